Context: an optimization exercise on an open-source flow, tuned for small area and a short achievable clock period. The choices shown serve that exercise and are no tape-out recipe.
At most, simulation tests tie the RTL to the original design; equivalence was not proved.
The runs stand in the order in which they began. Some may have run side by side, so a run need not build on the results above it, and the first need not be the original design.
Some runs may be left out. An edit can pass the tests and still lose a function that they never use.
No functional check of the RTL was part of runs 3 to 5.

==> design.v <==
`timescale 1ns / 10ps
`timescale 1ns / 10ps
module PC1(
       clk,
		 rst,       
		 nextPC,		 
		 currPC);
		 input clk,rst;		 
		 input [16 - 1:0]nextPC;		  
		 output reg [16 - 1:0]currPC;
always @( posedge clk)
begin
if (rst) begin
	 currPC <= 16'h0000;
	end else begin
	 currPC <= nextPC;
	end
end
endmodule	
`timescale 1ns / 10ps
module alu(
   a,    
   b,    
   op,    
   imm,    
	zero,  
   out    
   );
   input [16-1:0] a, b;
   input [2:0] op;
   input [16-1:0] imm;
	output zero;
   output [16-1:0] out;
	reg zero;
	reg [16-1:0] out; 
always @(a or b or op or imm)
begin
   case(op)
       4'h0: out = a+b;
       4'h1: out = a - b;
       4'h2: out = a & b;
       4'h3:  out = a^b;
       4'h4: out = a << imm;
       4'h5: out = a >> imm;
       4'h6: out = a<=b;
       4'h7: out = a*b;       
       default: out = a*b;
   endcase
	zero = out==0;
end
endmodule
`timescale 1ns / 10ps
module control(
	input [3:0] inst, 
	output reg reg_dst,
	output reg write_en,
	output reg alu_src,
	output reg branch,
	output reg mem_write,
	output reg mem_read,
	output reg mem_to_reg,
	output reg [2:0] aluop,
	output reg jump,
	output reg jal,
	output reg jr
	);
	always@(*)
	begin
		reg_dst = 0;
		alu_src = 0;
		branch = 0;
		write_en = 0;
		mem_write = 0;
		mem_read = 0;
		mem_to_reg = 1;
		aluop = inst[2:0];
		jal = 0;
		jump = 0;
		jr = 0;
		case(inst)
			4'h8:
				begin
					mem_read = 1;
					alu_src = 1;
					write_en = 1;
					mem_to_reg = 0;
					aluop = 4'h0;
				end
			4'h9:
				begin
					reg_dst = 1;
					mem_write = 1;
					alu_src = 1;
					aluop = 4'h0;
				end
			4'ha:
				begin
					reg_dst = 1;
					branch = 1;
					aluop = 4'h1;
				end
			4'hc:
				begin
					jr = 1;
				end
			4'hb:
				begin
					jump = 1;
				end
			4'hd:
				begin
					jal = 1;
					jump = 1;
				end
			default:
				begin
					write_en=1;
					mem_to_reg=1;
				end
		endcase
	end
endmodule
`timescale 1ns / 10ps
module regfile (
	clk,
	rst,
	wen,
	raddr1, 
	raddr2, 
	waddr, 
	wdata, 
	rdata1,
	rdata2
	);
	input clk;
	input rst;
	input wen;
	input [4-1:0] raddr1; 
	input [4-1:0] raddr2; 
	input [4-1:0] waddr; 
	input [16-1:0] wdata; 
	output [16-1:0] rdata1;
	output [16-1:0] rdata2;
	reg [16-1:0] regdata [0:16-1];
integer i;
	always@(posedge clk)
		begin
			if(rst)
				begin
					for (i=0; i<16; i=i+1)
					regdata[i] <=0;
					regdata[1] <=5; 
					end
			else
				regdata[waddr] <= ((wen == 1)) ? wdata : regdata[waddr];
		end
	assign rdata1 = ((wen) && (waddr == raddr1)) ? wdata : regdata[raddr1];
	assign rdata2 = ((wen) && (waddr == raddr2)) ? wdata : regdata[raddr2];
endmodule 
`timescale 1ns / 10ps
module ID_EXE_stage (
	input  clk,  rst, 
	input [16-1:0] nextpc_in,
	input [16-1:0] aluin1_in,
	input [16-1:0] aluin2_in,
	input [16-1:0] rdata2_in,
	input [16-1:0] imm_in,
	input [4-1:0] waddr_in,
	input write_en_in,
	input branch_in,
	input mem_write_in,
	input mem_read_in,
	input mem_to_reg_in,
	input [2:0] aluop_in,
	output reg [16-1:0] nextpc_out,
	output reg [16-1:0] aluin1_out,
	output reg [16-1:0] aluin2_out,
	output reg [16-1:0] rdata2_out,
	output reg [16-1:0] imm_out,
	output reg [4-1:0] waddr_out,
	output reg write_en_out,
	output reg branch_out,
	output reg mem_write_out,
	output reg mem_read_out,
	output reg mem_to_reg_out,
	output reg [2:0] aluop_out
);
always @ (posedge clk) begin
	if(rst)
	begin
		nextpc_out			<= 0;
		aluin1_out 			<= 0;
		aluin2_out 			<= 0;
		rdata2_out			<= 0;
		imm_out 				<= 0;
		waddr_out 			<= 0;
		write_en_out		<= 0;
		branch_out			<= 0;
		mem_write_out		<= 0;
		mem_read_out		<= 0;
		mem_to_reg_out		<= 0;
		aluop_out			<= 0;
	end
   else
	begin
		nextpc_out			<= nextpc_in;
		aluin1_out 			<= aluin1_in;
		aluin2_out 			<= aluin2_in;
		rdata2_out			<= rdata2_in;
		imm_out 				<= imm_in;
		waddr_out 			<= waddr_in;
		write_en_out		<= write_en_in;
		branch_out			<= branch_in;
		mem_write_out		<= mem_write_in;
		mem_read_out		<= mem_read_in;
		mem_to_reg_out		<= mem_to_reg_in;
		aluop_out			<= aluop_in;
	end
end
endmodule
`timescale 1ns / 10ps
module EXE_MEM_stage(
	input clk,
	input rst,
	input [16-1:0] aluout_in,
	input [16-1:0] rdata2_in,
	input [4-1:0] waddr_in,
	input write_en_in,
	input mem_write_in,
	input mem_read_in,
	input mem_to_reg_in,
	output reg [16-1:0] aluout_out,
	output reg [16-1:0] rdata2_out,
	output reg [4-1:0] waddr_out,
	output reg write_en_out,
	output reg mem_write_out,
	output reg mem_read_out,
	output reg mem_to_reg_out
   );
	always @ (posedge clk) begin
		if(rst)
		begin
			aluout_out 		<= 0;
			rdata2_out 		<= 0;
			waddr_out		<= 0;
			write_en_out 	<= 0;
			mem_write_out 	<= 0;
			mem_read_out	<= 0;
			mem_to_reg_out <= 0;
		end
		else
		begin
			aluout_out	 	<= aluout_in;
			rdata2_out 		<= rdata2_in;
			waddr_out		<= waddr_in;
			write_en_out 	<= write_en_in;
			mem_write_out 	<= mem_write_in;
			mem_read_out	<= mem_read_in;
			mem_to_reg_out <= mem_to_reg_in;
		end
	end
endmodule
`timescale 1ns / 10ps
`timescale 1ns / 1ps
module MEM_WB_stage(
    input clk,
    input rst,
    input [16-1:0] mem_data_in,
    input [16-1:0] aluout_in,
	 input [4-1:0] waddr_in,
	 input write_en_in,
	 input mem_to_reg_in,
    output reg [16-1:0] mem_data_out,
    output reg [16-1:0] aluout_out,
	 output reg [4-1:0] waddr_out,
	 output reg write_en_out,
	 output reg mem_to_reg_out
    );
	 always @ (posedge clk) begin
		if(rst)
			begin
				mem_data_out 	<= 0;
				aluout_out		<= 0;
				waddr_out		<= 0;
				write_en_out	<= 0;
				mem_to_reg_out	<= 0;
			end
		else
			begin
				mem_data_out	<= mem_data_in;
				aluout_out		<= aluout_in;
				waddr_out		<= waddr_in;
				write_en_out	<= write_en_in;
				mem_to_reg_out	<= mem_to_reg_in;
			end	 
	end
endmodule
`timescale 1ns / 1ps
`timescale 1ns / 10ps
module MEM_delay(
    input clk,
    input rst,
    input [16-1:0] aluout_in,
	 input [4-1:0] waddr_in,
	 input write_en_in,
	 input mem_to_reg_in,
    output reg [16-1:0] aluout_out,
	 output reg [4-1:0] waddr_out,
	 output reg write_en_out,
	 output reg mem_to_reg_out
    );
	 always @ (posedge clk) begin
		if(rst)
			begin
				aluout_out		<= 0;
				waddr_out		<= 0;
				write_en_out	<= 0;
				mem_to_reg_out	<= 0;
			end
		else
			begin
				aluout_out		<= aluout_in;
				waddr_out		<= waddr_in;
				write_en_out	<= write_en_in;
				mem_to_reg_out	<= mem_to_reg_in;
			end	 
	end
endmodule
`timescale 1ns / 1ps
`timescale 1ns / 10ps
module pipelined_regfile_3stage(clk, rst, aluout,
	imem_addr, imem_rdata,
	dmem_raddr, dmem_rdata, dmem_wen, dmem_waddr, dmem_wdata);
input clk;				
input	rst;
output [16-1:0] imem_addr;
input  [16-1:0] imem_rdata;
output [16-1:0] dmem_raddr;
input  [16-1:0] dmem_rdata;
output dmem_wen;
output [16-1:0] dmem_waddr;
output [16-1:0] dmem_wdata;
wire [16-1:0]PCOUT;
wire [16-1:0] INST;
output [16-1:0] aluout;				
wire [16-1:0]PCIN;
PC1 pc(.clk(clk),.rst(rst),.nextPC(PCIN),.currPC(PCOUT)); 
wire [16-1:0]nextpc;
assign nextpc = PCOUT + 16'b1;  
reg [16-1:0] im_addr_r;
always @(posedge clk)
	if (rst) im_addr_r <= 0;
	else     im_addr_r <= PCOUT;
assign imem_addr = im_addr_r;
assign INST = imem_rdata; 
wire [4-1:0] opcode = INST[15:12];
wire [4-1:0] rs = INST[7:4];
wire [4-1:0] rt = INST[3:0];
wire [4-1:0] imm = INST[3:0];
wire [4-1:0] rd = INST[11:8];
wire reg_dst_ID;
wire branch_ID;
wire mem_write_ID;
wire mem_read_ID;
wire mem_to_reg_ID;
wire write_en_ID;
wire alu_src_ID;
wire [2:0] aluop;
wire [4-1:0] waddr_ID;
wire jump;
wire jal;
wire jr;
control C0 (.inst(opcode),
				.reg_dst(reg_dst_ID),
				.write_en(write_en_ID),
				.alu_src(alu_src_ID),
				.branch(branch_ID),
				.mem_write(mem_write_ID),
				.mem_read(mem_read_ID),
				.mem_to_reg(mem_to_reg_ID),
				.aluop(aluop),
				.jump(jump),
				.jr(jr),
				.jal(jal)
				);
wire write_en_WB;
wire [4-1:0] waddr_WB;
wire [4-1:0] readaddr1 = rs;
wire [4-1:0] readaddr2 = (reg_dst_ID)? rd : rt;
wire [16-1:0] rdata1;
wire [16-1:0] rdata2;
wire [16-1:0] writeback_data;
wire [16-1:0] pcsrc_addr;
wire [16-1:0] jump_addr = {{nextpc[15:11]},{INST[11:0]}};
wire [16-1:0] pcsrc_or_jump_addr = (jump)? jump_addr : pcsrc_addr;
assign PCIN = (jr)? rdata1 : pcsrc_or_jump_addr;
wire [4-1:0] waddr = (jal)? 15'hf : waddr_WB;
wire [16-1:0] wdata = (jal)? nextpc : writeback_data;
regfile  RF0 (.clk(clk),
					.rst(rst),
					.wen(write_en_WB),
					.raddr1(readaddr1),
					.raddr2(readaddr2),
					.waddr(waddr),
					.wdata(wdata),
					.rdata1(rdata1),
					.rdata2(rdata2)
					); 
wire [16-1:0] imm_extended;
assign imm_extended = {{13{imm[3]}},{imm[2:0]}};
wire [16-1:0] aluin1_ID = rdata1;
wire [16-1:0] aluin2_ID = (alu_src_ID)?imm_extended:rdata2;
wire [16-1:0] nextpc_EXE;
wire [16-1:0] aluin1_EXE;
wire [16-1:0] aluin2_EXE;
wire [16-1:0] rdata2_EXE;
wire [16-1:0] imm_EXE;
wire [4-1:0] waddr_EXE;
wire [2:0] aluop_EXE;
wire branch_EXE;
wire mem_write_EXE;
wire mem_read_EXE;
wire mem_to_reg_EXE;
wire write_en_EXE;
wire [16-1:0] aluout_EXE;
wire aluzero;
ID_EXE_stage id_exe_pipe(.clk(clk),
								 .rst(rst),
								 .nextpc_in(nextpc),
								 .aluin1_in(aluin1_ID),
								 .aluin2_in(aluin2_ID),
								 .rdata2_in(rdata2),
								 .waddr_in(rd),
								 .imm_in(imm_extended),
								 .write_en_in(write_en_ID),
								 .branch_in(branch_ID),
								 .mem_write_in(mem_write_ID),
								 .mem_read_in(mem_read_ID),
								 .mem_to_reg_in(mem_to_reg_ID),
								 .aluop_in(aluop),
								 .nextpc_out(nextpc_EXE),
								 .waddr_out(waddr_EXE),
								 .imm_out(imm_EXE),
								 .aluin1_out(aluin1_EXE),
								 .aluin2_out(aluin2_EXE),
								 .rdata2_out(rdata2_EXE),
								 .write_en_out(write_en_EXE),
								 .branch_out(branch_EXE),
								 .mem_write_out(mem_write_EXE),
								 .mem_read_out(mem_read_EXE),
								 .mem_to_reg_out(mem_to_reg_EXE),
								 .aluop_out(aluop_EXE)
								 );
wire [16-1:0] newaddr = nextpc_EXE + imm_EXE;
wire pc_src = branch_EXE & aluzero;
assign pcsrc_addr = (pc_src)? newaddr: nextpc;
alu ALU0 (  .a(aluin1_EXE),
				.b(aluin2_EXE),
				.op(aluop_EXE),
				.imm(imm_EXE),
				.zero(aluzero),
				.out(aluout_EXE)); 
wire [16-1:0] aluout_MEM;
wire [16-1:0] rdata2_MEM;
wire [16-1:0] mem_data_MEM;
wire [4-1:0] waddr_MEM;
wire write_en_MEM;
wire mem_write_MEM;
wire mem_read_MEM;
wire mem_to_reg_MEM;
EXE_MEM_stage exe_mem_pipe(.clk(clk),
									.rst(rst),
									.aluout_in(aluout_EXE),
									.rdata2_in(rdata2_EXE),
									.waddr_in(waddr_EXE),
									.write_en_in(write_en_EXE),
									.mem_write_in(mem_write_EXE),
									.mem_read_in(mem_read_EXE),
									.mem_to_reg_in(mem_to_reg_EXE),
									.aluout_out(aluout_MEM),
									.rdata2_out(rdata2_MEM),
									.waddr_out(waddr_MEM),
									.write_en_out(write_en_MEM),
									.mem_write_out(mem_write_MEM),
									.mem_read_out(mem_read_MEM),
									.mem_to_reg_out(mem_to_reg_MEM)
									);
wire [16-1:0] aluout_delayed_MEM;
wire [16-1:0] rdata2_delayed_MEM;
wire [4-1:0] waddr_delayed_MEM;
wire write_en_delayed_MEM;
wire mem_write_delayed_MEM;
wire mem_read_delayed_MEM;
wire mem_to_reg_delayed_MEM;
reg [16-1:0] dm_addr_r;
always @(posedge clk)
	if (rst) dm_addr_r <= 0;
	else     dm_addr_r <= aluout_MEM;
assign dmem_raddr = dm_addr_r;
assign mem_data_MEM = dmem_rdata;
assign dmem_wen = mem_write_MEM & ~rst;
assign dmem_waddr = aluout_MEM;
assign dmem_wdata = rdata2_MEM;
MEM_delay delay(.clk(clk),
					 .rst(rst),
					 .aluout_in(aluout_MEM),
					 .waddr_in(waddr_MEM),
					 .write_en_in(write_en_MEM),
					 .mem_to_reg_in(mem_to_reg_MEM),
					 .aluout_out(aluout_delayed_MEM),
					 .waddr_out(waddr_delayed_MEM),
					 .write_en_out(write_en_delayed_MEM),
					 .mem_to_reg_out(mem_to_reg_delayed_MEM)
					 );
wire mem_to_reg_WB;
wire [16-1:0] mem_data_WB;
wire [16-1:0] aluout_WB;
MEM_WB_stage mem_wb_pipe(
    .clk(clk),
    .rst(rst),
    .mem_data_in(mem_data_MEM),
    .aluout_in(aluout_delayed_MEM),
	 .waddr_in(waddr_delayed_MEM),
	 .write_en_in(write_en_delayed_MEM),
	 .mem_to_reg_in(mem_to_reg_delayed_MEM),
    .mem_data_out(mem_data_WB),
    .aluout_out(aluout_WB),
	 .waddr_out(waddr_WB),
	 .write_en_out(write_en_WB),
	 .mem_to_reg_out(mem_to_reg_WB)
    );
assign writeback_data = (mem_to_reg_WB) ? aluout_WB : mem_data_WB;
assign aluout = aluout_WB;
endmodule
==> run.sh <==
#!/bin/bash
# synth_recipe.tcl (not shown) runs the flow's synth.tcl, then flattens the netlist and writes it again
# the make line also repeats each setting of config.mk as NAME=value (left out here)
make -C /OpenROAD-flow-scripts/flow DESIGN_CONFIG=/design/flow/config.mk WORK_HOME=/design/flow/orfs CLKGATE_MAP_FILE= SYNTH_SCRIPT=/design/flow/synth_recipe.tcl finish
==> config.mk <==
export PLATFORM = sky130hd
export DESIGN_NAME = pipelined_regfile_3stage
export DESIGN_NICKNAME = pipelined_regfile_3stage
export VERILOG_FILES = /design/flow/design.v
export SDC_FILE = /design/flow/constraint.sdc
export NUM_CORES = 4
export LEC_CHECK = 0
export CAP_MARGIN = 20
export CORE_MARGIN = 2
export CORE_UTILIZATION = 40
export SLEW_MARGIN = 20
==> constraint.sdc <==
create_clock -name core_clock -period 8.0 [get_ports {clk}]
set_input_delay 1.6000 -clock core_clock [delete_from_list [all_inputs] [get_ports {clk}]]
set_output_delay 1.6000 -clock core_clock [all_outputs]
set_load 0.01 [all_outputs]
==> results of run 1 <==
final cells by class:
class / instances / area [µm²] / share of cell area (%)
inverters: 171 / 642 / 2.01
flip-flops and latches: 466 / 11900 / 37.2
clock buffers: 70 / 1450 / 4.53
well taps: 940 / 1180 / 3.68
multi-input cells: 1822 / 14900 / 46.6
repair buffers: 184 / 1660 / 5.19
clock inverters: 28 / 256 / 0.801
state kept, by name, summed over array words and instances (netlist names), 4 cells and up:
| name | cells |
|---|---|
| RF0.regdata | 256 |
| delay.aluout_out | 16 |
| exe_mem_pipe.aluout_out | 16 |
| exe_mem_pipe.rdata2_out | 16 |
| id_exe_pipe.aluin1_out | 16 |
| id_exe_pipe.aluin2_out | 16 |
| id_exe_pipe.nextpc_out | 16 |
| id_exe_pipe.rdata2_out | 16 |
| im_addr_r | 16 |
| mem_wb_pipe.aluout_out | 16 |
| mem_wb_pipe.mem_data_out | 16 |
| pc.currPC | 16 |
| delay.waddr_out | 4 |
| exe_mem_pipe.waddr_out | 4 |
| id_exe_pipe.imm_out | 4 |
| id_exe_pipe.waddr_out | 4 |
| mem_wb_pipe.waddr_out | 4 |
layer usage:
layer	GRT usage, %	wire length, µm	up-vias
met4	8.84	3280	2
met3	5.10	8250	177
li1	-	-	9387
met5	0	7	-
met1	32.8	35800	10600
met2	42.2	44000	1105
logic make-up after synthesis:
group           Yosys count
xor+xnor                 77
mux                     219
buf+inv                 354
simple gates            979
compound gates          367
flops                   466
fa+ha+maj               180
metrics by stage:
stage / area, µm² / utilization (%) / hold slack [ns] / worst slack (ns)
after floorplan: 28100 / - / 0.414 / 1.57
after global placement: 30300 / 43.4 / 0.422 / 0.872
after detailed placement: 30300 / 43.4 / 0.422 / 0.797
after CTS: 32000 / 45.8 / 0.437 / 0.743
after global routing: 32000 / 45.9 / 0.454 / 0.375
final: 32000 / 45.9 / 0.434 / 0.759
Yosys cell counts, types with 4 or more instances:
cell type,count,area share [%]
ha_1,97,4.3
mux4_1,6,0.56
nor2b_1,129,2.9
o21ai_0,49,0.87
o211ai_1,19,0.51
o21bai_1,10,0.27
fa_1,83,5.9
a32oi_1,4,0.12
a31oi_1,10,0.22
buf_1,22,0.29
a21boi_0,4,0.11
inv_1,169,2.3
nor2_1,411,5.5
clkbuf_1,132,1.8
nand3_1,45,0.80
nand2_1,212,2.8
or4_1,4,0.11
xnor2_1,53,1.7
mux2i_1,41,1.5
a311oi_1,4,0.12
a211oi_1,18,0.48
nand2b_1,32,0.71
nor3_1,20,0.36
or2_2,15,0.33
dfxtp_1,210,15
a21oi_1,127,2.3
o31ai_1,10,0.27
a21o_1,23,0.62
and2_1,54,1.2
o21a_1,10,0.27
edfxtp_1,256,27
nand4_1,12,0.27
o22ai_1,20,0.45
mux2_2,12,0.48
a221oi_1,11,0.34
and3_1,12,0.27
buf_2,23,0.41
a22oi_1,5,0.13
xor2_1,23,0.72
nor4_1,5,0.11
mux4_2,158,13
or3_1,6,0.13
o21ai_1,7,0.12
how the worst max path moves through the flow:
stage / from / to / slack, ns / depth (start not counted)
after floorplan: id_exe_pipe.aluin1_out[1] / pc.currPC[15] / 1.57 / 24
after global placement: id_exe_pipe.aluin1_out[10] / pc.currPC[14] / 0.87 / 21
after detailed placement: id_exe_pipe.aluin1_out[10] / pc.currPC[14] / 0.80 / 21
after CTS: id_exe_pipe.aluin1_out[10] / pc.currPC[14] / 0.74 / 21
after global routing: id_exe_pipe.aluin1_out[11] / pc.currPC[14] / 0.38 / 21
final: id_exe_pipe.aluin1_out[10] / pc.currPC[14] / 0.76 / 21
==> reports/metrics.cfg, run 1 <==
[worst_setup_path]
path_class=reg2reg
crit_required_ns=8.55
end_kind=register
critical_path.max_stage_delay_ns=0.76
crit_family=adder cells
crit_buf_inv=3
rr_startpoint=id_exe_pipe.aluin1_out[10]
critPathSlowestCell=dfxtp_1
rrSetupSlack_ns=0.76
cp.arrival_ns=7.79
crit_top_cell=fa_1
start_kind=register
reg2reg_depth=21
r2r_end=pc.currPC[14]
crit_fanout=16
cp_cell_sequence=nand2_1 > fa_1 > fa_1 > fa_1 > fa_1 > inv_1 > fa_1 > inv_1 > fa_1 > inv_1 > ha_1 > nand2_1 > a211oi_1 > o21a_1 > o31ai_1 > a311oi_1 > nand2_1 > a211oi_2 > nand3_4 > mux2_4 > a211oi_2

[synth]
synth-simple-area-share_pct=16.2
synthXorXnorAreaFrac_pct=2.45
synth-edff-count=256
syn_avg_cell_area_um2=10.6
synthAdderAreaFrac_pct=10.2
synthArstFlopShare_pct=0
yosysUniqueCellTypes=90
postSynthCellCount=2642
yosysSeqAreaShare_pct=42.4
dominantRegCellSynth=edfxtp_1
synth_top_family_by_area=simple AND/OR/NAND/NOR gates
yosys_register_bits=466
synth_compound_area_share_pct=8.49
yosys_warnings=9
synthMuxAreaShare_pct=15.3
synthesis.area_mm2=0.0281
syn_nets=2856

[outcome]
status=timing/DRC/antenna clean

[clock_network]
cts_sinks=466
cts_made_buffers=53
cts-htree-levels=2
clock_latency_ns=0.63
cts_tree=yes
postCtsSetupRepairBufs=0
cts_buffer_depth=3
cts_hold_buffers=0
clockRootBuffer=clkbuf_16
cts-resized-gates=0
clk_pin_slew_worst_paths_ns=0.07

[min_path]
whs_path_depth=1
worstHoldStart=id_exe_pipe.mem_write_out
holdPathEnd=exe_mem_pipe.mem_write_out
hold_path_class=reg2reg

[route]
drt_iter0_drc=2129
wl_per_cell_um=24.8
vias=21300
dr.pass1.iters=5
ant_nets=0
drt-total-wl_mm=91.3
drc=0
viasPerCell=5.78

[global_route]
grt_pass1_wl_mm=137
grt_max_degree=74
antenna_found_initial=2
overflow=0
grt_pass1_vias=21300
track_usage_pct=25.3

[sta]
min_period_ns=7.24
finalMaxSlewViolations=0
setup_viol=0
skew_ns=0.0323
setup_tns_ns=0
relSlewSlack_pct=22.0
rsz0062_at_grt=false
tightest_slew_ns=1.17
hold_viol_final=0
fmax_ghz=0.138
fin_crit_sh_pct=90.5

[floorplanning]
initial_utilization_pct=40.2
die-area_mm2=0.0723
fp.dieH_um=269
placementRows=97
io_pins=115
core_area_mm2=0.0698
die_w_um=269

[placement]
dp.cells=3583
hpwlAfterDp_mm=65.0
gp_routability_congestion=0.965
portBuffers=114

[final_layout]
num-nets-final=2912
drive_above_1_share_pct=13.9
fill_cells=6445
antenna_cells=0
final_common_cell=nor2_1
final_cells=3681
syn2layout_area_growth_pct=14.0
final_cell_mix=nor2_1, edfxtp_1, nand2_1, dfxtp_1, inv_1

[job]
drv_cap=0

Power of run 1 is not shown: the default activity estimate is doubtful for this run.
==> inputs of run 2 (changes only) <==
==> design.v (replaced) <==
module mul16_csa(input [15:0] a, input [15:0] b, output [15:0] x, output [15:0] y);
wire one0, two0, neg0, pp0_0, pp0_1, pp0_2, pp0_3, pp0_4, pp0_5, pp0_6, pp0_7, pp0_8, pp0_9, pp0_10, pp0_11, pp0_12, pp0_13, pp0_14, pp0_15, nc0, one1, two1, neg1, pp1_0, pp1_1, pp1_2, pp1_3, pp1_4, pp1_5, pp1_6, pp1_7, pp1_8, pp1_9, pp1_10, pp1_11, pp1_12, pp1_13, nc1, one2, two2, neg2, pp2_0, pp2_1, pp2_2, pp2_3, pp2_4, pp2_5, pp2_6, pp2_7, pp2_8, pp2_9, pp2_10, pp2_11, nc2, one3, two3, neg3, pp3_0, pp3_1, pp3_2, pp3_3, pp3_4, pp3_5, pp3_6, pp3_7, pp3_8, pp3_9, nc3, one4, two4, neg4, pp4_0, pp4_1, pp4_2, pp4_3, pp4_4, pp4_5, pp4_6, pp4_7, nc4, one5, two5, neg5, pp5_0, pp5_1, pp5_2, pp5_3, pp5_4, pp5_5, nc5, one6, two6, neg6, pp6_0, pp6_1, pp6_2, pp6_3, nc6, one7, two7, neg7, pp7_0, pp7_1, nc7, s0, c0, s1, c1, s2, c2, s3, c3, s4, c4, s5, c5, s6, s7, s8, s9, c9, s10, c10, s11, c11, s12, c12, s13, c13, s14, c14, s15, c15, s16, c16, s17, c17, s18, c18, s19, c19, s20, c20, s21, c21, s22, c22, s23, s24, s25, c25, s26, c26, s27, c27, s28, c28, s29, c29, s30, c30, s31, c31, s32, c32, s33, c33, s34, c34, s35, s36, c36, s37, c37, s38, c38, s39, c39, s40, c40, s41, c41, s42, c42, s43, c43, s44, c44, s45, c45, s46, c46, s47, c47, s48;
assign one0 = b[0] ^ 1'b0;
assign two0 = (b[1] & ~b[0] & ~1'b0) | (~b[1] & b[0] & 1'b0);
assign neg0 = b[1];
assign pp0_0 = one0 & a[0];
assign pp0_1 = ((one0 & a[1]) | (two0 & a[0])) ^ neg0;
assign pp0_2 = ((one0 & a[2]) | (two0 & a[1])) ^ neg0;
assign pp0_3 = ((one0 & a[3]) | (two0 & a[2])) ^ neg0;
assign pp0_4 = ((one0 & a[4]) | (two0 & a[3])) ^ neg0;
assign pp0_5 = ((one0 & a[5]) | (two0 & a[4])) ^ neg0;
assign pp0_6 = ((one0 & a[6]) | (two0 & a[5])) ^ neg0;
assign pp0_7 = ((one0 & a[7]) | (two0 & a[6])) ^ neg0;
assign pp0_8 = ((one0 & a[8]) | (two0 & a[7])) ^ neg0;
assign pp0_9 = ((one0 & a[9]) | (two0 & a[8])) ^ neg0;
assign pp0_10 = ((one0 & a[10]) | (two0 & a[9])) ^ neg0;
assign pp0_11 = ((one0 & a[11]) | (two0 & a[10])) ^ neg0;
assign pp0_12 = ((one0 & a[12]) | (two0 & a[11])) ^ neg0;
assign pp0_13 = ((one0 & a[13]) | (two0 & a[12])) ^ neg0;
assign pp0_14 = ((one0 & a[14]) | (two0 & a[13])) ^ neg0;
assign pp0_15 = ((one0 & a[15]) | (two0 & a[14])) ^ neg0;
assign nc0 = neg0 & ~pp0_0;
assign one1 = b[2] ^ b[1];
assign two1 = (b[3] & ~b[2] & ~b[1]) | (~b[3] & b[2] & b[1]);
assign neg1 = b[3];
assign pp1_0 = one1 & a[0];
assign pp1_1 = ((one1 & a[1]) | (two1 & a[0])) ^ neg1;
assign pp1_2 = ((one1 & a[2]) | (two1 & a[1])) ^ neg1;
assign pp1_3 = ((one1 & a[3]) | (two1 & a[2])) ^ neg1;
assign pp1_4 = ((one1 & a[4]) | (two1 & a[3])) ^ neg1;
assign pp1_5 = ((one1 & a[5]) | (two1 & a[4])) ^ neg1;
assign pp1_6 = ((one1 & a[6]) | (two1 & a[5])) ^ neg1;
assign pp1_7 = ((one1 & a[7]) | (two1 & a[6])) ^ neg1;
assign pp1_8 = ((one1 & a[8]) | (two1 & a[7])) ^ neg1;
assign pp1_9 = ((one1 & a[9]) | (two1 & a[8])) ^ neg1;
assign pp1_10 = ((one1 & a[10]) | (two1 & a[9])) ^ neg1;
assign pp1_11 = ((one1 & a[11]) | (two1 & a[10])) ^ neg1;
assign pp1_12 = ((one1 & a[12]) | (two1 & a[11])) ^ neg1;
assign pp1_13 = ((one1 & a[13]) | (two1 & a[12])) ^ neg1;
assign nc1 = neg1 & ~pp1_0;
assign one2 = b[4] ^ b[3];
assign two2 = (b[5] & ~b[4] & ~b[3]) | (~b[5] & b[4] & b[3]);
assign neg2 = b[5];
assign pp2_0 = one2 & a[0];
assign pp2_1 = ((one2 & a[1]) | (two2 & a[0])) ^ neg2;
assign pp2_2 = ((one2 & a[2]) | (two2 & a[1])) ^ neg2;
assign pp2_3 = ((one2 & a[3]) | (two2 & a[2])) ^ neg2;
assign pp2_4 = ((one2 & a[4]) | (two2 & a[3])) ^ neg2;
assign pp2_5 = ((one2 & a[5]) | (two2 & a[4])) ^ neg2;
assign pp2_6 = ((one2 & a[6]) | (two2 & a[5])) ^ neg2;
assign pp2_7 = ((one2 & a[7]) | (two2 & a[6])) ^ neg2;
assign pp2_8 = ((one2 & a[8]) | (two2 & a[7])) ^ neg2;
assign pp2_9 = ((one2 & a[9]) | (two2 & a[8])) ^ neg2;
assign pp2_10 = ((one2 & a[10]) | (two2 & a[9])) ^ neg2;
assign pp2_11 = ((one2 & a[11]) | (two2 & a[10])) ^ neg2;
assign nc2 = neg2 & ~pp2_0;
assign one3 = b[6] ^ b[5];
assign two3 = (b[7] & ~b[6] & ~b[5]) | (~b[7] & b[6] & b[5]);
assign neg3 = b[7];
assign pp3_0 = one3 & a[0];
assign pp3_1 = ((one3 & a[1]) | (two3 & a[0])) ^ neg3;
assign pp3_2 = ((one3 & a[2]) | (two3 & a[1])) ^ neg3;
assign pp3_3 = ((one3 & a[3]) | (two3 & a[2])) ^ neg3;
assign pp3_4 = ((one3 & a[4]) | (two3 & a[3])) ^ neg3;
assign pp3_5 = ((one3 & a[5]) | (two3 & a[4])) ^ neg3;
assign pp3_6 = ((one3 & a[6]) | (two3 & a[5])) ^ neg3;
assign pp3_7 = ((one3 & a[7]) | (two3 & a[6])) ^ neg3;
assign pp3_8 = ((one3 & a[8]) | (two3 & a[7])) ^ neg3;
assign pp3_9 = ((one3 & a[9]) | (two3 & a[8])) ^ neg3;
assign nc3 = neg3 & ~pp3_0;
assign one4 = b[8] ^ b[7];
assign two4 = (b[9] & ~b[8] & ~b[7]) | (~b[9] & b[8] & b[7]);
assign neg4 = b[9];
assign pp4_0 = one4 & a[0];
assign pp4_1 = ((one4 & a[1]) | (two4 & a[0])) ^ neg4;
assign pp4_2 = ((one4 & a[2]) | (two4 & a[1])) ^ neg4;
assign pp4_3 = ((one4 & a[3]) | (two4 & a[2])) ^ neg4;
assign pp4_4 = ((one4 & a[4]) | (two4 & a[3])) ^ neg4;
assign pp4_5 = ((one4 & a[5]) | (two4 & a[4])) ^ neg4;
assign pp4_6 = ((one4 & a[6]) | (two4 & a[5])) ^ neg4;
assign pp4_7 = ((one4 & a[7]) | (two4 & a[6])) ^ neg4;
assign nc4 = neg4 & ~pp4_0;
assign one5 = b[10] ^ b[9];
assign two5 = (b[11] & ~b[10] & ~b[9]) | (~b[11] & b[10] & b[9]);
assign neg5 = b[11];
assign pp5_0 = one5 & a[0];
assign pp5_1 = ((one5 & a[1]) | (two5 & a[0])) ^ neg5;
assign pp5_2 = ((one5 & a[2]) | (two5 & a[1])) ^ neg5;
assign pp5_3 = ((one5 & a[3]) | (two5 & a[2])) ^ neg5;
assign pp5_4 = ((one5 & a[4]) | (two5 & a[3])) ^ neg5;
assign pp5_5 = ((one5 & a[5]) | (two5 & a[4])) ^ neg5;
assign nc5 = neg5 & ~pp5_0;
assign one6 = b[12] ^ b[11];
assign two6 = (b[13] & ~b[12] & ~b[11]) | (~b[13] & b[12] & b[11]);
assign neg6 = b[13];
assign pp6_0 = one6 & a[0];
assign pp6_1 = ((one6 & a[1]) | (two6 & a[0])) ^ neg6;
assign pp6_2 = ((one6 & a[2]) | (two6 & a[1])) ^ neg6;
assign pp6_3 = ((one6 & a[3]) | (two6 & a[2])) ^ neg6;
assign nc6 = neg6 & ~pp6_0;
assign one7 = b[14] ^ b[13];
assign two7 = (b[15] & ~b[14] & ~b[13]) | (~b[15] & b[14] & b[13]);
assign neg7 = b[15];
assign pp7_0 = one7 & a[0];
assign pp7_1 = ((one7 & a[1]) | (two7 & a[0])) ^ neg7;
assign nc7 = neg7 & ~pp7_0;
assign s0 = pp0_11 ^ pp1_9;
assign c0 = pp0_11 & pp1_9;
assign s1 = pp0_12 ^ pp1_10 ^ pp2_8;
assign c1 = (pp0_12 & pp1_10) | (pp0_12 & pp2_8) | (pp1_10 & pp2_8);
assign s2 = pp0_13 ^ pp1_11 ^ pp2_9;
assign c2 = (pp0_13 & pp1_11) | (pp0_13 & pp2_9) | (pp1_11 & pp2_9);
assign s3 = pp3_7 ^ pp4_5;
assign c3 = pp3_7 & pp4_5;
assign s4 = pp0_14 ^ pp1_12 ^ pp2_10;
assign c4 = (pp0_14 & pp1_12) | (pp0_14 & pp2_10) | (pp1_12 & pp2_10);
assign s5 = pp3_8 ^ pp4_6 ^ pp5_4;
assign c5 = (pp3_8 & pp4_6) | (pp3_8 & pp5_4) | (pp4_6 & pp5_4);
assign s6 = pp0_15 ^ pp1_13 ^ pp2_11;
assign s7 = pp3_9 ^ pp4_7 ^ pp5_5;
assign s8 = pp6_3 ^ pp7_1;
assign s9 = pp0_7 ^ pp1_5;
assign c9 = pp0_7 & pp1_5;
assign s10 = pp0_8 ^ pp1_6 ^ pp2_4;
assign c10 = (pp0_8 & pp1_6) | (pp0_8 & pp2_4) | (pp1_6 & pp2_4);
assign s11 = pp0_9 ^ pp1_7 ^ pp2_5;
assign c11 = (pp0_9 & pp1_7) | (pp0_9 & pp2_5) | (pp1_7 & pp2_5);
assign s12 = pp3_3 ^ pp4_1;
assign c12 = pp3_3 & pp4_1;
assign s13 = pp0_10 ^ pp1_8 ^ pp2_6;
assign c13 = (pp0_10 & pp1_8) | (pp0_10 & pp2_6) | (pp1_8 & pp2_6);
assign s14 = pp3_4 ^ pp4_2 ^ pp5_0;
assign c14 = (pp3_4 & pp4_2) | (pp3_4 & pp5_0) | (pp4_2 & pp5_0);
assign s15 = s0 ^ pp2_7 ^ pp3_5;
assign c15 = (s0 & pp2_7) | (s0 & pp3_5) | (pp2_7 & pp3_5);
assign s16 = pp4_3 ^ pp5_1 ^ nc5;
assign c16 = (pp4_3 & pp5_1) | (pp4_3 & nc5) | (pp5_1 & nc5);
assign s17 = c0 ^ s1 ^ pp3_6;
assign c17 = (c0 & s1) | (c0 & pp3_6) | (s1 & pp3_6);
assign s18 = pp4_4 ^ pp5_2 ^ pp6_0;
assign c18 = (pp4_4 & pp5_2) | (pp4_4 & pp6_0) | (pp5_2 & pp6_0);
assign s19 = c1 ^ s2 ^ s3;
assign c19 = (c1 & s2) | (c1 & s3) | (s2 & s3);
assign s20 = pp5_3 ^ pp6_1 ^ nc6;
assign c20 = (pp5_3 & pp6_1) | (pp5_3 & nc6) | (pp6_1 & nc6);
assign s21 = c2 ^ c3 ^ s4;
assign c21 = (c2 & c3) | (c2 & s4) | (c3 & s4);
assign s22 = s5 ^ pp6_2 ^ pp7_0;
assign c22 = (s5 & pp6_2) | (s5 & pp7_0) | (pp6_2 & pp7_0);
assign s23 = c4 ^ c5 ^ s6;
assign s24 = s7 ^ s8 ^ nc7;
assign s25 = pp0_5 ^ pp1_3;
assign c25 = pp0_5 & pp1_3;
assign s26 = pp0_6 ^ pp1_4 ^ pp2_2;
assign c26 = (pp0_6 & pp1_4) | (pp0_6 & pp2_2) | (pp1_4 & pp2_2);
assign s27 = s9 ^ pp2_3 ^ pp3_1;
assign c27 = (s9 & pp2_3) | (s9 & pp3_1) | (pp2_3 & pp3_1);
assign s28 = c9 ^ s10 ^ pp3_2;
assign c28 = (c9 & s10) | (c9 & pp3_2) | (s10 & pp3_2);
assign s29 = c10 ^ s11 ^ s12;
assign c29 = (c10 & s11) | (c10 & s12) | (s11 & s12);
assign s30 = c11 ^ c12 ^ s13;
assign c30 = (c11 & c12) | (c11 & s13) | (c12 & s13);
assign s31 = c13 ^ c14 ^ s15;
assign c31 = (c13 & c14) | (c13 & s15) | (c14 & s15);
assign s32 = c15 ^ c16 ^ s17;
assign c32 = (c15 & c16) | (c15 & s17) | (c16 & s17);
assign s33 = c17 ^ c18 ^ s19;
assign c33 = (c17 & c18) | (c17 & s19) | (c18 & s19);
assign s34 = c19 ^ c20 ^ s21;
assign c34 = (c19 & c20) | (c19 & s21) | (c20 & s21);
assign s35 = c21 ^ c22 ^ s23;
assign s36 = pp0_3 ^ pp1_1;
assign c36 = pp0_3 & pp1_1;
assign s37 = pp0_4 ^ pp1_2 ^ pp2_0;
assign c37 = (pp0_4 & pp1_2) | (pp0_4 & pp2_0) | (pp1_2 & pp2_0);
assign s38 = s25 ^ pp2_1 ^ nc2;
assign c38 = (s25 & pp2_1) | (s25 & nc2) | (pp2_1 & nc2);
assign s39 = c25 ^ s26 ^ pp3_0;
assign c39 = (c25 & s26) | (c25 & pp3_0) | (s26 & pp3_0);
assign s40 = c26 ^ s27 ^ nc3;
assign c40 = (c26 & s27) | (c26 & nc3) | (s27 & nc3);
assign s41 = c27 ^ s28 ^ pp4_0;
assign c41 = (c27 & s28) | (c27 & pp4_0) | (s28 & pp4_0);
assign s42 = c28 ^ s29 ^ nc4;
assign c42 = (c28 & s29) | (c28 & nc4) | (s29 & nc4);
assign s43 = c29 ^ s30 ^ s14;
assign c43 = (c29 & s30) | (c29 & s14) | (s30 & s14);
assign s44 = c30 ^ s31 ^ s16;
assign c44 = (c30 & s31) | (c30 & s16) | (s31 & s16);
assign s45 = c31 ^ s32 ^ s18;
assign c45 = (c31 & s32) | (c31 & s18) | (s32 & s18);
assign s46 = c32 ^ s33 ^ s20;
assign c46 = (c32 & s33) | (c32 & s20) | (s33 & s20);
assign s47 = c33 ^ s34 ^ s22;
assign c47 = (c33 & s34) | (c33 & s22) | (s34 & s22);
assign s48 = c34 ^ s35 ^ s24;
assign x = {c47, c46, c45, c44, c43, c42, c41, c40, c39, c38, c37, c36, s36, pp0_2, pp0_1, pp0_0};
assign y = {s48, s47, s46, s45, s44, s43, s42, s41, s40, s39, s38, s37, nc1, pp1_0, nc0, 1'b0};
endmodule
`timescale 1ns / 1ps
module pipelined_regfile_3stage(clk, rst, aluout,
	imem_addr, imem_rdata,
	dmem_raddr, dmem_rdata, dmem_wen, dmem_waddr, dmem_wdata);
input clk;
input rst;
output [15:0] imem_addr;
input  [15:0] imem_rdata;
output [15:0] dmem_raddr;
input  [15:0] dmem_rdata;
output dmem_wen;
output [15:0] dmem_waddr;
output [15:0] dmem_wdata;
output [15:0] aluout;
function [15:0] rev16(input [15:0] v);
	integer k;
	for (k = 0; k < 16; k = k + 1) rev16[k] = v[15-k];
endfunction
reg [15:0] pc;            
reg [15:0] ia;            
reg [15:0] a_E, b_E;
reg [3:0]  imm_E, wa_E;
reg [2:0]  op_E;
reg        v_E, we_E, ld_E, sw_E, br_E, ls_E;
reg [15:0] x_M, y_M;
reg [3:0]  wa_M;
reg        we_M, ld_M, sw_M, mul_M, srl_M;
reg [15:0] dm;            
reg [3:0]  wa_D;
reg        we_D, ld_D;
reg [15:0] alu_W, md_W;
reg [3:0]  wa_W;
reg        we_W, ld_W;
reg [15:0] rf [0:15];
wire [15:0] inst = imem_rdata;
wire [3:0] op = inst[15:12];
wire [3:0] rd = inst[11:8];
wire [3:0] rs = inst[7:4];
wire [3:0] rt = inst[3:0];
wire d_lw  = op == 4'h8;
wire d_sw  = op == 4'h9;
wire d_beq = op == 4'ha;
wire d_jr  = op == 4'hc;
wire d_jal = op == 4'hd;
wire d_jmp = (op == 4'hb) | d_jal;
wire d_we  = ~(d_sw | d_beq | (op == 4'hb) | d_jr | d_jal);
wire [2:0] d_aluop = (d_lw | d_sw) ? 3'd0 : d_beq ? 3'd1 : op[2:0];
wire d_sll = d_aluop == 3'd4;
wire d_srl = d_aluop == 3'd5;
wire [15:0] nextpc = pc + 16'd1;
wire [3:0]  ra2 = (d_sw | d_beq) ? rd : rt;
wire [3:0]  wa  = d_jal ? 4'hf : wa_W;
wire [15:0] wd  = d_jal ? nextpc : (ld_W ? md_W : alu_W);
wire [15:0] rdata1 = (we_W && wa == rs)  ? wd : rf[rs];
wire [15:0] rdata2 = (we_W && wa == ra2) ? wd : rf[ra2];
integer i;
always @(posedge clk) begin
	if (rst) begin
		for (i = 0; i < 16; i = i + 1) rf[i] <= 16'd0;
		rf[1] <= 16'd5;
	end else if (we_W)
		rf[wa] <= wd;
end
wire [15:0] shf = rt[3] ? 16'd0 : (16'd1 << rt[2:0]);
wire [15:0] immx_E = {{12{imm_E[3]}}, imm_E};
wire eq_E = a_E == b_E;
wire take = br_E & eq_E;
wire [15:0] btarget = ia + 16'd1 + immx_E;
wire sub_E = (op_E == 3'd1) | (op_E == 3'd6);
wire mul_E = (op_E == 3'd7) | (op_E == 3'd4) | (op_E == 3'd5);
wire [15:0] bb_E = (ls_E ? immx_E : b_E) ^ {16{sub_E}};
wire [16:0] as_E = {1'b0, a_E} + {1'b0, bb_E} + {16'd0, sub_E};
wire le_E = ~as_E[16] | eq_E;
wire [15:0] mx, my;
mul16_csa MUL0(.a(a_E), .b(b_E), .x(mx), .y(my));
reg [15:0] res_E;
always @(*) begin
	case (op_E)
		3'd0, 3'd1: res_E = as_E[15:0];
		3'd2:       res_E = a_E & b_E;
		3'd3:       res_E = a_E ^ b_E;
		3'd6:       res_E = {15'd0, le_E};
		default:    res_E = mx;
	endcase
end
wire [15:0] pcin = d_jr ? rdata1 : d_jmp ? {nextpc[14:11], inst[11:0]} :
                   take ? btarget : nextpc;
always @(posedge clk) begin
	if (rst) begin
		pc <= 16'd0;
		ia <= 16'd0;
	end else begin
		pc <= pcin;
		ia <= pc;
	end
end
assign imem_addr = ia;
wire [15:0] mem_sum = x_M + (mul_M ? y_M : 16'd0);
always @(posedge clk) begin
	a_E   <= d_srl ? rev16(rdata1) : rdata1;
	b_E   <= (d_sll | d_srl) ? shf : rdata2;
	imm_E <= rt;
	wa_E  <= rd;
	op_E  <= d_aluop;
	ld_E  <= d_lw;
	ls_E  <= d_lw | d_sw;
	y_M   <= mul_E ? my : b_E;
	wa_M  <= wa_E;
	ld_M  <= ld_E;
	srl_M <= op_E == 3'd5;
	wa_D  <= wa_M;
	ld_D  <= ld_M;
	md_W  <= dmem_rdata;
	wa_W  <= wa_D;
	ld_W  <= ld_D;
	if (rst) begin
		v_E <= 1'b0; we_E <= 1'b0; sw_E <= 1'b0; br_E <= 1'b0;
		x_M <= 16'd0; we_M <= 1'b0; sw_M <= 1'b0; mul_M <= 1'b0;
		dm <= 16'd0; we_D <= 1'b0;
		alu_W <= 16'd0; we_W <= 1'b0;
	end else begin
		v_E <= 1'b1; we_E <= d_we; sw_E <= d_sw; br_E <= d_beq;
		x_M <= v_E ? res_E : 16'd0;
		we_M <= we_E; sw_M <= sw_E; mul_M <= v_E & mul_E;
		dm <= srl_M ? rev16(mem_sum) : mem_sum;
		we_D <= we_M;
		alu_W <= dm;
		we_W <= we_D;
	end
end
assign dmem_raddr = dm;
assign dmem_wen   = sw_M & ~rst;
assign dmem_waddr = x_M;
assign dmem_wdata = y_M;
assign aluout     = alu_W;
endmodule
==> reports/metrics.cfg, run 2 <==
[outcome]
status=timing/DRC/antenna clean  ; unchanged

[sta]
rsz0062_at_grt=false  ; unchanged
finalMaxSlewViolations=0  ; unchanged
setup_tns_ns=0  ; unchanged
hold_viol_final=0  ; unchanged
skew_ns=0.0315  ; was 0.0323 ns
relSlewSlack_pct=25.6  ; was 22.0%
min_period_ns=5.36  ; was 7.24 ns
setup_viol=0  ; unchanged
fmax_ghz=0.187  ; was 0.138 GHz
fin_ws_ns=2.64  ; was 0.759 ns
fin_crit_sh_pct=67.0  ; was 90.5%
tightest_slew_ns=1.12  ; was 1.17 ns

[route]
dr.pass1.iters=6  ; was 5
vias=20700  ; was 21.3k
drt-total-wl_mm=85.6  ; was 91.3 mm
wl_per_cell_um=24.8  ; about the same
viasPerCell=5.99  ; was 5.78
drc=0  ; unchanged
drt_iter0_drc=2385  ; was 2129
ant_nets=0  ; unchanged

[floorplanning]
io_pins=115  ; unchanged
die_w_um=259  ; was 269 µm
placementRows=93  ; was 97
initial_utilization_pct=40.3  ; was 40.2%
fp.dieH_um=259  ; was 269 µm
core_area_mm2=0.0642  ; was 0.0698 mm²
die-area_mm2=0.0668  ; was 0.0723 mm²

[final_layout]
largest_reg_flops=256  ; unchanged
fill_cells=5996  ; was 6445
final_common_cell=nor2_1  ; unchanged
final_cells=3447  ; was 3681
antenna_cells=0  ; unchanged
drive_above_1_share_pct=10.9  ; was 13.9%
final_cell_mix=nor2_1, nand2_1, edfxtp_1, dfxtp_1, a21oi_1  ; was nor2_1, edfxtp_1, nand2_1, dfxtp_1, inv_1
syn2layout_area_growth_pct=12.4  ; was 14.0%
regArea_mm2=0.0113  ; was 0.0119 mm²
multi_input_area_mm2=0.0135  ; was 0.0149 mm²
num-nets-final=2697  ; was 2912
largest-register=rf  ; was RF0.regdata

[job]
drv_cap=0  ; unchanged

[synth]
postSynthCellCount=2546  ; was 2642
dominantRegCellSynth=edfxtp_1  ; unchanged
yosysMostFrequentCell=nor2_1  ; unchanged
yosys_register_bits=438  ; was 466
synthesis.area_mm2=0.0259  ; was 0.0281 mm²
syn_avg_cell_area_um2=10.2  ; was 10.6 µm²
synth-edff-count=256  ; unchanged
synthArstFlopShare_pct=0  ; unchanged
synth.top_cells.by_count=nor2_1, nand2_1, edfxtp_1, dfxtp_1, clkbuf_1  ; was nor2_1, edfxtp_1, nand2_1, dfxtp_1, inv_1
yosys_warnings=1  ; was 9
yosysSeqAreaShare_pct=43.7  ; was 42.4%
synth_area_leaders=edfxtp_1, dfxtp_1, mux4_2, nor2_1, nand2_1  ; was edfxtp_1, dfxtp_1, mux4_2, fa_1, nor2_1
yosysTopAreaCell=edfxtp_1  ; unchanged
synth_top_area_share_pct=29.7  ; was 27.4%
syn_nets=2687  ; was 2856
yosysUniqueCellTypes=79  ; was 90

[worst_setup_path]
path_class=in2reg  ; was reg2reg
cp.arrival_ns=5.55  ; was 7.79 ns
end_kind=register  ; unchanged
start_kind=primary input  ; was register
crit_fanout=17  ; was 16
crit_required_ns=8.19  ; was 8.55 ns

[clock_network]
cts-resized-gates=0  ; unchanged
cts-htree-levels=2  ; unchanged
cts_sinks=438  ; was 466
postCtsSetupRepairBufs=0  ; unchanged
clk_pin_slew_worst_paths_ns=0.07  ; about the same
cts_hold_buffers=0  ; unchanged
clockRootBuffer=clkbuf_16  ; unchanged
cts_made_buffers=46  ; was 53
cts_buffer_depth=3  ; unchanged
cts_tree=yes  ; unchanged
clock_latency_ns=0.59  ; was 0.63 ns

[global_route]
antenna_found_initial=0  ; was 2
overflow=0  ; unchanged
track_usage_pct=25.2  ; was 25.3%
grt_pass1_vias=19700  ; was 21.3k
grt_pass1_wl_mm=128  ; was 137 mm
grt_max_degree=73  ; was 74

[placement]
place_ws_ns=2.18  ; was 0.797 ns
dp.cells=3363  ; was 3583
hpwlAfterDp_mm=62.8  ; was 65.0 mm
portBuffers=114  ; unchanged
gp_routability_congestion=0.905  ; was 0.965

[min_path]
hold_path_class=reg2reg  ; unchanged

## run 2: cell families after synthesis
kind of cell / synth area share (%)
and+or+nand+nor: 15.6
buffers and inverters: 4.15
muxes: 15.0
adders and majority gates: 6.68
xor gates and xnor gates: 3.29
AOI/OAI and AO/OA: 11.5
DFF: 43.7
## run 2: per-stage QoR
step / util, % / cell area [µm²] / hold slack, ns
after floorplan: - / 25900 / 0.310
after global placement: 43.0 / 27600 / 0.310
after detailed placement: 43.0 / 27600 / 0.312
after CTS: 45.3 / 29100 / 0.322
after global routing: 45.3 / 29100 / 0.331
final: 45.3 / 29100 / 0.323
## run 2: final timing paths
| path | start | end | slack (ns) | depth (start not counted) |
|---|---|---|---|---|
| max | imem_rdata[13] | rf[15][12] | 2.64 | 6 |
| min | wa_E[2] | wa_M[2] | 0.32 | 0 |
| max reg2reg | b_E[2] | x_M[15] | 3.30 | 13 |
| min reg2reg | wa_E[2] | wa_M[2] | 0.32 | 0 |
## run 2: critical path: stages
cell	delay [ns]
clkdlybuf4s50_1	0.67
nor2b_1	0.73
nand3_1	0.74
o21ai_0	0.26
nand3_1	0.60
nand2_1	0.92
## run 2: area by class of cell
class	count	share of cell area, %
clock buffer	51	4.09
timing repair buffer	158	5.02
sequential	438	38.9
tap	855	3.67
multi-input combinational	1844	46.4
clock inverter	33	1.01
inverter	68	0.877
## run 2: per-layer routing
layer / vias to the layer above / wire length (µm) / share of wire [%] / global-route usage [%]
li1: 9195 / - / - / -
met1: 10200 / 36100 / 42 / 35.2
met2: 1128 / 39300 / 46 / 40.2
met3: 134 / 8290 / 9.7 / 5.01
met4: 0 / 1910 / 2.2 / 6.13
met5: - / 0 / 0 / 0
Power of run 2 is not shown: the default activity estimate is doubtful for this run.
==> inputs of run 3 (changes only) <==
--- a/design.v
+++ b/design.v
@@ -252,13 +252,23 @@
 wire [3:0]  wa  = d_jal ? 4'hf : wa_W;
 wire [15:0] wd  = d_jal ? nextpc : (ld_W ? md_W : alu_W);
-wire [15:0] rdata1 = (we_W && wa == rs)  ? wd : rf[rs];
-wire [15:0] rdata2 = (we_W && wa == ra2) ? wd : rf[ra2];
+reg [15:0] vld;
+wire [15:0] s1 = vld & (16'd1 << rs);
+wire [15:0] s2 = vld & (16'd1 << ra2);
+reg [15:0] t1, t2;
 integer i;
+always @(*) begin
+	t1 = {13'd0, rs == 4'd1 && !vld[1], 1'b0, rs == 4'd1 && !vld[1]};
+	t2 = {13'd0, ra2 == 4'd1 && !vld[1], 1'b0, ra2 == 4'd1 && !vld[1]};
+	for (i = 0; i < 16; i = i + 1) begin
+		t1 = t1 | (rf[i] & {16{s1[i]}});
+		t2 = t2 | (rf[i] & {16{s2[i]}});
+	end
+end
+wire [15:0] rdata1 = (we_W && wa == rs)  ? wd : t1;
+wire [15:0] rdata2 = (we_W && wa == ra2) ? wd : t2;
 always @(posedge clk) begin
-	if (rst) begin
-		for (i = 0; i < 16; i = i + 1) rf[i] <= 16'd0;
-		rf[1] <= 16'd5;
-	end else if (we_W)
-		rf[wa] <= wd;
+	if (we_W) rf[wa] <= wd;
+	if (rst) vld <= 16'd0;
+	else if (we_W) vld[wa] <= 1'b1;
 end
 wire [15:0] shf = rt[3] ? 16'd0 : (16'd1 << rt[2:0]);
--- a/config.mk
+++ b/config.mk
@@ -9,3 +9,4 @@
 export CORE_MARGIN = 2
 export CORE_UTILIZATION = 40
+export SETUP_SLACK_MARGIN = 4
 export SLEW_MARGIN = 20
==> reports/metrics.cfg, run 3 <==
[route]
dr_wl_met3_mm=10.8  ; was 8.29 mm
viasPerCell=6.42  ; was 5.99
dr.pass1.iters=7  ; was 6
wl_met2_mm=41.6  ; was 39.3 mm
wl_per_cell_um=28.3  ; was 24.8 µm
drt_iter0_drc=3104  ; was 2385
highest_layer=met5  ; was met4
drc=0  ; unchanged
vias=21200  ; was 20.7k
met1_length_mm=36.5  ; was 36.1 mm
ant_nets=0  ; unchanged
drt-total-wl_mm=93.1  ; was 85.6 mm

[min_path]
whs_path_depth=0  ; unchanged
hold_path_class=reg2reg  ; unchanged
worstHoldStart=wa_E[0]  ; was wa_E[2]
holdPathEnd=wa_M[0]  ; was wa_M[2]

[sta]
tightest_slew_ns=1.14  ; was 1.12 ns
hold_viol_final=0  ; unchanged
skew_ns=0.0400  ; was 0.0315 ns
setup_viol=0  ; unchanged
finalMaxSlewViolations=0  ; unchanged
setup_tns_ns=0  ; unchanged
fmax_ghz=0.251  ; was 0.187 GHz
relSlewSlack_pct=24.2  ; was 25.6%
min_period_ns=3.98  ; was 5.36 ns
rsz0062_at_grt=true  ; was false
fin_crit_sh_pct=49.8  ; was 67.0%

[floorplanning]
io_pins=115  ; unchanged
die-area_mm2=0.0638  ; was 0.0668 mm²
die_w_um=253  ; was 259 µm
placementRows=91  ; was 93
initial_utilization_pct=40.3  ; about the same
core_area_mm2=0.0614  ; was 0.0642 mm²
fp.dieH_um=253  ; was 259 µm

[synth]
yosysMostFrequentCell=edfxtp_1  ; was nor2_1
synth.top_cells.by_count=edfxtp_1, nand2_1, dfxtp_1, nor2_1, clkbuf_1  ; was nor2_1, nand2_1, edfxtp_1, dfxtp_1, clkbuf_1
synthesis.area_mm2=0.0247  ; was 0.0259 mm²
yosysUniqueCellTypes=77  ; was 79
dominantRegCellSynth=edfxtp_1  ; unchanged
yosysSeqAreaShare_pct=47.1  ; was 43.7%
postSynthCellCount=2406  ; was 2546
synth-edff-count=256  ; unchanged
synth_top_area_share_pct=31.1  ; was 29.7%
synthArstFlopShare_pct=0  ; unchanged
yosys_warnings=1  ; unchanged
syn_avg_cell_area_um2=10.3  ; was 10.2 µm²
synth_area_leaders=edfxtp_1, dfxtp_1, a221oi_1, a22o_1, ha_1  ; was edfxtp_1, dfxtp_1, mux4_2, nor2_1, nand2_1
yosys_register_bits=454  ; was 438
yosysTopAreaCell=edfxtp_1  ; unchanged
syn_nets=2552  ; was 2687

[clock_network]
clock_latency_ns=0.59  ; about the same
cts_made_buffers=48  ; was 46
cts-htree-levels=2  ; unchanged
cts_hold_buffers=0  ; unchanged
clockRootBuffer=clkbuf_16  ; unchanged
cts_sinks=454  ; was 438
cts_buffer_depth=3  ; unchanged
cts_tree=yes  ; unchanged
clk_pin_slew_worst_paths_ns=0.06  ; was 0.07 ns

[placement]
hpwlAfterDp_mm=61.6  ; was 62.8 mm
portBuffers=114  ; unchanged
gp_routability_congestion=0.952  ; was 0.905

[final_layout]
final_common_cell=edfxtp_1  ; was nor2_1
largest_reg_flops=256  ; unchanged
drive_above_1_share_pct=12.2  ; was 10.9%
syn2layout_area_growth_pct=17.6  ; was 12.4%
fill_cells=5558  ; was 5996
largest-register=rf  ; unchanged
num-nets-final=2611  ; was 2697
final_cell_mix=edfxtp_1, nand2_1, dfxtp_1, nor2_1, a21oi_1  ; was nor2_1, nand2_1, edfxtp_1, dfxtp_1, a21oi_1

[job]
drv_cap=0  ; unchanged

[global_route]
grt_pass1_wl_mm=134  ; was 128 mm
antenna_found_initial=6  ; was 0
track_usage_pct=28.3  ; was 25.2%
grt_max_degree=78  ; was 73
overflow=0  ; unchanged
grt_pass1_vias=20400  ; was 19.7k

[worst_setup_path]
rr_startpoint=b_E[3]  ; was b_E[2]
r2r_end=y_M[15]  ; was x_M[15]
path_class=in2reg  ; unchanged
cp.arrival_ns=4.45  ; was 5.55 ns
start_kind=primary input  ; unchanged
crit_required_ns=8.47  ; was 8.19 ns
end_kind=register  ; unchanged
crit_fanout=16  ; was 17
reg2reg_depth=20  ; was 13
rrSetupSlack_ns=4.02  ; was 3.30 ns

[outcome]
status=timing/DRC/antenna clean  ; unchanged

## run 3: cell count changes after synthesis, moves of 27 or more
cell / change
nor2_1: -205
nand4_1: +28
a22oi_1: +56
nand2_1: -93
mux4_2: -102
a221oi_1: +89
mux2i_1: -58
clkbuf_1: -27
a22o_1: +96
and3_1: +33
## run 3: worst max-delay path: stages
cell and delay (ns):
clkdlybuf4s15_2 0.47, xor2_4 0.36, nand3_1 0.23, a22oi_1 0.50, and3_4 0.53, a22o_1 0.21, a221oi_1 0.05, nand3_1 0.10
nor2_1 0.10, a211oi_1 0.28
## run 3: worst max-delay path by stage
stage / from / end / slack (ns) / cells after the start
6_report: imem_rdata[12] / b_E[14] / 4.02 / 10
5_1_grt: b_E[3] / y_M[15] / 3.87 / 20
4_1_cts: b_E[3] / y_M[15] / 3.82 / 20
3_5_place_dp: imem_rdata[13] / rf[1][14] / 2.26 / 7
3_3_place_gp: imem_rdata[13] / rf[7][14] / 1.82 / 7
2_1_floorplan: b_E[5] / x_M[14] / 4.00 / 15
## run 3: timing repair
item,in CTS,in global routing
setup buffers,18,8
hold endpoints to repair,0,0
endpoints found under the setup margin,355,284
gates cloned,3,1
resized for setup,92,56
pin swaps,13,20
## run 3: through the flow
| step | setup slack, ns | utilization (%) | hold WS [ns] | cells | instance area, µm² |
|---|---|---|---|---|---|
| global placement | 1.82 | 43.2 | 0.310 | 3175 | 26500 |
| floorplan | 4.00 | - | 0.310 | 2406 | 24700 |
| global route | 3.87 | 47.3 | 0.328 | 3293 | 29100 |
| finish | 4.02 | 47.3 | 0.322 | 3294 | 29100 |
| CTS | 3.82 | 46.9 | 0.321 | 3284 | 28800 |
| detailed placement | 2.26 | 43.2 | 0.312 | 3175 | 26500 |
## run 3: layout make-up
cell class              count  area [µm²]  share of cell area [%]
clock inverters            25         350                    1.21
multi-input cells        1699       12500                    42.9
inverters                  68         267                   0.917
clock buffers              63        1350                    4.65
repair buffers            194        1980                    6.80
flip-flops and latches    454       11700                    40.2
diodes                      1        2.50                 0.00861
well taps                 790         988                    3.40
## run 3: cells by family after synthesis
family	synth area share (%)
xor gates and xnor gates	3.51
buffers and inverters	4.37
DFF	47.1
and+or+nand+nor	13.8
muxes	3.57
AOI/OAI and AO/OA	20.2
adders and majority gates	7.42
## run 3: routing by layer
layer | up-vias | GRT usage (%)
li1 | 9143 | -
met1 | 10200 | 36.9
met2 | 1479 | 44.7
met3 | 354 | 7.44
met4 | 6 | 11.4
met5 | - | 0.232
Power of run 3 is not shown: the default activity estimate is doubtful for this run.
==> inputs of run 4 (changes only) <==
--- a/config.mk
+++ b/config.mk
@@ -9,4 +9,4 @@
 export CORE_MARGIN = 2
 export CORE_UTILIZATION = 40
-export SETUP_SLACK_MARGIN = 4
+export SETUP_SLACK_MARGIN = 3
 export SLEW_MARGIN = 20
==> reports/metrics.cfg, run 4 <==
[synth]
synthMuxAreaShare_pct=3.57  ; unchanged
syn_avg_cell_area_um2=10.3  ; unchanged
synth.top_cells.by_count=edfxtp_1, nand2_1, dfxtp_1, nor2_1, clkbuf_1  ; unchanged
yosysUniqueCellTypes=77  ; unchanged
yosysMostFrequentCell=edfxtp_1  ; unchanged
yosysTopAreaCell=edfxtp_1  ; unchanged
postSynthCellCount=2406  ; unchanged
yosys_register_bits=454  ; unchanged
synth_top_area_share_pct=31.1  ; unchanged
yosysSeqAreaShare_pct=47.1  ; unchanged
synthAdderAreaFrac_pct=7.42  ; unchanged
syn_nets=2552  ; unchanged
synthesis.area_mm2=0.0247  ; unchanged
synthXorXnorAreaFrac_pct=3.51  ; unchanged
yosys_warnings=1  ; unchanged
synth-simple-area-share_pct=13.8  ; unchanged
dominantRegCellSynth=edfxtp_1  ; unchanged
synth_compound_area_share_pct=20.2  ; unchanged
synth_area_leaders=edfxtp_1, dfxtp_1, a221oi_1, a22o_1, ha_1  ; unchanged
synth-edff-count=256  ; unchanged
synthArstFlopShare_pct=0  ; unchanged
synth_top_family_by_area=compound AO/OA/AOI/OAI gates  ; unchanged

[route]
viasPerCell=6.44  ; was 6.42
vias=21100  ; was 21.2k
ant_nets=0  ; unchanged
dr.pass1.iters=9  ; was 7
drt_iter0_drc=3157  ; was 3104
wl_per_cell_um=27.9  ; was 28.3 µm
drc=0  ; unchanged
drt-total-wl_mm=91.2  ; was 93.1 mm

[min_path]
hold_path_class=reg2reg  ; unchanged

[final_layout]
largest-register=rf  ; unchanged
final_common_cell=edfxtp_1  ; unchanged
largest_reg_flops=256  ; unchanged
drive_above_1_share_pct=9.70  ; was 12.2%
final_cell_mix=edfxtp_1, nand2_1, dfxtp_1, nor2_1, a21oi_1  ; unchanged
syn2layout_area_growth_pct=14.7  ; was 17.6%
num-nets-final=2581  ; was 2611

[worst_setup_path]
crit_family=simple AND/OR/NAND/NOR gates  ; was compound AO/OA/AOI/OAI gates
critPathSlowestCell=nor2b_1  ; was and3_4
cp.arrival_ns=5.37  ; was 4.45 ns
critical_path.max_stage_delay_ns=0.81  ; was 0.53 ns
crit_required_ns=8.53  ; was 8.47 ns
crit_buf_inv=1  ; unchanged
path_class=in2reg  ; unchanged
start_kind=primary input  ; unchanged
end_kind=register  ; unchanged
cp_cell_sequence=clkdlybuf4s50_1 > nor2b_1 > nand2_1 > a221oi_2 > and3_2 > a221oi_1 > nand4_1 > mux2i_1 > o21ai_1  ; was clkdlybuf4s15_2 > xor2_4 > nand3_1 > a22oi_1 > and3_4 > a22o_1 > a221oi_1 > nand3_1 > nor2_1 > a211oi_1
crit_fanout=16  ; unchanged

[sta]
tightest_slew_ns=1.30  ; was 1.14 ns
skew_ns=0.0343  ; was 0.0400 ns
hold_viol_final=0  ; unchanged
fmax_ghz=0.207  ; was 0.251 GHz
rsz0062_at_grt=true  ; unchanged
relSlewSlack_pct=13.6  ; was 24.2%
min_period_ns=4.84  ; was 3.98 ns
fin_crit_sh_pct=60.5  ; was 49.8%
finalMaxSlewViolations=0  ; unchanged
setup_tns_ns=0  ; unchanged
setup_viol=0  ; unchanged

[job]
drv_cap=0  ; unchanged

[outcome]
status=timing/DRC/antenna clean  ; unchanged

[clock_network]
cts_tree=yes  ; unchanged
clock_latency_ns=0.62  ; was 0.59 ns
cts-htree-levels=2  ; unchanged
cts_sinks=454  ; unchanged
clk_pin_slew_worst_paths_ns=0.07  ; was 0.06 ns
cts_made_buffers=49  ; was 48
cts_hold_buffers=0  ; unchanged
clockRootBuffer=clkbuf_16  ; unchanged
cts_buffer_depth=3  ; unchanged
postCtsSetupRepairBufs=0  ; was 18

[global_route]
antenna_found_initial=6  ; unchanged
overflow=0  ; unchanged
grt_pass1_vias=20000  ; was 20.4k
track_usage_pct=27.8  ; was 28.3%
grt_pass1_wl_mm=132  ; was 134 mm
grt_max_degree=47  ; was 78

[floorplanning]
die-area_mm2=0.0638  ; unchanged
io_pins=115  ; unchanged
die_w_um=253  ; unchanged
core_area_mm2=0.0614  ; unchanged
initial_utilization_pct=40.3  ; unchanged
placementRows=91  ; unchanged
fp.dieH_um=253  ; unchanged

[placement]
portBuffers=114  ; unchanged
hpwlAfterDp_mm=61.8  ; was 61.6 mm
gp_routability_congestion=0.947  ; was 0.952

[run 4: cell counts after synthesis]
Identical to the previous run, type by type.
[run 4: worst register-to-register path: stages, from the launching register on]
cell	delay [ns]
dfxtp_1	0.40
buf_4	0.37
clkinvlp_4	0.47
a22oi_1	0.33
o221ai_1	0.19
fa_1	0.57
inv_1	0.06
fa_1	0.53
inv_1	0.06
fa_1	0.43
xnor2_1	0.19
xnor2_1	0.16
xnor2_1	0.16
xnor2_1	0.15
xnor2_1	0.15
xnor2_1	0.08
o21ai_0	0.31
[run 4: worst paths after layout]
kind | slack, ns | endpoint | cells after the start | from
max | 3.16 | b_E[4] | 9 | imem_rdata[14]
max reg2reg | 3.25 | y_M[15] | 16 | b_E[2]
min reg2reg | 0.31 | wa_W[0] | 0 | wa_D[0]
min | 0.31 | wa_W[0] | 0 | wa_D[0]
[run 4: layout make-up]
class,instances,area (µm²)
diodes,2,5.00
clock buffers,55,1330
clock inverters,36,420
fillers,5623,33000
inverters,68,259
multi-input cells,1697,12200
flip-flops and latches,454,11700
well taps,790,988
repair buffers,165,1520
[run 4: cells by family (layout without fill, tap and decap cells)]
family / count (synthesis) / in the layout
adder cells (fa/ha/maj): 126 / 126
multiplexers: 84 / 84
other: 0 / 2
flip-flops: 454 / 454
AO/OA/AOI/OAI: 683 / 683
buffers and inverters: 256 / 324
AND/OR/NAND/NOR: 704 / 705
XOR/XNOR: 99 / 99
[run 4: per-stage QoR]
stage	cells	hold slack (ns)	worst slack (ns)	cell area, µm²	util [%]
global placement	3173	0.311	1.80	26500	43.1
finish	3267	0.315	3.16	28400	46.2
CTS	3264	0.319	2.88	28300	46.1
detailed placement	3173	0.312	2.21	26500	43.2
global route	3265	0.328	2.92	28300	46.2
floorplan	2406	0.310	3.92	24700	-
[run 4: what timing repair did]
| action | 4_1_cts | 5_1_grt |
|---|---|---|
| resized for setup | 9 | 16 |
| gates cloned | 0 | 1 |
| setup endpoints to repair | 58 | 183 |
| pin swaps | 0 | 0 |
[run 4: layer usage]
| metal | share of wire, % | track usage [%] |
|---|---|---|
| met1 | 40 | 36.8 |
| met2 | 44 | 43.5 |
| met3 | 12 | 6.84 |
| met4 | 4.5 | 11.3 |
| met5 | 0.12 | 0 |
Power of run 4 is not shown: the default activity estimate is doubtful for this run.
==> inputs of run 5 (changes only) <==
--- a/design.v
+++ b/design.v
@@ -1,4 +1,4 @@
-module mul16_csa(input [15:0] a, input [15:0] b, output [15:0] x, output [15:0] y);
-wire one0, two0, neg0, pp0_0, pp0_1, pp0_2, pp0_3, pp0_4, pp0_5, pp0_6, pp0_7, pp0_8, pp0_9, pp0_10, pp0_11, pp0_12, pp0_13, pp0_14, pp0_15, nc0, one1, two1, neg1, pp1_0, pp1_1, pp1_2, pp1_3, pp1_4, pp1_5, pp1_6, pp1_7, pp1_8, pp1_9, pp1_10, pp1_11, pp1_12, pp1_13, nc1, one2, two2, neg2, pp2_0, pp2_1, pp2_2, pp2_3, pp2_4, pp2_5, pp2_6, pp2_7, pp2_8, pp2_9, pp2_10, pp2_11, nc2, one3, two3, neg3, pp3_0, pp3_1, pp3_2, pp3_3, pp3_4, pp3_5, pp3_6, pp3_7, pp3_8, pp3_9, nc3, one4, two4, neg4, pp4_0, pp4_1, pp4_2, pp4_3, pp4_4, pp4_5, pp4_6, pp4_7, nc4, one5, two5, neg5, pp5_0, pp5_1, pp5_2, pp5_3, pp5_4, pp5_5, nc5, one6, two6, neg6, pp6_0, pp6_1, pp6_2, pp6_3, nc6, one7, two7, neg7, pp7_0, pp7_1, nc7, s0, c0, s1, c1, s2, c2, s3, c3, s4, c4, s5, c5, s6, s7, s8, s9, c9, s10, c10, s11, c11, s12, c12, s13, c13, s14, c14, s15, c15, s16, c16, s17, c17, s18, c18, s19, c19, s20, c20, s21, c21, s22, c22, s23, s24, s25, c25, s26, c26, s27, c27, s28, c28, s29, c29, s30, c30, s31, c31, s32, c32, s33, c33, s34, c34, s35, s36, c36, s37, c37, s38, c38, s39, c39, s40, c40, s41, c41, s42, c42, s43, c43, s44, c44, s45, c45, s46, c46, s47, c47, s48;
+module mul16_csa(input [15:0] a, input [15:0] b, output [15:0] x, output [15:0] y, output [15:0] z);
+wire one0, two0, neg0, pp0_0, pp0_1, pp0_2, pp0_3, pp0_4, pp0_5, pp0_6, pp0_7, pp0_8, pp0_9, pp0_10, pp0_11, pp0_12, pp0_13, pp0_14, pp0_15, nc0, one1, two1, neg1, pp1_0, pp1_1, pp1_2, pp1_3, pp1_4, pp1_5, pp1_6, pp1_7, pp1_8, pp1_9, pp1_10, pp1_11, pp1_12, pp1_13, nc1, one2, two2, neg2, pp2_0, pp2_1, pp2_2, pp2_3, pp2_4, pp2_5, pp2_6, pp2_7, pp2_8, pp2_9, pp2_10, pp2_11, nc2, one3, two3, neg3, pp3_0, pp3_1, pp3_2, pp3_3, pp3_4, pp3_5, pp3_6, pp3_7, pp3_8, pp3_9, nc3, one4, two4, neg4, pp4_0, pp4_1, pp4_2, pp4_3, pp4_4, pp4_5, pp4_6, pp4_7, nc4, one5, two5, neg5, pp5_0, pp5_1, pp5_2, pp5_3, pp5_4, pp5_5, nc5, one6, two6, neg6, pp6_0, pp6_1, pp6_2, pp6_3, nc6, one7, two7, neg7, pp7_0, pp7_1, nc7, s0, c0, s1, c1, s2, c2, s3, c3, s4, c4, s5, c5, s6, s7, s8, s9, c9, s10, c10, s11, c11, s12, c12, s13, c13, s14, c14, s15, c15, s16, c16, s17, c17, s18, c18, s19, c19, s20, c20, s21, c21, s22, c22, s23, s24, s25, c25, s26, c26, s27, c27, s28, c28, s29, c29, s30, c30, s31, c31, s32, c32, s33, c33, s34, c34, s35;
 assign one0 = b[0] ^ 1'b0;
 assign two0 = (b[1] & ~b[0] & ~1'b0) | (~b[1] & b[0] & 1'b0);
@@ -171,31 +171,7 @@
 assign c34 = (c19 & c20) | (c19 & s21) | (c20 & s21);
 assign s35 = c21 ^ c22 ^ s23;
-assign s36 = pp0_3 ^ pp1_1;
-assign c36 = pp0_3 & pp1_1;
-assign s37 = pp0_4 ^ pp1_2 ^ pp2_0;
-assign c37 = (pp0_4 & pp1_2) | (pp0_4 & pp2_0) | (pp1_2 & pp2_0);
-assign s38 = s25 ^ pp2_1 ^ nc2;
-assign c38 = (s25 & pp2_1) | (s25 & nc2) | (pp2_1 & nc2);
-assign s39 = c25 ^ s26 ^ pp3_0;
-assign c39 = (c25 & s26) | (c25 & pp3_0) | (s26 & pp3_0);
-assign s40 = c26 ^ s27 ^ nc3;
-assign c40 = (c26 & s27) | (c26 & nc3) | (s27 & nc3);
-assign s41 = c27 ^ s28 ^ pp4_0;
-assign c41 = (c27 & s28) | (c27 & pp4_0) | (s28 & pp4_0);
-assign s42 = c28 ^ s29 ^ nc4;
-assign c42 = (c28 & s29) | (c28 & nc4) | (s29 & nc4);
-assign s43 = c29 ^ s30 ^ s14;
-assign c43 = (c29 & s30) | (c29 & s14) | (s30 & s14);
-assign s44 = c30 ^ s31 ^ s16;
-assign c44 = (c30 & s31) | (c30 & s16) | (s31 & s16);
-assign s45 = c31 ^ s32 ^ s18;
-assign c45 = (c31 & s32) | (c31 & s18) | (s32 & s18);
-assign s46 = c32 ^ s33 ^ s20;
-assign c46 = (c32 & s33) | (c32 & s20) | (s33 & s20);
-assign s47 = c33 ^ s34 ^ s22;
-assign c47 = (c33 & s34) | (c33 & s22) | (s34 & s22);
-assign s48 = c34 ^ s35 ^ s24;
-assign x = {c47, c46, c45, c44, c43, c42, c41, c40, c39, c38, c37, c36, s36, pp0_2, pp0_1, pp0_0};
-assign y = {s48, s47, s46, s45, s44, s43, s42, s41, s40, s39, s38, s37, nc1, pp1_0, nc0, 1'b0};
+assign x = {c34, c33, c32, c31, c30, c29, c28, c27, c26, c25, s25, pp0_4, pp0_3, pp0_2, pp0_1, pp0_0};
+assign y = {s35, s34, s33, s32, s31, s30, s29, s28, s27, s26, pp2_1, pp1_2, pp1_1, pp1_0, nc0, 1'b0};
+assign z = {s24, s22, s20, s18, s16, s14, nc4, pp4_0, nc3, pp3_0, nc2, pp2_0, nc1, 1'b0, 1'b0, 1'b0};
 endmodule
 `timescale 1ns / 1ps
@@ -223,5 +199,5 @@
 reg [2:0]  op_E;
 reg        v_E, we_E, ld_E, sw_E, br_E, ls_E;
-reg [15:0] x_M, y_M;
+reg [15:0] x_M, y_M, z_M;
 reg [3:0]  wa_M;
 reg        we_M, ld_M, sw_M, mul_M, srl_M;
@@ -249,15 +225,19 @@
 wire d_srl = d_aluop == 3'd5;
 wire [15:0] nextpc = pc + 16'd1;
+wire [15:0] wbdata = ld_W ? md_W : alu_W;
+wire [15:0] woh = (16'd1 << wa_W) & {16{we_W}};
+wire [15:0] wen = d_jal ? {we_W, 15'd0} : woh;
+wire [15:0] wd  = d_jal ? nextpc : wbdata;
+wire [15:0] oh1 = 16'd1 << rs;
+wire [15:0] oh2 = (d_sw | d_beq) ? (16'd1 << rd) : (16'd1 << rt);
 wire [3:0]  ra2 = (d_sw | d_beq) ? rd : rt;
-wire [3:0]  wa  = d_jal ? 4'hf : wa_W;
-wire [15:0] wd  = d_jal ? nextpc : (ld_W ? md_W : alu_W);
 reg [15:0] vld;
-wire [15:0] s1 = vld & (16'd1 << rs);
-wire [15:0] s2 = vld & (16'd1 << ra2);
+wire [15:0] s1 = vld & oh1;
+wire [15:0] s2 = vld & oh2;
 reg [15:0] t1, t2;
 integer i;
 always @(*) begin
-	t1 = {13'd0, rs == 4'd1 && !vld[1], 1'b0, rs == 4'd1 && !vld[1]};
-	t2 = {13'd0, ra2 == 4'd1 && !vld[1], 1'b0, ra2 == 4'd1 && !vld[1]};
+	t1 = {13'd0, oh1[1] && !vld[1], 1'b0, oh1[1] && !vld[1]};
+	t2 = {13'd0, oh2[1] && !vld[1], 1'b0, oh2[1] && !vld[1]};
 	for (i = 0; i < 16; i = i + 1) begin
 		t1 = t1 | (rf[i] & {16{s1[i]}});
@@ -265,10 +245,16 @@
 	end
 end
-wire [15:0] rdata1 = (we_W && wa == rs)  ? wd : t1;
-wire [15:0] rdata2 = (we_W && wa == ra2) ? wd : t2;
+wire jb1 = we_W & d_jal & oh1[15];
+wire jb2 = we_W & d_jal & oh2[15];
+wire wb1 = we_W & ~d_jal & (wa_W == rs);
+wire wb2 = we_W & ~d_jal & (wa_W == ra2);
+wire [15:0] rdata1 = jb1 ? nextpc : wb1 ? wbdata : t1;
+wire [15:0] rdata2 = jb2 ? nextpc : wb2 ? wbdata : t2;
+integer k;
 always @(posedge clk) begin
-	if (we_W) rf[wa] <= wd;
+	for (k = 0; k < 16; k = k + 1)
+		if (wen[k]) rf[k] <= wd;
 	if (rst) vld <= 16'd0;
-	else if (we_W) vld[wa] <= 1'b1;
+	else     vld <= vld | wen;
 end
 wire [15:0] shf = rt[3] ? 16'd0 : (16'd1 << rt[2:0]);
@@ -282,6 +268,6 @@
 wire [16:0] as_E = {1'b0, a_E} + {1'b0, bb_E} + {16'd0, sub_E};
 wire le_E = ~as_E[16] | eq_E;
-wire [15:0] mx, my;
-mul16_csa MUL0(.a(a_E), .b(b_E), .x(mx), .y(my));
+wire [15:0] mx, my, mz;
+mul16_csa MUL0(.a(a_E), .b(b_E), .x(mx), .y(my), .z(mz));
 reg [15:0] res_E;
 always @(*) begin
@@ -294,6 +280,6 @@
 	endcase
 end
-wire [15:0] pcin = d_jr ? rdata1 : d_jmp ? {nextpc[14:11], inst[11:0]} :
-                   take ? btarget : nextpc;
+wire [15:0] pc_seq = d_jmp ? {nextpc[14:11], inst[11:0]} : take ? btarget : nextpc;
+wire [15:0] pcin = d_jr ? rdata1 : pc_seq;
 always @(posedge clk) begin
 	if (rst) begin
@@ -306,5 +292,5 @@
 end
 assign imem_addr = ia;
-wire [15:0] mem_sum = x_M + (mul_M ? y_M : 16'd0);
+wire [15:0] mem_sum = x_M + (mul_M ? y_M : 16'd0) + (mul_M ? z_M : 16'd0);
 always @(posedge clk) begin
 	a_E   <= d_srl ? rev16(rdata1) : rdata1;
@@ -316,4 +302,5 @@
 	ls_E  <= d_lw | d_sw;
 	y_M   <= mul_E ? my : b_E;
+	z_M   <= mz;
 	wa_M  <= wa_E;
 	ld_M  <= ld_E;
--- a/config.mk
+++ b/config.mk
@@ -9,4 +9,4 @@
 export CORE_MARGIN = 2
 export CORE_UTILIZATION = 40
-export SETUP_SLACK_MARGIN = 3
+export SETUP_SLACK_MARGIN = 4.5
 export SLEW_MARGIN = 20
==> reports/metrics.cfg, run 5 <==
[final_layout]
finalInstanceArea_mm2=0.0317  ; was 0.0284 mm²
final_cell_mix=edfxtp_1, dfxtp_1, nand2_1, nor2_1, a22oi_1  ; was edfxtp_1, nand2_1, dfxtp_1, nor2_1, a21oi_1
antenna_cells=0  ; was 2
largest_reg_flops=256  ; unchanged
final_common_cell=edfxtp_1  ; unchanged
fill_cells=5575  ; was 5623
largest-register=rf  ; unchanged
num-nets-final=2809  ; was 2581
syn2layout_area_growth_pct=23.8  ; was 14.7%
drive_above_1_share_pct=17.9  ; was 9.70%

[synth]
postSynthCellCount=2508  ; was 2406
yosysTopAreaCell=edfxtp_1  ; unchanged
yosysSeqAreaShare_pct=46.5  ; was 47.1%
yosysMostFrequentCell=edfxtp_1  ; unchanged
yosys_register_bits=467  ; was 454
synth.top_cells.by_count=edfxtp_1, dfxtp_1, nor2_1, nand2_1, a21oi_1  ; was edfxtp_1, nand2_1, dfxtp_1, nor2_1, clkbuf_1
yosysUniqueCellTypes=88  ; was 77
syn_nets=2651  ; was 2552
synthArstFlopShare_pct=0  ; unchanged
synth-edff-count=256  ; unchanged
syn_avg_cell_area_um2=10.2  ; was 10.3 µm²
synthesis.area_mm2=0.0256  ; was 0.0247 mm²
dominantRegCellSynth=edfxtp_1  ; unchanged
synth_area_leaders=edfxtp_1, dfxtp_1, a22oi_1, ha_1, fa_1  ; was edfxtp_1, dfxtp_1, a221oi_1, a22o_1, ha_1
yosys_warnings=2  ; was 1
synth_top_area_share_pct=30.0  ; was 31.1%

[worst_setup_path]
crit_buf_inv=3  ; was 1
crit_fanout=12  ; was 16
path_class=in2reg  ; unchanged
cp_cell_sequence=clkdlybuf4s50_1 > buf_8 > nand2_1 > mux2i_2 > and3_4 > buf_8 > a22o_1 > a221oi_2 > nand3_1 > o22a_1  ; was clkdlybuf4s50_1 > nor2b_1 > nand2_1 > a221oi_2 > and3_2 > a221oi_1 > nand4_1 > mux2i_1 > o21ai_1
critical_path.max_stage_delay_ns=0.49  ; was 0.81 ns
end_kind=register  ; unchanged
cp.arrival_ns=4.03  ; was 5.37 ns
cp.depth=10  ; was 9
start_kind=primary input  ; unchanged
crit_family=buffers and inverters  ; was simple AND/OR/NAND/NOR gates
critPathSlowestCell=clkdlybuf4s50_1  ; was nor2b_1
crit_top_cell=buf_8
crit_required_ns=8.51  ; was 8.53 ns
reg2reg_depth=13  ; was 16

[sta]
relSlewSlack_pct=27.1  ; was 13.6%
finalMaxSlewViolations=0  ; unchanged
setup_viol=0  ; unchanged
fmax_ghz=0.284  ; was 0.207 GHz
rsz0062_at_grt=true  ; unchanged
hold_viol_final=0  ; unchanged
setup_tns_ns=0  ; unchanged
min_period_ns=3.52  ; was 4.84 ns
fin_crit_sh_pct=44.0  ; was 60.5%
tightest_slew_ns=1.06  ; was 1.30 ns
skew_ns=0.0373  ; was 0.0343 ns

[global_route]
track_usage_pct=31.0  ; was 27.8%
grt_max_degree=49  ; was 47
overflow=0  ; unchanged
grt_pass1_vias=21800  ; was 20.0k
grt_pass1_wl_mm=152  ; was 132 mm
antenna_found_initial=0  ; was 6

[route]
drc=0  ; unchanged
wl_per_cell_um=30.2  ; was 27.9 µm
drt_iter0_drc=4338  ; was 3157
viasPerCell=6.62  ; was 6.44
dr.pass1.iters=13  ; was 9
vias=23500  ; was 21.1k
drt-total-wl_mm=107  ; was 91.2 mm
ant_nets=0  ; unchanged

[placement]
hpwlAfterDp_mm=69.3  ; was 61.8 mm
gp_routability_congestion=1.01  ; was 0.947
placed_area_mm2=0.0277  ; was 0.0265 mm²
portBuffers=114  ; unchanged

[floorplanning]
placementRows=92  ; was 91
core_area_mm2=0.0632  ; was 0.0614 mm²
initial_utilization_pct=40.6  ; was 40.3%
fp.dieH_um=257  ; was 253 µm
die_w_um=257  ; was 253 µm
die-area_mm2=0.0661  ; was 0.0638 mm²
io_pins=115  ; unchanged

[clock_network]
cts_tree=yes  ; unchanged
clockRootBuffer=clkbuf_16  ; unchanged
clock_latency_ns=0.63  ; was 0.62 ns
cts_buffer_depth=3  ; unchanged
cts_made_buffers=50  ; was 49
cts-htree-levels=2  ; unchanged
clk_pin_slew_worst_paths_ns=0.06  ; was 0.07 ns
cts_sinks=467  ; was 454

[min_path]
whs_path_depth=0  ; unchanged
hold_path_class=reg2reg  ; unchanged

[job]
drv_cap=0  ; unchanged

[outcome]
status=timing/DRC/antenna clean  ; unchanged

## run 5: changes by cell type in the layout (fill, tap and decap cells not counted), moves of 18 or more
| cell | previous run | this run |
|---|---|---|
| buf_12 | 0 | 34 |
| a22oi_1 | 83 | 137 |
| buf_4 | 51 | 123 |
| a221oi_1 | 111 | 37 |
| nand2_1 | 204 | 167 |
| a222oi_1 | 1 | 40 |
| a22o_1 | 106 | 34 |
| and3_1 | 30 | 48 |
## run 5: cells by family (layout without fill, tap and decap cells)
logic type,after synthesis,in the layout,share of synthesized area [%]
AO/OA/AOI/OAI,723,723,20.4
multiplexers,70,70,2.84
adder cells (fa/ha/maj),130,130,7.31
XOR/XNOR,92,92,3.25
AND/OR/NAND/NOR,771,772,15.6
flip-flops,467,467,46.5
buffers and inverters,255,451,4.15
## run 5: final cells by class
cell class | instances | area [µm²] | share of cell area, %
Multi-Input combinational cell | 1787 | 13500 | 42.6
Sequential cell | 467 | 11900 | 37.7
Timing Repair Buffer | 301 | 3280 | 10.4
Clock buffer | 68 | 1410 | 4.44
Tap cell | 846 | 1060 | 3.34
Clock inverter | 23 | 282 | 0.887
Inverter | 58 | 238 | 0.749
Timing Repair inverter | 1 | 7.51 | 0.0237
## run 5: worst reg2reg max path, delay by kind of cell (launching register included)
| family | cells | cell delay [ns] |
|---|---|---|
| adders and majority gates | 2 | 0.92 |
| xor gates and xnor gates | 5 | 0.92 |
| buffers and inverters | 2 | 0.48 |
| AOI/OAI and AO/OA | 3 | 0.43 |
| DFF | 1 | 0.35 |
| and+or+nand+nor | 1 | 0.19 |
## run 5: timing repair
item,4_1_cts,5_1_grt
buffers inserted,69,42
resized for setup,209,102
setup endpoints to repair,602,108
pin swaps,29,26
endpoints found under the hold margin,0,0
gates cloned,7,5
hold buffers,0,0
## run 5: worst paths after layout
check	startpoint	to	slack [ns]
hold / removal	wa_M[2]	wa_D[2]	0.32
hold reg to reg	wa_M[2]	wa_D[2]	0.32
setup reg to reg	a_E[6]	y_M[15]	4.57
setup / recovery	imem_rdata[1]	b_E[2]	4.48
## run 5: stage by stage
step	worst slack [ns]	util, %	instances	hold slack (ns)
6_report	4.48	50.2	3551	0.322
5_1_grt	4.45	50.2	3551	0.334
4_1_cts	4.41	48.9	3503	0.322
3_5_place_dp	2.58	43.9	3336	0.312
3_3_place_gp	2.41	43.8	3335	0.311
2_1_floorplan	4.38	-	2508	0.310
## run 5: routing by layer
| layer | GRT usage (%) | part of all wire [%] |
|---|---|---|
| met1 | 40.8 | 38 |
| met2 | 45.5 | 42 |
| met3 | 10.3 | 14 |
| met4 | 15.3 | 5.9 |
| met5 | 0 | 0 |
Power of run 5 is not shown: the default activity estimate is doubtful for this run.
==> inputs of run 6 (changes only) <==
==> design.v (replaced) <==
module mul16_csa(input [15:0] a, input [15:0] b, output [15:0] x, output [15:0] y, output [15:0] z);
wire pp0_0, pp0_1, pp0_2, pp0_3, pp0_4, pp0_5, pp0_6, pp0_7, pp0_8, pp0_9, pp0_10, pp0_11, pp0_12, pp0_13, pp0_14, pp0_15, pp1_0, pp1_1, pp1_2, pp1_3, pp1_4, pp1_5, pp1_6, pp1_7, pp1_8, pp1_9, pp1_10, pp1_11, pp1_12, pp1_13, pp1_14, pp2_0, pp2_1, pp2_2, pp2_3, pp2_4, pp2_5, pp2_6, pp2_7, pp2_8, pp2_9, pp2_10, pp2_11, pp2_12, pp2_13, pp3_0, pp3_1, pp3_2, pp3_3, pp3_4, pp3_5, pp3_6, pp3_7, pp3_8, pp3_9, pp3_10, pp3_11, pp3_12, pp4_0, pp4_1, pp4_2, pp4_3, pp4_4, pp4_5, pp4_6, pp4_7, pp4_8, pp4_9, pp4_10, pp4_11, pp5_0, pp5_1, pp5_2, pp5_3, pp5_4, pp5_5, pp5_6, pp5_7, pp5_8, pp5_9, pp5_10, pp6_0, pp6_1, pp6_2, pp6_3, pp6_4, pp6_5, pp6_6, pp6_7, pp6_8, pp6_9, pp7_0, pp7_1, pp7_2, pp7_3, pp7_4, pp7_5, pp7_6, pp7_7, pp7_8, pp8_0, pp8_1, pp8_2, pp8_3, pp8_4, pp8_5, pp8_6, pp8_7, pp9_0, pp9_1, pp9_2, pp9_3, pp9_4, pp9_5, pp9_6, pp10_0, pp10_1, pp10_2, pp10_3, pp10_4, pp10_5, pp11_0, pp11_1, pp11_2, pp11_3, pp11_4, pp12_0, pp12_1, pp12_2, pp12_3, pp13_0, pp13_1, pp13_2, pp14_0, pp14_1, pp15_0, s0, c0, s1, c1, s2, c2, s3, s4, s5, s6, c6, s7, c7, s8, c8, s9, c9, s10, c10, s11, c11, s12, c12, s13, c13, s14, c14, s15, c15, s16, c16, s17, c17, s18, c18, s19, c19, s20, c20, s21, c21, s22, c22, s23, c23, s24, s25, s26, s27, s28, c28, s29, c29, s30, c30, s31, c31, s32, c32, s33, c33, s34, c34, s35, c35, s36, c36, s37, c37, s38, c38, s39, c39, s40, c40, s41, c41, s42, c42, s43, c43, s44, c44, s45, c45, s46, c46, s47, c47, s48, c48, s49, c49, s50, c50, s51, c51, s52, s53, s54, s55, c55, s56, c56, s57, c57, s58, c58, s59, c59, s60, c60, s61, c61, s62, c62, s63, c63, s64, c64, s65, c65, s66, c66, s67, c67, s68, c68, s69, c69, s70, c70, s71, c71, s72, c72, s73, c73, s74, c74, s75, c75, s76, s77, s78, c78, s79, c79, s80, c80, s81, c81, s82, c82, s83, c83, s84, c84, s85, c85, s86, c86, s87, c87, s88, c88, s89, c89, s90;
assign pp0_0 = a[0] & b[0];
assign pp0_1 = a[1] & b[0];
assign pp0_2 = a[2] & b[0];
assign pp0_3 = a[3] & b[0];
assign pp0_4 = a[4] & b[0];
assign pp0_5 = a[5] & b[0];
assign pp0_6 = a[6] & b[0];
assign pp0_7 = a[7] & b[0];
assign pp0_8 = a[8] & b[0];
assign pp0_9 = a[9] & b[0];
assign pp0_10 = a[10] & b[0];
assign pp0_11 = a[11] & b[0];
assign pp0_12 = a[12] & b[0];
assign pp0_13 = a[13] & b[0];
assign pp0_14 = a[14] & b[0];
assign pp0_15 = a[15] & b[0];
assign pp1_0 = a[0] & b[1];
assign pp1_1 = a[1] & b[1];
assign pp1_2 = a[2] & b[1];
assign pp1_3 = a[3] & b[1];
assign pp1_4 = a[4] & b[1];
assign pp1_5 = a[5] & b[1];
assign pp1_6 = a[6] & b[1];
assign pp1_7 = a[7] & b[1];
assign pp1_8 = a[8] & b[1];
assign pp1_9 = a[9] & b[1];
assign pp1_10 = a[10] & b[1];
assign pp1_11 = a[11] & b[1];
assign pp1_12 = a[12] & b[1];
assign pp1_13 = a[13] & b[1];
assign pp1_14 = a[14] & b[1];
assign pp2_0 = a[0] & b[2];
assign pp2_1 = a[1] & b[2];
assign pp2_2 = a[2] & b[2];
assign pp2_3 = a[3] & b[2];
assign pp2_4 = a[4] & b[2];
assign pp2_5 = a[5] & b[2];
assign pp2_6 = a[6] & b[2];
assign pp2_7 = a[7] & b[2];
assign pp2_8 = a[8] & b[2];
assign pp2_9 = a[9] & b[2];
assign pp2_10 = a[10] & b[2];
assign pp2_11 = a[11] & b[2];
assign pp2_12 = a[12] & b[2];
assign pp2_13 = a[13] & b[2];
assign pp3_0 = a[0] & b[3];
assign pp3_1 = a[1] & b[3];
assign pp3_2 = a[2] & b[3];
assign pp3_3 = a[3] & b[3];
assign pp3_4 = a[4] & b[3];
assign pp3_5 = a[5] & b[3];
assign pp3_6 = a[6] & b[3];
assign pp3_7 = a[7] & b[3];
assign pp3_8 = a[8] & b[3];
assign pp3_9 = a[9] & b[3];
assign pp3_10 = a[10] & b[3];
assign pp3_11 = a[11] & b[3];
assign pp3_12 = a[12] & b[3];
assign pp4_0 = a[0] & b[4];
assign pp4_1 = a[1] & b[4];
assign pp4_2 = a[2] & b[4];
assign pp4_3 = a[3] & b[4];
assign pp4_4 = a[4] & b[4];
assign pp4_5 = a[5] & b[4];
assign pp4_6 = a[6] & b[4];
assign pp4_7 = a[7] & b[4];
assign pp4_8 = a[8] & b[4];
assign pp4_9 = a[9] & b[4];
assign pp4_10 = a[10] & b[4];
assign pp4_11 = a[11] & b[4];
assign pp5_0 = a[0] & b[5];
assign pp5_1 = a[1] & b[5];
assign pp5_2 = a[2] & b[5];
assign pp5_3 = a[3] & b[5];
assign pp5_4 = a[4] & b[5];
assign pp5_5 = a[5] & b[5];
assign pp5_6 = a[6] & b[5];
assign pp5_7 = a[7] & b[5];
assign pp5_8 = a[8] & b[5];
assign pp5_9 = a[9] & b[5];
assign pp5_10 = a[10] & b[5];
assign pp6_0 = a[0] & b[6];
assign pp6_1 = a[1] & b[6];
assign pp6_2 = a[2] & b[6];
assign pp6_3 = a[3] & b[6];
assign pp6_4 = a[4] & b[6];
assign pp6_5 = a[5] & b[6];
assign pp6_6 = a[6] & b[6];
assign pp6_7 = a[7] & b[6];
assign pp6_8 = a[8] & b[6];
assign pp6_9 = a[9] & b[6];
assign pp7_0 = a[0] & b[7];
assign pp7_1 = a[1] & b[7];
assign pp7_2 = a[2] & b[7];
assign pp7_3 = a[3] & b[7];
assign pp7_4 = a[4] & b[7];
assign pp7_5 = a[5] & b[7];
assign pp7_6 = a[6] & b[7];
assign pp7_7 = a[7] & b[7];
assign pp7_8 = a[8] & b[7];
assign pp8_0 = a[0] & b[8];
assign pp8_1 = a[1] & b[8];
assign pp8_2 = a[2] & b[8];
assign pp8_3 = a[3] & b[8];
assign pp8_4 = a[4] & b[8];
assign pp8_5 = a[5] & b[8];
assign pp8_6 = a[6] & b[8];
assign pp8_7 = a[7] & b[8];
assign pp9_0 = a[0] & b[9];
assign pp9_1 = a[1] & b[9];
assign pp9_2 = a[2] & b[9];
assign pp9_3 = a[3] & b[9];
assign pp9_4 = a[4] & b[9];
assign pp9_5 = a[5] & b[9];
assign pp9_6 = a[6] & b[9];
assign pp10_0 = a[0] & b[10];
assign pp10_1 = a[1] & b[10];
assign pp10_2 = a[2] & b[10];
assign pp10_3 = a[3] & b[10];
assign pp10_4 = a[4] & b[10];
assign pp10_5 = a[5] & b[10];
assign pp11_0 = a[0] & b[11];
assign pp11_1 = a[1] & b[11];
assign pp11_2 = a[2] & b[11];
assign pp11_3 = a[3] & b[11];
assign pp11_4 = a[4] & b[11];
assign pp12_0 = a[0] & b[12];
assign pp12_1 = a[1] & b[12];
assign pp12_2 = a[2] & b[12];
assign pp12_3 = a[3] & b[12];
assign pp13_0 = a[0] & b[13];
assign pp13_1 = a[1] & b[13];
assign pp13_2 = a[2] & b[13];
assign pp14_0 = a[0] & b[14];
assign pp14_1 = a[1] & b[14];
assign pp15_0 = a[0] & b[15];
assign s0 = pp0_13 ^ pp1_12;
assign c0 = pp0_13 & pp1_12;
assign s1 = pp0_14 ^ pp1_13 ^ pp2_12;
assign c1 = (pp0_14 & pp1_13) | (pp0_14 & pp2_12) | (pp1_13 & pp2_12);
assign s2 = pp3_11 ^ pp4_10;
assign c2 = pp3_11 & pp4_10;
assign s3 = pp0_15 ^ pp1_14 ^ pp2_13;
assign s4 = pp3_12 ^ pp4_11 ^ pp5_10;
assign s5 = pp6_9 ^ pp7_8;
assign s6 = pp0_9 ^ pp1_8;
assign c6 = pp0_9 & pp1_8;
assign s7 = pp0_10 ^ pp1_9 ^ pp2_8;
assign c7 = (pp0_10 & pp1_9) | (pp0_10 & pp2_8) | (pp1_9 & pp2_8);
assign s8 = pp3_7 ^ pp4_6;
assign c8 = pp3_7 & pp4_6;
assign s9 = pp0_11 ^ pp1_10 ^ pp2_9;
assign c9 = (pp0_11 & pp1_10) | (pp0_11 & pp2_9) | (pp1_10 & pp2_9);
assign s10 = pp3_8 ^ pp4_7 ^ pp5_6;
assign c10 = (pp3_8 & pp4_7) | (pp3_8 & pp5_6) | (pp4_7 & pp5_6);
assign s11 = pp6_5 ^ pp7_4;
assign c11 = pp6_5 & pp7_4;
assign s12 = pp0_12 ^ pp1_11 ^ pp2_10;
assign c12 = (pp0_12 & pp1_11) | (pp0_12 & pp2_10) | (pp1_11 & pp2_10);
assign s13 = pp3_9 ^ pp4_8 ^ pp5_7;
assign c13 = (pp3_9 & pp4_8) | (pp3_9 & pp5_7) | (pp4_8 & pp5_7);
assign s14 = pp6_6 ^ pp7_5 ^ pp8_4;
assign c14 = (pp6_6 & pp7_5) | (pp6_6 & pp8_4) | (pp7_5 & pp8_4);
assign s15 = pp9_3 ^ pp10_2;
assign c15 = pp9_3 & pp10_2;
assign s16 = s0 ^ pp2_11 ^ pp3_10;
assign c16 = (s0 & pp2_11) | (s0 & pp3_10) | (pp2_11 & pp3_10);
assign s17 = pp4_9 ^ pp5_8 ^ pp6_7;
assign c17 = (pp4_9 & pp5_8) | (pp4_9 & pp6_7) | (pp5_8 & pp6_7);
assign s18 = pp7_6 ^ pp8_5 ^ pp9_4;
assign c18 = (pp7_6 & pp8_5) | (pp7_6 & pp9_4) | (pp8_5 & pp9_4);
assign s19 = pp10_3 ^ pp11_2 ^ pp12_1;
assign c19 = (pp10_3 & pp11_2) | (pp10_3 & pp12_1) | (pp11_2 & pp12_1);
assign s20 = c0 ^ s1 ^ s2;
assign c20 = (c0 & s1) | (c0 & s2) | (s1 & s2);
assign s21 = pp5_9 ^ pp6_8 ^ pp7_7;
assign c21 = (pp5_9 & pp6_8) | (pp5_9 & pp7_7) | (pp6_8 & pp7_7);
assign s22 = pp8_6 ^ pp9_5 ^ pp10_4;
assign c22 = (pp8_6 & pp9_5) | (pp8_6 & pp10_4) | (pp9_5 & pp10_4);
assign s23 = pp11_3 ^ pp12_2 ^ pp13_1;
assign c23 = (pp11_3 & pp12_2) | (pp11_3 & pp13_1) | (pp12_2 & pp13_1);
assign s24 = c1 ^ c2 ^ s3;
assign s25 = s4 ^ s5 ^ pp8_7;
assign s26 = pp9_6 ^ pp10_5 ^ pp11_4;
assign s27 = pp12_3 ^ pp13_2 ^ pp14_1;
assign s28 = pp0_6 ^ pp1_5;
assign c28 = pp0_6 & pp1_5;
assign s29 = pp0_7 ^ pp1_6 ^ pp2_5;
assign c29 = (pp0_7 & pp1_6) | (pp0_7 & pp2_5) | (pp1_6 & pp2_5);
assign s30 = pp3_4 ^ pp4_3;
assign c30 = pp3_4 & pp4_3;
assign s31 = pp0_8 ^ pp1_7 ^ pp2_6;
assign c31 = (pp0_8 & pp1_7) | (pp0_8 & pp2_6) | (pp1_7 & pp2_6);
assign s32 = pp3_5 ^ pp4_4 ^ pp5_3;
assign c32 = (pp3_5 & pp4_4) | (pp3_5 & pp5_3) | (pp4_4 & pp5_3);
assign s33 = pp6_2 ^ pp7_1;
assign c33 = pp6_2 & pp7_1;
assign s34 = s6 ^ pp2_7 ^ pp3_6;
assign c34 = (s6 & pp2_7) | (s6 & pp3_6) | (pp2_7 & pp3_6);
assign s35 = pp4_5 ^ pp5_4 ^ pp6_3;
assign c35 = (pp4_5 & pp5_4) | (pp4_5 & pp6_3) | (pp5_4 & pp6_3);
assign s36 = pp7_2 ^ pp8_1 ^ pp9_0;
assign c36 = (pp7_2 & pp8_1) | (pp7_2 & pp9_0) | (pp8_1 & pp9_0);
assign s37 = c6 ^ s7 ^ s8;
assign c37 = (c6 & s7) | (c6 & s8) | (s7 & s8);
assign s38 = pp5_5 ^ pp6_4 ^ pp7_3;
assign c38 = (pp5_5 & pp6_4) | (pp5_5 & pp7_3) | (pp6_4 & pp7_3);
assign s39 = pp8_2 ^ pp9_1 ^ pp10_0;
assign c39 = (pp8_2 & pp9_1) | (pp8_2 & pp10_0) | (pp9_1 & pp10_0);
assign s40 = c7 ^ c8 ^ s9;
assign c40 = (c7 & c8) | (c7 & s9) | (c8 & s9);
assign s41 = s10 ^ s11 ^ pp8_3;
assign c41 = (s10 & s11) | (s10 & pp8_3) | (s11 & pp8_3);
assign s42 = pp9_2 ^ pp10_1 ^ pp11_0;
assign c42 = (pp9_2 & pp10_1) | (pp9_2 & pp11_0) | (pp10_1 & pp11_0);
assign s43 = c9 ^ c10 ^ c11;
assign c43 = (c9 & c10) | (c9 & c11) | (c10 & c11);
assign s44 = s12 ^ s13 ^ s14;
assign c44 = (s12 & s13) | (s12 & s14) | (s13 & s14);
assign s45 = s15 ^ pp11_1 ^ pp12_0;
assign c45 = (s15 & pp11_1) | (s15 & pp12_0) | (pp11_1 & pp12_0);
assign s46 = c12 ^ c13 ^ c14;
assign c46 = (c12 & c13) | (c12 & c14) | (c13 & c14);
assign s47 = c15 ^ s16 ^ s17;
assign c47 = (c15 & s16) | (c15 & s17) | (s16 & s17);
assign s48 = s18 ^ s19 ^ pp13_0;
assign c48 = (s18 & s19) | (s18 & pp13_0) | (s19 & pp13_0);
assign s49 = c16 ^ c17 ^ c18;
assign c49 = (c16 & c17) | (c16 & c18) | (c17 & c18);
assign s50 = c19 ^ s20 ^ s21;
assign c50 = (c19 & s20) | (c19 & s21) | (s20 & s21);
assign s51 = s22 ^ s23 ^ pp14_0;
assign c51 = (s22 & s23) | (s22 & pp14_0) | (s23 & pp14_0);
assign s52 = c20 ^ c21 ^ c22;
assign s53 = c23 ^ s24 ^ s25;
assign s54 = s26 ^ s27 ^ pp15_0;
assign s55 = pp0_4 ^ pp1_3;
assign c55 = pp0_4 & pp1_3;
assign s56 = pp0_5 ^ pp1_4 ^ pp2_3;
assign c56 = (pp0_5 & pp1_4) | (pp0_5 & pp2_3) | (pp1_4 & pp2_3);
assign s57 = pp3_2 ^ pp4_1;
assign c57 = pp3_2 & pp4_1;
assign s58 = s28 ^ pp2_4 ^ pp3_3;
assign c58 = (s28 & pp2_4) | (s28 & pp3_3) | (pp2_4 & pp3_3);
assign s59 = pp4_2 ^ pp5_1 ^ pp6_0;
assign c59 = (pp4_2 & pp5_1) | (pp4_2 & pp6_0) | (pp5_1 & pp6_0);
assign s60 = c28 ^ s29 ^ s30;
assign c60 = (c28 & s29) | (c28 & s30) | (s29 & s30);
assign s61 = pp5_2 ^ pp6_1 ^ pp7_0;
assign c61 = (pp5_2 & pp6_1) | (pp5_2 & pp7_0) | (pp6_1 & pp7_0);
assign s62 = c29 ^ c30 ^ s31;
assign c62 = (c29 & c30) | (c29 & s31) | (c30 & s31);
assign s63 = s32 ^ s33 ^ pp8_0;
assign c63 = (s32 & s33) | (s32 & pp8_0) | (s33 & pp8_0);
assign s64 = c31 ^ c32 ^ c33;
assign c64 = (c31 & c32) | (c31 & c33) | (c32 & c33);
assign s65 = s34 ^ s35 ^ s36;
assign c65 = (s34 & s35) | (s34 & s36) | (s35 & s36);
assign s66 = c34 ^ c35 ^ c36;
assign c66 = (c34 & c35) | (c34 & c36) | (c35 & c36);
assign s67 = s37 ^ s38 ^ s39;
assign c67 = (s37 & s38) | (s37 & s39) | (s38 & s39);
assign s68 = c37 ^ c38 ^ c39;
assign c68 = (c37 & c38) | (c37 & c39) | (c38 & c39);
assign s69 = s40 ^ s41 ^ s42;
assign c69 = (s40 & s41) | (s40 & s42) | (s41 & s42);
assign s70 = c40 ^ c41 ^ c42;
assign c70 = (c40 & c41) | (c40 & c42) | (c41 & c42);
assign s71 = s43 ^ s44 ^ s45;
assign c71 = (s43 & s44) | (s43 & s45) | (s44 & s45);
assign s72 = c43 ^ c44 ^ c45;
assign c72 = (c43 & c44) | (c43 & c45) | (c44 & c45);
assign s73 = s46 ^ s47 ^ s48;
assign c73 = (s46 & s47) | (s46 & s48) | (s47 & s48);
assign s74 = c46 ^ c47 ^ c48;
assign c74 = (c46 & c47) | (c46 & c48) | (c47 & c48);
assign s75 = s49 ^ s50 ^ s51;
assign c75 = (s49 & s50) | (s49 & s51) | (s50 & s51);
assign s76 = c49 ^ c50 ^ c51;
assign s77 = s52 ^ s53 ^ s54;
assign s78 = pp0_3 ^ pp1_2;
assign c78 = pp0_3 & pp1_2;
assign s79 = s55 ^ pp2_2 ^ pp3_1;
assign c79 = (s55 & pp2_2) | (s55 & pp3_1) | (pp2_2 & pp3_1);
assign s80 = c55 ^ s56 ^ s57;
assign c80 = (c55 & s56) | (c55 & s57) | (s56 & s57);
assign s81 = c56 ^ c57 ^ s58;
assign c81 = (c56 & c57) | (c56 & s58) | (c57 & s58);
assign s82 = c58 ^ c59 ^ s60;
assign c82 = (c58 & c59) | (c58 & s60) | (c59 & s60);
assign s83 = c60 ^ c61 ^ s62;
assign c83 = (c60 & c61) | (c60 & s62) | (c61 & s62);
assign s84 = c62 ^ c63 ^ s64;
assign c84 = (c62 & c63) | (c62 & s64) | (c63 & s64);
assign s85 = c64 ^ c65 ^ s66;
assign c85 = (c64 & c65) | (c64 & s66) | (c65 & s66);
assign s86 = c66 ^ c67 ^ s68;
assign c86 = (c66 & c67) | (c66 & s68) | (c67 & s68);
assign s87 = c68 ^ c69 ^ s70;
assign c87 = (c68 & c69) | (c68 & s70) | (c69 & s70);
assign s88 = c70 ^ c71 ^ s72;
assign c88 = (c70 & c71) | (c70 & s72) | (c71 & s72);
assign s89 = c72 ^ c73 ^ s74;
assign c89 = (c72 & c73) | (c72 & s74) | (c73 & s74);
assign s90 = c74 ^ c75 ^ s76;
assign x = {c89, c88, c87, c86, c85, c84, c83, c82, c81, c80, c79, c78, s78, pp0_2, pp0_1, pp0_0};
assign y = {s90, s89, s88, s87, s86, s85, s84, s83, s82, s81, s80, s79, pp2_1, pp1_1, pp1_0, 1'b0};
assign z = {s77, s75, s73, s71, s69, s67, s65, s63, s61, s59, pp5_0, pp4_0, pp3_0, pp2_0, 1'b0, 1'b0};
endmodule
`timescale 1ns / 1ps
module pipelined_regfile_3stage(clk, rst, aluout,
	imem_addr, imem_rdata,
	dmem_raddr, dmem_rdata, dmem_wen, dmem_waddr, dmem_wdata);
input clk;
input rst;
output [15:0] imem_addr;
input  [15:0] imem_rdata;
output [15:0] dmem_raddr;
input  [15:0] dmem_rdata;
output dmem_wen;
output [15:0] dmem_waddr;
output [15:0] dmem_wdata;
output [15:0] aluout;
function [15:0] rev16(input [15:0] v);
	integer k;
	for (k = 0; k < 16; k = k + 1) rev16[k] = v[15-k];
endfunction
reg [15:0] pc;            
reg [15:0] ia;            
reg [15:0] a_E, b_E;
reg [3:0]  imm_E, wa_E;
reg [2:0]  op_E;
reg        v_E, we_E, ld_E, sw_E, br_E, ls_E;
reg [15:0] x_M, y_M, z_M;
reg [3:0]  wa_M;
reg        we_M, ld_M, sw_M, mul_M, srl_M;
reg [15:0] dm;            
reg [3:0]  wa_D;
reg        we_D, ld_D;
reg [15:0] alu_W, md_W;
reg [3:0]  wa_W;
reg        we_W, ld_W;
reg [15:0] rf [0:15];
wire [15:0] inst = imem_rdata;
wire [3:0] op = inst[15:12];
wire [3:0] rd = inst[11:8];
wire [3:0] rs = inst[7:4];
wire [3:0] rt = inst[3:0];
wire d_lw  = op == 4'h8;
wire d_sw  = op == 4'h9;
wire d_beq = op == 4'ha;
wire d_jr  = op == 4'hc;
wire d_jal = op == 4'hd;
wire d_jmp = (op == 4'hb) | d_jal;
wire d_we  = ~(d_sw | d_beq | (op == 4'hb) | d_jr | d_jal);
wire [2:0] d_aluop = (d_lw | d_sw) ? 3'd0 : d_beq ? 3'd1 : op[2:0];
wire d_sll = d_aluop == 3'd4;
wire d_srl = d_aluop == 3'd5;
wire [15:0] nextpc = pc + 16'd1;
wire [15:0] wbdata = ld_W ? md_W : alu_W;
wire [15:0] woh = (16'd1 << wa_W) & {16{we_W}};
wire [15:0] wen = d_jal ? {we_W, 15'd0} : woh;
wire [15:0] wd  = d_jal ? nextpc : wbdata;
wire [15:0] oh1 = 16'd1 << rs;
wire [15:0] oh2 = (d_sw | d_beq) ? (16'd1 << rd) : (16'd1 << rt);
wire [3:0]  ra2 = (d_sw | d_beq) ? rd : rt;
reg [15:0] vld;
wire [15:0] s1 = vld & oh1;
wire [15:0] s2 = vld & oh2;
reg [15:0] t1, t2;
integer i;
always @(*) begin
	t1 = {13'd0, oh1[1] && !vld[1], 1'b0, oh1[1] && !vld[1]};
	t2 = {13'd0, oh2[1] && !vld[1], 1'b0, oh2[1] && !vld[1]};
	for (i = 0; i < 16; i = i + 1) begin
		t1 = t1 | (rf[i] & {16{s1[i]}});
		t2 = t2 | (rf[i] & {16{s2[i]}});
	end
end
wire jb1 = we_W & d_jal & oh1[15];
wire jb2 = we_W & d_jal & oh2[15];
wire wb1 = we_W & ~d_jal & (wa_W == rs);
wire wb2 = we_W & ~d_jal & (wa_W == ra2);
wire [15:0] rdata1 = jb1 ? nextpc : wb1 ? wbdata : t1;
wire [15:0] rdata2 = jb2 ? nextpc : wb2 ? wbdata : t2;
integer k;
always @(posedge clk) begin
	for (k = 0; k < 16; k = k + 1)
		if (wen[k]) rf[k] <= wd;
	if (rst) vld <= 16'd0;
	else     vld <= vld | wen;
end
wire [15:0] shf = rt[3] ? 16'd0 : (16'd1 << rt[2:0]);
wire [15:0] immx_E = {{12{imm_E[3]}}, imm_E};
wire eq_E = a_E == b_E;
wire take = br_E & eq_E;
wire [15:0] btarget = ia + 16'd1 + immx_E;
wire sub_E = (op_E == 3'd1) | (op_E == 3'd6);
wire mul_E = (op_E == 3'd7) | (op_E == 3'd4) | (op_E == 3'd5);
wire [15:0] bb_E = (ls_E ? immx_E : b_E) ^ {16{sub_E}};
wire [16:0] as_E = {1'b0, a_E} + {1'b0, bb_E} + {16'd0, sub_E};
wire le_E = ~as_E[16] | eq_E;
wire [15:0] mx, my, mz;
mul16_csa MUL0(.a(a_E), .b(b_E), .x(mx), .y(my), .z(mz));
reg [15:0] res_E;
always @(*) begin
	case (op_E)
		3'd0, 3'd1: res_E = as_E[15:0];
		3'd2:       res_E = a_E & b_E;
		3'd3:       res_E = a_E ^ b_E;
		3'd6:       res_E = {15'd0, le_E};
		default:    res_E = mx;
	endcase
end
wire [15:0] pc_seq = d_jmp ? {nextpc[14:11], inst[11:0]} : take ? btarget : nextpc;
wire [15:0] pcin = d_jr ? rdata1 : pc_seq;
always @(posedge clk) begin
	if (rst) begin
		pc <= 16'd0;
		ia <= 16'd0;
	end else begin
		pc <= pcin;
		ia <= pc;
	end
end
assign imem_addr = ia;
wire [15:0] mem_sum = x_M + (mul_M ? y_M : 16'd0) + (mul_M ? z_M : 16'd0);
always @(posedge clk) begin
	a_E   <= d_srl ? rev16(rdata1) : rdata1;
	b_E   <= (d_sll | d_srl) ? shf : rdata2;
	imm_E <= rt;
	wa_E  <= rd;
	op_E  <= d_aluop;
	ld_E  <= d_lw;
	ls_E  <= d_lw | d_sw;
	y_M   <= mul_E ? my : b_E;
	z_M   <= mz;
	wa_M  <= wa_E;
	ld_M  <= ld_E;
	srl_M <= op_E == 3'd5;
	wa_D  <= wa_M;
	ld_D  <= ld_M;
	md_W  <= dmem_rdata;
	wa_W  <= wa_D;
	ld_W  <= ld_D;
	if (rst) begin
		v_E <= 1'b0; we_E <= 1'b0; sw_E <= 1'b0; br_E <= 1'b0;
		x_M <= 16'd0; we_M <= 1'b0; sw_M <= 1'b0; mul_M <= 1'b0;
		dm <= 16'd0; we_D <= 1'b0;
		alu_W <= 16'd0; we_W <= 1'b0;
	end else begin
		v_E <= 1'b1; we_E <= d_we; sw_E <= d_sw; br_E <= d_beq;
		x_M <= v_E ? res_E : 16'd0;
		we_M <= we_E; sw_M <= sw_E; mul_M <= v_E & mul_E;
		dm <= srl_M ? rev16(mem_sum) : mem_sum;
		we_D <= we_M;
		alu_W <= dm;
		we_W <= we_D;
	end
end
assign dmem_raddr = dm;
assign dmem_wen   = sw_M & ~rst;
assign dmem_waddr = x_M;
assign dmem_wdata = y_M;
assign aluout     = alu_W;
endmodule
==> flow/run.sh (new file) <==
#!/bin/bash
# Standard layout, with plain buffers (instead of ORFS's default delay cell)
# on the input and output ports.
export BUFFER_PORTS_ARGS="-buffer_cell sky130_fd_sc_hd__buf_2"
bash standard.sh > standard.log 2>&1
==> standard.sh (new file) <==
#!/bin/bash
# synth_recipe.tcl (not shown) runs the flow's synth.tcl, then flattens the netlist and writes it again
# the make line also repeats each setting of config.mk as NAME=value (left out here)
make -C /OpenROAD-flow-scripts/flow DESIGN_CONFIG=/design/flow/config.mk WORK_HOME=/design/flow/orfs CLKGATE_MAP_FILE= SYNTH_SCRIPT=/design/flow/synth_recipe.tcl "${@:-finish}"
removed: run.sh
==> reports/metrics.cfg, run 6 <==
[outcome]
status=timing/DRC/antenna clean  ; unchanged

[sta]
fin_crit_sh_pct=44.9  ; was 44.0%
min_period_ns=3.59  ; was 3.52 ns
relSlewSlack_pct=30.6  ; was 27.1%
rsz0062_at_grt=true  ; unchanged
fin_ws_ns=4.41  ; was 4.48 ns
setup_viol=0  ; unchanged
hold_viol_final=0  ; unchanged
fmax_ghz=0.278  ; was 0.284 GHz
skew_ns=0.0364  ; was 0.0373 ns
tightest_slew_ns=1.04  ; was 1.06 ns
setup_tns_ns=0  ; unchanged
finalMaxSlewViolations=0  ; unchanged

[route]
drt_iter0_drc=2911  ; was 4338
drt-total-wl_mm=96.0  ; was 107 mm
wl_per_cell_um=29.4  ; was 30.2 µm
drc=0  ; unchanged
dr.pass1.iters=10  ; was 13
vias=20500  ; was 23.5k
ant_nets=0  ; unchanged
viasPerCell=6.28  ; was 6.62

[worst_setup_path]
end_kind=output pin  ; was register
critPathSlowestCell=buf_6  ; was clkdlybuf4s50_1
crit_family=buffers and inverters  ; unchanged
rr_startpoint=op_E[1]  ; was a_E[6]
crit_buf_inv=2  ; was 3
cp_cell_sequence=buf_12 > nor2b_4 > buf_6  ; was clkdlybuf4s50_1 > buf_8 > nand2_1 > mux2i_2 > and3_4 > buf_8 > a22o_1 > a221oi_2 > nand3_1 > o22a_1
reg2reg_depth=13  ; unchanged
r2r_end=x_M[9]  ; was y_M[15]
crit_fanout=2  ; was 12
critical_path.max_stage_delay_ns=0.15  ; was 0.49 ns
start_kind=primary input  ; unchanged
cp.arrival_ns=1.99  ; was 4.03 ns
path_class=in2out  ; was in2reg
crit_required_ns=6.40  ; was 8.51 ns
rrSetupSlack_ns=4.53  ; was 4.57 ns
cp.depth=3  ; was 10

[global_route]
use_met3_pct=7.32  ; was 10.3%
track_usage_pct=29.7  ; was 31.0%
grt_pass1_vias=20100  ; was 21.8k
overflow=0  ; unchanged
antenna_found_initial=0  ; unchanged
grt_use_met2_pct=48.1  ; was 45.5%
grt_max_degree=71  ; was 49
grtUsageMet1_pct=35.6  ; was 40.8%
grt_pass1_wl_mm=138  ; was 152 mm
grt.busiest_layer=met2  ; unchanged

[placement]
place_ws_ns=3.10  ; was 2.58 ns
dp.cells=3114  ; was 3336
gp_routability_congestion=1.01  ; about the same
hpwlAfterDp_mm=64.5  ; was 69.3 mm
portBuffers=114  ; unchanged

[clock_network]
cts_tree=yes  ; unchanged
clockRootBuffer=clkbuf_16  ; unchanged
cts-htree-levels=2  ; unchanged
cts_hold_buffers=0  ; unchanged
cts_made_buffers=51  ; was 50
clock_latency_ns=0.63  ; about the same
clk_pin_slew_worst_paths_ns=0.06  ; about the same
cts_sinks=468  ; was 467
cts_buffer_depth=3  ; unchanged

[min_path]
holdPathEnd=wa_W[2]  ; was wa_D[2]
hold_path_class=reg2reg  ; unchanged
worstHoldStart=wa_D[2]  ; was wa_M[2]
whs_path_depth=0  ; unchanged

[synth]
syn_avg_cell_area_um2=10.8  ; was 10.2 µm²
yosysSeqAreaShare_pct=48.5  ; was 46.5%
synthesis.area_mm2=0.0246  ; was 0.0256 mm²
synth.top_cells.by_count=edfxtp_1, dfxtp_1, nand2_1, and2_1, nor2_1  ; was edfxtp_1, dfxtp_1, nor2_1, nand2_1, a21oi_1
synth-edff-count=256  ; unchanged
dominantRegCellSynth=edfxtp_1  ; unchanged
yosys_warnings=2  ; unchanged
synth_area_leaders=edfxtp_1, dfxtp_1, fa_1, ha_1, and2_1  ; was edfxtp_1, dfxtp_1, a22oi_1, ha_1, fa_1
synthArstFlopShare_pct=0  ; unchanged
yosys_register_bits=468  ; was 467
yosysUniqueCellTypes=73  ; was 88
yosysMostFrequentCell=edfxtp_1  ; unchanged
syn_nets=2479  ; was 2651
postSynthCellCount=2288  ; was 2508
synth_top_area_share_pct=31.2  ; was 30.0%
yosysTopAreaCell=edfxtp_1  ; unchanged

[final_layout]
final_cell_mix=edfxtp_1, dfxtp_1, nand2_1, and2_1, nor2_1  ; was edfxtp_1, dfxtp_1, nand2_1, nor2_1, a22oi_1
num-nets-final=2629  ; was 2809
largest-register=rf  ; unchanged
final_cells=3262  ; was 3551
drive_above_1_share_pct=19.1  ; was 17.9%
final_common_cell=edfxtp_1  ; unchanged
syn2layout_area_growth_pct=19.5  ; was 23.8%
fill_cells=5416  ; was 5575
antenna_cells=0  ; unchanged
largest_reg_flops=256  ; unchanged

[floorplanning]
initial_utilization_pct=40.6  ; about the same
io_pins=115  ; unchanged
die_w_um=252  ; was 257 µm
core_area_mm2=0.0606  ; was 0.0632 mm²
fp.dieH_um=252  ; was 257 µm
placementRows=90  ; was 92
die-area_mm2=0.0635  ; was 0.0661 mm²

[job]
drv_cap=0  ; unchanged

-- run 6: changes by cell type in the layout (fill, tap and decap cells not counted), sizes merged, moves of 31 or more --
cell / previous run / this run
and2: 57 / 137
clkdlybuf4s50: 98 / 0
inv: 58 / 89
nor2: 186 / 132
fa: 40 / 82
a21oi: 154 / 122
nand2: 170 / 205
a22oi: 138 / 103
buf: 181 / 218
-- run 6: kinds of logic (layout without fill, tap and decap cells) --
logic type	after synthesis	after routing	share of synthesized area (%)
and+or+nand+nor	754	755	16.0
AOI/OAI and AO/OA	534	534	15.4
DFF	468	468	48.5
buffers and inverters	212	403	3.38
adders and majority gates	157	157	10.5
xor gates and xnor gates	100	100	3.59
muxes	63	63	2.65
-- run 6: repair_timing --
item,CTS,global route
setup endpoints to repair,92,74
cloned,1,0
gates resized for setup,91,84
pin swaps,16,22
buffers inserted,24,27
-- run 6: worst register-to-register path: cells and delay by family (launching register included) --
family	cells	cell delay [ns]
fa+ha+maj	1	0.21
xor+xnor	2	0.33
flops	1	0.32
simple gates	3	0.77
buf+inv	2	0.40
compound gates	5	1.31
-- run 6: worst max path at each step --
stage | start | to | slack [ns]
2_1_floorplan | imem_rdata[14] | rf[3][0] | 4.33
3_5_place_dp | imem_rdata[6] | pc[4] | 3.10
5_1_grt | op_E[1] | x_M[0] | 4.37
6_report | rst | dmem_wen | 4.41
4_1_cts | rst | dmem_wen | 4.41
3_3_place_gp | imem_rdata[12] | pc[0] | 3.14
-- run 6: through the flow --
| step | hold slack [ns] | util, % | area [µm²] |
|---|---|---|---|
| final | 0.323 | 48.6 | 29400 |
| after floorplan | 0.310 | - | 24900 |
| after global routing | 0.324 | 48.6 | 29400 |
| after global placement | 0.310 | 43.6 | 26400 |
| after CTS | 0.325 | 47.5 | 28800 |
| after detailed placement | 0.312 | 43.6 | 26400 |
-- run 6: routing by layer --
metal  vias to the layer above  wire length, µm
met5                         -                0
met3                       450            10200
met1                      9878            34800
li1                       8746                -
met2                      1399            43900
met4                         0             7110
-- run 6: area by class of cell --
class / instances / area [µm²] / share of cell area [%]
timing repair buffer: 222 / 1580 / 5.38
multi-input combinational: 1609 / 12800 / 43.4
clock buffer: 65 / 1380 / 4.69
clock inverter: 30 / 438 / 1.49
inverter: 86 / 323 / 1.10
tap: 782 / 978 / 3.33
sequential: 468 / 11900 / 40.6
Power of run 6 is not shown: the default activity estimate is doubtful for this run.
==> inputs of run 7 (changes only) <==
--- a/config.mk
+++ b/config.mk
@@ -9,4 +9,6 @@
 export CORE_MARGIN = 2
 export CORE_UTILIZATION = 40
+export CTS_BUF_LIST = sky130_fd_sc_hd__clkbuf_8
+export CTS_CLUSTER_SIZE = 25
 export SETUP_SLACK_MARGIN = 4.5
 export SLEW_MARGIN = 20
==> reports/metrics.cfg, run 7 <==
[job]
drv_cap=0  ; unchanged

[clock_network]
cts_sinks=468  ; unchanged
clockRootBuffer=clkbuf_8  ; was clkbuf_16
cts_hold_buffers=0  ; unchanged
cts_tree=yes  ; unchanged
clock_latency_ns=0.70  ; was 0.63 ns
cts_buffer_depth=3  ; unchanged
cts_made_buffers=81  ; was 51
clk_pin_slew_worst_paths_ns=0.06  ; about the same
cts-htree-levels=3  ; was 2

[global_route]
grt_max_degree=71  ; unchanged
overflow=0  ; unchanged
grt_pass1_vias=20400  ; was 20.1k
antenna_found_initial=2  ; was 0
grt_pass1_wl_mm=138  ; about the same
track_usage_pct=29.9  ; was 29.7%

[sta]
setup_tns_ns=0  ; unchanged
tightest_slew_ns=1.08  ; was 1.04 ns
fin_crit_sh_pct=45.0  ; was 44.9%
hold_viol_final=0  ; unchanged
fmax_ghz=0.278  ; about the same
finalMaxSlewViolations=0  ; unchanged
relSlewSlack_pct=27.5  ; was 30.6%
setup_viol=0  ; unchanged
rsz0062_at_grt=true  ; unchanged
skew_ns=0.0423  ; was 0.0364 ns
min_period_ns=3.60  ; was 3.59 ns

[synth]
dominantRegCellSynth=edfxtp_1  ; unchanged
synth_top_area_share_pct=31.2  ; unchanged
yosysUniqueCellTypes=73  ; unchanged
synthMuxAreaShare_pct=2.65  ; unchanged
synth-edff-count=256  ; unchanged
syn_nets=2479  ; unchanged
yosys_register_bits=468  ; unchanged
synthXorXnorAreaFrac_pct=3.59  ; unchanged
synth-simple-area-share_pct=16.0  ; unchanged
yosys_warnings=2  ; unchanged
yosysMostFrequentCell=edfxtp_1  ; unchanged
syn_avg_cell_area_um2=10.8  ; unchanged
synth_area_leaders=edfxtp_1, dfxtp_1, fa_1, ha_1, and2_1  ; unchanged
synthesis.area_mm2=0.0246  ; unchanged
synth.top_cells.by_count=edfxtp_1, dfxtp_1, nand2_1, and2_1, nor2_1  ; unchanged
synth_top_family_by_area=simple AND/OR/NAND/NOR gates  ; unchanged
postSynthCellCount=2288  ; unchanged
synth_compound_area_share_pct=15.4  ; unchanged
yosysSeqAreaShare_pct=48.5  ; unchanged
synthArstFlopShare_pct=0  ; unchanged
synthAdderAreaFrac_pct=10.5  ; unchanged
yosysTopAreaCell=edfxtp_1  ; unchanged

[final_layout]
multi_input_area_mm2=0.0127  ; was 0.0128 mm²
syn2layout_area_growth_pct=17.4  ; was 19.5%
regArea_mm2=0.0119  ; about the same
final_common_cell=edfxtp_1  ; unchanged
largest_reg_flops=256  ; unchanged
final_cell_mix=edfxtp_1, dfxtp_1, nand2_1, and2_1, nor2_1  ; unchanged
drive_above_1_share_pct=19.0  ; was 19.1%
finalInstanceArea_mm2=0.0289  ; was 0.0294 mm²
fill_cells=5522  ; was 5416
num-nets-final=2640  ; was 2629
largest-register=rf  ; unchanged

[min_path]
hold_path_class=reg2reg  ; unchanged
whs_path_depth=0  ; unchanged
holdPathEnd=wa_W[2]  ; unchanged
worstHoldStart=wa_D[2]  ; unchanged

[route]
viasPerCell=6.23  ; was 6.28
ant_nets=0  ; unchanged
dr.pass1.iters=11  ; was 10
drt_iter0_drc=3156  ; was 2911
wl_per_cell_um=29.1  ; was 29.4 µm
drc=0  ; unchanged
drt-total-wl_mm=95.8  ; was 96.0 mm
vias=20500  ; about the same

[floorplanning]
initial_utilization_pct=40.6  ; unchanged
placementRows=90  ; unchanged
die-area_mm2=0.0635  ; unchanged
io_pins=115  ; unchanged
die_w_um=252  ; unchanged
fp.dieH_um=252  ; unchanged
core_area_mm2=0.0606  ; unchanged

[worst_setup_path]
path_class=in2out  ; unchanged
end_kind=output pin  ; unchanged
start_kind=primary input  ; unchanged
rr_startpoint=ia[0]  ; was op_E[1]
cp.arrival_ns=2.00  ; was 1.99 ns
r2r_end=pc[10]  ; was x_M[9]
reg2reg_depth=12  ; was 13
crit_fanout=2  ; unchanged
rrSetupSlack_ns=4.59  ; was 4.53 ns
crit_required_ns=6.40  ; about the same

[outcome]
status=timing/DRC/antenna clean  ; unchanged

[placement]
placed_area_mm2=0.0264  ; unchanged
gp_routability_congestion=1.01  ; unchanged
portBuffers=114  ; unchanged
hpwlAfterDp_mm=64.5  ; unchanged

[run 7: worst max-delay path by stage]
stage	from	to	slack, ns	depth (start not counted)
after global routing	op_E[1]	x_M[0]	4.40	13
after detailed placement	imem_rdata[6]	pc[4]	3.10	9
after global placement	imem_rdata[12]	pc[0]	3.14	9
final	rst	dmem_wen	4.40	3
after CTS	op_E[1]	x_M[0]	4.38	13
after floorplan	imem_rdata[14]	rf[3][0]	4.33	5
[run 7: timing repair]
action	4_1_cts	5_1_grt
cloned	1	1
setup endpoints to repair	77	59
pin swaps	11	9
setup buffers	19	11
resized for setup	76	73
[run 7: final cells by class]
type / count / share of cell area [%]
Antenna cell: 1 / 0.00866
Clock buffer: 92 / 4.38
Clock inverter: 53 / 1.19
Inverter: 86 / 1.12
Multi-Input combinational cell: 1610 / 43.9
Sequential cell: 468 / 41.3
Tap cell: 782 / 3.39
Timing Repair Buffer: 202 / 4.70
[run 7: worst max-delay path: stages]
cell	delay, ns
buf_12	0.11
nor2b_4	0.14
buf_6	0.15
[run 7: routing by layer]
| layer | GRT usage, % | vias to the layer above | part of all wire [%] |
|---|---|---|---|
| met5 | 0 | - | 0.031 |
| met4 | 17.9 | 4 | 7.2 |
| met3 | 7.55 | 444 | 10 |
| met2 | 48.6 | 1411 | 46 |
| met1 | 35.7 | 9870 | 36 |
| li1 | - | 8783 | - |
[run 7: kinds of logic (layout without fill, tap and decap cells)]
family / Yosys count / after routing
xor+xnor: 100 / 100
buf+inv: 212 / 433
fa+ha+maj: 157 / 157
compound gates: 534 / 534
other cells: 0 / 1
simple gates: 754 / 756
mux: 63 / 63
flops: 468 / 468
[run 7: per-stage QoR]
stage / instances / worst slack (ns) / hold WS [ns] / util (%)
finish: 3294 / 4.40 / 0.316 / 47.7
global route: 3293 / 4.40 / 0.316 / 47.7
CTS: 3279 / 4.38 / 0.318 / 47.0
detailed placement: 3114 / 3.10 / 0.312 / 43.6
global placement: 3113 / 3.14 / 0.310 / 43.6
floorplan: 2288 / 4.33 / 0.310 / -
Power of run 7 is not shown: the default activity estimate is doubtful for this run.
==> inputs of run 8 (changes only) <==
--- a/design.v
+++ b/design.v
@@ -368,11 +368,11 @@
 wire [3:0]  ra2 = (d_sw | d_beq) ? rd : rt;
 reg [15:0] vld;
-wire [15:0] s1 = vld & oh1;
-wire [15:0] s2 = vld & oh2;
+wire [15:0] s1 = vld & oh1 & ~wen;
+wire [15:0] s2 = vld & oh2 & ~wen;
 reg [15:0] t1, t2;
 integer i;
 always @(*) begin
-	t1 = {13'd0, oh1[1] && !vld[1], 1'b0, oh1[1] && !vld[1]};
-	t2 = {13'd0, oh2[1] && !vld[1], 1'b0, oh2[1] && !vld[1]};
+	t1 = {13'd0, oh1[1] && !vld[1] && !wen[1], 1'b0, oh1[1] && !vld[1] && !wen[1]};
+	t2 = {13'd0, oh2[1] && !vld[1] && !wen[1], 1'b0, oh2[1] && !vld[1] && !wen[1]};
 	for (i = 0; i < 16; i = i + 1) begin
 		t1 = t1 | (rf[i] & {16{s1[i]}});
@@ -384,6 +384,6 @@
 wire wb1 = we_W & ~d_jal & (wa_W == rs);
 wire wb2 = we_W & ~d_jal & (wa_W == ra2);
-wire [15:0] rdata1 = jb1 ? nextpc : wb1 ? wbdata : t1;
-wire [15:0] rdata2 = jb2 ? nextpc : wb2 ? wbdata : t2;
+wire [15:0] rdata1 = t1 | ({16{jb1}} & nextpc) | ({16{wb1}} & wbdata);
+wire [15:0] rdata2 = t2 | ({16{jb2}} & nextpc) | ({16{wb2}} & wbdata);
 integer k;
 always @(posedge clk) begin
--- a/config.mk
+++ b/config.mk
@@ -8,7 +8,8 @@
 export CAP_MARGIN = 20
 export CORE_MARGIN = 2
-export CORE_UTILIZATION = 40
-export CTS_BUF_LIST = sky130_fd_sc_hd__clkbuf_8
-export CTS_CLUSTER_SIZE = 25
+export CORE_UTILIZATION = 55
+export CTS_BUF_LIST = sky130_fd_sc_hd__clkbuf_16
+export CTS_CLUSTER_DIAMETER = 100
+export CTS_CLUSTER_SIZE = 20
 export SETUP_SLACK_MARGIN = 4.5
 export SLEW_MARGIN = 20
==> reports/metrics.cfg, run 8 <==
[synth]
syn_avg_cell_area_um2=10.9  ; was 10.8 µm²
synthAdderAreaFrac_pct=10.4  ; was 10.5%
synth_top_family_by_area=simple AND/OR/NAND/NOR gates  ; unchanged
synth_compound_area_share_pct=16.1  ; was 15.4%
synth.top_cells.by_count=edfxtp_1, dfxtp_1, nand2_1, nor2_1, and2_1  ; was edfxtp_1, dfxtp_1, nand2_1, and2_1, nor2_1
synthArstFlopShare_pct=0  ; unchanged
synth-simple-area-share_pct=16.2  ; was 16.0%
yosysUniqueCellTypes=86  ; was 73
synthMuxAreaShare_pct=2.19  ; was 2.65%
yosys_register_bits=468  ; unchanged
postSynthCellCount=2281  ; was 2288
synth_top_area_share_pct=31.0  ; was 31.2%
synth-edff-count=256  ; unchanged
yosysTopAreaCell=edfxtp_1  ; unchanged
syn_nets=2472  ; was 2479
synth_area_leaders=edfxtp_1, dfxtp_1, fa_1, ha_1, and2_1  ; unchanged
yosysSeqAreaShare_pct=48.1  ; was 48.5%
dominantRegCellSynth=edfxtp_1  ; unchanged
synthesis.area_mm2=0.0248  ; was 0.0246 mm²
yosys_warnings=2  ; unchanged
yosysMostFrequentCell=edfxtp_1  ; unchanged
synthXorXnorAreaFrac_pct=3.60  ; was 3.59%

[sta]
fmax_ghz=0.278  ; about the same
rsz0062_at_grt=true  ; unchanged
finalMaxSlewViolations=0  ; unchanged
tightest_slew_ns=1.18  ; was 1.08 ns
hold_viol_final=0  ; unchanged
relSlewSlack_pct=20.9  ; was 27.5%
setup_viol=0  ; unchanged
fin_crit_sh_pct=45.0  ; about the same
min_period_ns=3.60  ; about the same
setup_tns_ns=0  ; unchanged
skew_ns=0.0207  ; was 0.0423 ns

[worst_setup_path]
crit_fanout=19  ; was 2
end_kind=register  ; was output pin
critical_path.max_stage_delay_ns=0.84  ; was 0.15 ns
critPathSlowestCell=nor2_4  ; was buf_6
crit_required_ns=8.49  ; was 6.40 ns
path_class=in2reg  ; was in2out
rrSetupSlack_ns=4.60  ; was 4.59 ns
cp.arrival_ns=4.09  ; was 2.00 ns
cp_cell_sequence=buf_12 > nand4b_4 > nand2_2 > nor2_4 > nor4b_4 > buf_4 > a22o_1 > a221oi_1 > nand4_1 > a2bb2oi_1  ; was buf_12 > nor2b_4 > buf_6
start_kind=primary input  ; unchanged

[final_layout]
final_common_cell=edfxtp_1  ; unchanged
fill_cells=3534  ; was 5522
drive_above_1_share_pct=18.8  ; was 19.0%
num-nets-final=2638  ; was 2640
largest-register=rf  ; unchanged
postLayoutCoreUtil_pct=64.9  ; was 47.7%
syn2layout_area_growth_pct=16.1  ; was 17.4%
largest_reg_flops=256  ; unchanged
finalInstanceArea_mm2=0.0288  ; was 0.0289 mm²
final_cell_mix=edfxtp_1, dfxtp_1, nand2_1, nor2_1, and2_1  ; was edfxtp_1, dfxtp_1, nand2_1, and2_1, nor2_1

[floorplanning]
die_w_um=216  ; was 252 µm
die-area_mm2=0.0469  ; was 0.0635 mm²
core_area_mm2=0.0444  ; was 0.0606 mm²
initial_utilization_pct=55.9  ; was 40.6%
fp.dieH_um=216  ; was 252 µm
placementRows=77  ; was 90
io_pins=115  ; unchanged

[placement]
gp_routability_congestion=0.991  ; was 1.01
hpwlAfterDp_mm=66.3  ; was 64.5 mm
portBuffers=114  ; unchanged
placed_area_mm2=0.0263  ; was 0.0264 mm²

[global_route]
overflow=0  ; unchanged
track_usage_pct=40.9  ; was 29.9%
antenna_found_initial=2  ; unchanged
grt_pass1_wl_mm=138  ; about the same
grt_pass1_vias=20400  ; about the same
grt_max_degree=41  ; was 71

[route]
drt-total-wl_mm=98.6  ; was 95.8 mm
drc=0  ; unchanged
ant_nets=0  ; unchanged
dr.pass1.iters=9  ; was 11
drt_iter0_drc=3310  ; was 3156
vias=21100  ; was 20.5k
viasPerCell=6.89  ; was 6.23
wl_per_cell_um=32.3  ; was 29.1 µm

[job]
drv_cap=0  ; unchanged

[clock_network]
cts_buffer_depth=3  ; unchanged
cts_sinks=468  ; unchanged
clk_pin_slew_worst_paths_ns=0.09  ; was 0.06 ns
cts-htree-levels=1  ; was 3
cts_tree=yes  ; unchanged
clockRootBuffer=clkbuf_16  ; was clkbuf_8
cts_made_buffers=28  ; was 81
cts_hold_buffers=0  ; unchanged
clock_latency_ns=0.62  ; was 0.70 ns

[min_path]
hold_path_class=reg2reg  ; unchanged

[outcome]
status=timing/DRC/antenna clean  ; unchanged

==> run 8: cell types whose count changed after synthesis, moves of 7 or more <==
cell and delta:
mux2i_1 -20, nand2_1 -12, a21oi_1 -24, o2111ai_1 +7
a211oi_1 -14, nand4_1 +15, nor2_1 +8, nand3_1 -13
a221oi_1 +19, nor4b_1 -10, nor2b_1 +7, nand2b_1 +9
mux2_2 +8
==> run 8: metrics by stage <==
step                cells  setup slack (ns)  hold WS (ns)
floorplan            2281              4.24         0.310
global placement     2902              2.74         0.310
detailed placement   2906              2.72         0.312
CTS                  3001              4.49         0.331
global route         3057              4.42         0.337
finish               3058              4.40         0.333
==> run 8: cell families (layout without fill, tap and decap cells) <==
logic type,Yosys count,in the layout
simple gates,750,752
compound gates,540,540
flops,468,468
buf+inv,213,395
fa+ha+maj,157,157
xor+xnor,102,102
mux,51,51
other cells,0,1
==> run 8: routing by layer <==
metal / global-route usage (%) / part of all wire (%) / up-vias
li1: - / - / 8773
met1: 49.6 / 35 / 10200
met2: 65.6 / 45 / 1521
met3: 8.88 / 11 / 540
met4: 27.7 / 8.7 / 2
met5: 0 / 0.014 / -
==> run 8: final timing paths <==
path                                 to  cells after the start            from
worst min-delay path            wa_M[0]                      0         wa_E[0]
worst min register to register  wa_M[0]                      0         wa_E[0]
worst max register to register  x_M[15]                      6         b_E[10]
worst max-delay path             b_E[6]                     10  imem_rdata[13]
==> run 8: repair_timing <==
action	CTS	global route
gates cloned	3	5
resized for setup	64	74
endpoints found under the setup margin	231	86
pin swaps	23	35
buffers inserted	44	51
==> run 8: cell type report <==
type | count | area [µm²] | area share, %
clock inverters | 18 | 86.3 | 0.300
clock buffers | 30 | 751 | 2.60
flip-flops and latches | 468 | 12000 | 41.5
repair buffers | 266 | 2240 | 7.77
diodes | 1 | 2.50 | 0.00868
inverters | 81 | 304 | 1.06
well taps | 592 | 741 | 2.57
multi-input cells | 1602 | 12700 | 44.2
==> run 8: critical path, delay by kind of cell <==
family                 cells  cell delay (ns)
AOI/OAI and AO/OA          3             0.66
and+or+nand+nor            5             1.46
buffers and inverters      2             0.34
Power of run 8 is not shown: the default activity estimate is doubtful for this run.
==> inputs of run 9 (changes only) <==
--- a/config.mk
+++ b/config.mk
@@ -9,7 +9,4 @@
 export CORE_MARGIN = 2
 export CORE_UTILIZATION = 55
-export CTS_BUF_LIST = sky130_fd_sc_hd__clkbuf_16
-export CTS_CLUSTER_DIAMETER = 100
-export CTS_CLUSTER_SIZE = 20
 export SETUP_SLACK_MARGIN = 4.5
 export SLEW_MARGIN = 20
==> reports/metrics.cfg, run 9 <==
[sta]
setup_viol=0  ; unchanged
fin_crit_sh_pct=44.0  ; was 45.0%
skew_ns=0.0290  ; was 0.0207 ns
relSlewSlack_pct=20.2  ; was 20.9%
fmax_ghz=0.284  ; was 0.278 GHz
tightest_slew_ns=1.20  ; was 1.18 ns
hold_viol_final=0  ; unchanged
rsz0062_at_grt=true  ; unchanged
finalMaxSlewViolations=0  ; unchanged
min_period_ns=3.52  ; was 3.60 ns
setup_tns_ns=0  ; unchanged
fin_ws_ns=4.48  ; was 4.40 ns

[placement]
gp_routability_congestion=0.991  ; unchanged
portBuffers=114  ; unchanged
hpwlAfterDp_mm=66.3  ; unchanged
place_ws_ns=2.72  ; unchanged

[clock_network]
cts_sinks=468  ; unchanged
cts-htree-levels=2  ; was 1
clockRootBuffer=clkbuf_16  ; unchanged
clock_latency_ns=0.61  ; was 0.62 ns
cts_made_buffers=49  ; was 28
cts_buffer_depth=3  ; unchanged
clk_pin_slew_worst_paths_ns=0.07  ; was 0.09 ns
cts_tree=yes  ; unchanged

[synth]
synth.top_cells.by_count=edfxtp_1, dfxtp_1, nand2_1, nor2_1, and2_1  ; unchanged
dominantRegCellSynth=edfxtp_1  ; unchanged
synth_top_area_share_pct=31.0  ; unchanged
postSynthCellCount=2281  ; unchanged
synthArstFlopShare_pct=0  ; unchanged
synthesis.area_mm2=0.0248  ; unchanged
syn_avg_cell_area_um2=10.9  ; unchanged
yosysSeqAreaShare_pct=48.1  ; unchanged
yosysMostFrequentCell=edfxtp_1  ; unchanged
yosysTopAreaCell=edfxtp_1  ; unchanged
synth_area_leaders=edfxtp_1, dfxtp_1, fa_1, ha_1, and2_1  ; unchanged
yosysUniqueCellTypes=86  ; unchanged
yosys_warnings=2  ; unchanged
synth-edff-count=256  ; unchanged
syn_nets=2472  ; unchanged
yosys_register_bits=468  ; unchanged

[route]
ant_nets=0  ; unchanged
vias=21200  ; was 21.1k
dr.pass1.iters=9  ; unchanged
drt_iter0_drc=3589  ; was 3310
wl_per_cell_um=31.9  ; was 32.3 µm
viasPerCell=6.85  ; was 6.89
drt-total-wl_mm=98.8  ; was 98.6 mm
drc=0  ; unchanged

[final_layout]
num-nets-final=2653  ; was 2638
drive_above_1_share_pct=19.9  ; was 18.8%
largest_reg_flops=256  ; unchanged
syn2layout_area_growth_pct=18.8  ; was 16.1%
fill_cells=3454  ; was 3534
largest-register=rf  ; unchanged
final_common_cell=edfxtp_1  ; unchanged
final_cell_mix=edfxtp_1, dfxtp_1, nand2_1, nor2_1, and2_1  ; unchanged

[worst_setup_path]
path_class=in2reg  ; unchanged
crit_required_ns=8.55  ; was 8.49 ns
crit_fanout=11  ; was 19
cp.arrival_ns=4.07  ; was 4.09 ns
end_kind=register  ; unchanged
start_kind=primary input  ; unchanged

[floorplanning]
die-area_mm2=0.0469  ; unchanged
io_pins=115  ; unchanged
placementRows=77  ; unchanged
core_area_mm2=0.0444  ; unchanged
fp.dieH_um=216  ; unchanged
initial_utilization_pct=55.9  ; unchanged
die_w_um=216  ; unchanged

[global_route]
antenna_found_initial=1  ; was 2
track_usage_pct=41.4  ; was 40.9%
grt_pass1_vias=20800  ; was 20.4k
overflow=0  ; unchanged
grt_max_degree=41  ; unchanged
grt_pass1_wl_mm=140  ; was 138 mm

[min_path]
hold_path_class=reg2reg  ; unchanged

[outcome]
status=timing/DRC/antenna clean  ; unchanged

[job]
drv_cap=0  ; unchanged

run 9: cell counts after synthesis:
Identical to the previous run, type by type.
run 9: cell families (layout without fill, tap and decap cells):
| family | after synthesis | after routing | share of synthesized area, % |
|---|---|---|---|
| buffers and inverters | 213 | 433 | 3.46 |
| and+or+nand+nor | 750 | 751 | 16.2 |
| DFF | 468 | 468 | 48.1 |
| AOI/OAI and AO/OA | 540 | 540 | 16.1 |
| adders and majority gates | 157 | 157 | 10.4 |
| xor gates and xnor gates | 102 | 102 | 3.60 |
| muxes | 51 | 51 | 2.19 |
| other | 0 | 2 | 0 |
run 9: layout make-up:
type                    instances  area [µm²]  share of cell area (%)
multi-input cells            1601       12700                    43.1
flip-flops and latches        468       11900                    40.5
repair buffers                261        2110                    7.15
clock buffers                  57        1300                    4.39
well taps                     592         741                    2.51
clock inverters                34         379                    1.29
inverters                      81         304                    1.03
diodes                          2        5.00                  0.0170
run 9: layer usage:
| layer | vias to the layer above | global-route usage, % | share of wire, % |
|---|---|---|---|
| met3 | 534 | 10.1 | 12 |
| met5 | - | 0 | 0 |
| met2 | 1585 | 65.5 | 45 |
| met1 | 10200 | 49.8 | 35 |
| li1 | 8836 | - | - |
| met4 | 0 | 29.4 | 8.9 |
run 9: stage by stage:
stage          area (µm²)  cells  utilization [%]  hold slack, ns
3_3_place_gp        26300   2902             59.2           0.310
4_1_cts             28800   3044             64.8           0.321
2_1_floorplan       25200   2281                -           0.310
5_1_grt             29500   3094             66.4           0.324
6_report            29500   3096             66.4           0.322
3_5_place_dp        26300   2906             59.3           0.312
run 9: what timing repair did:
action | CTS | global route
gates cloned | 3 | 1
setup endpoints to repair | 231 | 87
gates resized for setup | 62 | 61
setup buffers | 44 | 49
pin swaps | 24 | 32
hold buffers | 0 | 0
run 9: final timing paths:
kind / start / slack, ns / cells after the start / to
setup / recovery: imem_rdata[14] / 4.48 / 9 / pc[9]
hold / removal: wa_E[2] / 0.32 / 0 / wa_M[2]
setup reg to reg: wa_W[2] / 4.55 / 9 / pc[10]
hold reg to reg: wa_E[2] / 0.32 / 0 / wa_M[2]
run 9: critical path, stage by stage:
cell and delay (ns):
buf_12 0.12, clkbuf_2 0.15, nand2b_1 0.51, nor3b_1 0.11, buf_4 0.21, nor2_1 0.62
o21ai_0 0.33, a221oi_1 0.29, a21o_1 0.12
Power of run 9 is not shown: the default activity estimate is doubtful for this run.
==> inputs of run 10 (changes only) <==
--- a/design.v
+++ b/design.v
@@ -368,11 +368,11 @@
 wire [3:0]  ra2 = (d_sw | d_beq) ? rd : rt;
 reg [15:0] vld;
-wire [15:0] s1 = vld & oh1 & ~wen;
-wire [15:0] s2 = vld & oh2 & ~wen;
+wire [15:0] s1 = vld & oh1;
+wire [15:0] s2 = vld & oh2;
 reg [15:0] t1, t2;
 integer i;
 always @(*) begin
-	t1 = {13'd0, oh1[1] && !vld[1] && !wen[1], 1'b0, oh1[1] && !vld[1] && !wen[1]};
-	t2 = {13'd0, oh2[1] && !vld[1] && !wen[1], 1'b0, oh2[1] && !vld[1] && !wen[1]};
+	t1 = {13'd0, oh1[1] && !vld[1], 1'b0, oh1[1] && !vld[1]};
+	t2 = {13'd0, oh2[1] && !vld[1], 1'b0, oh2[1] && !vld[1]};
 	for (i = 0; i < 16; i = i + 1) begin
 		t1 = t1 | (rf[i] & {16{s1[i]}});
@@ -384,6 +384,6 @@
 wire wb1 = we_W & ~d_jal & (wa_W == rs);
 wire wb2 = we_W & ~d_jal & (wa_W == ra2);
-wire [15:0] rdata1 = t1 | ({16{jb1}} & nextpc) | ({16{wb1}} & wbdata);
-wire [15:0] rdata2 = t2 | ({16{jb2}} & nextpc) | ({16{wb2}} & wbdata);
+wire [15:0] rdata1 = jb1 ? nextpc : wb1 ? wbdata : t1;
+wire [15:0] rdata2 = jb2 ? nextpc : wb2 ? wbdata : t2;
 integer k;
 always @(posedge clk) begin
==> flow/run.sh (replaced) <==
#!/bin/bash
# Standard layout, with plain buffers (instead of ORFS's default delay cell)
# on the input and output ports, and the rst and dmem_wen pins side by side
# (dmem_wen is rst gated, a path from an input straight to an output).
export BUFFER_PORTS_ARGS="-buffer_cell sky130_fd_sc_hd__buf_2"
export IO_CONSTRAINTS=$PWD/flow/io.tcl
bash standard.sh > standard.log 2>&1
==> flow/io.tcl (new file) <==
set_io_pin_constraint -pin_names {rst dmem_wen} -group -order
--- a/config.mk
+++ b/config.mk
@@ -8,5 +8,7 @@
 export CAP_MARGIN = 20
 export CORE_MARGIN = 2
-export CORE_UTILIZATION = 55
+export CORE_UTILIZATION = 40
+export CTS_BUF_LIST = sky130_fd_sc_hd__clkbuf_8
+export CTS_CLUSTER_SIZE = 25
 export SETUP_SLACK_MARGIN = 4.5
 export SLEW_MARGIN = 20
==> reports/metrics.cfg, run 10 <==
[synth]
yosysSeqAreaShare_pct=48.5  ; was 48.1%
syn_avg_cell_area_um2=10.8  ; was 10.9 µm²
synth_compound_area_share_pct=15.4  ; was 16.1%
yosys_register_bits=468  ; unchanged
dominantRegCellSynth=edfxtp_1  ; unchanged
yosysMostFrequentCell=edfxtp_1  ; unchanged
yosysTopAreaCell=edfxtp_1  ; unchanged
synthMuxAreaShare_pct=2.65  ; was 2.19%
yosysUniqueCellTypes=73  ; was 86
synthArstFlopShare_pct=0  ; unchanged
synth_top_area_share_pct=31.2  ; was 31.0%
postSynthCellCount=2288  ; was 2281
synthXorXnorAreaFrac_pct=3.59  ; was 3.60%
yosys_warnings=2  ; unchanged
synth.top_cells.by_count=edfxtp_1, dfxtp_1, nand2_1, and2_1, nor2_1  ; was edfxtp_1, dfxtp_1, nand2_1, nor2_1, and2_1
synthAdderAreaFrac_pct=10.5  ; was 10.4%
synth-simple-area-share_pct=16.0  ; was 16.2%
synth-edff-count=256  ; unchanged
synth_top_family_by_area=simple AND/OR/NAND/NOR gates  ; unchanged
synth_area_leaders=edfxtp_1, dfxtp_1, fa_1, ha_1, and2_1  ; unchanged
syn_nets=2479  ; was 2472
synthesis.area_mm2=0.0246  ; was 0.0248 mm²

[sta]
setup_viol=0  ; unchanged
fmax_ghz=0.277  ; was 0.284 GHz
skew_ns=0.0415  ; was 0.0290 ns
tightest_slew_ns=1.12  ; was 1.20 ns
fin_ws_ns=4.39  ; was 4.48 ns
fin_crit_sh_pct=45.2  ; was 44.0%
relSlewSlack_pct=24.7  ; was 20.2%
min_period_ns=3.61  ; was 3.52 ns
setup_tns_ns=0  ; unchanged
rsz0062_at_grt=true  ; unchanged
hold_viol_final=0  ; unchanged
finalMaxSlewViolations=0  ; unchanged

[placement]
portBuffers=114  ; unchanged
gp_routability_congestion=0.995  ; was 0.991
hpwlAfterDp_mm=65.0  ; was 66.3 mm
place_ws_ns=3.18  ; was 2.72 ns
placed_area_mm2=0.0264  ; was 0.0263 mm²

[worst_setup_path]
path_class=in2out  ; was in2reg
crit_required_ns=6.40  ; was 8.55 ns
rrSetupSlack_ns=4.60  ; was 4.55 ns
cp.arrival_ns=2.01  ; was 4.07 ns
end_kind=output pin  ; was register
crit_fanout=2  ; was 11
start_kind=primary input  ; unchanged

[global_route]
overflow=0  ; unchanged
track_usage_pct=30.1  ; was 41.4%
antenna_found_initial=2  ; was 1
grt_pass1_vias=20200  ; was 20.8k
grt_max_degree=55  ; was 41
grt_pass1_wl_mm=139  ; was 140 mm

[route]
viasPerCell=6.29  ; was 6.85
ant_nets=0  ; unchanged
drt-total-wl_mm=97.4  ; was 98.8 mm
drt_iter0_drc=3087  ; was 3589
drc=0  ; unchanged
vias=20700  ; was 21.2k
dr.pass1.iters=9  ; unchanged
wl_per_cell_um=29.6  ; was 31.9 µm

[floorplanning]
initial_utilization_pct=40.6  ; was 55.9%
placementRows=90  ; was 77
io_pins=115  ; unchanged
fp.dieH_um=252  ; was 216 µm
core_area_mm2=0.0606  ; was 0.0444 mm²
die-area_mm2=0.0635  ; was 0.0469 mm²
die_w_um=252  ; was 216 µm

[clock_network]
clockRootBuffer=clkbuf_8  ; was clkbuf_16
clock_latency_ns=0.72  ; was 0.61 ns
cts_made_buffers=83  ; was 49
cts_buffer_depth=3  ; unchanged
cts-htree-levels=3  ; was 2
cts_sinks=468  ; unchanged
clk_pin_slew_worst_paths_ns=0.06  ; was 0.07 ns
cts_tree=yes  ; unchanged

[final_layout]
largest_reg_flops=256  ; unchanged
largest-register=rf  ; unchanged
finalInstanceArea_mm2=0.0290  ; was 0.0295 mm²
regArea_mm2=0.0119  ; about the same
syn2layout_area_growth_pct=17.9  ; was 18.8%
final_common_cell=edfxtp_1  ; unchanged
antenna_cells=0  ; was 2
multi_input_area_mm2=0.0127  ; about the same
fill_cells=5526  ; was 3454
drive_above_1_share_pct=19.3  ; was 19.9%
num-nets-final=2641  ; was 2653
final_cell_mix=edfxtp_1, nand2_1, dfxtp_1, and2_1  ; was edfxtp_1, dfxtp_1, nand2_1, nor2_1, and2_1

[job]
drv_cap=0  ; unchanged

[min_path]
hold_path_class=reg2reg  ; unchanged

[outcome]
status=timing/DRC/antenna clean  ; unchanged

-- run 10: area by class of cell --
| cell class | count | share of cell area (%) |
|---|---|---|
| multi-input combinational | 1609 | 43.6 |
| sequential | 468 | 41.1 |
| timing repair buffer | 202 | 5.14 |
| clock buffer | 95 | 4.50 |
| tap | 782 | 3.37 |
| inverter | 86 | 1.11 |
| clock inverter | 51 | 1.09 |
-- run 10: worst paths after layout --
check | cells after the start | endpoint | from
worst min register to register | 0 | wa_W[3] | wa_D[3]
worst max register to register | 10 | x_M[14] | a_E[6]
worst max-delay path | 4 | dmem_wen | rst
worst min-delay path | 0 | wa_W[3] | wa_D[3]
-- run 10: through the flow --
step	utilization [%]	hold WS (ns)	cells
floorplan	-	0.310	2288
global placement	43.6	0.310	3117
detailed placement	43.6	0.312	3117
CTS	47.1	0.326	3281
finish	47.9	0.325	3293
global route	47.9	0.325	3293
-- run 10: per-layer routing --
layer,up-vias,GRT usage (%),part of all wire (%)
li1,8763,-,-
met1,10000,36.0,36
met2,1464,48.3,46
met3,446,8.90,11
met4,2,17.8,7.2
met5,-,0,0.012
-- run 10: repair_timing --
item,4_1_cts,5_1_grt
cloned,2,1
pin swaps,6,20
gates resized for setup,81,73
setup endpoints to repair,72,55
buffers inserted,16,11
hold buffers,0,0
hold endpoints to repair,0,0
-- run 10: cell families after synthesis --
logic type,count (synthesis)
simple gates,754
compound gates,534
flops,468
buf+inv,212
fa+ha+maj,157
xor+xnor,100
mux,63
-- run 10: critical path: stages --
cell     delay, ns
buf_8         0.10
buf_12        0.11
nor2b_4       0.10
buf_6         0.10
Power of run 10 is not shown: the default activity estimate is doubtful for this run.
==> inputs of run 11 (changes only) <==
--- a/design.v
+++ b/design.v
@@ -380,10 +380,9 @@
 	end
 end
-wire jb1 = we_W & d_jal & oh1[15];
-wire jb2 = we_W & d_jal & oh2[15];
-wire wb1 = we_W & ~d_jal & (wa_W == rs);
-wire wb2 = we_W & ~d_jal & (wa_W == ra2);
-wire [15:0] rdata1 = jb1 ? nextpc : wb1 ? wbdata : t1;
-wire [15:0] rdata2 = jb2 ? nextpc : wb2 ? wbdata : t2;
+wire hit1 = we_W & (wa_W == rs);
+wire hit2 = we_W & (wa_W == ra2);
+wire [15:0] rdata1 = hit1 ? wbdata : t1;
+wire [15:0] rdata2 = hit2 ? wbdata : t2;
+wire [15:0] rdata1_jal = (we_W & oh1[15]) ? nextpc : t1;
 integer k;
 always @(posedge clk) begin
@@ -429,5 +428,5 @@
 wire [15:0] mem_sum = x_M + (mul_M ? y_M : 16'd0) + (mul_M ? z_M : 16'd0);
 always @(posedge clk) begin
-	a_E   <= d_srl ? rev16(rdata1) : rdata1;
+	a_E   <= d_srl ? rev16(d_jal ? rdata1_jal : rdata1) : rdata1;
 	b_E   <= (d_sll | d_srl) ? shf : rdata2;
 	imm_E <= rt;
--- a/config.mk
+++ b/config.mk
@@ -11,4 +11,4 @@
 export CTS_BUF_LIST = sky130_fd_sc_hd__clkbuf_8
 export CTS_CLUSTER_SIZE = 25
-export SETUP_SLACK_MARGIN = 4.5
+export SETUP_SLACK_MARGIN = 4.6
 export SLEW_MARGIN = 20
==> reports/metrics.cfg, run 11 <==
[synth]
yosysMostFrequentCell=edfxtp_1  ; unchanged
syn_avg_cell_area_um2=10.8  ; about the same
yosysUniqueCellTypes=94  ; was 73
synthAdderAreaFrac_pct=10.2  ; was 10.5%
synthXorXnorAreaFrac_pct=3.37  ; was 3.59%
synth_compound_area_share_pct=15.6  ; was 15.4%
synth.top_cells.by_count=edfxtp_1, dfxtp_1, nand2_1, and2_1, nor2_1  ; unchanged
synthMuxAreaShare_pct=3.07  ; was 2.65%
yosys_register_bits=468  ; unchanged
synthArstFlopShare_pct=0  ; unchanged
synthesis.area_mm2=0.0252  ; was 0.0246 mm²
synth_top_family_by_area=simple AND/OR/NAND/NOR gates  ; unchanged
synth_top_area_share_pct=30.5  ; was 31.2%
synth_area_leaders=edfxtp_1, dfxtp_1, fa_1, ha_1, and2_1  ; unchanged
yosysSeqAreaShare_pct=47.4  ; was 48.5%
synth-edff-count=256  ; unchanged
yosys_warnings=2  ; unchanged
synth-simple-area-share_pct=16.5  ; was 16.0%
yosysTopAreaCell=edfxtp_1  ; unchanged
syn_nets=2527  ; was 2479
postSynthCellCount=2336  ; was 2288
dominantRegCellSynth=edfxtp_1  ; unchanged

[route]
ant_nets=0  ; unchanged
viasPerCell=6.37  ; was 6.29
drc=0  ; unchanged
drt_iter0_drc=3676  ; was 3087
drt-total-wl_mm=104  ; was 97.4 mm
vias=21600  ; was 20.7k
dr.pass1.iters=11  ; was 9
wl_per_cell_um=30.7  ; was 29.6 µm

[worst_setup_path]
crit_fanout=2  ; unchanged
r2r_end=y_M[15]  ; was x_M[14]
crit_required_ns=6.40  ; about the same
reg2reg_depth=10  ; unchanged
start_kind=primary input  ; unchanged
cp.arrival_ns=1.92  ; was 2.01 ns
end_kind=output pin  ; unchanged
rrSetupSlack_ns=4.68  ; was 4.60 ns
path_class=in2out  ; unchanged
rr_startpoint=a_E[12]  ; was a_E[6]

[sta]
hold_viol_final=0  ; unchanged
skew_ns=0.0508  ; was 0.0415 ns
tightest_slew_ns=0.982  ; was 1.12 ns
relSlewSlack_pct=34.3  ; was 24.7%
min_period_ns=3.52  ; was 3.61 ns
rsz0062_at_grt=true  ; unchanged
holdWs_ns=0.323  ; was 0.325 ns
fin_ws_ns=4.48  ; was 4.39 ns
finalMaxSlewViolations=0  ; unchanged
fin_crit_sh_pct=44.0  ; was 45.2%
setup_tns_ns=0  ; unchanged
setup_viol=0  ; unchanged
fmax_ghz=0.284  ; was 0.277 GHz

[min_path]
holdPathEnd=ld_D  ; was wa_W[3]
whs_path_depth=0  ; unchanged
worstHoldStart=ld_M  ; was wa_D[3]
hold_path_class=reg2reg  ; unchanged

[clock_network]
cts_made_buffers=80  ; was 83
clock_latency_ns=0.73  ; was 0.72 ns
cts_tree=yes  ; unchanged
cts_sinks=468  ; unchanged
cts_buffer_depth=3  ; unchanged
cts_hold_buffers=0  ; unchanged
clockRootBuffer=clkbuf_8  ; unchanged
cts-htree-levels=3  ; unchanged
clk_pin_slew_worst_paths_ns=0.06  ; about the same

[final_layout]
final_cell_mix=edfxtp_1, dfxtp_1, nand2_1, and2_1, nor2_1  ; was edfxtp_1, nand2_1, dfxtp_1, and2_1
num-nets-final=2679  ; was 2641
fill_cells=5705  ; was 5526
largest-register=rf  ; unchanged
drive_above_1_share_pct=21.5  ; was 19.3%
syn2layout_area_growth_pct=18.5  ; was 17.9%
final_cells=3391  ; was 3293
final_common_cell=edfxtp_1  ; unchanged
largest_reg_flops=256  ; unchanged

[floorplanning]
die_w_um=255  ; was 252 µm
placementRows=91  ; was 90
die-area_mm2=0.0650  ; was 0.0635 mm²
core_area_mm2=0.0619  ; was 0.0606 mm²
initial_utilization_pct=40.7  ; was 40.6%
io_pins=115  ; unchanged
fp.dieH_um=255  ; was 252 µm

[placement]
portBuffers=114  ; unchanged
hpwlAfterDp_mm=68.9  ; was 65.0 mm
place_ws_ns=2.82  ; was 3.18 ns
dp.cells=3173  ; was 3117
gp_routability_congestion=1.01  ; was 0.995

[global_route]
antenna_found_initial=4  ; was 2
grt_max_degree=55  ; unchanged
overflow=0  ; unchanged
grt_pass1_vias=21200  ; was 20.2k
grt_pass1_wl_mm=146  ; was 139 mm
track_usage_pct=31.3  ; was 30.1%

[outcome]
status=timing/DRC/antenna clean  ; unchanged

[job]
drv_cap=0  ; unchanged

## run 11: changes by cell type after synthesis, moves of 17 or more
cell	previous run	this run
and3_1	29	68
a221oi_1	36	19
a31oi_1	10	27
a21oi_1	121	78
nand2_1	205	185
xnor2_1	71	50
xor2_1	28	47
## run 11: final cells by class
type / instances / area [µm²] / area share (%)
multi-input combinational: 1647 / 13100 / 43.8
sequential: 468 / 12000 / 40.1
timing repair buffer: 214 / 1730 / 5.81
clock buffer: 92 / 1270 / 4.24
tap: 837 / 1050 / 3.51
clock inverter: 54 / 449 / 1.51
inverter: 77 / 293 / 0.981
antenna: 2 / 5.00 / 0.0168
## run 11: how the worst max path moves through the flow
stage | start | end | slack (ns) | cells past startpoint
after CTS | imem_rdata[12] | b_E[12] | 4.31 | 9
final | rst | dmem_wen | 4.48 | 3
after global routing | rst | dmem_wen | 4.47 | 3
after detailed placement | imem_rdata[15] | b_E[0] | 2.82 | 9
after global placement | imem_rdata[15] | b_E[0] | 2.76 | 9
after floorplan | imem_rdata[13] | rf[0][0] | 4.37 | 9
## run 11: per-layer routing
layer  up-vias  part of all wire [%]  global-route usage [%]
li1       8956                     -                       -
met1     10500                    36                    36.5
met2      1660                    45                    49.8
met3       515                    12                    9.50
met4         2                   7.5                    21.0
met5         -                 0.013                       0
## run 11: stage by stage
| stage | util, % | cell area [µm²] |
|---|---|---|
| final | 48.2 | 29800 |
| after global routing | 48.2 | 29800 |
| after CTS | 47.2 | 29200 |
| after detailed placement | 43.1 | 26700 |
| after global placement | 43.1 | 26700 |
| after floorplan | - | 25600 |
## run 11: critical path: stages
cell	delay, ns
buf_16	0.10
nor2b_4	0.11
buf_6	0.11
## run 11: cells by family (layout without fill, tap and decap cells)
group / count (synthesis) / in the layout
simple gates: 782 / 783
fa+ha+maj: 157 / 157
other cells: 0 / 2
flops: 468 / 468
compound gates: 536 / 536
mux: 73 / 73
buf+inv: 223 / 437
xor+xnor: 97 / 98
## run 11: what timing repair did
action,CTS,global route
resized for setup,104,76
endpoints found under the setup margin,504,189
gates cloned,2,3
pin swaps,20,22
buffers inserted,35,30
endpoints found under the hold margin,0,0
Power of run 11 is not shown: the default activity estimate is doubtful for this run.
==> inputs of run 12 (changes only) <==
--- a/design.v
+++ b/design.v
@@ -380,9 +380,10 @@
 	end
 end
-wire hit1 = we_W & (wa_W == rs);
-wire hit2 = we_W & (wa_W == ra2);
-wire [15:0] rdata1 = hit1 ? wbdata : t1;
-wire [15:0] rdata2 = hit2 ? wbdata : t2;
-wire [15:0] rdata1_jal = (we_W & oh1[15]) ? nextpc : t1;
+wire jb1 = we_W & d_jal & oh1[15];
+wire jb2 = we_W & d_jal & oh2[15];
+wire wb1 = we_W & ~d_jal & (wa_W == rs);
+wire wb2 = we_W & ~d_jal & (wa_W == ra2);
+wire [15:0] rdata1 = jb1 ? nextpc : wb1 ? wbdata : t1;
+wire [15:0] rdata2 = jb2 ? nextpc : wb2 ? wbdata : t2;
 integer k;
 always @(posedge clk) begin
@@ -428,5 +429,5 @@
 wire [15:0] mem_sum = x_M + (mul_M ? y_M : 16'd0) + (mul_M ? z_M : 16'd0);
 always @(posedge clk) begin
-	a_E   <= d_srl ? rev16(d_jal ? rdata1_jal : rdata1) : rdata1;
+	a_E   <= d_srl ? rev16(rdata1) : rdata1;
 	b_E   <= (d_sll | d_srl) ? shf : rdata2;
 	imm_E <= rt;
==> flow/run.sh (replaced) <==
#!/bin/bash
# Standard layout, with plain buffers (instead of ORFS's default delay cell)
# on the input and output ports.
export BUFFER_PORTS_ARGS="-buffer_cell sky130_fd_sc_hd__buf_2"
bash standard.sh > standard.log 2>&1
--- a/config.mk
+++ b/config.mk
@@ -9,6 +9,7 @@
 export CORE_MARGIN = 2
 export CORE_UTILIZATION = 40
-export CTS_BUF_LIST = sky130_fd_sc_hd__clkbuf_8
-export CTS_CLUSTER_SIZE = 25
-export SETUP_SLACK_MARGIN = 4.6
+export CTS_BUF_LIST = sky130_fd_sc_hd__clkbuf_16
+export CTS_CLUSTER_DIAMETER = 100
+export CTS_CLUSTER_SIZE = 20
+export SETUP_SLACK_MARGIN = 4.5
 export SLEW_MARGIN = 20
removed: flow/io.tcl
==> reports/metrics.cfg, run 12 <==
[route]
drc=0  ; unchanged
viasPerCell=6.28  ; was 6.37
dr.pass1.iters=11  ; unchanged
vias=20100  ; was 21.6k
drt-total-wl_mm=95.0  ; was 104 mm
ant_nets=0  ; unchanged
wl_per_cell_um=29.6  ; was 30.7 µm
drt_iter0_drc=3188  ; was 3676

[synth]
yosysMostFrequentCell=edfxtp_1  ; unchanged
synth-simple-area-share_pct=16.0  ; was 16.5%
synthXorXnorAreaFrac_pct=3.59  ; was 3.37%
synth-edff-count=256  ; unchanged
synth_area_leaders=edfxtp_1, dfxtp_1, fa_1, ha_1, and2_1  ; unchanged
synthAdderAreaFrac_pct=10.5  ; was 10.2%
synth_top_area_share_pct=31.2  ; was 30.5%
synth.top_cells.by_count=edfxtp_1, dfxtp_1, nand2_1, and2_1, nor2_1  ; unchanged
yosysSeqAreaShare_pct=48.5  ; was 47.4%
synth_top_family_by_area=simple AND/OR/NAND/NOR gates  ; unchanged
synthArstFlopShare_pct=0  ; unchanged
yosys_warnings=2  ; unchanged
yosysTopAreaCell=edfxtp_1  ; unchanged
synthMuxAreaShare_pct=2.65  ; was 3.07%
dominantRegCellSynth=edfxtp_1  ; unchanged
yosys_register_bits=468  ; unchanged
syn_nets=2479  ; was 2527
syn_avg_cell_area_um2=10.8  ; about the same
yosysUniqueCellTypes=73  ; was 94
postSynthCellCount=2288  ; was 2336
synth_compound_area_share_pct=15.4  ; was 15.6%
synthesis.area_mm2=0.0246  ; was 0.0252 mm²

[clock_network]
cts-htree-levels=1  ; was 3
cts_tree=yes  ; unchanged
cts_sinks=468  ; unchanged
clk_pin_slew_worst_paths_ns=0.08  ; was 0.06 ns
cts_made_buffers=29  ; was 80
cts_hold_buffers=0  ; unchanged
clock_latency_ns=0.64  ; was 0.73 ns
clockRootBuffer=clkbuf_16  ; was clkbuf_8
cts_buffer_depth=3  ; unchanged

[global_route]
antenna_found_initial=0  ; was 4
overflow=0  ; unchanged
grt_pass1_wl_mm=136  ; was 146 mm
grt_pass1_vias=19800  ; was 21.2k
track_usage_pct=29.2  ; was 31.3%
grt_max_degree=71  ; was 55

[worst_setup_path]
r2r_end=x_M[0]  ; was y_M[15]
reg2reg_depth=14  ; was 10
crit_family=buffers and inverters  ; unchanged
crit_path_end=dmem_wen  ; unchanged
rr_startpoint=op_E[1]  ; was a_E[12]
cp.depth=3  ; unchanged
crit_required_ns=6.40  ; about the same
start_kind=primary input  ; unchanged
cp.arrival_ns=2.00  ; was 1.92 ns
rrSetupSlack_ns=4.60  ; was 4.68 ns
crit_fanout=2  ; unchanged
critPathSlowestCell=buf_6  ; was nor2b_4
cp_cell_sequence=buf_12 > nor2b_4 > buf_6  ; was buf_16 > nor2b_4 > buf_6
critical_path.max_stage_delay_ns=0.15  ; was 0.11 ns
end_kind=output pin  ; unchanged
crit_start=rst  ; unchanged
path_class=in2out  ; unchanged
crit_buf_inv=2  ; unchanged

[sta]
setup_viol=0  ; unchanged
hold_viol_final=0  ; unchanged
min_period_ns=3.60  ; was 3.52 ns
skew_ns=0.0348  ; was 0.0508 ns
holdWs_ns=0.325  ; was 0.323 ns
tightest_slew_ns=1.04  ; was 0.982 ns
fmax_ghz=0.278  ; was 0.284 GHz
relSlewSlack_pct=30.6  ; was 34.3%
rsz0062_at_grt=true  ; unchanged
setup_tns_ns=0  ; unchanged
fin_crit_sh_pct=45.0  ; was 44.0%
finalMaxSlewViolations=0  ; unchanged

[floorplanning]
core_area_mm2=0.0606  ; was 0.0619 mm²
die_w_um=252  ; was 255 µm
fp.dieH_um=252  ; was 255 µm
die-area_mm2=0.0635  ; was 0.0650 mm²
io_pins=115  ; unchanged
initial_utilization_pct=40.6  ; was 40.7%
placementRows=90  ; was 91

[min_path]
hold_path_class=reg2reg  ; unchanged

[final_layout]
final_common_cell=edfxtp_1  ; unchanged
final_cell_mix=edfxtp_1, dfxtp_1, nand2_1, and2_1, nor2_1  ; unchanged
drive_above_1_share_pct=17.2  ; was 21.5%
fill_cells=5517  ; was 5705
largest-register=rf  ; unchanged
num-nets-final=2597  ; was 2679
syn2layout_area_growth_pct=15.3  ; was 18.5%
largest_reg_flops=256  ; unchanged
postLayoutCoreUtil_pct=46.9  ; was 48.2%

[placement]
portBuffers=114  ; unchanged
gp_routability_congestion=1.01  ; about the same
hpwlAfterDp_mm=64.5  ; was 68.9 mm

[job]
drv_cap=0  ; unchanged

[outcome]
status=timing/DRC/antenna clean  ; unchanged

run 12: repair_timing:
action | CTS | global route
buffers inserted | 23 | 17
cloned | 1 | 1
resized for setup | 94 | 85
endpoints found under the setup margin | 92 | 74
pin swaps | 14 | 16
run 12: worst min-delay path by stage:
stage / startpoint / endpoint / slack [ns] / cells after the start
final: ld_E / ld_M / 0.32 / 0
after global routing: ld_E / ld_M / 0.33 / 0
after CTS: ld_E / ld_M / 0.33 / 0
after detailed placement: ld_D / ld_W / 0.31 / 0
after global placement: wa_E[0] / wa_M[0] / 0.31 / 0
after floorplan: ld_M / ld_D / 0.31 / 0
run 12: area by class of cell:
type                            count  area, µm²  share of cell area (%)
Antenna cell                        1       2.50                 0.00881
Inverter                           86        323                    1.14
Timing Repair Buffer              211       1490                    5.26
Clock inverter                     19        156                   0.551
Multi-Input combinational cell   1610      12800                    45.0
Clock buffer                       29        726                    2.56
Tap cell                          782        978                    3.45
Sequential cell                   468      11900                    42.1
run 12: cell families after synthesis:
group | count (synthesis)
and+or+nand+nor | 754
AOI/OAI and AO/OA | 534
DFF | 468
buffers and inverters | 212
adders and majority gates | 157
xor gates and xnor gates | 100
muxes | 63
run 12: layer usage:
metal / track usage [%] / vias up / wire length, µm
met4: 16.6 / 0 / 7140
met3: 6.61 / 411 / 9710
met5: 0 / - / 0
met2: 48.1 / 1338 / 43400
li1: - / 8656 / -
met1: 35.4 / 9742 / 34700
run 12: per-stage QoR:
stage          area (µm²)  setup WS (ns)  cells
3_5_place_dp        26400           3.10   3114
5_1_grt             28400           4.40   3205
4_1_cts             27900           4.37   3186
6_report            28400           4.40   3206
2_1_floorplan       24900           4.33   2288
3_3_place_gp        26400           3.14   3113
run 12: worst register-to-register path, cell delays in order (launching register included):
cell	delay, ns
dfxtp_1	0.35
buf_8	0.22
nor2_2	0.14
a22o_4	0.31
xnor2_1	0.26
inv_1	0.09
fa_1	0.41
nor2b_1	0.12
o21ai_0	0.13
a21boi_2	0.27
o31ai_4	0.11
a211oi_2	0.25
o21ai_1	0.14
o31ai_1	0.32
o41ai_2	0.14
Power of run 12 is not shown: the default activity estimate is doubtful for this run.
==> inputs of run 13 (changes only) <==
==> config.mk (replaced) <==
export PLATFORM = sky130hd
export DESIGN_NAME = pipelined_regfile_3stage
export DESIGN_NICKNAME = pipelined_regfile_3stage
export VERILOG_FILES = /design/flow/design.v
export SDC_FILE = /design/flow/constraint.sdc
export NUM_CORES = 4
export LEC_CHECK = 0
export CAP_MARGIN = 10
export CORE_MARGIN = 2
export CORE_UTILIZATION = 40
export CTS_BUF_LIST = sky130_fd_sc_hd__clkbuf_8
export CTS_CLUSTER_SIZE = 25
export PLACE_DENSITY = 0.72
export SETUP_SLACK_MARGIN = 4.5
export SLEW_MARGIN = 10
==> reports/metrics.cfg, run 13 <==
[outcome]
status=timing/DRC/antenna clean  ; unchanged

[global_route]
antenna_found_initial=3  ; was 0
grt_max_degree=36  ; was 71
overflow=0  ; unchanged
grt_pass1_vias=21000  ; was 19.8k
grt_pass1_wl_mm=132  ; was 136 mm
track_usage_pct=27.8  ; was 29.2%

[floorplanning]
die-area_mm2=0.0635  ; unchanged
placementRows=90  ; unchanged
initial_utilization_pct=40.6  ; unchanged
fp.dieH_um=252  ; unchanged
core_area_mm2=0.0606  ; unchanged
die_w_um=252  ; unchanged
io_pins=115  ; unchanged

[synth]
syn_nets=2479  ; unchanged
yosysMostFrequentCell=edfxtp_1  ; unchanged
postSynthCellCount=2288  ; unchanged
dominantRegCellSynth=edfxtp_1  ; unchanged
synthArstFlopShare_pct=0  ; unchanged
synthesis.area_mm2=0.0246  ; unchanged
syn_avg_cell_area_um2=10.8  ; unchanged
yosysUniqueCellTypes=73  ; unchanged
yosys_register_bits=468  ; unchanged
synth.top_cells.by_count=edfxtp_1, dfxtp_1, nand2_1, and2_1, nor2_1  ; unchanged
synth_area_leaders=edfxtp_1, dfxtp_1, fa_1, ha_1, and2_1  ; unchanged
synth_top_area_share_pct=31.2  ; unchanged
synth-edff-count=256  ; unchanged
yosysSeqAreaShare_pct=48.5  ; unchanged
yosys_warnings=2  ; unchanged
yosysTopAreaCell=edfxtp_1  ; unchanged

[clock_network]
clockRootBuffer=clkbuf_8  ; was clkbuf_16
clk_pin_slew_worst_paths_ns=0.06  ; was 0.08 ns
cts_tree=yes  ; unchanged
cts_hold_buffers=0  ; unchanged
cts_sinks=468  ; unchanged
cts_made_buffers=74  ; was 29
cts_buffer_depth=3  ; unchanged
clock_latency_ns=0.71  ; was 0.64 ns
cts-htree-levels=3  ; was 1

[worst_setup_path]
cp.arrival_ns=2.05  ; was 2.00 ns
crit_top_cell=buf_12
start_kind=primary input  ; unchanged
cp_cell_sequence=buf_12 > buf_12 > nor2b_4 > buf_6  ; was buf_12 > nor2b_4 > buf_6
reg2reg_depth=13  ; was 14
critPathSlowestCell=buf_12  ; was buf_6
rrSetupSlack_ns=4.54  ; was 4.60 ns
crit_fanout=2  ; unchanged
crit_family=buffers and inverters  ; unchanged
crit_buf_inv=3  ; was 2
crit_required_ns=6.40  ; about the same
path_class=in2out  ; unchanged
rr_startpoint=op_E[0]  ; was op_E[1]
r2r_end=x_M[11]  ; was x_M[0]
critical_path.max_stage_delay_ns=0.13  ; was 0.15 ns
end_kind=output pin  ; unchanged

[min_path]
whs_path_depth=0  ; unchanged
hold_path_class=reg2reg  ; unchanged
holdPathEnd=ld_W  ; was ld_M
worstHoldStart=ld_D  ; was ld_E

[route]
vias=21100  ; was 20.1k
drt-total-wl_mm=90.8  ; was 95.0 mm
wl_per_cell_um=27.5  ; was 29.6 µm
drc=0  ; unchanged
dr.pass1.iters=13  ; was 11
drt_iter0_drc=3755  ; was 3188
viasPerCell=6.39  ; was 6.28
ant_nets=0  ; unchanged

[sta]
fin_ws_ns=4.35  ; was 4.40 ns
finalMaxSlewViolations=0  ; unchanged
tightest_slew_ns=1.32  ; was 1.04 ns
setup_viol=0  ; unchanged
fmax_ghz=0.274  ; was 0.278 GHz
skew_ns=0.0547  ; was 0.0348 ns
hold_viol_final=0  ; unchanged
fin_crit_sh_pct=45.6  ; was 45.0%
relSlewSlack_pct=11.7  ; was 30.6%
min_period_ns=3.65  ; was 3.60 ns
rsz0062_at_grt=true  ; unchanged
setup_tns_ns=0  ; unchanged

[placement]
portBuffers=114  ; unchanged
place_ws_ns=3.31  ; was 3.10 ns
hpwlAfterDp_mm=60.8  ; was 64.5 mm
gp_routability_congestion=1.05  ; was 1.01

[final_layout]
final_cell_mix=edfxtp_1, dfxtp_1, nand2_1, and2_1, nor2_1  ; unchanged
final_common_cell=edfxtp_1  ; unchanged
syn2layout_area_growth_pct=17.9  ; was 15.3%
largest-register=rf  ; unchanged
fill_cells=5387  ; was 5517
largest_reg_flops=256  ; unchanged
num-nets-final=2651  ; was 2597
drive_above_1_share_pct=18.9  ; was 17.2%

[job]
drv_cap=0  ; unchanged

[run 13: cell families (layout without fill, tap and decap cells)]
family                     after synthesis  count (layout)  share of synthesized area, %
adders and majority gates              157             157                          10.5
xor gates and xnor gates               100             100                          3.59
buffers and inverters                  212             441                          3.38
muxes                                   63              63                          2.65
and+or+nand+nor                        754             755                          16.0
DFF                                    468             468                          48.5
other                                    0               3                             0
AOI/OAI and AO/OA                      534             534                          15.4
[run 13: layer usage]
metal  wire (µm)  global-route usage [%]  vias to the layer above
met1       31400                    32.5                    10000
met3       11700                    8.90                      570
li1            -                       -                     8776
met4        7440                    19.3                        2
met5          35                       0                        -
met2       40200                    43.6                     1733
[run 13: worst max path at each step]
stage                        start        to  slack [ns]  depth (start not counted)
detailed placement  imem_rdata[14]    b_E[4]        3.31                          8
global route                   rst  dmem_wen        4.34                          4
finish                         rst  dmem_wen        4.35                          4
CTS                            rst  dmem_wen        4.35                          4
floorplan           imem_rdata[14]  rf[3][0]        4.33                          5
global placement    imem_rdata[15]   b_E[15]        2.76                          8
[run 13: area by class of cell]
class | count | area (µm²) | share of cell area [%]
well taps | 782 | 978 | 3.37
flip-flops and latches | 468 | 11900 | 41.2
inverters | 86 | 323 | 1.11
repair buffers | 221 | 1690 | 5.83
clock buffers | 86 | 1180 | 4.08
clock inverters | 48 | 304 | 1.05
multi-input cells | 1609 | 12600 | 43.4
diodes | 3 | 7.51 | 0.0259
[run 13: metrics by stage]
| step | std cells | util [%] | area, µm² | hold slack (ns) |
|---|---|---|---|---|
| after floorplan | 2288 | - | 24900 | 0.310 |
| after global placement | 3101 | 43.4 | 26300 | 0.310 |
| after detailed placement | 3102 | 43.4 | 26300 | 0.313 |
| after CTS | 3270 | 46.9 | 28400 | 0.329 |
| after global routing | 3302 | 47.9 | 29000 | 0.331 |
| final | 3303 | 47.9 | 29000 | 0.328 |
[run 13: timing repair]
item,4_1_cts,5_1_grt
resized for setup,70,73
endpoints found under the setup margin,74,64
gates cloned,3,0
setup buffers,31,30
pin swaps,15,18
Power of run 13 is not shown: the default activity estimate is doubtful for this run.
==> inputs of run 14 (changes only) <==
--- a/design.v
+++ b/design.v
@@ -368,11 +368,11 @@
 wire [3:0]  ra2 = (d_sw | d_beq) ? rd : rt;
 reg [15:0] vld;
-wire [15:0] s1 = vld & oh1;
-wire [15:0] s2 = vld & oh2;
+wire [15:0] s1 = vld & oh1 & ~wen;
+wire [15:0] s2 = vld & oh2 & ~wen;
 reg [15:0] t1, t2;
 integer i;
 always @(*) begin
-	t1 = {13'd0, oh1[1] && !vld[1], 1'b0, oh1[1] && !vld[1]};
-	t2 = {13'd0, oh2[1] && !vld[1], 1'b0, oh2[1] && !vld[1]};
+	t1 = {13'd0, oh1[1] && !vld[1] && !wen[1], 1'b0, oh1[1] && !vld[1] && !wen[1]};
+	t2 = {13'd0, oh2[1] && !vld[1] && !wen[1], 1'b0, oh2[1] && !vld[1] && !wen[1]};
 	for (i = 0; i < 16; i = i + 1) begin
 		t1 = t1 | (rf[i] & {16{s1[i]}});
@@ -384,6 +384,6 @@
 wire wb1 = we_W & ~d_jal & (wa_W == rs);
 wire wb2 = we_W & ~d_jal & (wa_W == ra2);
-wire [15:0] rdata1 = jb1 ? nextpc : wb1 ? wbdata : t1;
-wire [15:0] rdata2 = jb2 ? nextpc : wb2 ? wbdata : t2;
+wire [15:0] rdata1 = t1 | ({16{jb1}} & nextpc) | ({16{wb1}} & wbdata);
+wire [15:0] rdata2 = t2 | ({16{jb2}} & nextpc) | ({16{wb2}} & wbdata);
 integer k;
 always @(posedge clk) begin
==> config.mk (replaced) <==
export PLATFORM = sky130hd
export DESIGN_NAME = pipelined_regfile_3stage
export DESIGN_NICKNAME = pipelined_regfile_3stage
export VERILOG_FILES = /design/flow/design.v
export SDC_FILE = /design/flow/constraint.sdc
export NUM_CORES = 4
export LEC_CHECK = 0
export CAP_MARGIN = 20
export CORE_MARGIN = 2
export CORE_UTILIZATION = 40
export CTS_BUF_LIST = sky130_fd_sc_hd__clkbuf_16
export CTS_CLUSTER_DIAMETER = 100
export CTS_CLUSTER_SIZE = 20
export SETUP_SLACK_MARGIN = 4.5
export SLEW_MARGIN = 20
==> reports/metrics.cfg, run 14 <==
[synth]
synth-simple-area-share_pct=16.2  ; was 16.0%
synth_compound_area_share_pct=16.1  ; was 15.4%
synth.top_cells.by_count=edfxtp_1, dfxtp_1, nand2_1, nor2_1, and2_1  ; was edfxtp_1, dfxtp_1, nand2_1, and2_1, nor2_1
yosysTopAreaCell=edfxtp_1  ; unchanged
yosysSeqAreaShare_pct=48.1  ; was 48.5%
synth-edff-count=256  ; unchanged
postSynthCellCount=2281  ; was 2288
synthAdderAreaFrac_pct=10.4  ; was 10.5%
synth_top_area_share_pct=31.0  ; was 31.2%
synthesis.area_mm2=0.0248  ; was 0.0246 mm²
syn_nets=2472  ; was 2479
yosys_warnings=2  ; unchanged
synth_area_leaders=edfxtp_1, dfxtp_1, fa_1, ha_1, and2_1  ; unchanged
synthMuxAreaShare_pct=2.19  ; was 2.65%
dominantRegCellSynth=edfxtp_1  ; unchanged
yosys_register_bits=468  ; unchanged
syn_avg_cell_area_um2=10.9  ; was 10.8 µm²
yosysUniqueCellTypes=86  ; was 73
synth_top_family_by_area=simple AND/OR/NAND/NOR gates  ; unchanged
synthXorXnorAreaFrac_pct=3.60  ; was 3.59%
synthArstFlopShare_pct=0  ; unchanged
yosysMostFrequentCell=edfxtp_1  ; unchanged

[clock_network]
cts_hold_buffers=0  ; unchanged
clk_pin_slew_worst_paths_ns=0.08  ; was 0.06 ns
clockRootBuffer=clkbuf_16  ; was clkbuf_8
cts_buffer_depth=3  ; unchanged
cts_sinks=468  ; unchanged
cts_tree=yes  ; unchanged
clock_latency_ns=0.67  ; was 0.71 ns
cts-htree-levels=1  ; was 3
cts_made_buffers=28  ; was 74

[final_layout]
drive_above_1_share_pct=18.7  ; was 18.9%
syn2layout_area_growth_pct=16.2  ; was 17.9%
largest_reg_flops=256  ; unchanged
antenna_cells=0  ; was 3
final_common_cell=edfxtp_1  ; unchanged
num-nets-final=2635  ; was 2651
fill_cells=5621  ; was 5387
largest-register=rf  ; unchanged
finalInstanceArea_mm2=0.0288  ; was 0.0290 mm²
final_cell_mix=edfxtp_1, dfxtp_1, nand2_1, and2_1, nor2_1  ; unchanged

[worst_setup_path]
critical_path.max_stage_delay_ns=0.10  ; was 0.13 ns
critPathSlowestCell=buf_16  ; was buf_12
cp_cell_sequence=buf_16 > nor2b_4 > buf_6  ; was buf_12 > buf_12 > nor2b_4 > buf_6
crit_required_ns=6.40  ; about the same
path_class=in2out  ; unchanged
rrSetupSlack_ns=4.59  ; was 4.54 ns
cp.arrival_ns=1.91  ; was 2.05 ns
crit_fanout=2  ; unchanged
end_kind=output pin  ; unchanged
start_kind=primary input  ; unchanged

[sta]
setup_tns_ns=0  ; unchanged
finalMaxSlewViolations=0  ; unchanged
fin_crit_sh_pct=43.9  ; was 45.6%
holdWs_ns=0.331  ; was 0.328 ns
skew_ns=0.0758  ; was 0.0547 ns
hold_viol_final=0  ; unchanged
setup_viol=0  ; unchanged
relSlewSlack_pct=22.7  ; was 11.7%
rsz0062_at_grt=true  ; unchanged
tightest_slew_ns=1.16  ; was 1.32 ns
fmax_ghz=0.285  ; was 0.274 GHz
min_period_ns=3.51  ; was 3.65 ns

[route]
vias=21000  ; was 21.1k
wl_per_cell_um=31.7  ; was 27.5 µm
drt-total-wl_mm=103  ; was 90.8 mm
drt_iter0_drc=3230  ; was 3755
dr.pass1.iters=7  ; was 13
drc=0  ; unchanged
viasPerCell=6.45  ; was 6.39
ant_nets=0  ; unchanged

[global_route]
grt_pass1_wl_mm=144  ; was 132 mm
antenna_found_initial=4  ; was 3
overflow=0  ; unchanged
grt_max_degree=46  ; was 36
track_usage_pct=31.3  ; was 27.8%
grt_pass1_vias=20200  ; was 21.0k

[floorplanning]
die-area_mm2=0.0641  ; was 0.0635 mm²
fp.dieH_um=253  ; was 252 µm
io_pins=115  ; unchanged
initial_utilization_pct=40.4  ; was 40.6%
placementRows=91  ; was 90
die_w_um=253  ; was 252 µm
core_area_mm2=0.0615  ; was 0.0606 mm²

[placement]
gp_routability_congestion=0.981  ; was 1.05
hpwlAfterDp_mm=68.3  ; was 60.8 mm
portBuffers=114  ; unchanged
placed_area_mm2=0.0266  ; was 0.0263 mm²

[min_path]
hold_path_class=reg2reg  ; unchanged

[job]
drv_cap=0  ; unchanged

[outcome]
status=timing/DRC/antenna clean  ; unchanged

==> run 14: cell types whose count changed after synthesis, moves of 8 or more <==
cell / before / now
a21oi_1: 121 / 97
a211oi_1: 28 / 14
nand2b_1: 7 / 16
mux2i_1: 45 / 25
a221oi_1: 36 / 55
nand3_1: 57 / 44
mux2_2: 18 / 26
nand4_1: 24 / 39
nor2_1: 132 / 140
nand2_1: 205 / 193
nor4b_1: 11 / 1
==> run 14: kinds of logic (layout without fill, tap and decap cells) <==
group,Yosys count,after routing
buffers and inverters,213,392
flip-flops,468,468
adder cells (fa/ha/maj),157,157
AO/OA/AOI/OAI,540,541
AND/OR/NAND/NOR,750,751
multiplexers,51,51
XOR/XNOR,102,103
==> run 14: routing by layer <==
layer	vias to the layer above	wire length (µm)	global-route usage, %
li1	8768	-	-
met1	10300	39700	40.6
met2	1535	44500	48.7
met3	397	12000	7.14
met4	2	7100	16.6
met5	-	15	0
==> run 14: area by class of cell <==
class | instances | area (µm²) | area share [%]
Sequential cell | 468 | 12000 | 41.5
Tap cell | 790 | 988 | 3.43
Multi-Input combinational cell | 1603 | 12700 | 44.1
Timing Repair Buffer | 262 | 2030 | 7.02
Clock buffer | 29 | 726 | 2.52
Clock inverter | 20 | 119 | 0.412
Inverter | 81 | 308 | 1.07
==> run 14: path summary, 6_finish.rpt <==
path,start,cells after the start,endpoint
hold reg to reg,wa_M[1],0,wa_D[1]
setup / recovery,rst,3,dmem_wen
hold / removal,wa_M[1],0,wa_D[1]
setup reg to reg,a_E[4],10,x_M[14]
==> run 14: timing repair <==
| action | CTS | global route |
|---|---|---|
| setup endpoints to repair | 75 | 57 |
| gates cloned | 2 | 3 |
| pin swaps | 20 | 31 |
| gates resized for setup | 80 | 58 |
| buffers inserted | 54 | 32 |
==> run 14: per-stage QoR <==
| step | std cells | setup WS [ns] | utilization [%] |
|---|---|---|---|
| floorplan | 2281 | 4.24 | - |
| global placement | 3113 | 2.80 | 43.3 |
| detailed placement | 3113 | 2.72 | 43.3 |
| CTS | 3218 | 4.45 | 46.0 |
| global route | 3253 | 4.45 | 46.9 |
| finish | 3253 | 4.49 | 46.9 |
==> run 14: worst max-delay path, delay by kind of cell <==
family        cells  cell delay [ns]
buf+inv           2             0.20
simple gates      1             0.10
Power of run 14 is not shown: the default activity estimate is doubtful for this run.
==> inputs of run 15 (changes only) <==
--- a/design.v
+++ b/design.v
@@ -368,11 +368,11 @@
 wire [3:0]  ra2 = (d_sw | d_beq) ? rd : rt;
 reg [15:0] vld;
-wire [15:0] s1 = vld & oh1 & ~wen;
-wire [15:0] s2 = vld & oh2 & ~wen;
+wire [15:0] s1 = vld & oh1;
+wire [15:0] s2 = vld & oh2;
 reg [15:0] t1, t2;
 integer i;
 always @(*) begin
-	t1 = {13'd0, oh1[1] && !vld[1] && !wen[1], 1'b0, oh1[1] && !vld[1] && !wen[1]};
-	t2 = {13'd0, oh2[1] && !vld[1] && !wen[1], 1'b0, oh2[1] && !vld[1] && !wen[1]};
+	t1 = {13'd0, oh1[1] && !vld[1], 1'b0, oh1[1] && !vld[1]};
+	t2 = {13'd0, oh2[1] && !vld[1], 1'b0, oh2[1] && !vld[1]};
 	for (i = 0; i < 16; i = i + 1) begin
 		t1 = t1 | (rf[i] & {16{s1[i]}});
@@ -384,6 +384,6 @@
 wire wb1 = we_W & ~d_jal & (wa_W == rs);
 wire wb2 = we_W & ~d_jal & (wa_W == ra2);
-wire [15:0] rdata1 = t1 | ({16{jb1}} & nextpc) | ({16{wb1}} & wbdata);
-wire [15:0] rdata2 = t2 | ({16{jb2}} & nextpc) | ({16{wb2}} & wbdata);
+wire [15:0] rdata1 = jb1 ? nextpc : wb1 ? wbdata : t1;
+wire [15:0] rdata2 = jb2 ? nextpc : wb2 ? wbdata : t2;
 integer k;
 always @(posedge clk) begin
==> flow/run.sh (replaced) <==
#!/bin/bash
# Standard layout, with plain buffers (instead of ORFS's default delay cell)
# on the input and output ports, and the rst and dmem_wen pins side by side
# (dmem_wen is rst gated, a path from an input straight to an output).
export BUFFER_PORTS_ARGS="-buffer_cell sky130_fd_sc_hd__buf_2"
export IO_CONSTRAINTS=$PWD/flow/io.tcl
bash standard.sh > standard.log 2>&1
==> flow/io.tcl (new file) <==
set_io_pin_constraint -pin_names {rst dmem_wen} -group -order
==> reports/metrics.cfg, run 15 <==
[floorplanning]
io_pins=115  ; unchanged
initial_utilization_pct=40.6  ; was 40.4%
die-area_mm2=0.0635  ; was 0.0641 mm²
fp.dieH_um=252  ; was 253 µm
core_area_mm2=0.0606  ; was 0.0615 mm²
placementRows=90  ; was 91
die_w_um=252  ; was 253 µm

[synth]
yosysSeqAreaShare_pct=48.5  ; was 48.1%
synthArstFlopShare_pct=0  ; unchanged
synth_top_area_share_pct=31.2  ; was 31.0%
dominantRegCellSynth=edfxtp_1  ; unchanged
synth-edff-count=256  ; unchanged
synth_area_leaders=edfxtp_1, dfxtp_1, fa_1, ha_1, and2_1  ; unchanged
yosys_warnings=2  ; unchanged
yosys_register_bits=468  ; unchanged
yosysMostFrequentCell=edfxtp_1  ; unchanged
synth.top_cells.by_count=edfxtp_1, dfxtp_1, nand2_1, and2_1, nor2_1  ; was edfxtp_1, dfxtp_1, nand2_1, nor2_1, and2_1
yosysTopAreaCell=edfxtp_1  ; unchanged
postSynthCellCount=2288  ; was 2281
syn_avg_cell_area_um2=10.8  ; was 10.9 µm²
synthesis.area_mm2=0.0246  ; was 0.0248 mm²
syn_nets=2479  ; was 2472
yosysUniqueCellTypes=73  ; was 86

[clock_network]
cts_tree=yes  ; unchanged
cts_made_buffers=28  ; unchanged
cts_sinks=468  ; unchanged
cts_buffer_depth=3  ; unchanged
clock_latency_ns=0.62  ; was 0.67 ns
cts-htree-levels=1  ; unchanged
clockRootBuffer=clkbuf_16  ; unchanged
clk_pin_slew_worst_paths_ns=0.08  ; about the same

[final_layout]
fill_cells=5513  ; was 5621
final_cell_mix=edfxtp_1, nand2_1, dfxtp_1, and2_1, nor2_1  ; was edfxtp_1, dfxtp_1, nand2_1, and2_1, nor2_1
largest-register=rf  ; unchanged
num-nets-final=2631  ; was 2635
drive_above_1_share_pct=19.2  ; was 18.7%
final_common_cell=edfxtp_1  ; unchanged
final_cells=3242  ; was 3253
syn2layout_area_growth_pct=17.1  ; was 16.2%
largest_reg_flops=256  ; unchanged

[sta]
skew_ns=0.0202  ; was 0.0758 ns
setup_tns_ns=0  ; unchanged
tightest_slew_ns=1.09  ; was 1.16 ns
min_period_ns=3.62  ; was 3.51 ns
fin_crit_sh_pct=45.2  ; was 43.9%
hold_viol_final=0  ; unchanged
fmax_ghz=0.277  ; was 0.285 GHz
relSlewSlack_pct=26.6  ; was 22.7%
finalMaxSlewViolations=0  ; unchanged
rsz0062_at_grt=true  ; unchanged
setup_viol=0  ; unchanged

[min_path]
hold_path_class=reg2reg  ; unchanged

[worst_setup_path]
crit_fanout=2  ; unchanged
crit_required_ns=6.40  ; about the same
start_kind=primary input  ; unchanged
end_kind=output pin  ; unchanged
cp.arrival_ns=2.02  ; was 1.91 ns
path_class=in2out  ; unchanged

[placement]
gp_routability_congestion=0.995  ; was 0.981
portBuffers=114  ; unchanged
dp.cells=3117  ; was 3113
hpwlAfterDp_mm=65.0  ; was 68.3 mm

[route]
viasPerCell=6.32  ; was 6.45
wl_per_cell_um=29.7  ; was 31.7 µm
vias=20500  ; was 21.0k
drc=0  ; unchanged
drt-total-wl_mm=96.4  ; was 103 mm
ant_nets=0  ; unchanged
dr.pass1.iters=10  ; was 7
drt_iter0_drc=3017  ; was 3230

[global_route]
track_usage_pct=29.5  ; was 31.3%
overflow=0  ; unchanged
grt_pass1_vias=19700  ; was 20.2k
antenna_found_initial=2  ; was 4
grt_pass1_wl_mm=137  ; was 144 mm
grt_max_degree=55  ; was 46

[outcome]
status=timing/DRC/antenna clean  ; unchanged

[job]
drv_cap=0  ; unchanged

## run 15: final cells by class
| class | instances | area (µm²) | area share, % |
|---|---|---|---|
| antenna | 2 | 5.00 | 0.0174 |
| inverter | 86 | 327 | 1.13 |
| sequential | 468 | 12000 | 41.5 |
| clock inverter | 20 | 110 | 0.382 |
| multi-input combinational | 1609 | 12900 | 44.6 |
| timing repair buffer | 247 | 1880 | 6.51 |
| tap | 782 | 978 | 3.40 |
| clock buffer | 28 | 701 | 2.43 |
## run 15: final timing paths
| kind | startpoint | end | slack (ns) | cells after the start |
|---|---|---|---|---|
| max | rst | dmem_wen | 4.38 | 4 |
| max reg2reg | op_E[1] | x_M[0] | 4.60 | 14 |
| min | wa_D[3] | wa_W[3] | 0.33 | 0 |
| min reg2reg | wa_D[3] | wa_W[3] | 0.33 | 0 |
## run 15: repair_timing
| item | in CTS | in global routing |
|---|---|---|
| pin swaps | 13 | 39 |
| cloned | 2 | 1 |
| hold buffers | 0 | 0 |
| hold endpoints to repair | 0 | 0 |
| resized for setup | 94 | 108 |
| setup endpoints to repair | 72 | 65 |
| setup buffers | 25 | 47 |
## run 15: stage by stage
| step | hold slack [ns] | setup WS (ns) | instance area, µm² | utilization [%] |
|---|---|---|---|---|
| after floorplan | 0.310 | 4.33 | 24900 | - |
| after global placement | 0.310 | 3.20 | 26400 | 43.6 |
| after detailed placement | 0.312 | 3.18 | 26400 | 43.6 |
| after CTS | 0.333 | 4.38 | 27900 | 46.1 |
| after global routing | 0.338 | 4.37 | 28800 | 47.6 |
| final | 0.330 | 4.38 | 28800 | 47.6 |
## run 15: layer usage
layer	track usage, %	part of all wire (%)	vias to the layer above
li1	-	-	8711
met1	36.4	37	10000
met2	48.2	46	1374
met3	6.22	9.9	369
met4	16.4	6.9	2
met5	0.386	0.037	-
## run 15: kinds of logic after synthesis
logic type	synth area share (%)
and+or+nand+nor	16.0
xor gates and xnor gates	3.59
AOI/OAI and AO/OA	15.4
buffers and inverters	3.38
adders and majority gates	10.5
muxes	2.65
DFF	48.5
## run 15: critical path, stage by stage
cell     delay [ns]
buf_8          0.10
buf_12         0.11
nor2b_4        0.10
buf_6          0.10
Power of run 15 is not shown: the default activity estimate is doubtful for this run.
==> inputs of run 16 (changes only) <==
==> flow/run.sh (replaced) <==
#!/bin/bash
# Standard layout, with plain buffers (instead of ORFS's default delay cell)
# on the input and output ports.
export BUFFER_PORTS_ARGS="-buffer_cell sky130_fd_sc_hd__buf_2"
bash standard.sh > standard.log 2>&1
--- a/config.mk
+++ b/config.mk
@@ -10,6 +10,6 @@
 export CORE_UTILIZATION = 40
 export CTS_BUF_LIST = sky130_fd_sc_hd__clkbuf_16
-export CTS_CLUSTER_DIAMETER = 100
-export CTS_CLUSTER_SIZE = 20
+export CTS_CLUSTER_DIAMETER = 115
+export CTS_CLUSTER_SIZE = 24
 export SETUP_SLACK_MARGIN = 4.5
 export SLEW_MARGIN = 20
removed: flow/io.tcl
==> reports/metrics.cfg, run 16 <==
[clock_network]
cts-htree-levels=1  ; unchanged
cts_sinks=468  ; unchanged
clock_latency_ns=0.62  ; about the same
cts_buffer_depth=3  ; unchanged
clk_pin_slew_worst_paths_ns=0.10  ; was 0.08 ns
cts_hold_buffers=0  ; unchanged
cts_tree=yes  ; unchanged
clockRootBuffer=clkbuf_16  ; unchanged
cts_made_buffers=24  ; was 28

[final_layout]
final_cell_mix=edfxtp_1, dfxtp_1, nand2_1, and2_1, nor2_1  ; was edfxtp_1, nand2_1, dfxtp_1, and2_1, nor2_1
num-nets-final=2595  ; was 2631
drive_above_1_share_pct=17.1  ; was 19.2%
final_common_cell=edfxtp_1  ; unchanged
syn2layout_area_growth_pct=14.8  ; was 17.1%
largest-register=rf  ; unchanged
largest_reg_flops=256  ; unchanged

[sta]
tightest_slew_ns=1.15  ; was 1.09 ns
skew_ns=0.0441  ; was 0.0202 ns
fmax_ghz=0.277  ; about the same
hold_viol_final=0  ; unchanged
relSlewSlack_pct=23.1  ; was 26.6%
min_period_ns=3.60  ; was 3.62 ns
fin_ws_ns=4.40  ; was 4.38 ns
setup_viol=0  ; unchanged
rsz0062_at_grt=true  ; unchanged
finalMaxSlewViolations=0  ; unchanged
fin_crit_sh_pct=45.1  ; was 45.2%
setup_tns_ns=0  ; unchanged

[synth]
synthArstFlopShare_pct=0  ; unchanged
syn_avg_cell_area_um2=10.8  ; unchanged
synth.top_cells.by_count=edfxtp_1, dfxtp_1, nand2_1, and2_1, nor2_1  ; unchanged
yosys_register_bits=468  ; unchanged
synth_area_leaders=edfxtp_1, dfxtp_1, fa_1, ha_1, and2_1  ; unchanged
yosys_warnings=2  ; unchanged
postSynthCellCount=2288  ; unchanged
synth-edff-count=256  ; unchanged
yosysUniqueCellTypes=73  ; unchanged
synth_top_area_share_pct=31.2  ; unchanged
syn_nets=2479  ; unchanged
synthesis.area_mm2=0.0246  ; unchanged
yosysMostFrequentCell=edfxtp_1  ; unchanged
yosysSeqAreaShare_pct=48.5  ; unchanged
yosysTopAreaCell=edfxtp_1  ; unchanged
dominantRegCellSynth=edfxtp_1  ; unchanged

[floorplanning]
fp.dieH_um=252  ; unchanged
die-area_mm2=0.0635  ; unchanged
placementRows=90  ; unchanged
core_area_mm2=0.0606  ; unchanged
io_pins=115  ; unchanged
die_w_um=252  ; unchanged
initial_utilization_pct=40.6  ; unchanged

[route]
drt_iter0_drc=3173  ; was 3017
ant_nets=0  ; unchanged
vias=20200  ; was 20.5k
drt-total-wl_mm=94.9  ; was 96.4 mm
drc=0  ; unchanged
wl_per_cell_um=29.6  ; was 29.7 µm
viasPerCell=6.31  ; was 6.32
dr.pass1.iters=7  ; was 10

[global_route]
track_usage_pct=29.2  ; was 29.5%
grt_max_degree=71  ; was 55
antenna_found_initial=0  ; was 2
overflow=0  ; unchanged
grt_pass1_wl_mm=136  ; was 137 mm
grt_pass1_vias=19800  ; was 19.7k

[min_path]
hold_path_class=reg2reg  ; unchanged

[placement]
place_ws_ns=3.10  ; was 3.18 ns
hpwlAfterDp_mm=64.5  ; was 65.0 mm
gp_routability_congestion=1.01  ; was 0.995
portBuffers=114  ; unchanged

[worst_setup_path]
cp.arrival_ns=2.00  ; was 2.02 ns
start_kind=primary input  ; unchanged
path_class=in2out  ; unchanged
crit_fanout=2  ; unchanged
end_kind=output pin  ; unchanged
crit_required_ns=6.40  ; about the same

[job]
drv_cap=0  ; unchanged

[outcome]
status=timing/DRC/antenna clean  ; unchanged

run 16: cell families (layout without fill, tap and decap cells):
group,Yosys count,count (layout),synth area share [%]
AO/OA/AOI/OAI,534,534,15.4
other,0,1,0
AND/OR/NAND/NOR,754,756,16.0
XOR/XNOR,100,100,3.59
multiplexers,63,63,2.65
buffers and inverters,212,340,3.38
adder cells (fa/ha/maj),157,157,10.5
flip-flops,468,468,48.5
run 16: critical path, cell delays in order:
cell and delay, ns:
buf_12 0.10, nor2b_4 0.15, buf_6 0.15
run 16: through the flow:
| stage | instance area, µm² | hold slack [ns] | utilization, % | cells |
|---|---|---|---|---|
| after detailed placement | 26400 | 0.312 | 43.6 | 3114 |
| after global placement | 26400 | 0.310 | 43.6 | 3113 |
| after floorplan | 24900 | 0.310 | - | 2288 |
| final | 28200 | 0.329 | 46.6 | 3201 |
| after global routing | 28200 | 0.343 | 46.6 | 3200 |
| after CTS | 27700 | 0.333 | 45.7 | 3179 |
run 16: what timing repair did:
item                                   4_1_cts  5_1_grt
cloned                                       1        1
pin swaps                                   15       20
endpoints found under the hold margin        0        0
gates resized for setup                     96       79
setup buffers                               24       19
setup endpoints to repair                   92       74
run 16: path summary, 6_finish.rpt:
check	depth (start not counted)	from	slack, ns	endpoint
min reg2reg	0	wa_E[2]	0.33	wa_M[2]
max	3	rst	4.40	dmem_wen
max reg2reg	13	op_E[1]	4.56	x_M[0]
min	0	wa_E[2]	0.33	wa_M[2]
run 16: per-layer routing:
layer,GRT usage [%],up-vias,wire length [µm]
li1,-,8648,-
met1,35.6,9755,34600
met2,48.5,1384,43900
met3,5.91,398,9560
met4,16.3,0,6830
met5,0,-,0
run 16: area by class of cell:
cell class	instances	area (µm²)
Fill cell	5555	32300
Multi-Input combinational cell	1610	12800
Sequential cell	468	11900
Timing Repair Buffer	214	1490
Tap cell	782	978
Clock buffer	24	601
Inverter	86	323
Clock inverter	16	125
Antenna cell	1	2.50
Power of run 16 is not shown: the default activity estimate is doubtful for this run.
==> inputs of run 17 (changes only) <==
--- a/config.mk
+++ b/config.mk
@@ -10,6 +10,6 @@
 export CORE_UTILIZATION = 40
 export CTS_BUF_LIST = sky130_fd_sc_hd__clkbuf_16
-export CTS_CLUSTER_DIAMETER = 115
-export CTS_CLUSTER_SIZE = 24
-export SETUP_SLACK_MARGIN = 4.5
+export CTS_CLUSTER_DIAMETER = 100
+export CTS_CLUSTER_SIZE = 20
+export SETUP_SLACK_MARGIN = 4.4
 export SLEW_MARGIN = 20
==> reports/metrics.cfg, run 17 <==
[worst_setup_path]
path_class=reg2reg  ; was in2out
end_kind=register  ; was output pin
cp.arrival_ns=4.14  ; was 2.00 ns
crit_family=simple AND/OR/NAND/NOR gates  ; was buffers and inverters
r2r_end=pc[5]  ; was x_M[0]
critical_path.max_stage_delay_ns=0.78  ; was 0.15 ns
rrSetupSlack_ns=4.35  ; was 4.56 ns
crit_path_end=pc[5]  ; was dmem_wen
reg2reg_depth=8  ; was 13
crit_required_ns=8.49  ; was 6.40 ns
cp_cell_sequence=ha_1 > nor4_1 > and4_1 > and2_2 > nor2_1 > a211oi_1 > o22a_1 > nor2_1  ; was buf_12 > nor2b_4 > buf_6
crit_fanout=18  ; was 2
critPathSlowestCell=a211oi_1  ; was nor2b_4
crit_start=a_E[2]  ; was rst
crit_buf_inv=0  ; was 2
crit_top_cell=nor2_1
start_kind=register  ; was primary input
cp.depth=8  ; was 3
rr_startpoint=a_E[2]  ; was op_E[1]

[final_layout]
num-nets-final=2591  ; was 2595
antenna_cells=0  ; was 1
final_common_cell=edfxtp_1  ; unchanged
syn2layout_area_growth_pct=14.5  ; was 14.8%
largest-register=rf  ; unchanged
drive_above_1_share_pct=16.3  ; was 17.1%
final_cells=3200  ; was 3201
largest_reg_flops=256  ; unchanged
final_cell_mix=edfxtp_1, dfxtp_1, nand2_1, and2_1, nor2_1  ; unchanged

[global_route]
track_usage_pct=30.0  ; was 29.2%
grt_pass1_vias=19900  ; was 19.8k
grt_pass1_wl_mm=139  ; was 136 mm
overflow=0  ; unchanged
antenna_found_initial=0  ; unchanged
grt_max_degree=37  ; was 71

[clock_network]
cts_tree=yes  ; unchanged
cts_made_buffers=29  ; was 24
cts-htree-levels=1  ; unchanged
cts_hold_buffers=0  ; unchanged
clockRootBuffer=clkbuf_16  ; unchanged
cts_sinks=468  ; unchanged
clk_pin_slew_worst_paths_ns=0.10  ; about the same
clock_latency_ns=0.63  ; was 0.62 ns
cts_buffer_depth=3  ; unchanged

[synth]
synth_area_leaders=edfxtp_1, dfxtp_1, fa_1, ha_1, and2_1  ; unchanged
syn_nets=2479  ; unchanged
yosysMostFrequentCell=edfxtp_1  ; unchanged
yosysSeqAreaShare_pct=48.5  ; unchanged
yosysUniqueCellTypes=73  ; unchanged
syn_avg_cell_area_um2=10.8  ; unchanged
yosys_warnings=2  ; unchanged
yosys_register_bits=468  ; unchanged
postSynthCellCount=2288  ; unchanged
dominantRegCellSynth=edfxtp_1  ; unchanged
synth.top_cells.by_count=edfxtp_1, dfxtp_1, nand2_1, and2_1, nor2_1  ; unchanged
synthesis.area_mm2=0.0246  ; unchanged
yosysTopAreaCell=edfxtp_1  ; unchanged
synth_top_area_share_pct=31.2  ; unchanged
synth-edff-count=256  ; unchanged
synthArstFlopShare_pct=0  ; unchanged

[route]
drt_iter0_drc=3244  ; was 3173
ant_nets=0  ; unchanged
viasPerCell=6.41  ; was 6.31
drc=0  ; unchanged
vias=20500  ; was 20.2k
dr.pass1.iters=10  ; was 7
drt-total-wl_mm=97.8  ; was 94.9 mm
wl_per_cell_um=30.6  ; was 29.6 µm

[placement]
hpwlAfterDp_mm=66.3  ; was 64.5 mm
dp.cells=3122  ; was 3114
gp_routability_congestion=0.991  ; was 1.01
portBuffers=114  ; unchanged

[min_path]
hold_path_class=reg2reg  ; unchanged

[floorplanning]
core_area_mm2=0.0606  ; unchanged
die_w_um=252  ; unchanged
fp.dieH_um=252  ; unchanged
placementRows=90  ; unchanged
io_pins=115  ; unchanged
die-area_mm2=0.0635  ; unchanged
initial_utilization_pct=40.6  ; unchanged

[job]
drv_cap=0  ; unchanged

[sta]
skew_ns=0.0239  ; was 0.0441 ns
finalMaxSlewViolations=0  ; unchanged
min_period_ns=3.65  ; was 3.60 ns
tightest_slew_ns=1.11  ; was 1.15 ns
relSlewSlack_pct=26.0  ; was 23.1%
hold_viol_final=0  ; unchanged
fmax_ghz=0.274  ; was 0.277 GHz
rsz0062_at_grt=true  ; unchanged
setup_tns_ns=0  ; unchanged
setup_viol=0  ; unchanged
fin_crit_sh_pct=45.6  ; was 45.1%

[outcome]
status=timing/DRC/antenna clean  ; unchanged

==> run 17: cell counts after synthesis <==
Identical to the previous run, type by type.
==> run 17: routing by layer <==
layer	wire, µm	track usage, %	vias up
met2	45500	49.5	1404
met4	6630	16.6	0
met5	0	0	-
met3	9210	5.74	400
li1	-	-	8635
met1	36500	37.2	10100
==> run 17: how the worst min path moves through the flow <==
| stage | start | to | slack, ns | cells after the start |
|---|---|---|---|---|
| 3_5_place_dp | wa_D[0] | wa_W[0] | 0.31 | 0 |
| 6_report | wa_D[3] | wa_W[3] | 0.33 | 0 |
| 5_1_grt | wa_D[3] | wa_W[3] | 0.34 | 0 |
| 2_1_floorplan | ld_M | ld_D | 0.31 | 0 |
| 4_1_cts | wa_D[3] | wa_W[3] | 0.33 | 0 |
| 3_3_place_gp | wa_M[3] | wa_D[3] | 0.31 | 0 |
==> run 17: worst register-to-register path, stage by stage (launching register included) <==
cell	delay, ns
dfxtp_1	0.77
ha_1	0.42
nor4_1	0.32
and4_1	0.36
and2_2	0.46
nor2_1	0.10
a211oi_1	0.78
o22a_1	0.26
nor2_1	0.04
==> run 17: what timing repair did <==
item | CTS | global route
setup buffers | 16 | 8
setup endpoints to repair | 71 | 93
pin swaps | 9 | 8
cloned | 3 | 1
resized for setup | 74 | 68
==> run 17: cell type report <==
type | count | area [µm²]
clock buffer | 29 | 726
clock inverter | 20 | 136
fill | 5590 | 32400
inverter | 86 | 323
multi-input combinational | 1609 | 12600
sequential | 468 | 11900
tap | 782 | 978
timing repair buffer | 206 | 1480
==> run 17: logic make-up (layout without fill, tap and decap cells) <==
kind of cell,after synthesis,in the layout,share of synthesized area (%)
compound gates,534,534,15.4
xor+xnor,100,100,3.59
fa+ha+maj,157,157,10.5
buf+inv,212,341,3.38
flops,468,468,48.5
mux,63,63,2.65
simple gates,754,755,16.0
==> run 17: through the flow <==
stage	hold WS, ns	worst slack, ns	utilization [%]	instance area [µm²]
after global routing	0.337	4.33	46.5	28200
after CTS	0.332	4.35	45.8	27800
after global placement	0.310	2.92	43.5	26400
after detailed placement	0.312	2.89	43.6	26400
final	0.331	4.35	46.5	28200
after floorplan	0.310	4.14	-	24700
Power of run 17 is not shown: the default activity estimate is doubtful for this run.
==> inputs of run 18 (changes only) <==
--- a/design.v
+++ b/design.v
@@ -368,11 +368,11 @@
 wire [3:0]  ra2 = (d_sw | d_beq) ? rd : rt;
 reg [15:0] vld;
-wire [15:0] s1 = vld & oh1;
-wire [15:0] s2 = vld & oh2;
+wire [15:0] s1 = vld & oh1 & ~wen;
+wire [15:0] s2 = vld & oh2 & ~wen;
 reg [15:0] t1, t2;
 integer i;
 always @(*) begin
-	t1 = {13'd0, oh1[1] && !vld[1], 1'b0, oh1[1] && !vld[1]};
-	t2 = {13'd0, oh2[1] && !vld[1], 1'b0, oh2[1] && !vld[1]};
+	t1 = {13'd0, oh1[1] && !vld[1] && !wen[1], 1'b0, oh1[1] && !vld[1] && !wen[1]};
+	t2 = {13'd0, oh2[1] && !vld[1] && !wen[1], 1'b0, oh2[1] && !vld[1] && !wen[1]};
 	for (i = 0; i < 16; i = i + 1) begin
 		t1 = t1 | (rf[i] & {16{s1[i]}});
@@ -384,6 +384,6 @@
 wire wb1 = we_W & ~d_jal & (wa_W == rs);
 wire wb2 = we_W & ~d_jal & (wa_W == ra2);
-wire [15:0] rdata1 = jb1 ? nextpc : wb1 ? wbdata : t1;
-wire [15:0] rdata2 = jb2 ? nextpc : wb2 ? wbdata : t2;
+wire [15:0] rdata1 = t1 | ({16{jb1}} & nextpc) | ({16{wb1}} & wbdata);
+wire [15:0] rdata2 = t2 | ({16{jb2}} & nextpc) | ({16{wb2}} & wbdata);
 integer k;
 always @(posedge clk) begin
--- a/config.mk
+++ b/config.mk
@@ -10,6 +10,6 @@
 export CORE_UTILIZATION = 40
 export CTS_BUF_LIST = sky130_fd_sc_hd__clkbuf_16
-export CTS_CLUSTER_DIAMETER = 100
-export CTS_CLUSTER_SIZE = 20
-export SETUP_SLACK_MARGIN = 4.4
+export CTS_CLUSTER_DIAMETER = 115
+export CTS_CLUSTER_SIZE = 24
+export SETUP_SLACK_MARGIN = 4.5
 export SLEW_MARGIN = 20
==> reports/metrics.cfg, run 18 <==
[sta]
setup_viol=0  ; unchanged
fmax_ghz=0.283  ; was 0.274 GHz
rsz0062_at_grt=true  ; unchanged
min_period_ns=3.54  ; was 3.65 ns
relSlewSlack_pct=26.1  ; was 26.0%
fin_crit_sh_pct=44.2  ; was 45.6%
hold_viol_final=0  ; unchanged
skew_ns=0.0589  ; was 0.0239 ns
setup_tns_ns=0  ; unchanged
tightest_slew_ns=1.11  ; about the same
finalMaxSlewViolations=0  ; unchanged

[worst_setup_path]
rrSetupSlack_ns=4.58  ; was 4.35 ns
cp.arrival_ns=4.02  ; was 4.14 ns
crit_fanout=15  ; was 18
cp.depth=9  ; was 8
crit_required_ns=8.48  ; was 8.49 ns
reg2reg_depth=11  ; was 8
r2r_end=dm[14]  ; was pc[5]
crit_buf_inv=1  ; was 0
end_kind=register  ; unchanged
critPathSlowestCell=or3_2  ; was a211oi_1
critical_path.max_stage_delay_ns=0.63  ; was 0.78 ns
start_kind=primary input  ; was register
rr_startpoint=mul_M  ; was a_E[2]
crit_family=simple AND/OR/NAND/NOR gates  ; unchanged
path_class=in2reg  ; was reg2reg
cp_cell_sequence=buf_2 > nand4_1 > or3_2 > nor2_1 > a221oi_1 > nand3_1 > nor3_4 > nand2_1 > o21a_1  ; was ha_1 > nor4_1 > and4_1 > and2_2 > nor2_1 > a211oi_1 > o22a_1 > nor2_1

[final_layout]
final_cell_mix=edfxtp_1, dfxtp_1, nand2_1, and2_1, nor2_1  ; unchanged
fill_cells=5611  ; was 5590
largest-register=rf  ; unchanged
final_common_cell=edfxtp_1  ; unchanged
regArea_mm2=0.0120  ; was 0.0119 mm²
num-nets-final=2613  ; was 2591
finalInstanceArea_mm2=0.0287  ; was 0.0282 mm²
drive_above_1_share_pct=17.9  ; was 16.3%
multi_input_area_mm2=0.0127  ; was 0.0126 mm²
postLayoutCoreUtil_pct=46.6  ; was 46.5%
largest_reg_flops=256  ; unchanged
syn2layout_area_growth_pct=15.5  ; was 14.5%

[floorplanning]
initial_utilization_pct=40.4  ; was 40.6%
io_pins=115  ; unchanged
die_w_um=253  ; was 252 µm
placementRows=91  ; was 90
die-area_mm2=0.0641  ; was 0.0635 mm²
fp.dieH_um=253  ; was 252 µm
core_area_mm2=0.0615  ; was 0.0606 mm²

[route]
wl_per_cell_um=31.9  ; was 30.6 µm
vias=20900  ; was 20.5k
met1_length_mm=39.3  ; was 36.5 mm
highest_layer=met4  ; unchanged
drt_iter0_drc=3526  ; was 3244
viasPerCell=6.46  ; was 6.41
ant_nets=0  ; unchanged
drt-total-wl_mm=103  ; was 97.8 mm
drc=0  ; unchanged
dr_wl_met3_mm=12.1  ; was 9.21 mm
dr.pass1.iters=11  ; was 10
wl_met2_mm=45.5  ; about the same

[min_path]
whs_path_depth=0  ; unchanged
holdPathEnd=wa_D[1]  ; was wa_W[3]
worstHoldStart=wa_M[1]  ; was wa_D[3]
hold_path_class=reg2reg  ; unchanged

[synth]
yosysTopAreaCell=edfxtp_1  ; unchanged
synth_top_area_share_pct=31.0  ; was 31.2%
yosysSeqAreaShare_pct=48.1  ; was 48.5%
synthArstFlopShare_pct=0  ; unchanged
syn_avg_cell_area_um2=10.9  ; was 10.8 µm²
synth-edff-count=256  ; unchanged
yosysUniqueCellTypes=86  ; was 73
yosys_register_bits=468  ; unchanged
yosys_warnings=2  ; unchanged
syn_nets=2472  ; was 2479
postSynthCellCount=2281  ; was 2288
dominantRegCellSynth=edfxtp_1  ; unchanged
yosysMostFrequentCell=edfxtp_1  ; unchanged
synth_area_leaders=edfxtp_1, dfxtp_1, fa_1, ha_1, and2_1  ; unchanged
synthesis.area_mm2=0.0248  ; was 0.0246 mm²
synth.top_cells.by_count=edfxtp_1, dfxtp_1, nand2_1, nor2_1, and2_1  ; was edfxtp_1, dfxtp_1, nand2_1, and2_1, nor2_1

[placement]
portBuffers=114  ; unchanged
hpwlAfterDp_mm=68.3  ; was 66.3 mm
gp_routability_congestion=0.981  ; was 0.991
placed_area_mm2=0.0266  ; was 0.0264 mm²

[clock_network]
cts-htree-levels=1  ; unchanged
cts_hold_buffers=0  ; unchanged
cts_sinks=468  ; unchanged
cts_buffer_depth=3  ; unchanged
clockRootBuffer=clkbuf_16  ; unchanged
clk_pin_slew_worst_paths_ns=0.09  ; was 0.10 ns
clock_latency_ns=0.64  ; was 0.63 ns
cts_made_buffers=24  ; was 29
cts_tree=yes  ; unchanged

[outcome]
status=timing/DRC/antenna clean  ; unchanged

[global_route]
overflow=0  ; unchanged
grt_pass1_vias=20200  ; was 19.9k
track_usage_pct=31.3  ; was 30.0%
grt_max_degree=46  ; was 37
antenna_found_initial=3  ; was 0
grt_pass1_wl_mm=144  ; was 139 mm

[job]
drv_cap=0  ; unchanged

==> run 18: changes by cell type after synthesis, sizes merged, moves of 9 or more <==
cell    change
nand4      +15
nor2        +9
a211oi     -14
nand2b      +9
nand2      -12
nand3      -14
a221oi     +19
mux2i      -20
a21oi      -25
==> run 18: stage by stage <==
stage                     hold WS, ns  setup WS [ns]  cells
after floorplan                 0.310           4.24   2281
after global placement          0.312           2.80   3113
after detailed placement        0.312           2.72   3113
after CTS                       0.335           4.49   3204
after global routing            0.344           4.46   3228
final                           0.334           4.46   3230
==> run 18: cells by family after synthesis <==
| group | Yosys count | share of synthesized area, % |
|---|---|---|
| simple gates | 750 | 16.2 |
| compound gates | 540 | 16.1 |
| flops | 468 | 48.1 |
| buf+inv | 213 | 3.46 |
| fa+ha+maj | 157 | 10.4 |
| xor+xnor | 102 | 3.60 |
| mux | 51 | 2.19 |
==> run 18: cell type report <==
class	instances	area share (%)
Clock buffer	24	2.09
Clock inverter	18	0.441
Inverter	81	1.07
Tap cell	790	3.45
Sequential cell	468	41.7
Antenna cell	2	0.0175
Timing Repair Buffer	246	6.78
Multi-Input combinational cell	1601	44.4
==> run 18: per-layer routing <==
metal  vias up  GRT usage (%)
li1       8713              -
met1     10200           40.2
met2      1547           49.0
met3       370           7.64
met4         0           16.5
met5         -              0
==> run 18: worst max path at each step <==
| stage | from | endpoint | slack, ns |
|---|---|---|---|
| floorplan | imem_rdata[12] | a_E[7] | 4.24 |
| global placement | imem_rdata[12] | b_E[13] | 2.80 |
| detailed placement | imem_rdata[12] | b_E[13] | 2.72 |
| CTS | rst | dmem_wen | 4.49 |
| global route | imem_rdata[12] | b_E[9] | 4.46 |
| finish | imem_rdata[6] | a_E[13] | 4.46 |
==> run 18: what timing repair did <==
item | CTS | global route
hold endpoints to repair | 0 | 0
endpoints found under the setup margin | 75 | 54
pin swaps | 24 | 25
gates cloned | 2 | 2
buffers inserted | 47 | 21
gates resized for setup | 84 | 61
Power of run 18 is not shown: the default activity estimate is doubtful for this run.
==> inputs of run 19 (changes only) <==
--- a/design.v
+++ b/design.v
@@ -368,11 +368,11 @@
 wire [3:0]  ra2 = (d_sw | d_beq) ? rd : rt;
 reg [15:0] vld;
-wire [15:0] s1 = vld & oh1 & ~wen;
-wire [15:0] s2 = vld & oh2 & ~wen;
+wire [15:0] s1 = vld & oh1;
+wire [15:0] s2 = vld & oh2;
 reg [15:0] t1, t2;
 integer i;
 always @(*) begin
-	t1 = {13'd0, oh1[1] && !vld[1] && !wen[1], 1'b0, oh1[1] && !vld[1] && !wen[1]};
-	t2 = {13'd0, oh2[1] && !vld[1] && !wen[1], 1'b0, oh2[1] && !vld[1] && !wen[1]};
+	t1 = {13'd0, oh1[1] && !vld[1], 1'b0, oh1[1] && !vld[1]};
+	t2 = {13'd0, oh2[1] && !vld[1], 1'b0, oh2[1] && !vld[1]};
 	for (i = 0; i < 16; i = i + 1) begin
 		t1 = t1 | (rf[i] & {16{s1[i]}});
@@ -384,6 +384,6 @@
 wire wb1 = we_W & ~d_jal & (wa_W == rs);
 wire wb2 = we_W & ~d_jal & (wa_W == ra2);
-wire [15:0] rdata1 = t1 | ({16{jb1}} & nextpc) | ({16{wb1}} & wbdata);
-wire [15:0] rdata2 = t2 | ({16{jb2}} & nextpc) | ({16{wb2}} & wbdata);
+wire [15:0] rdata1 = jb1 ? nextpc : wb1 ? wbdata : t1;
+wire [15:0] rdata2 = jb2 ? nextpc : wb2 ? wbdata : t2;
 integer k;
 always @(posedge clk) begin
--- a/config.mk
+++ b/config.mk
@@ -12,4 +12,4 @@
 export CTS_CLUSTER_DIAMETER = 115
 export CTS_CLUSTER_SIZE = 24
-export SETUP_SLACK_MARGIN = 4.5
+export SETUP_SLACK_MARGIN = 4.55
 export SLEW_MARGIN = 20
==> reports/metrics.cfg, run 19 <==
[worst_setup_path]
critPathSlowestCell=nor2b_4  ; was or3_2
start_kind=primary input  ; unchanged
cp.arrival_ns=2.13  ; was 4.02 ns
path_class=in2out  ; was in2reg
critical_path.max_stage_delay_ns=0.15  ; was 0.63 ns
crit_required_ns=6.40  ; was 8.48 ns
crit_fanout=2  ; was 15
cp_cell_sequence=buf_12 > buf_12 > nor2b_4 > buf_6  ; was buf_2 > nand4_1 > or3_2 > nor2_1 > a221oi_1 > nand3_1 > nor3_4 > nand2_1 > o21a_1
crit_top_cell=buf_12
end_kind=output pin  ; was register

[final_layout]
largest_reg_flops=256  ; unchanged
postLayoutCoreUtil_pct=47.4  ; was 46.6%
final_common_cell=edfxtp_1  ; unchanged
drive_above_1_share_pct=18.5  ; was 17.9%
final_cell_mix=edfxtp_1, nand2_1, dfxtp_1, and2_1, nor2_1  ; was edfxtp_1, dfxtp_1, nand2_1, and2_1, nor2_1
largest-register=rf  ; unchanged
finalInstanceArea_mm2=0.0287  ; about the same
syn2layout_area_growth_pct=16.6  ; was 15.5%
fill_cells=5532  ; was 5611
num-nets-final=2618  ; was 2613

[synth]
yosysUniqueCellTypes=73  ; was 86
synth-edff-count=256  ; unchanged
synthesis.area_mm2=0.0246  ; was 0.0248 mm²
synth_top_area_share_pct=31.2  ; was 31.0%
synth_area_leaders=edfxtp_1, dfxtp_1, fa_1, ha_1, and2_1  ; unchanged
yosysTopAreaCell=edfxtp_1  ; unchanged
postSynthCellCount=2288  ; was 2281
syn_nets=2479  ; was 2472
synth.top_cells.by_count=edfxtp_1, dfxtp_1, nand2_1, and2_1, nor2_1  ; was edfxtp_1, dfxtp_1, nand2_1, nor2_1, and2_1
dominantRegCellSynth=edfxtp_1  ; unchanged
yosysMostFrequentCell=edfxtp_1  ; unchanged
yosysSeqAreaShare_pct=48.5  ; was 48.1%
yosys_warnings=2  ; unchanged
yosys_register_bits=468  ; unchanged
synthArstFlopShare_pct=0  ; unchanged
syn_avg_cell_area_um2=10.8  ; was 10.9 µm²

[sta]
relSlewSlack_pct=26.9  ; was 26.1%
hold_viol_final=0  ; unchanged
rsz0062_at_grt=true  ; unchanged
setup_tns_ns=0  ; unchanged
skew_ns=0.0409  ; was 0.0589 ns
fin_crit_sh_pct=46.6  ; was 44.2%
min_period_ns=3.73  ; was 3.54 ns
fmax_ghz=0.268  ; was 0.283 GHz
fin_ws_ns=4.27  ; was 4.46 ns
finalMaxSlewViolations=0  ; unchanged
setup_viol=0  ; unchanged
tightest_slew_ns=1.10  ; was 1.11 ns

[route]
ant_nets=0  ; unchanged
met1_length_mm=34.7  ; was 39.3 mm
drt_iter0_drc=2859  ; was 3526
drt-total-wl_mm=97.3  ; was 103 mm
dr_wl_met3_mm=10.2  ; was 12.1 mm
vias=20500  ; was 20.9k
dr.pass1.iters=8  ; was 11
viasPerCell=6.37  ; was 6.46
wl_per_cell_um=30.2  ; was 31.9 µm
drc=0  ; unchanged
highest_layer=met4  ; unchanged
wl_met2_mm=44.7  ; was 45.5 mm

[global_route]
overflow=0  ; unchanged
grt_pass1_wl_mm=138  ; was 144 mm
grt_max_degree=37  ; was 46
grt_pass1_vias=20300  ; was 20.2k
track_usage_pct=29.7  ; was 31.3%
antenna_found_initial=0  ; was 3

[placement]
gp_routability_congestion=1.01  ; was 0.981
portBuffers=114  ; unchanged
hpwlAfterDp_mm=65.5  ; was 68.3 mm
placed_area_mm2=0.0265  ; was 0.0266 mm²
place_ws_ns=3.10  ; was 2.72 ns

[clock_network]
cts_made_buffers=24  ; unchanged
cts_tree=yes  ; unchanged
clk_pin_slew_worst_paths_ns=0.09  ; about the same
clock_latency_ns=0.61  ; was 0.64 ns
clockRootBuffer=clkbuf_16  ; unchanged
cts_buffer_depth=3  ; unchanged
cts_sinks=468  ; unchanged
cts-htree-levels=1  ; unchanged

[floorplanning]
placementRows=90  ; was 91
fp.dieH_um=252  ; was 253 µm
die-area_mm2=0.0635  ; was 0.0641 mm²
io_pins=115  ; unchanged
initial_utilization_pct=40.6  ; was 40.4%
die_w_um=252  ; was 253 µm
core_area_mm2=0.0606  ; was 0.0615 mm²

[outcome]
status=timing/DRC/antenna clean  ; unchanged

[job]
drv_cap=0  ; unchanged

[min_path]
hold_path_class=reg2reg  ; unchanged

## run 19: changes by cell type in the layout (fill, tap and decap cells not counted), sizes merged, moves of 9 or more
cell / previous run / this run
nand2b: 16 / 7
buf: 244 / 234
a221oi: 55 / 36
mux2i: 25 / 45
a211oi: 14 / 28
a21oi: 97 / 122
nand3: 44 / 58
nand4: 40 / 25
nor2: 141 / 132
nand2: 193 / 205
## run 19: cell families after synthesis
family,count (synthesis),share of synthesized area [%]
xor+xnor,100,3.59
fa+ha+maj,157,10.5
flops,468,48.5
simple gates,754,16.0
compound gates,534,15.4
mux,63,2.65
buf+inv,212,3.38
## run 19: critical path, delay by kind of cell
kind          cells  cell delay, ns
simple gates      1            0.15
buf+inv           3            0.37
## run 19: layer usage
metal / vias up / GRT usage, %
met5: - / 0
met4: 0 / 19.6
met3: 406 / 7.25
met2: 1471 / 48.3
met1: 9962 / 35.0
li1: 8697 / -
## run 19: path summary, 6_finish.rpt
kind	start	to	slack (ns)	cells past startpoint
setup / recovery	rst	dmem_wen	4.27	4
hold / removal	wa_M[2]	wa_D[2]	0.33	0
setup reg to reg	b_E[1]	y_M[15]	4.66	11
hold reg to reg	wa_M[2]	wa_D[2]	0.33	0
## run 19: final cells by class
| type | count | area, µm² | share of cell area (%) |
|---|---|---|---|
| inverter | 86 | 323 | 1.13 |
| clock inverter | 17 | 104 | 0.362 |
| clock buffer | 25 | 626 | 2.18 |
| multi-input combinational | 1611 | 12900 | 44.8 |
| sequential | 468 | 12000 | 41.7 |
| timing repair buffer | 236 | 1840 | 6.41 |
| antenna | 1 | 2.50 | 0.00872 |
| tap | 782 | 978 | 3.41 |
## run 19: through the flow
stage	hold slack [ns]	std cells
2_1_floorplan	0.310	2288
5_1_grt	0.340	3225
6_report	0.334	3226
3_3_place_gp	0.310	3110
4_1_cts	0.336	3192
3_5_place_dp	0.312	3110
## run 19: what timing repair did
item	in CTS	in global routing
setup buffers	37	30
pin swaps	14	33
gates resized for setup	91	97
cloned	3	2
setup endpoints to repair	163	127
hold buffers	0	0
Power of run 19 is not shown: the default activity estimate is doubtful for this run.

==> re-timing with driven ports <==
The flow's constraints put no driver on any port. The routed layouts listed below were extracted and timed again, unchanged, in two steps. Step 1 assumes that a clkbuf_16 drives the clock port and a buf_2 every other input. Step 2 adds t to the input delays and takes it off the output delays; t is the mean of the earliest and latest rising clock arrival at the registers after step 1. Input paths then give back, and output paths get back, about the clock's delay inside the block. Slacks: ideal / step 1 / step 2; pairs: ideal / step 1.
| run | t, ns | setup WS [ns] | worst setup path after step 2 | worst data-port slew with drivers (ns) |
|---|---|---|---|---|
| run 1 | 0.678 | 0.759 / 0.759 / 0.759 | register to register | 0.06 |
| run 2 | 0.628 | 2.643 / 2.650 / 2.022 | input to register | 0.07 |
| run 3 | 0.631 | 4.016 / 4.012 / 3.381 | input to register | 0.10 |
| run 4 | 0.653 | 3.158 / 3.155 / 2.502 | input to register | 0.12 |
| run 5 | 0.671 | 4.481 / 4.389 / 3.844 | input to register | 0.14 |
| run 6 | 0.670 | 4.406 / 4.262 / 3.832 | input to register | 0.22 |
| run 7 | 0.738 | 4.402 / 4.256 / 3.767 | input to register | 0.23 |
| run 8 | 0.664 | 4.402 / 4.342 / 3.678 | input to register | 0.18 |
| run 9 | 0.657 | 4.482 / 4.393 / 3.791 | input to register | 0.14 |
| run 10 | 0.752 | 4.386 / 4.347 / 3.792 | input to register | 0.10 |
| run 11 | 0.756 | 4.477 / 4.384 / 3.730 | input to register | 0.14 |
| run 12 | 0.681 | 4.402 / 4.252 / 3.859 | input to register | 0.23 |
| run 13 | 0.728 | 4.349 / 4.293 / 3.793 | input to register | 0.13 |
| run 14 | 0.683 | 4.491 / 4.343 / 3.758 | input to register | 0.23 |
| run 15 | 0.667 | 4.384 / 4.346 / 3.852 | input to register | 0.10 |
| run 16 | 0.662 | 4.396 / 4.250 / 3.787 | input to register | 0.23 |
| run 17 | 0.674 | 4.353 / 4.172 / 3.626 | input to register | 0.31 |
| run 18 | 0.668 | 4.461 / 4.348 / 3.774 | input to register | 0.22 |
| run 19 | 0.647 | 4.272 / 4.226 / 3.924 | input to register | 0.09 |
After both steps setup and hold are still met in every run listed. For run 11, which loses most, drivers alone change the setup slack by -0.093 ns; drivers and shift together by -0.747 ns.
